Source: an optimization exercise on an open RTL-to-GDS flow (aim: small area). Production flows keep margins and buffers that such runs may drop. Where RTL was checked, it was by simulation tests only, not by an equivalence proof against the original. The runs stand in the order in which they began. Some may have run side by side, so a run need not build on the results above it, and the first need not be the original design. Some runs may be left out. An edit can pass the tests and still lose a function that they never use. The RTL of runs 1 and 3 was laid out without a check of its function.

$ cat config.mk
export PLATFORM = sky130hd
export DESIGN_NAME = demodulate
export DESIGN_NICKNAME = demodulate
export VERILOG_FILES = /design/flow/design.v
export SDC_FILE = /design/flow/constraint.sdc
export NUM_CORES = 4
export LEC_CHECK = 0
export CAP_MARGIN = 20
export CORE_MARGIN = 2
export CORE_UTILIZATION = 40
export SLEW_MARGIN = 20
$ cat constraint.sdc
create_clock -name core_clock -period 10.0 [get_ports {clk}]
set_input_delay 2.0000 -clock core_clock [delete_from_list [all_inputs] [get_ports {clk}]]
set_output_delay 2.0000 -clock core_clock [all_outputs]
set_load 0.01 [all_outputs]
$ cat design.v
module demodulate (
    input  wire               clk,
    input  wire               rst_n,
    input  wire               valid_in,
    input  wire signed [31:0] real_in,
    input  wire signed [31:0] imag_in,
    output reg                valid_out,
    output wire signed [31:0] demod_out
);
    localparam [9:0] CUT = 10'b0100100100;
    reg signed [13:0] a, b;
    wire signed [13:0] c = real_in[13:0];
    wire signed [13:0] d = imag_in[13:0];
    always @(posedge clk or negedge rst_n)
        if (!rst_n) begin a <= 14'sd0; b <= 14'sd0; end
        else if (valid_in) begin a <= c; b <= d; end
    wire signed [27:0] p_ac = a * c;
    wire signed [27:0] p_bd = b * d;
    wire signed [27:0] p_ad = a * d;
    wire signed [27:0] p_bc = b * c;
    function signed [17:0] dq;
        input signed [27:0] x;
        dq = (x + (x[27] ? 28'sd1023 : 28'sd0)) >>> 10;
    endfunction
    wire signed [18:0] r_w = dq(p_ac) + dq(p_bd);
    wire signed [18:0] i_w = dq(p_ad) - dq(p_bc);
    reg signed [18:0] r1, i1;
    reg v1;
    always @(posedge clk) begin r1 <= r_w; i1 <= i_w; end
    wire        sr = r1[18];
    wire        si = i1[18];
    wire [17:0] R  = sr ? -r1[17:0] : r1[17:0];
    wire [17:0] Y  = (si ? -i1[17:0] : i1[17:0]) + 18'd1;
    wire [18:0] df = {1'b0, R} - {1'b0, Y};
    wire        t  = ~df[18];
    wire [17:0] An = t ? df[17:0] : -df[17:0];
    wire [17:0] D  = R + Y;
    wire        rz = (R == 18'd0);
    wire [17:0] rem [0:10];
    wire [17:0] den [0:10];
    wire [9:0]  qb  [0:10];
    wire [3:0]  fl  [0:10];    
    wire        vv  [0:10];
    assign rem[0] = An;
    assign den[0] = D;
    assign qb[0]  = 10'd0;
    assign fl[0]  = {rz, si, sr, t};
    assign vv[0]  = v1;
    genvar k;
    generate
        for (k = 0; k < 10; k = k + 1) begin : dv
            wire [18:0] r2 = {rem[k], 1'b0};
            wire [19:0] sb = {1'b0, r2} - {2'b0, den[k]};
            wire        ge = ~sb[19];
            wire [17:0] nr = ge ? sb[17:0] : r2[17:0];
            wire [9:0]  nq = {qb[k][8:0], ge};
            if (CUT[k]) begin : rg
                reg [17:0] rem_r, den_r;
                reg [9:0]  q_r;
                reg [3:0]  f_r;
                always @(posedge clk) begin
                    rem_r <= nr; den_r <= den[k]; q_r <= nq; f_r <= fl[k];
                end
                assign rem[k+1] = rem_r;
                assign den[k+1] = den_r;
                assign qb[k+1]  = q_r;
                assign fl[k+1]  = f_r;
            end else begin : cb
                assign rem[k+1] = nr;
                assign den[k+1] = den[k];
                assign qb[k+1]  = nq;
                assign fl[k+1]  = fl[k];
            end
        end
    endgenerate
    localparam integer NV = (CUT[0]+CUT[1]+CUT[2]+CUT[3]+CUT[4]+CUT[5]+CUT[6]+CUT[7]+CUT[8]+CUT[9]);
    reg [NV:0] vp;
    always @(posedge clk or negedge rst_n)
        if (!rst_n) begin v1 <= 1'b0; vp <= 0; valid_out <= 1'b0; end
        else begin v1 <= valid_in; vp <= {vp[NV-1:0], v1}; valid_out <= vp[NV-1]; end
    reg [10:0] qf;
    reg [2:0]  ff;   
    always @(posedge clk) begin
        qf <= fl[10][3] ? 11'd1024 : {1'b0, qb[10]};
        ff <= fl[10][2:0];
    end
    wire [17:0] m201  = {qf, 7'd0} + {qf, 6'd0} + {qf, 3'd0} + qf;
    wire [9:0]  m     = m201[17:8];
    wire [11:0] base  = ff[1] ? 12'd2412 : 12'd804;
    wire [11:0] angle = (ff[1] == ff[0]) ? base + m : base - m;
    wire [20:0] g379  = {angle, 8'd0} + {angle, 7'd0} - {angle, 2'd0} - angle;
    wire [11:0] mag   = g379[20:9];
    wire [12:0] smag  = ff[2] ? -{1'b0, mag} : {1'b0, mag};
    assign demod_out = {{19{smag[12]}}, smag};
endmodule
$ cat run.sh
#!/bin/bash
# synth_recipe.tcl (not shown) runs the flow's synth.tcl, then flattens the netlist and writes it again
# the make line also repeats each setting of config.mk as NAME=value (left out here)
make -C /OpenROAD-flow-scripts/flow DESIGN_CONFIG=/design/flow/config.mk WORK_HOME=/design/flow/orfs CLKGATE_MAP_FILE= SYNTH_SCRIPT=/design/flow/synth_recipe.tcl finish
==> results of run 1 <==
-- area by class of cell --
cell class	instances	area [µm²]	share of cell area, %
clock inverter	24	289	0.397
antenna	2	5.00	0.00688
inverter	1021	3840	5.29
timing repair buffer	1580	13300	18.3
clock buffer	30	739	1.02
multi-input combinational	4736	47700	65.6
tap	1768	2210	3.04
sequential	223	4650	6.39
-- metal layers --
layer	track usage, %	up-vias
met1	29.6	23452
met3	2.15	233
met5	0	-
met4	8.12	0
met2	41.4	941
li1	-	22748
-- cell usage after synthesis, drive strengths merged, types with 26 or more instances --
| cell type | number |
|---|---|
| a211oi | 28 |
| a21boi | 31 |
| a21o | 120 |
| a21oi | 250 |
| a31oi | 27 |
| and2 | 348 |
| buf | 38 |
| clkbuf | 207 |
| dfrtp | 33 |
| dfxtp | 190 |
| fa | 812 |
| ha | 614 |
| inv | 1018 |
| mux2 | 94 |
| nand2 | 609 |
| nand2b | 114 |
| nand3 | 64 |
| nand4 | 26 |
| nor2 | 285 |
| nor2b | 59 |
| nor3 | 81 |
| o21a | 74 |
| o21ai | 219 |
| o21bai | 34 |
| or3 | 31 |
| xnor2 | 320 |
| xor2 | 142 |
-- flip-flops by register name, indices dropped and copies added, names as in the netlist --
name,flops
dv.rg.q_r,18
dv.rg.den_r,54
v1,1
r1,19
dv.rg.rem_r,54
vp,3
ff,3
a,14
i1,19
valid_out,1
dv.rg.f_r,12
qf,11
b,14
-- stage by stage --
stage | setup slack [ns] | hold WS (ns) | instance area [µm²] | cells | setup TNS (ns)
after floorplan | -1.27 | 0.310 | 55000 | 6221 | -28.60
after global placement | -2.21 | 0.311 | 66500 | 9052 | -111.15
after detailed placement | -2.36 | 0.312 | 66500 | 9052 | -121.86
after CTS | -1.64 | 0.324 | 71000 | 9339 | -67.29
after global routing | -2.04 | 0.333 | 72700 | 9383 | -95.01
final | -1.58 | 0.327 | 72700 | 9384 | -66.39
-- cell usage in the layout, fill, tap and decap left out, types with 37 or more instances in the layout --
master and instances:
a21o_1 120, nand2_1 573, dfxtp_1 181, fa_2 47
a21oi_1 209, fa_1 765, o21a_1 71, nor2b_1 51
inv_2 37, nor3_1 67, buf_12 67, xor2_1 126
buf_6 105, nand3_1 54, buf_4 1357, xnor2_1 292
o21ai_0 154, and2_1 321, nand2b_1 104, ha_4 67
ha_1 541, mux2_2 93, inv_1 978, nor2_1 253
-- cells by family after synthesis --
| group | share of synthesized area (%) |
|---|---|
| muxes | 2.45 |
| adders and majority gates | 44.4 |
| and+or+nand+nor | 16.0 |
| buffers and inverters | 9.01 |
| xor gates and xnor gates | 7.55 |
| DFF | 8.59 |
| AOI/OAI and AO/OA | 12.0 |
-- worst paths after layout --
check / end / slack [ns] / from
max: dv[2].rg.rem_r[2] / -1.58 / i1[3]
min: ff[2] / 0.33 / dv[8].rg.f_r[2]
max reg2reg: dv[2].rg.rem_r[2] / -1.58 / i1[3]
min reg2reg: ff[2] / 0.33 / dv[8].rg.f_r[2]
max in group asynchronous: b[8] / 7.85 / rst_n
min in group asynchronous: vp[2] / 1.54 / rst_n
-- critical path: cells and delay by family, from the launching register on --
family                   cells  cell delay, ns
multiplexers                 3            0.62
buffers and inverters        9            1.19
XOR/XNOR                     3            0.40
adder cells (fa/ha/maj)      4            1.04
AO/OA/AOI/OAI               28            5.08
flip-flops                   1            0.34
AND/OR/NAND/NOR             16            2.72
-- what timing repair did --
item,4_1_cts,5_1_grt
setup endpoints to repair,85,116
gates resized for setup,589,353
gates cloned,9,3
setup buffers,245,98
pin swaps,261,271
==> run_results.csv, run 1 <==
group,metric,value,unit
floorplanning,die-area,138000,µm²
worst_hold_path,min_path_cells,0,
drt,ant_nets,0,
clock_tree,cts_hold_buf,0,
synthesis,yosysUniqueCellTypes,97,
synthesis,async_flop_share,14.8,%
clock_tree,clk_pin_slew,0.07,ns
synthesis,synth_top_cell_by_area,"fa_1",
global_route,grt_pass1_wl,259,mm
setup_path,cp_max_fo,7,
place,dp_hpwl,130,mm
drt,drtIter0Drc,2454,
synthesis,synth-edff-count,0,
final_layout,num-nets-final,9084,
drt,wire_per_inst,17.2,µm
final_layout,drive_gt1_share,30.0,%
timing,finalWorstSetupSlack,-1.58,ns
final_layout,fill_cells,11932,
global_route,grt_max_degree,34,
timing,slew-limit-headroom,23.0,%
synthesis,synth_warnings,1,
global_route,antenna_found_initial,1,
setup_path,worstSetupPathType,"reg2reg",
setup_path,crit_required,10.48,ns
floorplanning,rows,134,
synthesis,avgSynthCellArea,8.66,µm²
timing,fmax,86.4,MHz
timing,final-setup-viol-count,73,
setup_path,end_kind,"flop",
place,portBuffers,63,
drt,first_pass_iters,5,
setup_path,worst_r2r_path_depth,63,
timing,period_minus_slack,11.58,ns
synthesis,synth_ff_type,"dfxtp_1",
global_route,overflow,0,
timing,finalHoldViolCount,0,
floorplanning,initial_utilization,40.3,%
drt,wl_met2,79.6,mm
worst_hold_path,hp-class,"reg2reg",
setup_path,cp_slowest_cell,"a221o_2",
floorplanning,coreArea,134000,µm²
setup_path,path_common_cell,"a21o_1",
drt,num_vias,47374,
timing,period_share,116,%
place,place.gp.congestion,0.917,
synthesis,synth_fp_nets,7714,
timing,worstMarginPinSlew,1.15,ns
drt,wl_met1,69.2,mm
clock_tree,cts_made_buffers,29,
setup_path,arrival,12.06,ns
drt,vias_per_cell,5.05,
clock_tree,cts_tree,"done",
drt,met3WireLength,6.14,mm
floorplanning,die_h,371,µm
synthesis,netlist_top_cells_area,"fa_1 30%, ha_1 14%, inv_1 7.1%",
synthesis,yosys_register_bits,223,
floorplanning,dieWidth,371,µm
timing,slew_violations,0,
timing,skew,0.0437,ns
run_status,outcome,"failed layout checks",
final_layout,final_core_util,54.4,%
clock_tree,htreeDepth,1,
synthesis,synth_area,53900,µm²
synthesis,postSynthCellCount,6221,
setup_path,cpPeakStageDelay,0.48,ns
clock_tree,root_buffer,"clkbuf_16",
clock_tree,cts_sinks,223,
drt,routed.top_layer,"met4",
clock_tree,clk_path_buf_depth,3,
setup_path,start_kind,"flop",
final_layout,synthToLayoutAreaGrowth,35.0,%
global_route,grt_usage,23.3,%
timing,rsz0062_at_grt,"true",
drt,routed_wl,161,mm
floorplanning,ioPinCount,100,
flow_run,max_cap_viol_count,0,
synthesis,synth_top_cell_area_share,30.2,%
clock_tree,clk_latency,0.63,ns
global_route,grt_pass1_vias,49775,
drt,drcViolationCount,0,
run_status,so_faults,"negative setup slack",
synthesis,yosysSeqAreaShare,8.59,%
Power of run 1 is left out: the tool's default activity adds up to more than one toggle a clock period on the data nets, which glitch-free logic cannot reach.
## Run 2: large edit since run 1, in outline
design.v: 95 -> 1475 lines; modules unchanged: 0
  demodulate: edited, 95 -> 1475 lines, shown in part
==> module demodulate, changes in run 2, first 41 of 1408 lines <==
@@ -9,3 +9,3 @@
 );
-    localparam [9:0] CUT = 10'b0100100100;
+    localparam [9:0] CUT = 10'b0001001001;
     reg signed [13:0] a, b;
@@ -16,12 +16,1392 @@
         else if (valid_in) begin a <= c; b <= d; end
-    wire signed [27:0] p_ac = a * c;
-    wire signed [27:0] p_bd = b * d;
-    wire signed [27:0] p_ad = a * d;
-    wire signed [27:0] p_bc = b * c;
-    function signed [17:0] dq;
-        input signed [27:0] x;
-        dq = (x + (x[27] ? 28'sd1023 : 28'sd0)) >>> 10;
-    endfunction
-    wire signed [18:0] r_w = dq(p_ac) + dq(p_bd);
-    wire signed [18:0] i_w = dq(p_ad) - dq(p_bc);
+  wire eaone1 = a[0] ^ 1'b0;
+  wire eatwo2 = (a[1] & ~a[0] & ~1'b0) | (~a[1] & a[0] & 1'b0);
+  wire eaone3 = a[2] ^ a[1];
+  wire eatwo4 = (a[3] & ~a[2] & ~a[1]) | (~a[3] & a[2] & a[1]);
+  wire eaone5 = a[4] ^ a[3];
+  wire eatwo6 = (a[5] & ~a[4] & ~a[3]) | (~a[5] & a[4] & a[3]);
+  wire eaone7 = a[6] ^ a[5];
+  wire eatwo8 = (a[7] & ~a[6] & ~a[5]) | (~a[7] & a[6] & a[5]);
+  wire eaone9 = a[8] ^ a[7];
+  wire eatwo10 = (a[9] & ~a[8] & ~a[7]) | (~a[9] & a[8] & a[7]);
+  wire eaone11 = a[10] ^ a[9];
+  wire eatwo12 = (a[11] & ~a[10] & ~a[9]) | (~a[11] & a[10] & a[9]);
+  wire eaone13 = a[12] ^ a[11];
+  wire eatwo14 = (a[13] & ~a[12] & ~a[11]) | (~a[13] & a[12] & a[11]);
+  wire ebone15 = b[0] ^ 1'b0;
+  wire ebtwo16 = (b[1] & ~b[0] & ~1'b0) | (~b[1] & b[0] & 1'b0);
+  wire ebone17 = b[2] ^ b[1];
+  wire ebtwo18 = (b[3] & ~b[2] & ~b[1]) | (~b[3] & b[2] & b[1]);
+  wire ebone19 = b[4] ^ b[3];
+  wire ebtwo20 = (b[5] & ~b[4] & ~b[3]) | (~b[5] & b[4] & b[3]);
+  wire ebone21 = b[6] ^ b[5];
+  wire ebtwo22 = (b[7] & ~b[6] & ~b[5]) | (~b[7] & b[6] & b[5]);
+  wire ebone23 = b[8] ^ b[7];
+  wire ebtwo24 = (b[9] & ~b[8] & ~b[7]) | (~b[9] & b[8] & b[7]);
--- a/config.mk
+++ b/config.mk
@@ -7,2 +7,3 @@
 export LEC_CHECK = 0
+export ABC_AREA = 1
 export CAP_MARGIN = 20
==> run 2 against run 1 <==
  * Now clean on timing, DRC and antenna
  * Cell count is 28% lower
  * Global-route usage increased by 1.3 points
  * Synthesized cell count decreased by 14%
  * Non-clock buffer count shrank 1340
  * Fmax grew 20%
  * Wire length decreased by 21%
  * Via count fell by 23%
  * Die area fell by 25%
  * First-iteration DRC count up 16%
  * Flip-flop and latch count fell by 6
  * Register-to-register slack improved by 3.5 ns
  * Critical path type is now reg2out
  * Critical endpoint is now demod_out[16]
==> run_results.csv, run 2 <==
group,metric,value,unit
run_status,outcome,"no timing/DRC/antenna violations",
clock_tree,clk_pin_slew,0.06,ns
drt,vias_per_cell,5.42,
floorplanning,die_h,322,µm
floorplanning,initial_utilization,40.3,%
synthesis,avgSynthCellArea,7.51,µm²
drt,routed.top_layer,"met5",
global_route,antenna_found_initial,2,
drt,drtIter0Drc,2845,
final_layout,diodes,0,
timing,final-setup-viol-count,0,
synthesis,postSynthCellCount,5375,
final_layout,finalInstanceArea,44600,µm²
timing,fin_hold_ws,0.325,ns
synthesis,synth-edff-count,0,
drt,wl_met2,58.6,mm
setup_path,cp_slowest_cell,"fa_1",
floorplanning,die-area,104000,µm²
timing,slew_violations,0,
worst_hold_path,hp-class,"reg2reg",
setup_path,cp_max_fo,5,
synthesis,synth_fp_nets,6252,
final_layout,layout_commonest_cell,"inv_1",
synthesis,synth.top_cells.by_count,"871 x inv_1, 818 x nand2_1, 561 x xor2_1",
synthesis,yosys_register_bits,217,
final_layout,largestRegisters,"dv.rg.den_r (54), dv.rg.rem_r (54)",
clock_tree,cts_hold_buf,0,
setup_path,worstSetupPathType,"reg2out",
setup_path,cpPeakStageDelay,0.56,ns
global_route,grt_max_degree,58,
clock_tree,cts_sinks,217,
synthesis,async_flop_share,15.2,%
drt,routed_wl,127,mm
timing,finalHoldViolCount,0,
synthesis,yosysSeqAreaShare,11.2,%
clock_tree,cts_made_buffers,29,
setup_path,start_kind,"flop",
global_route,overflow,0,
timing,skew,0.0376,ns
drt,ant_nets,0,
floorplanning,rows,116,
drt,wl_met1,51.0,mm
clock_tree,clk_latency,0.64,ns
drt,drcViolationCount,0,
global_route,grt_pass1_wl,202,mm
final_layout,num-nets-final,6283,
synthesis,synth_most_common_cell,"inv_1",
synthesis,synth_warnings,1,
setup_path,end_kind,"output pin",
flow_run,max_cap_viol_count,0,
setup_path,crit_required,8.00,ns
final_layout,fill_cells,10081,
setup_path,path_common_cell,"nand2_2",
synthesis,synth_area,40400,µm²
final_layout,final_cell_mix,"853 x inv_1, 766 x nand2_1, 558 x xor2_1",
synthesis,synth_top_cell_by_area,"fa_1",
synthesis,synth_top_cell_area_share,19.5,%
place,portBuffers,63,
final_layout,drive_gt1_share,9.86,%
timing,slew-limit-headroom,26.4,%
place,dp_hpwl,98.5,mm
place,place.gp.congestion,0.953,
timing,period_minus_slack,9.68,ns
synthesis,netlist_top_cells_area,"fa_1 20%, ha_1 13%, xor2_1 12%",
floorplanning,ioPinCount,100,
setup_path,arrival,7.68,ns
floorplanning,dieWidth,322,µm
clock_tree,cts_tree,"done",
global_route,grt_usage,24.6,%
synthesis,yosysUniqueCellTypes,67,
drt,first_pass_iters,6,
clock_tree,root_buffer,"clkbuf_16",
synthesis,synth_ff_type,"dfxtp_1",
timing,worstMarginPinSlew,1.10,ns
drt,met3WireLength,9.21,mm
clock_tree,htreeDepth,1,
timing,period_share,96.8,%
place,place_area,42800,µm²
floorplanning,coreArea,100000,µm²
clock_tree,clk_path_buf_depth,3,
final_layout,synthToLayoutAreaGrowth,10.5,%
drt,wire_per_inst,18.9,µm
global_route,grt_pass1_vias,37045,
timing,fmax,103,MHz
drt,num_vias,36429,
## run 2: cell types whose count changed after synthesis, sizes merged, moves of 96 or more
cell,before,now
nand2,609,839
and2,348,5
inv,1018,909
fa,812,394
a21o,120,24
nand3,64,193
ha,614,416
o22ai,5,365
xor2,142,571
nand2b,114,0
xnor2,320,87
## run 2: cells by family after synthesis
logic type               share of synthesized area, %
multiplexers                                   0.0248
AND/OR/NAND/NOR                                  14.9
adder cells (fa/ha/maj)                          32.4
XOR/XNOR                                         14.5
AO/OA/AOI/OAI                                    15.8
buffers and inverters                            11.2
flip-flops                                       11.2
## run 2: path summary, 6_finish.rpt
check | start | to | slack, ns | cells past startpoint
setup / recovery | qf[1] | demod_out[16] | 0.32 | 45
hold / removal | dv[3].rg.f_r[1] | dv[6].rg.f_r[1] | 0.32 | 0
setup reg to reg | b[3] | r1[18] | 1.90 | 32
hold reg to reg | dv[3].rg.f_r[1] | dv[6].rg.f_r[1] | 0.32 | 0
max in group asynchronous | rst_n | a[10] | 7.75 | 1
min in group asynchronous | rst_n | a[0] | 1.56 | 1
## run 2: final cells by class
class                      count  area [µm²]  area share [%]
multi-input combinational   3995       32100            72.0
sequential                   217        4510            10.1
inverter                     923        3470            7.78
timing repair buffer         240        1910            4.29
tap                         1298        1620            3.64
clock buffer                  37         816            1.83
clock inverter                16         135           0.303
## run 2: critical path: cells and delay by family (launching register included)
kind            cells  cell delay [ns]
flops               1             0.33
simple gates       23             2.16
fa+ha+maj           8             3.11
buf+inv            10             0.95
compound gates      2             0.16
xor+xnor            2             0.33
## run 2: per-layer routing
layer / track usage [%] / vias up
met5: 0 / -
met1: 29.6 / 17177
met2: 41.8 / 1324
met3: 3.85 / 429
li1: - / 17497
met4: 13.9 / 2
## run 2: stage by stage
step | setup TNS (ns) | util (%) | instances | setup WS, ns
2_1_floorplan | 0 | - | 5375 | 0.206
3_3_place_gp | 0 | 42.8 | 6650 | 0.175
3_5_place_dp | 0 | 42.8 | 6650 | 0.0552
4_1_cts | 0 | 43.9 | 6710 | 0.00355
5_1_grt | -0.541 | 44.6 | 6726 | -0.0562
6_report | 0 | 44.6 | 6726 | 0.318
## run 2: timing repair
action / in CTS / in global routing
endpoints found under the setup margin: 30 / 31
pin swaps: 16 / 81
gates resized for setup: 84 / 194
gates cloned: 2 / 1
setup buffers: 5 / 16
Power of run 2 is left out for the same reason.
==> run 3, diff against run 2 <==
==> design.v (replaced) <==
module demodulate (
    input  wire               clk,
    input  wire               rst_n,
    input  wire               valid_in,
    input  wire signed [31:0] real_in,
    input  wire signed [31:0] imag_in,
    output reg                valid_out,
    output wire signed [31:0] demod_out
);
    localparam [9:0] CUT = 10'b0001001001;
    reg signed [13:0] c, d;
    reg signed [13:0] a, b;
    reg v0;
    always @(posedge clk) begin c <= real_in[13:0]; d <= imag_in[13:0]; end
    always @(posedge clk or negedge rst_n)
        if (!rst_n) begin a <= 14'sd0; b <= 14'sd0; end
        else if (v0) begin a <= c; b <= d; end
    reg ph_p, ph_n;
    always @(posedge clk or negedge rst_n)
        if (!rst_n) ph_p <= 1'b0; else ph_p <= ~ph_p;
    always @(negedge clk or negedge rst_n)
        if (!rst_n) ph_n <= 1'b0; else ph_n <= ph_p;
    wire h1 = ph_p ^ ph_n;
    wire nh = ~h1;
    wire [13:0] x1 = h1 ? c : d;
    wire [13:0] x2 = h1 ? d : c;
  wire eaone1 = a[0] ^ 1'b0;
  wire eatwo2 = (a[1] & ~a[0] & ~1'b0) | (~a[1] & a[0] & 1'b0);
  wire eaone3 = a[2] ^ a[1];
  wire eatwo4 = (a[3] & ~a[2] & ~a[1]) | (~a[3] & a[2] & a[1]);
  wire eaone5 = a[4] ^ a[3];
  wire eatwo6 = (a[5] & ~a[4] & ~a[3]) | (~a[5] & a[4] & a[3]);
  wire eaone7 = a[6] ^ a[5];
  wire eatwo8 = (a[7] & ~a[6] & ~a[5]) | (~a[7] & a[6] & a[5]);
  wire eaone9 = a[8] ^ a[7];
  wire eatwo10 = (a[9] & ~a[8] & ~a[7]) | (~a[9] & a[8] & a[7]);
  wire eaone11 = a[10] ^ a[9];
  wire eatwo12 = (a[11] & ~a[10] & ~a[9]) | (~a[11] & a[10] & a[9]);
  wire eaone13 = a[12] ^ a[11];
  wire eatwo14 = (a[13] & ~a[12] & ~a[11]) | (~a[13] & a[12] & a[11]);
  wire ebone15 = b[0] ^ 1'b0;
  wire ebtwo16 = (b[1] & ~b[0] & ~1'b0) | (~b[1] & b[0] & 1'b0);
  wire ebone17 = b[2] ^ b[1];
  wire ebtwo18 = (b[3] & ~b[2] & ~b[1]) | (~b[3] & b[2] & b[1]);
  wire ebone19 = b[4] ^ b[3];
  wire ebtwo20 = (b[5] & ~b[4] & ~b[3]) | (~b[5] & b[4] & b[3]);
  wire ebone21 = b[6] ^ b[5];
  wire ebtwo22 = (b[7] & ~b[6] & ~b[5]) | (~b[7] & b[6] & b[5]);
  wire ebone23 = b[8] ^ b[7];
  wire ebtwo24 = (b[9] & ~b[8] & ~b[7]) | (~b[9] & b[8] & b[7]);
  wire ebone25 = b[10] ^ b[9];
  wire ebtwo26 = (b[11] & ~b[10] & ~b[9]) | (~b[11] & b[10] & b[9]);
  wire ebone27 = b[12] ^ b[11];
  wire ebtwo28 = (b[13] & ~b[12] & ~b[11]) | (~b[13] & b[12] & b[11]);
  wire n1 = a[13] ^ x1[13];
  wire n2 = b[13] ^ x2[13] ^ nh;
  wire ng29 = a[1];
  wire pp30 = (eaone1 & x1[0]) ^ ng29;
  wire pp31 = ((eaone1 & x1[1]) | (eatwo2 & x1[0])) ^ ng29;
  wire pp32 = ((eaone1 & x1[2]) | (eatwo2 & x1[1])) ^ ng29;
  wire pp33 = ((eaone1 & x1[3]) | (eatwo2 & x1[2])) ^ ng29;
  wire pp34 = ((eaone1 & x1[4]) | (eatwo2 & x1[3])) ^ ng29;
  wire pp35 = ((eaone1 & x1[5]) | (eatwo2 & x1[4])) ^ ng29;
  wire pp36 = ((eaone1 & x1[6]) | (eatwo2 & x1[5])) ^ ng29;
  wire pp37 = ((eaone1 & x1[7]) | (eatwo2 & x1[6])) ^ ng29;
  wire pp38 = ((eaone1 & x1[8]) | (eatwo2 & x1[7])) ^ ng29;
  wire pp39 = ((eaone1 & x1[9]) | (eatwo2 & x1[8])) ^ ng29;
  wire pp40 = ((eaone1 & x1[10]) | (eatwo2 & x1[9])) ^ ng29;
  wire pp41 = ((eaone1 & x1[11]) | (eatwo2 & x1[10])) ^ ng29;
  wire pp42 = ((eaone1 & x1[12]) | (eatwo2 & x1[11])) ^ ng29;
  wire pp43 = ((eaone1 & x1[13]) | (eatwo2 & x1[12])) ^ ng29;
  wire pp44 = ((eaone1 & x1[13]) | (eatwo2 & x1[13])) ^ ng29;
  wire pp45 = ~(((eaone1 & x1[13]) | (eatwo2 & x1[13])) ^ ng29);
  wire ng46 = a[3];
  wire pp47 = (eaone3 & x1[0]) ^ ng46;
  wire pp48 = ((eaone3 & x1[1]) | (eatwo4 & x1[0])) ^ ng46;
  wire pp49 = ((eaone3 & x1[2]) | (eatwo4 & x1[1])) ^ ng46;
  wire pp50 = ((eaone3 & x1[3]) | (eatwo4 & x1[2])) ^ ng46;
  wire pp51 = ((eaone3 & x1[4]) | (eatwo4 & x1[3])) ^ ng46;
  wire pp52 = ((eaone3 & x1[5]) | (eatwo4 & x1[4])) ^ ng46;
  wire pp53 = ((eaone3 & x1[6]) | (eatwo4 & x1[5])) ^ ng46;
  wire pp54 = ((eaone3 & x1[7]) | (eatwo4 & x1[6])) ^ ng46;
  wire pp55 = ((eaone3 & x1[8]) | (eatwo4 & x1[7])) ^ ng46;
  wire pp56 = ((eaone3 & x1[9]) | (eatwo4 & x1[8])) ^ ng46;
  wire pp57 = ((eaone3 & x1[10]) | (eatwo4 & x1[9])) ^ ng46;
  wire pp58 = ((eaone3 & x1[11]) | (eatwo4 & x1[10])) ^ ng46;
  wire pp59 = ((eaone3 & x1[12]) | (eatwo4 & x1[11])) ^ ng46;
  wire pp60 = ((eaone3 & x1[13]) | (eatwo4 & x1[12])) ^ ng46;
  wire pp61 = ((eaone3 & x1[13]) | (eatwo4 & x1[13])) ^ ng46;
  wire pp62 = ~(((eaone3 & x1[13]) | (eatwo4 & x1[13])) ^ ng46);
  wire ng63 = a[5];
  wire pp64 = (eaone5 & x1[0]) ^ ng63;
  wire pp65 = ((eaone5 & x1[1]) | (eatwo6 & x1[0])) ^ ng63;
  wire pp66 = ((eaone5 & x1[2]) | (eatwo6 & x1[1])) ^ ng63;
  wire pp67 = ((eaone5 & x1[3]) | (eatwo6 & x1[2])) ^ ng63;
  wire pp68 = ((eaone5 & x1[4]) | (eatwo6 & x1[3])) ^ ng63;
  wire pp69 = ((eaone5 & x1[5]) | (eatwo6 & x1[4])) ^ ng63;
  wire pp70 = ((eaone5 & x1[6]) | (eatwo6 & x1[5])) ^ ng63;
  wire pp71 = ((eaone5 & x1[7]) | (eatwo6 & x1[6])) ^ ng63;
  wire pp72 = ((eaone5 & x1[8]) | (eatwo6 & x1[7])) ^ ng63;
  wire pp73 = ((eaone5 & x1[9]) | (eatwo6 & x1[8])) ^ ng63;
  wire pp74 = ((eaone5 & x1[10]) | (eatwo6 & x1[9])) ^ ng63;
  wire pp75 = ((eaone5 & x1[11]) | (eatwo6 & x1[10])) ^ ng63;
  wire pp76 = ((eaone5 & x1[12]) | (eatwo6 & x1[11])) ^ ng63;
  wire pp77 = ((eaone5 & x1[13]) | (eatwo6 & x1[12])) ^ ng63;
  wire pp78 = ((eaone5 & x1[13]) | (eatwo6 & x1[13])) ^ ng63;
  wire pp79 = ~(((eaone5 & x1[13]) | (eatwo6 & x1[13])) ^ ng63);
  wire ng80 = a[7];
  wire pp81 = (eaone7 & x1[0]) ^ ng80;
  wire pp82 = ((eaone7 & x1[1]) | (eatwo8 & x1[0])) ^ ng80;
  wire pp83 = ((eaone7 & x1[2]) | (eatwo8 & x1[1])) ^ ng80;
  wire pp84 = ((eaone7 & x1[3]) | (eatwo8 & x1[2])) ^ ng80;
  wire pp85 = ((eaone7 & x1[4]) | (eatwo8 & x1[3])) ^ ng80;
  wire pp86 = ((eaone7 & x1[5]) | (eatwo8 & x1[4])) ^ ng80;
  wire pp87 = ((eaone7 & x1[6]) | (eatwo8 & x1[5])) ^ ng80;
  wire pp88 = ((eaone7 & x1[7]) | (eatwo8 & x1[6])) ^ ng80;
  wire pp89 = ((eaone7 & x1[8]) | (eatwo8 & x1[7])) ^ ng80;
  wire pp90 = ((eaone7 & x1[9]) | (eatwo8 & x1[8])) ^ ng80;
  wire pp91 = ((eaone7 & x1[10]) | (eatwo8 & x1[9])) ^ ng80;
  wire pp92 = ((eaone7 & x1[11]) | (eatwo8 & x1[10])) ^ ng80;
  wire pp93 = ((eaone7 & x1[12]) | (eatwo8 & x1[11])) ^ ng80;
  wire pp94 = ((eaone7 & x1[13]) | (eatwo8 & x1[12])) ^ ng80;
  wire pp95 = ((eaone7 & x1[13]) | (eatwo8 & x1[13])) ^ ng80;
  wire pp96 = ~(((eaone7 & x1[13]) | (eatwo8 & x1[13])) ^ ng80);
  wire ng97 = a[9];
  wire pp98 = (eaone9 & x1[0]) ^ ng97;
  wire pp99 = ((eaone9 & x1[1]) | (eatwo10 & x1[0])) ^ ng97;
  wire pp100 = ((eaone9 & x1[2]) | (eatwo10 & x1[1])) ^ ng97;
  wire pp101 = ((eaone9 & x1[3]) | (eatwo10 & x1[2])) ^ ng97;
  wire pp102 = ((eaone9 & x1[4]) | (eatwo10 & x1[3])) ^ ng97;
  wire pp103 = ((eaone9 & x1[5]) | (eatwo10 & x1[4])) ^ ng97;
  wire pp104 = ((eaone9 & x1[6]) | (eatwo10 & x1[5])) ^ ng97;
  wire pp105 = ((eaone9 & x1[7]) | (eatwo10 & x1[6])) ^ ng97;
  wire pp106 = ((eaone9 & x1[8]) | (eatwo10 & x1[7])) ^ ng97;
  wire pp107 = ((eaone9 & x1[9]) | (eatwo10 & x1[8])) ^ ng97;
  wire pp108 = ((eaone9 & x1[10]) | (eatwo10 & x1[9])) ^ ng97;
  wire pp109 = ((eaone9 & x1[11]) | (eatwo10 & x1[10])) ^ ng97;
  wire pp110 = ((eaone9 & x1[12]) | (eatwo10 & x1[11])) ^ ng97;
  wire pp111 = ((eaone9 & x1[13]) | (eatwo10 & x1[12])) ^ ng97;
  wire pp112 = ((eaone9 & x1[13]) | (eatwo10 & x1[13])) ^ ng97;
  wire pp113 = ~(((eaone9 & x1[13]) | (eatwo10 & x1[13])) ^ ng97);
  wire ng114 = a[11];
  wire pp115 = (eaone11 & x1[0]) ^ ng114;
  wire pp116 = ((eaone11 & x1[1]) | (eatwo12 & x1[0])) ^ ng114;
  wire pp117 = ((eaone11 & x1[2]) | (eatwo12 & x1[1])) ^ ng114;
  wire pp118 = ((eaone11 & x1[3]) | (eatwo12 & x1[2])) ^ ng114;
  wire pp119 = ((eaone11 & x1[4]) | (eatwo12 & x1[3])) ^ ng114;
  wire pp120 = ((eaone11 & x1[5]) | (eatwo12 & x1[4])) ^ ng114;
  wire pp121 = ((eaone11 & x1[6]) | (eatwo12 & x1[5])) ^ ng114;
  wire pp122 = ((eaone11 & x1[7]) | (eatwo12 & x1[6])) ^ ng114;
  wire pp123 = ((eaone11 & x1[8]) | (eatwo12 & x1[7])) ^ ng114;
  wire pp124 = ((eaone11 & x1[9]) | (eatwo12 & x1[8])) ^ ng114;
  wire pp125 = ((eaone11 & x1[10]) | (eatwo12 & x1[9])) ^ ng114;
  wire pp126 = ((eaone11 & x1[11]) | (eatwo12 & x1[10])) ^ ng114;
  wire pp127 = ((eaone11 & x1[12]) | (eatwo12 & x1[11])) ^ ng114;
  wire pp128 = ((eaone11 & x1[13]) | (eatwo12 & x1[12])) ^ ng114;
  wire pp129 = ((eaone11 & x1[13]) | (eatwo12 & x1[13])) ^ ng114;
  wire pp130 = ~(((eaone11 & x1[13]) | (eatwo12 & x1[13])) ^ ng114);
  wire ng131 = a[13];
  wire pp132 = (eaone13 & x1[0]) ^ ng131;
  wire pp133 = ((eaone13 & x1[1]) | (eatwo14 & x1[0])) ^ ng131;
  wire pp134 = ((eaone13 & x1[2]) | (eatwo14 & x1[1])) ^ ng131;
  wire pp135 = ((eaone13 & x1[3]) | (eatwo14 & x1[2])) ^ ng131;
  wire pp136 = ((eaone13 & x1[4]) | (eatwo14 & x1[3])) ^ ng131;
  wire pp137 = ((eaone13 & x1[5]) | (eatwo14 & x1[4])) ^ ng131;
  wire pp138 = ((eaone13 & x1[6]) | (eatwo14 & x1[5])) ^ ng131;
  wire pp139 = ((eaone13 & x1[7]) | (eatwo14 & x1[6])) ^ ng131;
  wire pp140 = ((eaone13 & x1[8]) | (eatwo14 & x1[7])) ^ ng131;
  wire pp141 = ((eaone13 & x1[9]) | (eatwo14 & x1[8])) ^ ng131;
  wire pp142 = ((eaone13 & x1[10]) | (eatwo14 & x1[9])) ^ ng131;
  wire pp143 = ((eaone13 & x1[11]) | (eatwo14 & x1[10])) ^ ng131;
  wire pp144 = ((eaone13 & x1[12]) | (eatwo14 & x1[11])) ^ ng131;
  wire pp145 = ((eaone13 & x1[13]) | (eatwo14 & x1[12])) ^ ng131;
  wire pp146 = ((eaone13 & x1[13]) | (eatwo14 & x1[13])) ^ ng131;
  wire pp147 = ~(((eaone13 & x1[13]) | (eatwo14 & x1[13])) ^ ng131);
  wire s148 = ng29 ^ n1;
  wire c149 = ng29 & n1;
  wire s150 = n1 ^ pp31;
  wire c151 = n1 & pp31;
  wire s152 = ng46 ^ n1 ^ pp32;
  wire c153 = (ng46 & n1) | (ng46 & pp32) | (n1 & pp32);
  wire s154 = pp47 ^ c151;
  wire c155 = pp47 & c151;
  wire s156 = n1 ^ pp33 ^ pp48;
  wire c157 = (n1 & pp33) | (n1 & pp48) | (pp33 & pp48);
  wire s158 = c153 ^ s156;
  wire c159 = c153 & s156;
  wire s160 = ng63 ^ n1 ^ pp34;
  wire c161 = (ng63 & n1) | (ng63 & pp34) | (n1 & pp34);
  wire s162 = pp49 ^ pp64 ^ c157;
  wire c163 = (pp49 & pp64) | (pp49 & c157) | (pp64 & c157);
  wire s164 = s160 ^ c159;
  wire c165 = s160 & c159;
  wire s166 = n1 ^ pp35 ^ pp50;
  wire c167 = (n1 & pp35) | (n1 & pp50) | (pp35 & pp50);
  wire s168 = pp65 ^ c161 ^ s166;
  wire c169 = (pp65 & c161) | (pp65 & s166) | (c161 & s166);
  wire s170 = c163 ^ s168;
  wire c171 = c163 & s168;
  wire s172 = ng80 ^ n1 ^ pp36;
  wire c173 = (ng80 & n1) | (ng80 & pp36) | (n1 & pp36);
  wire s174 = pp51 ^ pp66 ^ pp81;
  wire c175 = (pp51 & pp66) | (pp51 & pp81) | (pp66 & pp81);
  wire s176 = c167 ^ s172 ^ s174;
  wire c177 = (c167 & s172) | (c167 & s174) | (s172 & s174);
  wire s178 = c169 ^ s176;
  wire c179 = c169 & s176;
  wire s180 = n1 ^ pp37 ^ pp52;
  wire c181 = (n1 & pp37) | (n1 & pp52) | (pp37 & pp52);
  wire s182 = pp67 ^ pp82 ^ c173;
  wire c183 = (pp67 & pp82) | (pp67 & c173) | (pp82 & c173);
  wire s184 = c175 ^ s180 ^ c177;
  wire c185 = (c175 & s180) | (c175 & c177) | (s180 & c177);
  wire s186 = s182 ^ c179;
  wire c187 = s182 & c179;
  wire s188 = ng97 ^ n1 ^ pp38;
  wire c189 = (ng97 & n1) | (ng97 & pp38) | (n1 & pp38);
  wire s190 = pp53 ^ pp68 ^ pp83;
  wire c191 = (pp53 & pp68) | (pp53 & pp83) | (pp68 & pp83);
  wire s192 = pp98 ^ c181 ^ s188;
  wire c193 = (pp98 & c181) | (pp98 & s188) | (c181 & s188);
  wire s194 = s190 ^ c183 ^ s192;
  wire c195 = (s190 & c183) | (s190 & s192) | (c183 & s192);
  wire s196 = c185 ^ s194;
  wire c197 = c185 & s194;
  wire s198 = n1 ^ pp39 ^ pp54;
  wire c199 = (n1 & pp39) | (n1 & pp54) | (pp39 & pp54);
  wire s200 = pp69 ^ pp84 ^ pp99;
  wire c201 = (pp69 & pp84) | (pp69 & pp99) | (pp84 & pp99);
  wire s202 = c189 ^ c191 ^ s198;
  wire c203 = (c189 & c191) | (c189 & s198) | (c191 & s198);
  wire s204 = s200 ^ c193 ^ s202;
  wire c205 = (s200 & c193) | (s200 & s202) | (c193 & s202);
  wire s206 = c195 ^ s204;
  wire c207 = c195 & s204;
  wire [10:0] lo208 = {1'b0, c197, c187, s184, c171, c165, s162, c155, s152, c149, pp30} + {1'b0, s206, s196, s186, s178, s170, s164, s158, s154, s150, s148};
  wire ng209 = b[1] ^ nh;
  wire pp210 = (ebone15 & x2[0]) ^ ng209;
  wire pp211 = ((ebone15 & x2[1]) | (ebtwo16 & x2[0])) ^ ng209;
  wire pp212 = ((ebone15 & x2[2]) | (ebtwo16 & x2[1])) ^ ng209;
  wire pp213 = ((ebone15 & x2[3]) | (ebtwo16 & x2[2])) ^ ng209;
  wire pp214 = ((ebone15 & x2[4]) | (ebtwo16 & x2[3])) ^ ng209;
  wire pp215 = ((ebone15 & x2[5]) | (ebtwo16 & x2[4])) ^ ng209;
  wire pp216 = ((ebone15 & x2[6]) | (ebtwo16 & x2[5])) ^ ng209;
  wire pp217 = ((ebone15 & x2[7]) | (ebtwo16 & x2[6])) ^ ng209;
  wire pp218 = ((ebone15 & x2[8]) | (ebtwo16 & x2[7])) ^ ng209;
  wire pp219 = ((ebone15 & x2[9]) | (ebtwo16 & x2[8])) ^ ng209;
  wire pp220 = ((ebone15 & x2[10]) | (ebtwo16 & x2[9])) ^ ng209;
  wire pp221 = ((ebone15 & x2[11]) | (ebtwo16 & x2[10])) ^ ng209;
  wire pp222 = ((ebone15 & x2[12]) | (ebtwo16 & x2[11])) ^ ng209;
  wire pp223 = ((ebone15 & x2[13]) | (ebtwo16 & x2[12])) ^ ng209;
  wire pp224 = ((ebone15 & x2[13]) | (ebtwo16 & x2[13])) ^ ng209;
  wire pp225 = ~(((ebone15 & x2[13]) | (ebtwo16 & x2[13])) ^ ng209);
  wire ng226 = b[3] ^ nh;
  wire pp227 = (ebone17 & x2[0]) ^ ng226;
  wire pp228 = ((ebone17 & x2[1]) | (ebtwo18 & x2[0])) ^ ng226;
  wire pp229 = ((ebone17 & x2[2]) | (ebtwo18 & x2[1])) ^ ng226;
  wire pp230 = ((ebone17 & x2[3]) | (ebtwo18 & x2[2])) ^ ng226;
  wire pp231 = ((ebone17 & x2[4]) | (ebtwo18 & x2[3])) ^ ng226;
  wire pp232 = ((ebone17 & x2[5]) | (ebtwo18 & x2[4])) ^ ng226;
  wire pp233 = ((ebone17 & x2[6]) | (ebtwo18 & x2[5])) ^ ng226;
  wire pp234 = ((ebone17 & x2[7]) | (ebtwo18 & x2[6])) ^ ng226;
  wire pp235 = ((ebone17 & x2[8]) | (ebtwo18 & x2[7])) ^ ng226;
  wire pp236 = ((ebone17 & x2[9]) | (ebtwo18 & x2[8])) ^ ng226;
  wire pp237 = ((ebone17 & x2[10]) | (ebtwo18 & x2[9])) ^ ng226;
  wire pp238 = ((ebone17 & x2[11]) | (ebtwo18 & x2[10])) ^ ng226;
  wire pp239 = ((ebone17 & x2[12]) | (ebtwo18 & x2[11])) ^ ng226;
  wire pp240 = ((ebone17 & x2[13]) | (ebtwo18 & x2[12])) ^ ng226;
  wire pp241 = ((ebone17 & x2[13]) | (ebtwo18 & x2[13])) ^ ng226;
  wire pp242 = ~(((ebone17 & x2[13]) | (ebtwo18 & x2[13])) ^ ng226);
  wire ng243 = b[5] ^ nh;
  wire pp244 = (ebone19 & x2[0]) ^ ng243;
  wire pp245 = ((ebone19 & x2[1]) | (ebtwo20 & x2[0])) ^ ng243;
  wire pp246 = ((ebone19 & x2[2]) | (ebtwo20 & x2[1])) ^ ng243;
  wire pp247 = ((ebone19 & x2[3]) | (ebtwo20 & x2[2])) ^ ng243;
  wire pp248 = ((ebone19 & x2[4]) | (ebtwo20 & x2[3])) ^ ng243;
  wire pp249 = ((ebone19 & x2[5]) | (ebtwo20 & x2[4])) ^ ng243;
  wire pp250 = ((ebone19 & x2[6]) | (ebtwo20 & x2[5])) ^ ng243;
  wire pp251 = ((ebone19 & x2[7]) | (ebtwo20 & x2[6])) ^ ng243;
  wire pp252 = ((ebone19 & x2[8]) | (ebtwo20 & x2[7])) ^ ng243;
  wire pp253 = ((ebone19 & x2[9]) | (ebtwo20 & x2[8])) ^ ng243;
  wire pp254 = ((ebone19 & x2[10]) | (ebtwo20 & x2[9])) ^ ng243;
  wire pp255 = ((ebone19 & x2[11]) | (ebtwo20 & x2[10])) ^ ng243;
  wire pp256 = ((ebone19 & x2[12]) | (ebtwo20 & x2[11])) ^ ng243;
  wire pp257 = ((ebone19 & x2[13]) | (ebtwo20 & x2[12])) ^ ng243;
  wire pp258 = ((ebone19 & x2[13]) | (ebtwo20 & x2[13])) ^ ng243;
  wire pp259 = ~(((ebone19 & x2[13]) | (ebtwo20 & x2[13])) ^ ng243);
  wire ng260 = b[7] ^ nh;
  wire pp261 = (ebone21 & x2[0]) ^ ng260;
  wire pp262 = ((ebone21 & x2[1]) | (ebtwo22 & x2[0])) ^ ng260;
  wire pp263 = ((ebone21 & x2[2]) | (ebtwo22 & x2[1])) ^ ng260;
  wire pp264 = ((ebone21 & x2[3]) | (ebtwo22 & x2[2])) ^ ng260;
  wire pp265 = ((ebone21 & x2[4]) | (ebtwo22 & x2[3])) ^ ng260;
  wire pp266 = ((ebone21 & x2[5]) | (ebtwo22 & x2[4])) ^ ng260;
  wire pp267 = ((ebone21 & x2[6]) | (ebtwo22 & x2[5])) ^ ng260;
  wire pp268 = ((ebone21 & x2[7]) | (ebtwo22 & x2[6])) ^ ng260;
  wire pp269 = ((ebone21 & x2[8]) | (ebtwo22 & x2[7])) ^ ng260;
  wire pp270 = ((ebone21 & x2[9]) | (ebtwo22 & x2[8])) ^ ng260;
  wire pp271 = ((ebone21 & x2[10]) | (ebtwo22 & x2[9])) ^ ng260;
  wire pp272 = ((ebone21 & x2[11]) | (ebtwo22 & x2[10])) ^ ng260;
  wire pp273 = ((ebone21 & x2[12]) | (ebtwo22 & x2[11])) ^ ng260;
  wire pp274 = ((ebone21 & x2[13]) | (ebtwo22 & x2[12])) ^ ng260;
  wire pp275 = ((ebone21 & x2[13]) | (ebtwo22 & x2[13])) ^ ng260;
  wire pp276 = ~(((ebone21 & x2[13]) | (ebtwo22 & x2[13])) ^ ng260);
  wire ng277 = b[9] ^ nh;
  wire pp278 = (ebone23 & x2[0]) ^ ng277;
  wire pp279 = ((ebone23 & x2[1]) | (ebtwo24 & x2[0])) ^ ng277;
  wire pp280 = ((ebone23 & x2[2]) | (ebtwo24 & x2[1])) ^ ng277;
  wire pp281 = ((ebone23 & x2[3]) | (ebtwo24 & x2[2])) ^ ng277;
  wire pp282 = ((ebone23 & x2[4]) | (ebtwo24 & x2[3])) ^ ng277;
  wire pp283 = ((ebone23 & x2[5]) | (ebtwo24 & x2[4])) ^ ng277;
  wire pp284 = ((ebone23 & x2[6]) | (ebtwo24 & x2[5])) ^ ng277;
  wire pp285 = ((ebone23 & x2[7]) | (ebtwo24 & x2[6])) ^ ng277;
  wire pp286 = ((ebone23 & x2[8]) | (ebtwo24 & x2[7])) ^ ng277;
  wire pp287 = ((ebone23 & x2[9]) | (ebtwo24 & x2[8])) ^ ng277;
  wire pp288 = ((ebone23 & x2[10]) | (ebtwo24 & x2[9])) ^ ng277;
  wire pp289 = ((ebone23 & x2[11]) | (ebtwo24 & x2[10])) ^ ng277;
  wire pp290 = ((ebone23 & x2[12]) | (ebtwo24 & x2[11])) ^ ng277;
  wire pp291 = ((ebone23 & x2[13]) | (ebtwo24 & x2[12])) ^ ng277;
  wire pp292 = ((ebone23 & x2[13]) | (ebtwo24 & x2[13])) ^ ng277;
  wire pp293 = ~(((ebone23 & x2[13]) | (ebtwo24 & x2[13])) ^ ng277);
  wire ng294 = b[11] ^ nh;
  wire pp295 = (ebone25 & x2[0]) ^ ng294;
  wire pp296 = ((ebone25 & x2[1]) | (ebtwo26 & x2[0])) ^ ng294;
  wire pp297 = ((ebone25 & x2[2]) | (ebtwo26 & x2[1])) ^ ng294;
  wire pp298 = ((ebone25 & x2[3]) | (ebtwo26 & x2[2])) ^ ng294;
  wire pp299 = ((ebone25 & x2[4]) | (ebtwo26 & x2[3])) ^ ng294;
  wire pp300 = ((ebone25 & x2[5]) | (ebtwo26 & x2[4])) ^ ng294;
  wire pp301 = ((ebone25 & x2[6]) | (ebtwo26 & x2[5])) ^ ng294;
  wire pp302 = ((ebone25 & x2[7]) | (ebtwo26 & x2[6])) ^ ng294;
  wire pp303 = ((ebone25 & x2[8]) | (ebtwo26 & x2[7])) ^ ng294;
  wire pp304 = ((ebone25 & x2[9]) | (ebtwo26 & x2[8])) ^ ng294;
  wire pp305 = ((ebone25 & x2[10]) | (ebtwo26 & x2[9])) ^ ng294;
  wire pp306 = ((ebone25 & x2[11]) | (ebtwo26 & x2[10])) ^ ng294;
  wire pp307 = ((ebone25 & x2[12]) | (ebtwo26 & x2[11])) ^ ng294;
  wire pp308 = ((ebone25 & x2[13]) | (ebtwo26 & x2[12])) ^ ng294;
  wire pp309 = ((ebone25 & x2[13]) | (ebtwo26 & x2[13])) ^ ng294;
  wire pp310 = ~(((ebone25 & x2[13]) | (ebtwo26 & x2[13])) ^ ng294);
  wire ng311 = b[13] ^ nh;
  wire pp312 = (ebone27 & x2[0]) ^ ng311;
  wire pp313 = ((ebone27 & x2[1]) | (ebtwo28 & x2[0])) ^ ng311;
  wire pp314 = ((ebone27 & x2[2]) | (ebtwo28 & x2[1])) ^ ng311;
  wire pp315 = ((ebone27 & x2[3]) | (ebtwo28 & x2[2])) ^ ng311;
  wire pp316 = ((ebone27 & x2[4]) | (ebtwo28 & x2[3])) ^ ng311;
  wire pp317 = ((ebone27 & x2[5]) | (ebtwo28 & x2[4])) ^ ng311;
  wire pp318 = ((ebone27 & x2[6]) | (ebtwo28 & x2[5])) ^ ng311;
  wire pp319 = ((ebone27 & x2[7]) | (ebtwo28 & x2[6])) ^ ng311;
  wire pp320 = ((ebone27 & x2[8]) | (ebtwo28 & x2[7])) ^ ng311;
  wire pp321 = ((ebone27 & x2[9]) | (ebtwo28 & x2[8])) ^ ng311;
  wire pp322 = ((ebone27 & x2[10]) | (ebtwo28 & x2[9])) ^ ng311;
  wire pp323 = ((ebone27 & x2[11]) | (ebtwo28 & x2[10])) ^ ng311;
  wire pp324 = ((ebone27 & x2[12]) | (ebtwo28 & x2[11])) ^ ng311;
  wire pp325 = ((ebone27 & x2[13]) | (ebtwo28 & x2[12])) ^ ng311;
  wire pp326 = ((ebone27 & x2[13]) | (ebtwo28 & x2[13])) ^ ng311;
  wire pp327 = ~(((ebone27 & x2[13]) | (ebtwo28 & x2[13])) ^ ng311);
  wire s328 = ng209 ^ n2;
  wire c329 = ng209 & n2;
  wire s330 = n2 ^ pp211;
  wire c331 = n2 & pp211;
  wire s332 = ng226 ^ n2 ^ pp212;
  wire c333 = (ng226 & n2) | (ng226 & pp212) | (n2 & pp212);
  wire s334 = pp227 ^ c331;
  wire c335 = pp227 & c331;
  wire s336 = n2 ^ pp213 ^ pp228;
  wire c337 = (n2 & pp213) | (n2 & pp228) | (pp213 & pp228);
  wire s338 = c333 ^ s336;
  wire c339 = c333 & s336;
  wire s340 = ng243 ^ n2 ^ pp214;
  wire c341 = (ng243 & n2) | (ng243 & pp214) | (n2 & pp214);
  wire s342 = pp229 ^ pp244 ^ c337;
  wire c343 = (pp229 & pp244) | (pp229 & c337) | (pp244 & c337);
  wire s344 = s340 ^ c339;
  wire c345 = s340 & c339;
  wire s346 = n2 ^ pp215 ^ pp230;
  wire c347 = (n2 & pp215) | (n2 & pp230) | (pp215 & pp230);
  wire s348 = pp245 ^ c341 ^ s346;
  wire c349 = (pp245 & c341) | (pp245 & s346) | (c341 & s346);
  wire s350 = c343 ^ s348;
  wire c351 = c343 & s348;
  wire s352 = ng260 ^ n2 ^ pp216;
  wire c353 = (ng260 & n2) | (ng260 & pp216) | (n2 & pp216);
  wire s354 = pp231 ^ pp246 ^ pp261;
  wire c355 = (pp231 & pp246) | (pp231 & pp261) | (pp246 & pp261);
  wire s356 = c347 ^ s352 ^ s354;
  wire c357 = (c347 & s352) | (c347 & s354) | (s352 & s354);
  wire s358 = c349 ^ s356;
  wire c359 = c349 & s356;
  wire s360 = n2 ^ pp217 ^ pp232;
  wire c361 = (n2 & pp217) | (n2 & pp232) | (pp217 & pp232);
  wire s362 = pp247 ^ pp262 ^ c353;
  wire c363 = (pp247 & pp262) | (pp247 & c353) | (pp262 & c353);
  wire s364 = c355 ^ s360 ^ c357;
  wire c365 = (c355 & s360) | (c355 & c357) | (s360 & c357);
  wire s366 = s362 ^ c359;
  wire c367 = s362 & c359;
  wire s368 = ng277 ^ n2 ^ pp218;
  wire c369 = (ng277 & n2) | (ng277 & pp218) | (n2 & pp218);
  wire s370 = pp233 ^ pp248 ^ pp263;
  wire c371 = (pp233 & pp248) | (pp233 & pp263) | (pp248 & pp263);
  wire s372 = pp278 ^ c361 ^ s368;
  wire c373 = (pp278 & c361) | (pp278 & s368) | (c361 & s368);
  wire s374 = s370 ^ c363 ^ s372;
  wire c375 = (s370 & c363) | (s370 & s372) | (c363 & s372);
  wire s376 = c365 ^ s374;
  wire c377 = c365 & s374;
  wire s378 = n2 ^ pp219 ^ pp234;
  wire c379 = (n2 & pp219) | (n2 & pp234) | (pp219 & pp234);
  wire s380 = pp249 ^ pp264 ^ pp279;
  wire c381 = (pp249 & pp264) | (pp249 & pp279) | (pp264 & pp279);
  wire s382 = c369 ^ c371 ^ s378;
  wire c383 = (c369 & c371) | (c369 & s378) | (c371 & s378);
  wire s384 = s380 ^ c373 ^ s382;
  wire c385 = (s380 & c373) | (s380 & s382) | (c373 & s382);
  wire s386 = c375 ^ s384;
  wire c387 = c375 & s384;
  wire [10:0] lo388 = {1'b0, c377, c367, s364, c351, c345, s342, c335, s332, c329, pp210} + {1'b0, s386, s376, s366, s358, s350, s344, s338, s334, s330, s328};
  wire s389 = ng114 ^ ng294 ^ pp40;
  wire c390 = (ng114 & ng294) | (ng114 & pp40) | (ng294 & pp40);
  wire s391 = pp55 ^ pp70 ^ pp85;
  wire c392 = (pp55 & pp70) | (pp55 & pp85) | (pp70 & pp85);
  wire s393 = pp100 ^ pp115 ^ pp220;
  wire c394 = (pp100 & pp115) | (pp100 & pp220) | (pp115 & pp220);
  wire s395 = pp235 ^ pp250 ^ pp265;
  wire c396 = (pp235 & pp250) | (pp235 & pp265) | (pp250 & pp265);
  wire s397 = pp280 ^ pp295 ^ c199;
  wire c398 = (pp280 & pp295) | (pp280 & c199) | (pp295 & c199);
  wire s399 = c201 ^ c379 ^ c381;
  wire c400 = (c201 & c379) | (c201 & c381) | (c379 & c381);
  wire s401 = s389 ^ s391 ^ s393;
  wire c402 = (s389 & s391) | (s389 & s393) | (s391 & s393);
  wire s403 = s395 ^ c203 ^ c383;
  wire c404 = (s395 & c203) | (s395 & c383) | (c203 & c383);
  wire s405 = s397 ^ s399 ^ s401;
  wire c406 = (s397 & s399) | (s397 & s401) | (s399 & s401);
  wire s407 = c205 ^ c385 ^ s403;
  wire c408 = (c205 & c385) | (c205 & s403) | (c385 & s403);
  wire s409 = s405 ^ c207 ^ c387;
  wire c410 = (s405 & c207) | (s405 & c387) | (c207 & c387);
  wire s411 = pp41 ^ pp56 ^ pp71;
  wire c412 = (pp41 & pp56) | (pp41 & pp71) | (pp56 & pp71);
  wire s413 = pp86 ^ pp101 ^ pp116;
  wire c414 = (pp86 & pp101) | (pp86 & pp116) | (pp101 & pp116);
  wire s415 = pp221 ^ pp236 ^ pp251;
  wire c416 = (pp221 & pp236) | (pp221 & pp251) | (pp236 & pp251);
  wire s417 = pp266 ^ pp281 ^ pp296;
  wire c418 = (pp266 & pp281) | (pp266 & pp296) | (pp281 & pp296);
  wire s419 = c390 ^ c392 ^ c394;
  wire c420 = (c390 & c392) | (c390 & c394) | (c392 & c394);
  wire s421 = c396 ^ s411 ^ s413;
  wire c422 = (c396 & s411) | (c396 & s413) | (s411 & s413);
  wire s423 = s415 ^ s417 ^ c398;
  wire c424 = (s415 & s417) | (s415 & c398) | (s417 & c398);
  wire s425 = c400 ^ c402 ^ s419;
  wire c426 = (c400 & c402) | (c400 & s419) | (c402 & s419);
  wire s427 = s421 ^ s423 ^ c404;
  wire c428 = (s421 & s423) | (s421 & c404) | (s423 & c404);
  wire s429 = c406 ^ s425 ^ c408;
  wire c430 = (c406 & s425) | (c406 & c408) | (s425 & c408);
  wire s431 = s427 ^ c410;
  wire c432 = s427 & c410;
  wire s433 = ng131 ^ ng311 ^ pp42;
  wire c434 = (ng131 & ng311) | (ng131 & pp42) | (ng311 & pp42);
  wire s435 = pp57 ^ pp72 ^ pp87;
  wire c436 = (pp57 & pp72) | (pp57 & pp87) | (pp72 & pp87);
  wire s437 = pp102 ^ pp117 ^ pp132;
  wire c438 = (pp102 & pp117) | (pp102 & pp132) | (pp117 & pp132);
  wire s439 = pp222 ^ pp237 ^ pp252;
  wire c440 = (pp222 & pp237) | (pp222 & pp252) | (pp237 & pp252);
  wire s441 = pp267 ^ pp282 ^ pp297;
  wire c442 = (pp267 & pp282) | (pp267 & pp297) | (pp282 & pp297);
  wire s443 = pp312 ^ c412 ^ c414;
  wire c444 = (pp312 & c412) | (pp312 & c414) | (c412 & c414);
  wire s445 = c416 ^ c418 ^ s433;
  wire c446 = (c416 & c418) | (c416 & s433) | (c418 & s433);
  wire s447 = s435 ^ s437 ^ s439;
  wire c448 = (s435 & s437) | (s435 & s439) | (s437 & s439);
  wire s449 = s441 ^ c420 ^ c422;
  wire c450 = (s441 & c420) | (s441 & c422) | (c420 & c422);
  wire s451 = s443 ^ s445 ^ s447;
  wire c452 = (s443 & s445) | (s443 & s447) | (s445 & s447);
  wire s453 = c424 ^ c426 ^ s449;
  wire c454 = (c424 & c426) | (c424 & s449) | (c426 & s449);
  wire s455 = s451 ^ c428 ^ s453;
  wire c456 = (s451 & c428) | (s451 & s453) | (c428 & s453);
  wire s457 = c430 ^ s455;
  wire c458 = c430 & s455;
  wire s459 = pp43 ^ pp58 ^ pp73;
  wire c460 = (pp43 & pp58) | (pp43 & pp73) | (pp58 & pp73);
  wire s461 = pp88 ^ pp103 ^ pp118;
  wire c462 = (pp88 & pp103) | (pp88 & pp118) | (pp103 & pp118);
  wire s463 = pp133 ^ pp223 ^ pp238;
  wire c464 = (pp133 & pp223) | (pp133 & pp238) | (pp223 & pp238);
  wire s465 = pp253 ^ pp268 ^ pp283;
  wire c466 = (pp253 & pp268) | (pp253 & pp283) | (pp268 & pp283);
  wire s467 = pp298 ^ pp313 ^ c434;
  wire c468 = (pp298 & pp313) | (pp298 & c434) | (pp313 & c434);
  wire s469 = c436 ^ c438 ^ c440;
  wire c470 = (c436 & c438) | (c436 & c440) | (c438 & c440);
  wire s471 = c442 ^ s459 ^ s461;
  wire c472 = (c442 & s459) | (c442 & s461) | (s459 & s461);
  wire s473 = s463 ^ s465 ^ c444;
  wire c474 = (s463 & s465) | (s463 & c444) | (s465 & c444);
  wire s475 = c446 ^ c448 ^ s467;
  wire c476 = (c446 & c448) | (c446 & s467) | (c448 & s467);
  wire s477 = s469 ^ s471 ^ s473;
  wire c478 = (s469 & s471) | (s469 & s473) | (s471 & s473);
  wire s479 = c450 ^ c452 ^ s475;
  wire c480 = (c450 & c452) | (c450 & s475) | (c452 & s475);
  wire s481 = s477 ^ c454 ^ s479;
  wire c482 = (s477 & c454) | (s477 & s479) | (c454 & s479);
  wire s483 = c456 ^ s481;
  wire c484 = c456 & s481;
  wire s485 = pp44 ^ pp59 ^ pp74;
  wire c486 = (pp44 & pp59) | (pp44 & pp74) | (pp59 & pp74);
  wire s487 = pp89 ^ pp104 ^ pp119;
  wire c488 = (pp89 & pp104) | (pp89 & pp119) | (pp104 & pp119);
  wire s489 = pp134 ^ pp224 ^ pp239;
  wire c490 = (pp134 & pp224) | (pp134 & pp239) | (pp224 & pp239);
  wire s491 = pp254 ^ pp269 ^ pp284;
  wire c492 = (pp254 & pp269) | (pp254 & pp284) | (pp269 & pp284);
  wire s493 = pp299 ^ pp314 ^ c460;
  wire c494 = (pp299 & pp314) | (pp299 & c460) | (pp314 & c460);
  wire s495 = c462 ^ c464 ^ c466;
  wire c496 = (c462 & c464) | (c462 & c466) | (c464 & c466);
  wire s497 = s485 ^ s487 ^ s489;
  wire c498 = (s485 & s487) | (s485 & s489) | (s487 & s489);
  wire s499 = s491 ^ c468 ^ c470;
  wire c500 = (s491 & c468) | (s491 & c470) | (c468 & c470);
  wire s501 = c472 ^ s493 ^ s495;
  wire c502 = (c472 & s493) | (c472 & s495) | (s493 & s495);
  wire s503 = s497 ^ c474 ^ s499;
  wire c504 = (s497 & c474) | (s497 & s499) | (c474 & s499);
  wire s505 = c476 ^ s501 ^ c478;
  wire c506 = (c476 & s501) | (c476 & c478) | (s501 & c478);
  wire s507 = s503 ^ c480 ^ s505;
  wire c508 = (s503 & c480) | (s503 & s505) | (c480 & s505);
  wire s509 = c482 ^ c484;
  wire c510 = c482 & c484;
  wire s511 = pp45 ^ pp60 ^ pp75;
  wire c512 = (pp45 & pp60) | (pp45 & pp75) | (pp60 & pp75);
  wire s513 = pp90 ^ pp105 ^ pp120;
  wire c514 = (pp90 & pp105) | (pp90 & pp120) | (pp105 & pp120);
  wire s515 = pp135 ^ pp225 ^ pp240;
  wire c516 = (pp135 & pp225) | (pp135 & pp240) | (pp225 & pp240);
  wire s517 = pp255 ^ pp270 ^ pp285;
  wire c518 = (pp255 & pp270) | (pp255 & pp285) | (pp270 & pp285);
  wire s519 = pp300 ^ pp315 ^ c486;
  wire c520 = (pp300 & pp315) | (pp300 & c486) | (pp315 & c486);
  wire s521 = c488 ^ c490 ^ c492;
  wire c522 = (c488 & c490) | (c488 & c492) | (c490 & c492);
  wire s523 = s511 ^ s513 ^ s515;
  wire c524 = (s511 & s513) | (s511 & s515) | (s513 & s515);
  wire s525 = s517 ^ c494 ^ c496;
  wire c526 = (s517 & c494) | (s517 & c496) | (c494 & c496);
  wire s527 = c498 ^ s519 ^ s521;
  wire c528 = (c498 & s519) | (c498 & s521) | (s519 & s521);
  wire s529 = s523 ^ c500 ^ s525;
  wire c530 = (s523 & c500) | (s523 & s525) | (c500 & s525);
  wire s531 = c502 ^ s527 ^ c504;
  wire c532 = (c502 & s527) | (c502 & c504) | (s527 & c504);
  wire s533 = s529 ^ c506 ^ s531;
  wire c534 = (s529 & c506) | (s529 & s531) | (c506 & s531);
  wire s535 = c508 ^ s533;
  wire c536 = c508 & s533;
  wire s537 = 1'b1 ^ pp61 ^ pp76;
  wire c538 = (1'b1 & pp61) | (1'b1 & pp76) | (pp61 & pp76);
  wire s539 = pp91 ^ pp106 ^ pp121;
  wire c540 = (pp91 & pp106) | (pp91 & pp121) | (pp106 & pp121);
  wire s541 = pp136 ^ pp241 ^ pp256;
  wire c542 = (pp136 & pp241) | (pp136 & pp256) | (pp241 & pp256);
  wire s543 = pp271 ^ pp286 ^ pp301;
  wire c544 = (pp271 & pp286) | (pp271 & pp301) | (pp286 & pp301);
  wire s545 = pp316 ^ c512 ^ c514;
  wire c546 = (pp316 & c512) | (pp316 & c514) | (c512 & c514);
  wire s547 = c516 ^ c518 ^ s537;
  wire c548 = (c516 & c518) | (c516 & s537) | (c518 & s537);
  wire s549 = s539 ^ s541 ^ s543;
  wire c550 = (s539 & s541) | (s539 & s543) | (s541 & s543);
  wire s551 = c520 ^ c522 ^ c524;
  wire c552 = (c520 & c522) | (c520 & c524) | (c522 & c524);
  wire s553 = s545 ^ s547 ^ s549;
  wire c554 = (s545 & s547) | (s545 & s549) | (s547 & s549);
  wire s555 = c526 ^ c528 ^ s551;
  wire c556 = (c526 & c528) | (c526 & s551) | (c528 & s551);
  wire s557 = s553 ^ c530 ^ s555;
  wire c558 = (s553 & c530) | (s553 & s555) | (c530 & s555);
  wire s559 = c532 ^ s557 ^ c534;
  wire c560 = (c532 & s557) | (c532 & c534) | (s557 & c534);
  wire s561 = 1'b1 ^ pp62 ^ pp77;
  wire c562 = (1'b1 & pp62) | (1'b1 & pp77) | (pp62 & pp77);
  wire s563 = pp92 ^ pp107 ^ pp122;
  wire c564 = (pp92 & pp107) | (pp92 & pp122) | (pp107 & pp122);
  wire s565 = pp137 ^ pp242 ^ pp257;
  wire c566 = (pp137 & pp242) | (pp137 & pp257) | (pp242 & pp257);
  wire s567 = pp272 ^ pp287 ^ pp302;
  wire c568 = (pp272 & pp287) | (pp272 & pp302) | (pp287 & pp302);
  wire s569 = pp317 ^ c538 ^ c540;
  wire c570 = (pp317 & c538) | (pp317 & c540) | (c538 & c540);
  wire s571 = c542 ^ c544 ^ s561;
  wire c572 = (c542 & c544) | (c542 & s561) | (c544 & s561);
  wire s573 = s563 ^ s565 ^ s567;
  wire c574 = (s563 & s565) | (s563 & s567) | (s565 & s567);
  wire s575 = c546 ^ c548 ^ c550;
  wire c576 = (c546 & c548) | (c546 & c550) | (c548 & c550);
  wire s577 = s569 ^ s571 ^ s573;
  wire c578 = (s569 & s571) | (s569 & s573) | (s571 & s573);
  wire s579 = c552 ^ c554 ^ s575;
  wire c580 = (c552 & c554) | (c552 & s575) | (c554 & s575);
  wire s581 = s577 ^ c556 ^ s579;
  wire c582 = (s577 & c556) | (s577 & s579) | (c556 & s579);
  wire s583 = c558 ^ s581;
  wire c584 = c558 & s581;
  wire s585 = pp78 ^ pp93 ^ pp108;
  wire c586 = (pp78 & pp93) | (pp78 & pp108) | (pp93 & pp108);
  wire s587 = pp123 ^ pp138 ^ pp258;
  wire c588 = (pp123 & pp138) | (pp123 & pp258) | (pp138 & pp258);
  wire s589 = pp273 ^ pp288 ^ pp303;
  wire c590 = (pp273 & pp288) | (pp273 & pp303) | (pp288 & pp303);
  wire s591 = pp318 ^ c562 ^ c564;
  wire c592 = (pp318 & c562) | (pp318 & c564) | (c562 & c564);
  wire s593 = c566 ^ c568 ^ s585;
  wire c594 = (c566 & c568) | (c566 & s585) | (c568 & s585);
  wire s595 = s587 ^ s589 ^ c570;
  wire c596 = (s587 & s589) | (s587 & c570) | (s589 & c570);
  wire s597 = c572 ^ c574 ^ s591;
  wire c598 = (c572 & c574) | (c572 & s591) | (c574 & s591);
  wire s599 = s593 ^ s595 ^ c576;
  wire c600 = (s593 & s595) | (s593 & c576) | (s595 & c576);
  wire s601 = c578 ^ s597 ^ c580;
  wire c602 = (c578 & s597) | (c578 & c580) | (s597 & c580);
  wire s603 = s599 ^ c582 ^ s601;
  wire c604 = (s599 & c582) | (s599 & s601) | (c582 & s601);
  wire s605 = 1'b1 ^ pp79 ^ pp94;
  wire c606 = (1'b1 & pp79) | (1'b1 & pp94) | (pp79 & pp94);
  wire s607 = pp109 ^ pp124 ^ pp139;
  wire c608 = (pp109 & pp124) | (pp109 & pp139) | (pp124 & pp139);
  wire s609 = pp259 ^ pp274 ^ pp289;
  wire c610 = (pp259 & pp274) | (pp259 & pp289) | (pp274 & pp289);
  wire s611 = pp304 ^ pp319 ^ c586;
  wire c612 = (pp304 & pp319) | (pp304 & c586) | (pp319 & c586);
  wire s613 = c588 ^ c590 ^ s605;
  wire c614 = (c588 & c590) | (c588 & s605) | (c590 & s605);
  wire s615 = s607 ^ s609 ^ c592;
  wire c616 = (s607 & s609) | (s607 & c592) | (s609 & c592);
  wire s617 = c594 ^ s611 ^ s613;
  wire c618 = (c594 & s611) | (c594 & s613) | (s611 & s613);
  wire s619 = c596 ^ s615 ^ c598;
  wire c620 = (c596 & s615) | (c596 & c598) | (s615 & c598);
  wire s621 = s617 ^ c600 ^ s619;
  wire c622 = (s617 & c600) | (s617 & s619) | (c600 & s619);
  wire s623 = c602 ^ s621;
  wire c624 = c602 & s621;
  wire s625 = pp95 ^ pp110 ^ pp125;
  wire c626 = (pp95 & pp110) | (pp95 & pp125) | (pp110 & pp125);
  wire s627 = pp140 ^ pp275 ^ pp290;
  wire c628 = (pp140 & pp275) | (pp140 & pp290) | (pp275 & pp290);
  wire s629 = pp305 ^ pp320 ^ c606;
  wire c630 = (pp305 & pp320) | (pp305 & c606) | (pp320 & c606);
  wire s631 = c608 ^ c610 ^ s625;
  wire c632 = (c608 & c610) | (c608 & s625) | (c610 & s625);
  wire s633 = s627 ^ c612 ^ c614;
  wire c634 = (s627 & c612) | (s627 & c614) | (c612 & c614);
  wire s635 = s629 ^ s631 ^ c616;
  wire c636 = (s629 & s631) | (s629 & c616) | (s631 & c616);
  wire s637 = c618 ^ s633 ^ s635;
  wire c638 = (c618 & s633) | (c618 & s635) | (s633 & s635);
  wire s639 = c620 ^ s637 ^ c622;
  wire c640 = (c620 & s637) | (c620 & c622) | (s637 & c622);
  wire s641 = 1'b1 ^ pp96 ^ pp111;
  wire c642 = (1'b1 & pp96) | (1'b1 & pp111) | (pp96 & pp111);
  wire s643 = pp126 ^ pp141 ^ pp276;
  wire c644 = (pp126 & pp141) | (pp126 & pp276) | (pp141 & pp276);
  wire s645 = pp291 ^ pp306 ^ pp321;
  wire c646 = (pp291 & pp306) | (pp291 & pp321) | (pp306 & pp321);
  wire s647 = c626 ^ c628 ^ s641;
  wire c648 = (c626 & c628) | (c626 & s641) | (c628 & s641);
  wire s649 = s643 ^ s645 ^ c630;
  wire c650 = (s643 & s645) | (s643 & c630) | (s645 & c630);
  wire s651 = c632 ^ s647 ^ s649;
  wire c652 = (c632 & s647) | (c632 & s649) | (s647 & s649);
  wire s653 = c634 ^ c636 ^ s651;
  wire c654 = (c634 & c636) | (c634 & s651) | (c636 & s651);
  wire s655 = c638 ^ s653;
  wire c656 = c638 & s653;
  wire s657 = pp112 ^ pp127 ^ pp142;
  wire c658 = (pp112 & pp127) | (pp112 & pp142) | (pp127 & pp142);
  wire s659 = pp292 ^ pp307 ^ pp322;
  wire c660 = (pp292 & pp307) | (pp292 & pp322) | (pp307 & pp322);
  wire s661 = c642 ^ c644 ^ c646;
  wire c662 = (c642 & c644) | (c642 & c646) | (c644 & c646);
  wire s663 = s657 ^ s659 ^ c648;
  wire c664 = (s657 & s659) | (s657 & c648) | (s659 & c648);
  wire s665 = s661 ^ c650 ^ s663;
  wire c666 = (s661 & c650) | (s661 & s663) | (c650 & s663);
  wire s667 = c652 ^ s665 ^ c654;
  wire c668 = (c652 & s665) | (c652 & c654) | (s665 & c654);
  wire s669 = 1'b1 ^ pp113 ^ pp128;
  wire c670 = (1'b1 & pp113) | (1'b1 & pp128) | (pp113 & pp128);
  wire s671 = pp143 ^ pp293 ^ pp308;
  wire c672 = (pp143 & pp293) | (pp143 & pp308) | (pp293 & pp308);
  wire s673 = pp323 ^ c658 ^ c660;
  wire c674 = (pp323 & c658) | (pp323 & c660) | (c658 & c660);
  wire s675 = s669 ^ s671 ^ c662;
  wire c676 = (s669 & s671) | (s669 & c662) | (s671 & c662);
  wire s677 = s673 ^ s675 ^ c664;
  wire c678 = (s673 & s675) | (s673 & c664) | (s675 & c664);
  wire s679 = c666 ^ s677;
  wire c680 = c666 & s677;
  wire s681 = pp129 ^ pp144 ^ pp309;
  wire c682 = (pp129 & pp144) | (pp129 & pp309) | (pp144 & pp309);
  wire s683 = pp324 ^ c670 ^ c672;
  wire c684 = (pp324 & c670) | (pp324 & c672) | (c670 & c672);
  wire s685 = s681 ^ c674 ^ s683;
  wire c686 = (s681 & c674) | (s681 & s683) | (c674 & s683);
  wire s687 = c676 ^ s685 ^ c678;
  wire c688 = (c676 & s685) | (c676 & c678) | (s685 & c678);
  wire s689 = 1'b1 ^ pp130 ^ pp145;
  wire c690 = (1'b1 & pp130) | (1'b1 & pp145) | (pp130 & pp145);
  wire s691 = pp310 ^ pp325 ^ c682;
  wire c692 = (pp310 & pp325) | (pp310 & c682) | (pp325 & c682);
  wire s693 = s689 ^ c684 ^ s691;
  wire c694 = (s689 & c684) | (s689 & s691) | (c684 & s691);
  wire s695 = c686 ^ s693;
  wire c696 = c686 & s693;
  wire s697 = pp146 ^ pp326 ^ c690;
  wire c698 = (pp146 & pp326) | (pp146 & c690) | (pp326 & c690);
  wire s699 = c692 ^ s697 ^ c694;
  wire c700 = (c692 & s697) | (c692 & c694) | (s697 & c694);
  wire s701 = 1'b1 ^ pp147 ^ pp327;
  wire c702 = (1'b1 & pp147) | (1'b1 & pp327) | (pp147 & pp327);
  wire s703 = s701 ^ c698;
  wire c704 = s701 & c698;
  wire [18:0] csA = {c702, s703, c696, s695, c680, s679, c656, s655, c624, s623, c584, s583, c536, c510, s507, c458, c432, s429, s407};
  wire [18:0] csB = {c704, c700, s699, c688, s687, c668, s667, c640, s639, c604, s603, c560, s559, s535, s509, s483, s457, s431, s409};
  wire lc0 = lo208[10];
  wire lc1 = lo388[10];
    reg [18:0] rsA, rsB;
    reg        rc0, rc1;
    always @(negedge clk or negedge rst_n)
        if (!rst_n) begin rsA <= 19'd0; rsB <= 19'd0; rc0 <= 1'b0; rc1 <= 1'b0; end
        else begin rsA <= csA; rsB <= csB; rc0 <= lc0; rc1 <= lc1; end
    reg signed [18:0] r1;
    reg [18:0] isA, isB;
    reg        ic0, ic1;
    reg v1;
    always @(posedge clk) begin
        r1 <= rsA + rsB + rc0 + rc1;
        isA <= csA; isB <= csB; ic0 <= lc0; ic1 <= lc1;
    end
    wire signed [18:0] i1 = isA + isB + ic0 + ic1;
    wire        sr = r1[18];
    wire        si = i1[18];
    wire [17:0] R  = sr ? -r1[17:0] : r1[17:0];
    wire [17:0] Y  = (si ? -i1[17:0] : i1[17:0]) + 18'd1;
    wire [18:0] df = {1'b0, R} - {1'b0, Y};
    wire        t  = ~df[18];
    wire [17:0] An = t ? df[17:0] : -df[17:0];
    wire [17:0] D  = R + Y;
    wire        rz = (R == 18'd0);
    wire [17:0] rem [0:10];
    wire [17:0] den [0:10];
    wire [9:0]  qb  [0:10];
    wire [3:0]  fl  [0:10];    
    wire        vv  [0:10];
    assign rem[0] = An;
    assign den[0] = D;
    assign qb[0]  = 10'd0;
    assign fl[0]  = {rz, si, sr, t};
    assign vv[0]  = v1;
    genvar k;
    generate
        for (k = 0; k < 10; k = k + 1) begin : dv
            wire [18:0] r2 = {rem[k], 1'b0};
            wire [19:0] sb = {1'b0, r2} - {2'b0, den[k]};
            wire        ge = ~sb[19];
            wire [17:0] nr = ge ? sb[17:0] : r2[17:0];
            wire [9:0]  nq = {qb[k][8:0], ge};
            if (CUT[k]) begin : rg
                reg [17:0] rem_r, den_r;
                reg [9:0]  q_r;
                reg [3:0]  f_r;
                always @(posedge clk) begin
                    rem_r <= nr; den_r <= den[k]; q_r <= nq; f_r <= fl[k];
                end
                assign rem[k+1] = rem_r;
                assign den[k+1] = den_r;
                assign qb[k+1]  = q_r;
                assign fl[k+1]  = f_r;
            end else begin : cb
                assign rem[k+1] = nr;
                assign den[k+1] = den[k];
                assign qb[k+1]  = nq;
                assign fl[k+1]  = fl[k];
            end
        end
    endgenerate
    localparam integer NV = (CUT[0]+CUT[1]+CUT[2]+CUT[3]+CUT[4]+CUT[5]+CUT[6]+CUT[7]+CUT[8]+CUT[9]);
    reg [NV:0] vp;
    always @(posedge clk or negedge rst_n)
        if (!rst_n) begin v0 <= 1'b0; v1 <= 1'b0; vp <= 0; valid_out <= 1'b0; end
        else begin v0 <= valid_in; v1 <= v0; vp <= {vp[NV-1:0], v1}; valid_out <= vp[NV-1]; end
    reg [10:0] qf;
    reg [2:0]  ff;   
    always @(posedge clk) begin
        qf <= fl[10][3] ? 11'd1024 : {1'b0, qb[10]};
        ff <= fl[10][2:0];
    end
    wire [17:0] m201  = {qf, 7'd0} + {qf, 6'd0} + {qf, 3'd0} + qf;
    wire [9:0]  m     = m201[17:8];
    wire [11:0] base  = ff[1] ? 12'd2412 : 12'd804;
    wire [11:0] angle = (ff[1] == ff[0]) ? base + m : base - m;
    wire [20:0] g379  = {angle, 8'd0} + {angle, 7'd0} - {angle, 2'd0} - angle;
    wire [11:0] mag   = g379[20:9];
    wire [12:0] smag  = ff[2] ? -{1'b0, mag} : {1'b0, mag};
    assign demod_out = {{19{smag[12]}}, smag};
endmodule
==> run 3 against run 2 <==
  * Area after synthesis down 13%
  * Cell area shrank 8.8%
  * Still clean
  * Worst setup slack got worse by 0.25 ns
  * Clock skew up 0.0014 ns
  * Global-route usage is 4.1 points lower
  * Flip-flop and latch count up 92
  * Utilization increased by 2.3 points
  * Critical endpoint is now rsB[5]
  * Non-clock buffer count increased by 69
==> run_results.csv, run 3 <==
group,metric,value,unit
run_status,outcome,"no timing/DRC/antenna violations",
drt,first_pass_iters,5,
drt,num_vias,30672,
drt,drcViolationCount,0,
synthesis,postSynthCellCount,4679,
clock_tree,clk_latency,0.56,ns
setup_path,crit_buf_inv,6,
synthesis,synthMuxAreaShare,0.221,%
worst_hold_path,min_path_cells,0,
setup_path,crit_family,"adder cells",
global_route,overflow,0,
final_layout,drive_gt1_share,13.3,%
synthesis,synth_most_common_cell,"nand2_1",
synthesis,netlist_top_cells_area,"ha_1 14%, dfxtp_1 13%, fa_1 12%",
final_layout,largestRegisters,"dv.rg.den_r (54), dv.rg.rem_r (54)",
timing,skew,0.0390,ns
floorplanning,rows,108,
synthesis,synth_ff_type,"dfxtp_1",
timing,finalWorstSetupSlack,0.0683,ns
clock_tree,cts_tree,"done",
synthesis,synth_top_cell_area_share,14.2,%
global_route,antenna_found_initial,0,
drt,routed_wl,93.7,mm
synthesis,synth_fp_nets,5358,
final_layout,synthToLayoutAreaGrowth,15.8,%
synthesis,synth_area,35100,µm²
setup_path,arrival,5.29,ns
clock_tree,cts_hold_buf,0,
clock_tree,clk_path_buf_depth,3,
synthesis,yosys.area_share.simple,18.4,%
floorplanning,dieWidth,300,µm
final_layout,final_cell_mix,"832 x nand2_1, 658 x inv_1, 386 x ha_1",
clock_tree,htreeDepth,2,
synthesis,avgSynthCellArea,7.51,µm²
setup_path,cp_slowest_cell,"fa_1",
clock_tree,cts_sinks,309,
timing,worstMarginPinSlew,0.994,ns
global_route,grt_pass1_vias,29702,
synthesis,yosysSeqAreaShare,18.7,%
drt,vias_per_cell,5.06,
timing,final-setup-viol-count,0,
setup_path,end_kind,"flop",
clock_tree,clk_pin_slew,0.06,ns
final_layout,num-nets-final,5560,
timing,slew_violations,0,
synthesis,synthAdderAreaFrac,26.3,%
timing,finalSetupTns,0,ns
timing,slew-limit-headroom,33.0,%
setup_path,crit_chain,"or2_4 > nand2_4 > buf_12 > buf_6 > clkbuf_16 > nand2_2 > o21ai_2 > o22ai_2 > xor2_2 > fa_2 > fa_2 > fa_1 > inv_2 > fa_2 > fa_1 > inv_2 > fa_2 > inv_1 > ha_1",
floorplanning,ioPinCount,100,
global_route,grt_max_degree,52,
setup_path,worst_r2r_path_depth,19,
synthesis,synth-edff-count,0,
synthesis,async_flop_share,24.6,%
final_layout,final_core_util,46.8,%
floorplanning,coreArea,86900,µm²
setup_path,reg2reg_slack,0.07,ns
final_layout,layout_commonest_cell,"nand2_1",
worst_hold_path,hp-class,"reg2reg",
setup_path,start_kind,"flop",
synthesis,synth.top_cells.by_count,"884 x nand2_1, 678 x inv_1, 400 x ha_1",
synthesis,yosysUniqueCellTypes,69,
drt,drtIter0Drc,1783,
clock_tree,cts_made_buffers,36,
synthesis,synthXorXnorAreaFrac,12.0,%
place,dp_hpwl,77.2,mm
setup_path,worstSetupPathType,"reg2reg",
setup_path,path_common_cell,"fa_2",
place,portBuffers,63,
global_route,grt_usage,20.5,%
synthesis,synth_warnings,1,
floorplanning,initial_utilization,40.4,%
floorplanning,die_h,300,µm
timing,finalHoldViolCount,0,
flow_run,max_cap_viol_count,0,
synthesis,synth_top_family_by_area,"adder cells",
setup_path,cpPeakStageDelay,0.54,ns
drt,ant_nets,0,
worst_hold_path,hold_end,"dv[6].rg.q_r[5]",
drt,wire_per_inst,15.4,µm
place,pre_cts_ws,-0.155,ns
synthesis,yosys_register_bits,309,
floorplanning,die-area,90200,µm²
synthesis,synth-compound-area-share,14.8,%
setup_path,r2r_end,"rsB[5]",
place,place.gp.congestion,0.913,
setup_path,crit_required,5.36,ns
worst_hold_path,hp-start,"dv[3].rg.q_r[2]",
synthesis,synth_top_cell_by_area,"ha_1",
clock_tree,root_buffer,"clkbuf_16",
global_route,grt_pass1_wl,151,mm
timing,rsz0062_at_grt,"true",
setup_path,cp_max_fo,7,
setup_path,r2r_start,"ph_p",
[run 3: cell families (layout without fill, tap and decap cells)]
group,Yosys count,count (layout)
other,0,1
adder cells (fa/ha/maj),612,612
AO/OA/AOI/OAI,907,909
multiplexers,7,7
flip-flops,309,309
buffers and inverters,854,1081
AND/OR/NAND/NOR,1523,1523
XOR/XNOR,467,467
[run 3: worst reg2reg max path, stage by stage (launching register included)]
cell and delay, ns:
dfrtp_1 0.40, or2_4 0.24, nand2_4 0.08, buf_12 0.10
buf_6 0.10, clkbuf_16 0.14, nand2_2 0.05, o21ai_2 0.07
o22ai_2 0.12, xor2_2 0.18, fa_2 0.43, fa_2 0.40
fa_1 0.54, inv_2 0.06, fa_2 0.39, fa_1 0.54
inv_2 0.05, fa_2 0.54, inv_1 0.04, ha_1 0.27
[run 3: metrics by stage]
step / area (µm²) / hold WS, ns / instances
2_1_floorplan: 35200 / 0.310 / 4679
3_3_place_gp: 38200 / 0.310 / 5958
3_5_place_dp: 38200 / 0.314 / 5958
4_1_cts: 39600 / 0.328 / 6033
5_1_grt: 40700 / 0.331 / 6063
6_report: 40700 / 0.325 / 6064
[run 3: worst max path at each step]
stage	cells after the start	startpoint	slack, ns	endpoint
after floorplan	16	ph_p	-0.01	rsB[6]
after global placement	45	qf[3]	-0.07	demod_out[23]
after detailed placement	45	qf[3]	-0.16	demod_out[29]
after CTS	47	qf[4]	-0.03	demod_out[18]
after global routing	50	qf[0]	-0.12	demod_out[11]
final	19	ph_p	0.07	rsB[5]
[run 3: layout make-up]
cell class | count | area, µm²
multi-input combinational | 3518 | 26200
clock buffer | 50 | 1010
inverter | 707 | 2660
antenna | 1 | 2.50
clock inverter | 15 | 121
timing repair buffer | 309 | 2690
sequential | 309 | 6580
fill | 8553 | 46200
tap | 1155 | 1450
[run 3: repair_timing]
action	4_1_cts	5_1_grt
resized for setup	79	273
endpoints found under the hold margin	0	0
pin swaps	24	91
buffers inserted	8	29
gates cloned	2	2
setup endpoints to repair	34	54
[run 3: per-layer routing]
layer  track usage [%]  vias up  share of wire (%)
li1                  -    15679                  -
met1              25.6    14179                 43
met2              36.7      656                 49
met3              1.97      158                3.7
met4              7.45        0                3.8
met5                 0        -                  0
Power of run 3 is left out for the same reason.
==> run 4: too many edits to list; what changed since run 3 <==
design.v: 816 -> 1897 lines; modules unchanged: 0
  demodulate: edited, 816 -> 1897 lines, shown in part
==> module demodulate, changes in run 4, first 43 of 2475 lines <==
@@ -9,19 +9,8 @@
 );
-    localparam [9:0] CUT = 10'b0001001001;
-    reg signed [13:0] c, d;
-    reg signed [13:0] a, b;
-    reg v0;
-    always @(posedge clk) begin c <= real_in[13:0]; d <= imag_in[13:0]; end
+    reg [13:0] a, b;
+    wire [13:0] c = real_in[13:0];
+    wire [13:0] d = imag_in[13:0];
     always @(posedge clk or negedge rst_n)
-        if (!rst_n) begin a <= 14'sd0; b <= 14'sd0; end
-        else if (v0) begin a <= c; b <= d; end
-    reg ph_p, ph_n;
-    always @(posedge clk or negedge rst_n)
-        if (!rst_n) ph_p <= 1'b0; else ph_p <= ~ph_p;
-    always @(negedge clk or negedge rst_n)
-        if (!rst_n) ph_n <= 1'b0; else ph_n <= ph_p;
-    wire h1 = ph_p ^ ph_n;
-    wire nh = ~h1;
-    wire [13:0] x1 = h1 ? c : d;
-    wire [13:0] x2 = h1 ? d : c;
+        if (!rst_n) begin a <= 14'd0; b <= 14'd0; end
+        else if (valid_in) begin a <= c; b <= d; end
   wire eaone1 = a[0] ^ 1'b0;
@@ -54,137 +43,139 @@
   wire ebtwo28 = (b[13] & ~b[12] & ~b[11]) | (~b[13] & b[12] & b[11]);
-  wire n1 = a[13] ^ x1[13];
-  wire n2 = b[13] ^ x2[13] ^ nh;
+  wire nac = a[13] ^ c[13];
+  wire nbd = b[13] ^ d[13];
+  wire nad = a[13] ^ d[13];
+  wire nbc = ~(b[13] ^ c[13]);
   wire ng29 = a[1];
-  wire pp30 = (eaone1 & x1[0]) ^ ng29;
-  wire pp31 = ((eaone1 & x1[1]) | (eatwo2 & x1[0])) ^ ng29;
-  wire pp32 = ((eaone1 & x1[2]) | (eatwo2 & x1[1])) ^ ng29;
-  wire pp33 = ((eaone1 & x1[3]) | (eatwo2 & x1[2])) ^ ng29;
-  wire pp34 = ((eaone1 & x1[4]) | (eatwo2 & x1[3])) ^ ng29;
-  wire pp35 = ((eaone1 & x1[5]) | (eatwo2 & x1[4])) ^ ng29;
-  wire pp36 = ((eaone1 & x1[6]) | (eatwo2 & x1[5])) ^ ng29;
-  wire pp37 = ((eaone1 & x1[7]) | (eatwo2 & x1[6])) ^ ng29;
-  wire pp38 = ((eaone1 & x1[8]) | (eatwo2 & x1[7])) ^ ng29;
--- a/config.mk
+++ b/config.mk
@@ -10,3 +10,4 @@
 export CORE_MARGIN = 2
-export CORE_UTILIZATION = 40
+export CORE_UTILIZATION = 60
+export PLACE_DENSITY = 0.7
 export SLEW_MARGIN = 20
==> run 4 against run 3 <==
  * Global-route usage increased by 11 points
  * Worst setup slack improved by 0.99 ns
  * Still clean
  * Via count decreased by 1.9%
  * Flip-flop and latch count decreased by 78
  * Hold slack got worse by 0.015 ns
  * Register-to-register slack improved by 0.99 ns
  * Count of clock-buffer cells in the layout decreased by 15
  * Area after synthesis increased by 7.6%
  * Die area decreased by 28%
  * Critical path depth increased by 37
==> run_results.csv, run 4 <==
group,metric,value,unit
setup_path,crit_family,"simple AND/OR/NAND/NOR gates",
clock_tree,htreeDepth,1,
drt,wire_per_inst,18.4,µm
final_layout,largestRegisters,"i1 (19), r1 (19)",
clock_tree,cts_tree,"done",
setup_path,cpPeakStageDelay,0.43,ns
final_layout,layout_commonest_cell,"inv_1",
setup_path,cp_slowest_cell,"fa_1",
synthesis,synth_most_common_cell,"inv_1",
timing,rsz0062_at_grt,"false",
clock_tree,root_buffer,"clkbuf_16",
global_route,overflow,0,
synthesis,synth_top_cell_area_share,25.3,%
timing,slew-limit-headroom,26.5,%
place,place.gp.congestion,1.01,
timing,slew_violations,0,
setup_path,worst_r2r_path_depth,56,
clock_tree,clk_pin_slew,0.06,ns
floorplanning,initial_utilization,60.4,%
timing,period_minus_slack,8.94,ns
setup_path,crit_end,"rem4[11]",
setup_path,end_kind,"flop",
final_layout,diodes,0,
setup_path,arrival,9.41,ns
final_layout,synthToLayoutAreaGrowth,6.55,%
setup_path,crit_required,10.47,ns
synthesis,yosys_register_bits,231,
final_layout,drive_gt1_share,5.68,%
synthesis,synth_ff_type,"dfxtp_1",
setup_path,path_depth,56,
timing,finalHoldViolCount,0,
synthesis,avgSynthCellArea,8.41,µm²
drt,vias_per_cell,5.66,
synthesis,synth-edff-count,0,
setup_path,cp_max_fo,32,
setup_path,path_common_cell,"nand2_1",
final_layout,num-nets-final,5416,
setup_path,worstSetupPathType,"reg2reg",
final_layout,fill_cells,5468,
synthesis,yosysUniqueCellTypes,56,
clock_tree,cts_sinks,231,
setup_path,r2r_end,"rem4[11]",
clock_tree,clk_latency,0.61,ns
synthesis,yosysSeqAreaShare,12.7,%
drt,num_vias,30101,
floorplanning,dieWidth,255,µm
flow_run,max_cap_viol_count,0,
global_route,antenna_found_initial,0,
clock_tree,clk_path_buf_depth,3,
floorplanning,ioPinCount,100,
worst_hold_path,hp-class,"reg2reg",
timing,worstMarginPinSlew,1.10,ns
global_route,grt_usage,31.3,%
setup_path,start_kind,"flop",
setup_path,reg2reg_slack,1.06,ns
global_route,grt_pass1_vias,30531,
synthesis,synth_top_cell_by_area,"fa_1",
synthesis,synth_warnings,1,
timing,period_share,89.4,%
run_status,outcome,"no timing/DRC/antenna violations",
timing,finalSetupTns,0,ns
drt,first_pass_iters,8,
synthesis,synth.top_cells.by_count,"841 x inv_1, 538 x xor2_1, 529 x nand2_1",
final_layout,final_cell_mix,"841 x inv_1, 538 x xor2_1, 529 x nand2_1",
drt,ant_nets,0,
setup_path,crit_buf_inv,8,
synthesis,postSynthCellCount,4492,
floorplanning,rows,92,
global_route,grt_pass1_wl,160,mm
synthesis,synth_fp_nets,5460,
drt,drtIter0Drc,2410,
drt,drcViolationCount,0,
timing,final-setup-viol-count,0,
setup_path,r2r_start,"nd1[0]",
timing,skew,0.0452,ns
timing,fmax,112,MHz
place,dp_hpwl,75.7,mm
global_route,grt_max_degree,58,
synthesis,netlist_top_cells_area,"fa_1 25%, ha_1 14%, xor2_1 12%",
setup_path,cp-startpoint,"nd1[0]",
synthesis,synth_area,37800,µm²
place,portBuffers,63,
floorplanning,die_h,255,µm
floorplanning,coreArea,62600,µm²
synthesis,async_flop_share,14.7,%
clock_tree,cts_made_buffers,27,
floorplanning,die-area,65000,µm²
drt,routed_wl,97.7,mm
-- run 4: changes by cell type in the layout (fill, tap and decap cells not counted), moves of 97 or more --
cell	change
o21ai_0	-127
a21oi_1	-97
xor2_1	+175
buf_4	-114
fa_1	+283
nor2_1	-137
inv_1	+183
nand2_1	-303
o22ai_1	+189
-- run 4: layout make-up --
type / instances / area (µm²) / share of cell area [%]
Clock buffer: 35 / 777 / 1.93
Clock inverter: 14 / 209 / 0.519
Inverter: 872 / 3270 / 8.13
Multi-Input combinational cell: 3149 / 28700 / 71.4
Sequential cell: 231 / 4790 / 11.9
Tap cell: 846 / 1060 / 2.63
Timing Repair Buffer: 167 / 1410 / 3.51
-- run 4: kinds of logic (layout without fill, tap and decap cells) --
| group | count (synthesis) | count (layout) | share of synthesized area (%) |
|---|---|---|---|
| flip-flops | 231 | 231 | 12.7 |
| XOR/XNOR | 625 | 625 | 14.8 |
| AND/OR/NAND/NOR | 807 | 807 | 8.82 |
| AO/OA/AOI/OAI | 816 | 816 | 13.0 |
| adder cells (fa/ha/maj) | 901 | 901 | 39.3 |
| buffers and inverters | 1112 | 1088 | 11.4 |
-- run 4: worst min path at each step --
| stage | cells past startpoint | end | slack, ns | startpoint |
|---|---|---|---|---|
| 3_5_place_dp | 0 | fl7[0] | 0.31 | fl4[0] |
| 3_3_place_gp | 0 | ff[1] | 0.31 | fl7[1] |
| 2_1_floorplan | 0 | ff[0] | 0.31 | fl7[0] |
| 6_report | 0 | qr4[3] | 0.31 | qr1 |
| 5_1_grt | 0 | ff[1] | 0.32 | fl7[1] |
| 4_1_cts | 0 | ff[1] | 0.32 | fl7[1] |
-- run 4: through the flow --
step           instances  setup slack (ns)  cell area, µm²  hold WS (ns)  utilization (%)
3_3_place_gp        5265              1.00           39300         0.313             62.7
5_1_grt             5314            0.0747           40300         0.323             64.3
3_5_place_dp        5265             0.965           39300         0.313             62.7
6_report            5314              1.06           40300         0.310             64.3
4_1_cts             5314             0.971           40300         0.320             64.3
2_1_floorplan       4492              2.00           37800         0.310                -
-- run 4: layer usage --
metal  global-route usage, %  share of wire, %
met5                       0                 0
met4                    14.2               5.6
met3                    6.95                10
met2                    49.6                44
met1                    41.0                40
-- run 4: repair_timing --
item	CTS	global route
hold buffers	0	0
setup buffers	0	0
endpoints found under the setup margin	0	18
gates resized for setup	0	1
Power of run 4 is left out for the same reason.
==> run 5, diff against run 4 <==
--- a/config.mk
+++ b/config.mk
@@ -10,4 +10,3 @@
 export CORE_MARGIN = 2
-export CORE_UTILIZATION = 60
-export PLACE_DENSITY = 0.7
+export CORE_UTILIZATION = 40
 export SLEW_MARGIN = 20
==> run 5 against run 4 <==
  * Cell area grew 1.5%
  * Count of clock-buffer cells in the layout unchanged
  * Register-to-register slack gained 0.09 ns
  * Critical path type unchanged
  * Critical endpoint is now rem4[13]
  * Largest cell class unchanged
==> run_results.csv, run 5 <==
group,metric,value,unit
synthesis,yosysSeqAreaShare,12.7,%
timing,fin_hold_ws,0.324,ns
floorplanning,ioPinCount,100,
timing,slew_violations,0,
setup_path,path_common_cell,"nand2_1",
timing,rsz0062_at_grt,"false",
clock_tree,cts_tree,"done",
flow_run,max_cap_viol_count,0,
floorplanning,dieWidth,311,µm
clock_tree,htreeDepth,1,
global_route,overflow,0,
synthesis,async_flop_share,14.7,%
final_layout,largestRegisters,"i1 (19), r1 (19)",
synthesis,synth_fp_nets,5460,
synthesis,yosys_register_bits,231,
clock_tree,clk_latency,0.64,ns
setup_path,cp_slowest_cell,"dfxtp_1",
timing,finalHoldViolCount,0,
global_route,use_met2,38.0,%
synthesis,synth_warnings,1,
synthesis,postSynthCellCount,4492,
drt,drtIter0Drc,1993,
synthesis,yosysUniqueCellTypes,56,
global_route,grt_max_degree,58,
setup_path,start_kind,"flop",
final_layout,multi_input_area,28800,µm²
synthesis,synth_top_cell_area_share,25.3,%
floorplanning,die_h,311,µm
global_route,antenna_found_initial,0,
global_route,grt_pass1_vias,30878,
final_layout,diodes,0,
synthesis,synth_most_common_cell,"inv_1",
synthesis,synth_top_cell_by_area,"fa_1",
floorplanning,coreArea,93500,µm²
synthesis,synth-edff-count,0,
final_layout,final_cell_mix,"841 x inv_1, 538 x xor2_1, 529 x nand2_1",
place,place.gp.congestion,0.942,
clock_tree,cts_made_buffers,29,
drt,routed_wl,106,mm
synthesis,synth.top_cells.by_count,"841 x inv_1, 538 x xor2_1, 529 x nand2_1",
floorplanning,rows,112,
final_layout,synthToLayoutAreaGrowth,8.14,%
global_route,met1_usage,26.6,%
clock_tree,root_buffer,"clkbuf_16",
timing,fmax,113,MHz
drt,num_vias,30001,
global_route,use_met3,3.25,%
run_status,outcome,"no timing/DRC/antenna violations",
clock_tree,cts_sinks,231,
synthesis,netlist_top_cells_area,"fa_1 25%, ha_1 14%, xor2_1 12%",
drt,drcViolationCount,0,
setup_path,worstSetupPathType,"reg2reg",
place,dp_hpwl,82.5,mm
floorplanning,die-area,97000,µm²
clock_tree,clk_path_buf_depth,3,
final_layout,register_area,4790,µm²
clock_tree,cts_hold_buf,0,
setup_path,arrival,9.34,ns
final_layout,fill_cells,9358,
timing,final-setup-viol-count,0,
global_route,grt_pass1_wl,169,mm
timing,period_share,88.6,%
drt,first_pass_iters,6,
place,portBuffers,63,
timing,period_minus_slack,8.86,ns
clock_tree,cts_setup_buffers,0,
timing,skew,0.0489,ns
synthesis,avgSynthCellArea,8.41,µm²
setup_path,crit_required,10.48,ns
global_route,top_usage_layer,"met2",
drt,vias_per_cell,5.23,
synthesis,synth_ff_type,"dfxtp_1",
setup_path,cpPeakStageDelay,0.53,ns
global_route,grt_usage,21.9,%
drt,wire_per_inst,18.5,µm
setup_path,end_kind,"flop",
floorplanning,initial_utilization,40.4,%
timing,finalSetupTns,0,ns
final_layout,layout_commonest_cell,"inv_1",
clock_tree,clk_pin_slew,0.06,ns
drt,ant_nets,0,
timing,slew-limit-headroom,29.7,%
timing,worstMarginPinSlew,1.05,ns
final_layout,drive_gt1_share,5.96,%
worst_hold_path,hp-class,"reg2reg",
setup_path,cp_max_fo,32,
synthesis,synth_area,37800,µm²
final_layout,num-nets-final,5425,
==> run 5: cell types whose count changed in the layout (fill, tap and decap cells not counted), moves of 2 or more <==
| cell | before | now |
|---|---|---|
| buf_4 | 103 | 112 |
| clkinv_2 | 1 | 6 |
| clkbuf_8 | 5 | 2 |
| clkbuf_16 | 28 | 30 |
| inv_6 | 2 | 0 |
| o21ai_1 | 10 | 8 |
==> run 5: final cells by class <==
cell class	instances	area share (%)
repair buffers	174	3.56
clock buffers	35	1.93
well taps	1254	3.84
multi-input cells	3149	70.4
clock inverters	18	0.551
inverters	872	8.01
flip-flops and latches	231	11.7
==> run 5: layer usage <==
metal,vias to the layer above,wire length (µm)
li1,14209,-
met1,14290,42500
met2,1155,50200
met3,347,7400
met4,0,5630
met5,-,0
==> run 5: cells by family (layout without fill, tap and decap cells) <==
kind of cell             count (synthesis)  count (layout)  synth area share (%)
AO/OA/AOI/OAI                          816             816                  13.0
XOR/XNOR                               625             625                  14.8
adder cells (fa/ha/maj)                901             901                  39.3
buffers and inverters                 1112            1099                  11.4
flip-flops                             231             231                  12.7
AND/OR/NAND/NOR                        807             807                  8.82
==> run 5: what timing repair did <==
action                                  in CTS  in global routing
hold endpoints to repair                     0                  0
endpoints found under the setup margin       0                 19
resized for setup                            0                  1
==> run 5: critical path, delay by kind of cell, from the launching register on <==
kind	cells	cell delay [ns]
compound gates	14	3.00
fa+ha+maj	3	0.91
buf+inv	7	1.03
flops	1	0.53
simple gates	31	3.21
==> run 5: final timing paths <==
check,end,depth (start not counted),from,slack (ns)
setup / recovery,rem4[13],55,nd1[2],1.14
hold / removal,qr4[3],0,qr1,0.32
setup reg to reg,rem4[13],55,nd1[2],1.14
hold reg to reg,qr4[3],0,qr1,0.32
max in group asynchronous,b[8],1,rst_n,7.80
min in group asynchronous,b[1],1,rst_n,1.55
==> run 5: through the flow <==
stage	util, %	setup slack [ns]	area [µm²]	cells
3_5_place_dp	42.6	0.951	39800	5680
2_1_floorplan	-	2.00	37800	4492
4_1_cts	43.7	0.933	40900	5733
5_1_grt	43.7	0.0875	40900	5733
6_report	43.7	1.14	40900	5733
3_3_place_gp	42.6	1.00	39800	5680
Power of run 5 is left out for the same reason.
==> run 6, diff against run 5 <==
--- a/config.mk
+++ b/config.mk
@@ -8,5 +8,6 @@
 export ABC_AREA = 1
-export CAP_MARGIN = 20
+export CAP_MARGIN = 5
 export CORE_MARGIN = 2
 export CORE_UTILIZATION = 40
-export SLEW_MARGIN = 20
+export CTS_BUF_LIST = sky130_fd_sc_hd__clkbuf_4 sky130_fd_sc_hd__clkbuf_8
+export SLEW_MARGIN = 5
==> run 6 against run 5 <==
  * Cell count up 0.56%
  * Sequential share of layout area hardly changed
  * Clock skew is 0.027 ns higher
  * Cell area grew 0.31%
  * Fmax is 0.54% lower
  * Hold slack improved by 0.0023 ns
  * Non-clock buffer count is the same
  * Die area did not move
  * Highest routed layer is now met5
==> run_results.csv, run 6 <==
group,metric,value,unit
timing,fmax,112,MHz
global_route,met1_usage,26.5,%
place,portBuffers,63,
timing,finalHoldViolCount,0,
run_status,outcome,"no timing/DRC/antenna violations",
synthesis,yosys_register_bits,231,
timing,final-setup-viol-count,0,
timing,rsz0062_at_grt,"false",
floorplanning,initial_utilization,40.4,%
synthesis,synth_fp_nets,5460,
synthesis,synth.top_cells.by_count,"841 x inv_1, 538 x xor2_1, 529 x nand2_1",
global_route,antenna_found_initial,3,
final_layout,final_core_util,43.9,%
clock_tree,cts_made_buffers,46,
clock_tree,htreeDepth,2,
setup_path,crit_required,10.49,ns
drt,drcViolationCount,0,
clock_tree,clk_latency,0.67,ns
global_route,grt_usage,22.0,%
drt,num_vias,30121,
final_layout,drive_gt1_share,6.67,%
setup_path,reg2reg_slack,1.09,ns
drt,first_pass_iters,6,
clock_tree,cts_hold_buf,0,
timing,period_share,89.1,%
synthesis,postSynthCellCount,4492,
floorplanning,die-area,97000,µm²
timing,finalSetupTns,0,ns
drt,ant_nets,0,
synthesis,yosysUniqueCellTypes,56,
clock_tree,root_buffer,"clkbuf_8",
timing,slew-limit-headroom,23.8,%
synthesis,avgSynthCellArea,8.41,µm²
final_layout,final_cell_mix,"841 x inv_1, 538 x xor2_1, 529 x nand2_1",
synthesis,synth_warnings,1,
synthesis,yosysSeqAreaShare,12.7,%
global_route,use_met3,3.62,%
worst_hold_path,min_path_cells,0,
setup_path,end_kind,"flop",
global_route,top_usage_layer,"met2",
worst_hold_path,hp-class,"reg2reg",
place,dp_hpwl,82.5,mm
flow_run,max_cap_viol_count,0,
clock_tree,cts_tree,"done",
synthesis,netlist_top_cells_area,"fa_1 25%, ha_1 14%, xor2_1 12%",
synthesis,synth_top_cell_area_share,25.3,%
drt,vias_per_cell,5.22,
drt,wire_per_inst,18.4,µm
worst_hold_path,hold_end,"qr4[3]",
setup_path,crit_family,"simple AND/OR/NAND/NOR gates",
final_layout,layout_commonest_cell,"inv_1",
floorplanning,ioPinCount,100,
setup_path,worst_r2r_path_depth,55,
setup_path,arrival,9.39,ns
clock_tree,clk_pin_slew,0.06,ns
floorplanning,coreArea,93500,µm²
clock_tree,cts_setup_buffers,0,
drt,drtIter0Drc,2118,
synthesis,async_flop_share,14.7,%
place,place.gp.congestion,0.942,
final_layout,largestRegisters,"i1 (19), r1 (19)",
global_route,grt_pass1_vias,31005,
timing,worstMarginPinSlew,1.14,ns
clock_tree,cts_sinks,231,
synthesis,synth_area,37800,µm²
timing,skew,0.0755,ns
synthesis,synth_most_common_cell,"inv_1",
timing,slew_violations,0,
setup_path,cp_max_fo,32,
setup_path,r2r_start,"nd1[2]",
setup_path,path_common_cell,"nand2_1",
setup_path,start_kind,"flop",
final_layout,synthToLayoutAreaGrowth,8.47,%
drt,routed_wl,106,mm
setup_path,cp_slowest_cell,"dfxtp_1",
setup_path,crit_buf_inv,7,
global_route,use_met2,38.1,%
clock_tree,clk_path_buf_depth,3,
timing,fin_hold_ws,0.326,ns
floorplanning,die_h,311,µm
timing,period_minus_slack,8.91,ns
synthesis,synth_ff_type,"dfxtp_1",
synthesis,synth_top_cell_by_area,"fa_1",
setup_path,cpPeakStageDelay,0.53,ns
global_route,grt_max_degree,58,
floorplanning,rows,112,
global_route,overflow,0,
floorplanning,dieWidth,311,µm
final_layout,num-nets-final,5442,
worst_hold_path,hp-start,"qr1",
setup_path,worstSetupPathType,"reg2reg",
setup_path,r2r_end,"rem4[14]",
global_route,grt_pass1_wl,170,mm
synthesis,synth-edff-count,0,
==> run 6: cell counts after synthesis <==
Identical to the previous run, type by type.
==> run 6: per-stage QoR <==
step	setup WS (ns)	instances	instance area (µm²)
after CTS	0.926	5764	41000
after global placement	1.00	5680	39800
after global routing	0.0953	5765	41000
after floorplan	2.00	4492	37800
final	1.09	5765	41000
after detailed placement	0.951	5680	39800
==> run 6: layer usage <==
| metal | routed length (µm) | up-vias |
|---|---|---|
| li1 | - | 14244 |
| met1 | 42500 | 14457 |
| met2 | 50900 | 1074 |
| met3 | 7490 | 342 |
| met4 | 5210 | 4 |
| met5 | 27 | - |
==> run 6: kinds of logic (layout without fill, tap and decap cells) <==
family	count (synthesis)	in the layout	synth area share, %
buffers and inverters	1112	1130	11.4
adder cells (fa/ha/maj)	901	901	39.3
AO/OA/AOI/OAI	816	816	13.0
AND/OR/NAND/NOR	807	807	8.82
XOR/XNOR	625	625	14.8
flip-flops	231	231	12.7
other	0	1	0
==> run 6: cell type report <==
| cell class | instances | area, µm² |
|---|---|---|
| tap | 1254 | 1570 |
| clock buffer | 60 | 776 |
| sequential | 231 | 4790 |
| clock inverter | 24 | 367 |
| timing repair buffer | 174 | 1450 |
| fill | 9340 | 52500 |
| antenna | 1 | 2.50 |
| multi-input combinational | 3149 | 28800 |
| inverter | 872 | 3270 |
==> run 6: worst register-to-register path: cells and delay by family, from the launching register on <==
kind	cells	cell delay, ns
fa+ha+maj	3	0.92
simple gates	31	3.23
compound gates	14	3.02
buf+inv	7	1.04
flops	1	0.53
==> run 6: worst max path at each step <==
stage                            from        to  slack [ns]  cells after the start
after global placement    imag_in[13]    i1[18]        1.00                     29
final                          nd1[2]  rem4[14]        1.09                     55
after floorplan           imag_in[13]    r1[17]        2.00                     30
after detailed placement  imag_in[13]    i1[18]        0.95                     29
after global routing           nd1[2]  rem4[12]         0.1                     55
after CTS                      nd4[1]   rem7[3]        0.93                     54
==> run 6: timing repair <==
action	in CTS	in global routing
setup endpoints to repair	0	19
gates resized for setup	0	1
endpoints found under the hold margin	0	0
Power of run 6 is left out for the same reason.
==> run 7, diff against run 6 <==
==> flow/run.sh (new file) <==
#!/bin/bash
# Own flow: the standard synthesis, then flow/invopt.py removes inverters around
# full adders and xor gates (a full adder is self-dual), then the standard layout
# of the modified netlist. Registers, their names and cell types are unchanged.
set -euo pipefail
W=$(pwd)
R=$W/orfs/results/$FLOW_PLATFORM/demodulate/base
bash standard.sh synth > "$W/flow_synth.log" 2>&1
cp "$R/1_2_yosys.v" "$W/1_2_yosys.standard.v"
python3 "$W/flow/invopt.py" "$W/1_2_yosys.standard.v" "$W/1_2_yosys.invopt.v" > "$W/flow_invopt.log" 2>&1
cp "$W/1_2_yosys.invopt.v" "$R/1_2_yosys.v"
rm -f "$R/1_synth.odb" "$R/1_synth.sdc"
bash standard.sh > "$W/flow_layout.log" 2>&1
==> flow/invopt.py (new file) <==
#!/usr/bin/env python3
"""Remove inverters around full adders and xor gates in a Yosys-written sky130 netlist.

A full adder is self-dual: FA(~a,~b,~c) = (~sum, ~cout), so each full adder may be
'flipped' (fed complemented inputs; its outputs then carry complemented values).
An xor2/xnor2 gate takes its inputs in whichever polarity is at hand and picks
xor2 or xnor2 (same area) to give its output the polarity wanted. Flips are chosen
greedily to minimise inverters; then every inverter not driving a port is rebuilt:
at most one inv_1 per signal that some load needs complemented. Registers and all
other cells keep their names, types and connections.
usage: invopt.py in.v out.v [report]
"""
import re, sys, collections

OUT_PINS = {'X', 'Y', 'Q', 'Q_N', 'SUM', 'COUT', 'HI', 'LO'}
src = open(sys.argv[1]).read()
m = re.search(r'^module\s+(\S+)\s*\((.*?)\);', src, re.M | re.S)
body_start = m.end()
endm = src.rindex('endmodule')
body = src[body_start:endm]
cell_re = re.compile(r'^\s*(sky130_fd_sc_hd__\w+)\s+(\S+)\s*\((.*?)\);', re.M | re.S)
pin_re = re.compile(r'\.(\w+)\(([^()]*)\)')
cells = []
first_cell = None
for cm in cell_re.finditer(body):
    if first_cell is None:
        first_cell = cm.start()
    typ, name, conns = cm.group(1), cm.group(2), cm.group(3)
    pins = [[p, n.strip()] for p, n in pin_re.findall(conns)]
    cells.append([typ, name, pins])
decls = body[:first_cell]
rest = body[first_cell:]
if cell_re.sub('', rest).strip():
    sys.stderr.write("unexpected non-cell statements\n")
    sys.exit(2)
ports = set()
for pm in re.finditer(r'^\s*(input|output)\s+(\[\d+:\d+\]\s+)?(\S+);', decls, re.M):
    rng, nm = pm.group(2), pm.group(3)
    if rng:
        hi, lo = map(int, re.findall(r'\d+', rng))
        for k in range(min(hi, lo), max(hi, lo) + 1):
            ports.add(f"{nm}[{k}]")
    ports.add(nm)

def is_inv(t): return re.match(r'sky130_fd_sc_hd__(clk)?inv_\d+$', t) is not None
def is_fa(t): return re.match(r'sky130_fd_sc_hd__fa_\d+$', t) is not None
XT = {'sky130_fd_sc_hd__xor2_1': ('sky130_fd_sc_hd__xnor2_1', 'X', 'Y'),
      'sky130_fd_sc_hd__xnor2_1': ('sky130_fd_sc_hd__xor2_1', 'Y', 'X')}
def is_x(t): return t in XT

driver = {}
for ci, (t, n, pins) in enumerate(cells):
    for p, net in pins:
        if p in OUT_PINS and net:
            driver[net] = (ci, p)
removable = set()
for ci, (t, n, pins) in enumerate(cells):
    if is_inv(t) and dict(pins)['Y'] not in ports:
        removable.add(ci)
memo = {}
def resolve(net):
    if net in memo:
        return memo[net]
    d = driver.get(net)
    if d is not None and d[0] in removable:
        b, par = resolve(dict(cells[d[0]][2])['A'])
        r = (b, par ^ 1)
    else:
        r = (net, 0)
    memo[net] = r
    return r

flex = {}          # cell index -> kind ('fa' or 'x')
for ci, (t, n, pins) in enumerate(cells):
    if is_fa(t): flex[ci] = 'fa'
    elif is_x(t): flex[ci] = 'x'
fixed0 = set()
out_of = {}        # base net -> flexible cell driving it
for ci in flex:
    for p, net in cells[ci][2]:
        if p in OUT_PINS and net:
            out_of[net] = ci
            if net in ports:
                fixed0.add(ci)
loads = []         # [cell, pin index, base, parity]
base_loads = collections.defaultdict(list)
in_bases = collections.defaultdict(list)
for ci, (t, n, pins) in enumerate(cells):
    if ci in removable:
        continue
    for pi, (p, net) in enumerate(pins):
        if p in OUT_PINS or not net or net.startswith("1'b") or net == 'clk':
            continue
        b, par = resolve(net)
        li = len(loads)
        loads.append((ci, pi, b, par))
        base_loads[b].append(li)
        in_bases[ci].append(b)
flip = collections.defaultdict(int)

def phi(b):
    return flip[out_of[b]] if b in out_of else 0
def req(li):
    ci, pi, b, par = loads[li]
    k = flex.get(ci)
    if k == 'x':
        return None
    return par ^ (flip[ci] if k == 'fa' else 0)
def need_inv(b):
    ph = phi(b)
    for li in base_loads[b]:
        r = req(li)
        if r is not None and r != ph:
            return 1
    return 0
def affected(ci):
    s = set(in_bases[ci]) if flex[ci] == 'fa' else set()
    for p, net in cells[ci][2]:
        if p in OUT_PINS and net:
            s.add(net)
    return s
before = sum(need_inv(b) for b in base_loads)
order = [ci for ci in flex if ci not in fixed0]
for it in range(30):
    changed = 0
    for ci in order:
        aff = affected(ci)
        c0 = sum(need_inv(b) for b in aff)
        flip[ci] ^= 1
        c1 = sum(need_inv(b) for b in aff)
        if c1 < c0 or (c1 == c0 and it % 2 == 1 and flex[ci] == 'x'):
            changed += 1 if c1 < c0 else 0
        else:
            flip[ci] ^= 1
    if not changed:
        break
after = sum(need_inv(b) for b in base_loads)
sys.stderr.write(f"inverters: {sum(1 for c in cells if is_inv(c[0]))} in netlist, {len(removable)} removable; "
                 f"needed before {before}, after {after}; flipped {sum(flip[c] for c in flex)} of {len(flex)}\n")
# rebuild
newwires, newcells, inv_of = [], [], {}
k = 0
for b in sorted(base_loads):
    if need_inv(b):
        k += 1
        nn = f"_invopt_n{k}_"
        inv_of[b] = nn
        newwires.append(nn)
        newcells.append(["sky130_fd_sc_hd__inv_1", f"_invopt_c{k}_", [["A", b], ["Y", nn]]])
xdelta = collections.defaultdict(int)
for li, (ci, pi, b, par) in enumerate(loads):
    r = req(li)
    if r is None:          # xor input: take the base as it physically is
        net = b
        xdelta[ci] ^= phi(b) ^ par
    else:
        net = b if r == phi(b) else inv_of[b]
    cells[ci][2][pi][1] = net
for ci, kind in flex.items():
    if kind == 'x' and (xdelta[ci] ^ flip[ci]):
        t = cells[ci][0]
        nt, op, np_ = XT[t]
        cells[ci][0] = nt
        for pin in cells[ci][2]:
            if pin[0] == op:
                pin[0] = np_
def fmt(net):
    return net + ' ' if net.startswith('\\') else net
out = [src[:body_start], decls]
for nn in newwires:
    out.append(f"  wire {nn};\n")
for ci, (t, n, pins) in enumerate(cells):
    if ci in removable:
        continue
    out.append(f"  {t} {n} (\n" + ",\n".join(f"    .{p}({fmt(net)})" for p, net in pins) + "\n  );\n")
for t, n, pins in newcells:
    out.append(f"  {t} {n} (\n" + ",\n".join(f"    .{p}({fmt(net)})" for p, net in pins) + "\n  );\n")
out.append("endmodule\n")
open(sys.argv[2], 'w').write("".join(out))
==> standard.sh (new file) <==
#!/bin/bash
# synth_recipe.tcl (not shown) runs the flow's synth.tcl, then flattens the netlist and writes it again
# the make line also repeats each setting of config.mk as NAME=value (left out here)
make -C /OpenROAD-flow-scripts/flow DESIGN_CONFIG=/design/flow/config.mk WORK_HOME=/design/flow/orfs CLKGATE_MAP_FILE= SYNTH_SCRIPT=/design/flow/synth_recipe.tcl "${@:-finish}"
--- a/config.mk
+++ b/config.mk
@@ -8,6 +8,5 @@
 export ABC_AREA = 1
-export CAP_MARGIN = 5
+export CAP_MARGIN = 20
 export CORE_MARGIN = 2
 export CORE_UTILIZATION = 40
-export CTS_BUF_LIST = sky130_fd_sc_hd__clkbuf_4 sky130_fd_sc_hd__clkbuf_8
-export SLEW_MARGIN = 5
+export SLEW_MARGIN = 20
removed: run.sh
==> run 7 against run 6 <==
  * Count of clock-buffer cells in the layout fell by 18
  * Global-route usage is 1.0 points higher
  * Cell area shrank 3.8%
  * Non-clock buffer count rose by 8
  * Die area is 3.4% lower
  * Wire length up 1.2%
  * Register-to-register slack hardly changed
  * Synthesized cell count decreased by 7.8%
  * Area after synthesis shrank 3.5%
  * Hold slack got worse by 0.0050 ns
  * Cell count decreased by 7.8%
  * Largest cell class unchanged
  * Still clean on timing, DRC and antenna
  * Clock skew is 0.018 ns lower
==> run_results.csv, run 7 <==
group,metric,value,unit
synthesis,synth_fp_nets,5111,
timing,skew,0.0571,ns
final_layout,largestRegisters,"i1 (19), r1 (19)",
drt,vias_per_cell,5.50,
clock_tree,clk_pin_slew,0.06,ns
final_layout,synthToLayoutAreaGrowth,8.10,%
clock_tree,cts_made_buffers,29,
synthesis,synth_area,36500,µm²
drt,drtIter0Drc,2574,
final_layout,multi_input_area,28800,µm²
drt,wire_per_inst,20.2,µm
flow_run,max_cap_viol_count,0,
timing,finalSetupTns,0,ns
clock_tree,htreeDepth,1,
setup_path,crit_required,10.48,ns
final_layout,register_area,4790,µm²
timing,finalHoldViolCount,0,
clock_tree,clk_path_buf_depth,3,
clock_tree,clk_latency,0.64,ns
place,dp_hpwl,81.2,mm
drt,routed_wl,107,mm
drt,drcViolationCount,0,
clock_tree,cts_tree,"done",
floorplanning,coreArea,90100,µm²
setup_path,worstSetupPathType,"reg2reg",
global_route,grt_pass1_wl,168,mm
final_layout,final_cell_mix,"529 x nand2_1, 523 x inv_1, 478 x fa_1",
synthesis,postSynthCellCount,4143,
drt,num_vias,29204,
run_status,outcome,"no timing/DRC/antenna violations",
synthesis,synth_warnings,1,
setup_path,end_kind,"flop",
timing,final-setup-viol-count,0,
floorplanning,die-area,93700,µm²
timing,period_share,89.1,%
worst_hold_path,hp-class,"reg2reg",
setup_path,start_kind,"flop",
synthesis,avgSynthCellArea,8.81,µm²
timing,worstMarginPinSlew,1.19,ns
floorplanning,die_h,306,µm
final_layout,fill_cells,8806,
clock_tree,root_buffer,"clkbuf_16",
setup_path,cpPeakStageDelay,0.44,ns
drt,first_pass_iters,6,
floorplanning,ioPinCount,100,
place,portBuffers,63,
timing,slew_violations,0,
global_route,overflow,0,
floorplanning,rows,110,
place,place.gp.congestion,0.975,
timing,period_minus_slack,8.91,ns
global_route,grt_pass1_vias,30015,
floorplanning,dieWidth,306,µm
setup_path,path_common_cell,"nand2_1",
timing,slew-limit-headroom,20.6,%
timing,rsz0062_at_grt,"false",
global_route,grt_usage,23.0,%
final_layout,num-nets-final,5084,
clock_tree,cts_sinks,231,
final_layout,diodes,0,
drt,ant_nets,0,
final_layout,layout_commonest_cell,"nand2_1",
global_route,antenna_found_initial,4,
final_layout,drive_gt1_share,5.99,%
global_route,grt_max_degree,58,
setup_path,cp_max_fo,29,
floorplanning,initial_utilization,40.5,%
setup_path,cp_slowest_cell,"fa_1",
timing,fmax,112,MHz
setup_path,arrival,9.39,ns
-- run 7: cell types whose count changed in the layout (fill, tap and decap cells not counted), sizes merged --
cell,change
buf,+8
clkbuf,-18
clkinvlp,-1
xor2,-78
diode,-1
clkinv,-17
xnor2,+78
inv,-337
bufinv,-8
-- run 7: worst max-delay path, delay by kind of cell, from the launching register on --
family	cells	cell delay, ns
compound gates	17	2.99
simple gates	29	2.98
buf+inv	7	1.35
fa+ha+maj	3	1.02
flops	1	0.39
-- run 7: repair_timing --
item | 4_1_cts | 5_1_grt
gates resized for setup | 0 | 1
hold buffers | 0 | 0
endpoints found under the setup margin | 0 | 19
setup buffers | 0 | 0
-- run 7: path summary, 6_finish.rpt --
kind	from	slack, ns	depth (start not counted)	to
worst max register to register	nd4[0]	1.09	56	rem7[5]
worst min register to register	fl7[2]	0.32	0	ff[2]
min in group asynchronous	rst_n	1.48	1	a[0]
max in group asynchronous	rst_n	7.94	1	b[4]
worst max-delay path	nd4[0]	1.09	56	rem7[5]
worst min-delay path	fl7[2]	0.32	0	ff[2]
-- run 7: area by class of cell --
class                   instances  share of cell area, %
inverters                     523                   4.98
flip-flops and latches        231                   12.2
multi-input cells            3149                   72.9
repair buffers                182                   3.87
clock inverters                10                  0.260
clock buffers                  42                   2.12
well taps                    1176                   3.73
-- run 7: routing by layer --
metal	vias to the layer above	track usage [%]	part of all wire, %	routed length [µm]
met2	1391	37.9	45	48400
li1	13521	-	-	-
met1	13838	27.6	38	41100
met4	6	12.4	6.7	7210
met5	-	0	0.040	43
met3	448	5.58	9.9	10700
-- run 7: metrics by stage --
step / setup slack, ns / cell area [µm²] / cells / utilization, % / hold WS (ns)
floorplan: 1.88 / 36500 / 4143 / - / 0.310
global placement: 0.853 / 38500 / 5261 / 42.7 / 0.310
detailed placement: 0.809 / 38500 / 5261 / 42.7 / 0.312
CTS: 0.809 / 39400 / 5313 / 43.7 / 0.324
global route: 0.0502 / 39400 / 5313 / 43.8 / 0.328
finish: 1.09 / 39400 / 5313 / 43.8 / 0.321
Power of run 7 is left out for the same reason.
==> run 8, diff against run 7 <==
--- a/flow/invopt.py
+++ b/flow/invopt.py
@@ -7,3 +7,3 @@
 xor2 or xnor2 (same area) to give its output the polarity wanted. Flips are chosen
-greedily to minimise inverters; then every inverter not driving a port is rebuilt:
+with greedy moves and simulated annealing (fixed seed) to minimise inverters; then every inverter not driving a port is rebuilt:
 at most one inv_1 per signal that some load needs complemented. Registers and all
@@ -123,15 +123,42 @@
 order = [ci for ci in flex if ci not in fixed0]
-for it in range(30):
-    changed = 0
-    for ci in order:
-        aff = affected(ci)
-        c0 = sum(need_inv(b) for b in aff)
+import random
+rng = random.Random(1)
+def greedy():
+    for it in range(30):
+        changed = 0
+        for ci in order:
+            aff = affected(ci)
+            c0 = sum(need_inv(b) for b in aff)
+            flip[ci] ^= 1
+            c1 = sum(need_inv(b) for b in aff)
+            if c1 < c0:
+                changed += 1
+            else:
+                flip[ci] ^= 1
+        if not changed:
+            break
+greedy()
+cur = sum(need_inv(b) for b in base_loads)
+best = cur
+best_flip = dict(flip)
+T = 1.0
+for step in range(2000000):
+    ci = order[rng.randrange(len(order))]
+    aff = affected(ci)
+    c0 = sum(need_inv(b) for b in aff)
+    flip[ci] ^= 1
+    c1 = sum(need_inv(b) for b in aff)
+    dlt = c1 - c0
+    if dlt <= 0 or rng.random() < pow(2.718, -dlt / T):
+        cur += dlt
+        if cur < best:
+            best = cur
+            best_flip = dict(flip)
+    else:
         flip[ci] ^= 1
-        c1 = sum(need_inv(b) for b in aff)
-        if c1 < c0 or (c1 == c0 and it % 2 == 1 and flex[ci] == 'x'):
-            changed += 1 if c1 < c0 else 0
-        else:
-            flip[ci] ^= 1
-    if not changed:
-        break
+    if step % 100000 == 99999:
+        T *= 0.8
+flip.clear()
+flip.update(best_flip)
+greedy()
 after = sum(need_inv(b) for b in base_loads)
==> run 8 against run 7 <==
  * Fmax grew 1.4%
  * Cell area shrank 1.0%
  * Wire length shrank 7.8%
  * Utilization shrank 0.19 points
  * Global-route usage shrank 1.6 points
  * Hold slack gained 0.0036 ns
  * Via count shrank 3.3%
  * Largest cell class unchanged
  * Worst setup slack gained 0.12 ns
  * Critical path type unchanged
  * Flip-flop and latch count is the same
  * Count of clock-buffer cells in the layout grew 2
  * Area after synthesis shrank 1.3%
  * Non-clock buffer count grew 1
  * Critical endpoint is now rem4[13]
==> run_results.csv, run 8 <==
group,metric,value,unit
run_status,outcome,"no timing/DRC/antenna violations",
drt,drcViolationCount,0,
timing,fmax,114,MHz
global_route,antenna_found_initial,4,
place,dp_hpwl,78.2,mm
place,portBuffers,63,
timing,slew-limit-headroom,30.5,%
setup_path,start_kind,"flop",
final_layout,largestRegisters,"i1 (19), r1 (19)",
setup_path,cp_slowest_cell,"fa_1",
timing,finalSetupTns,0,ns
timing,period_minus_slack,8.79,ns
final_layout,final_core_util,43.6,%
global_route,overflow,0,
setup_path,crit_buf_inv,8,
clock_tree,cts_tree,"done",
drt,first_pass_iters,7,
clock_tree,root_buffer,"clkbuf_16",
setup_path,crit_required,10.48,ns
global_route,grt_pass1_vias,28768,
drt,ant_nets,0,
synthesis,synth_fp_nets,4984,
floorplanning,coreArea,89600,µm²
setup_path,worstSetupPathType,"reg2reg",
clock_tree,clk_pin_slew,0.06,ns
floorplanning,dieWidth,304,µm
drt,routed_wl,99.0,mm
clock_tree,cts-resized-gates,0,
floorplanning,rows,110,
floorplanning,ioPinCount,100,
synthesis,synth_area,36000,µm²
global_route,grt_usage,21.4,%
drt,vias_per_cell,5.44,
final_layout,fill_cells,8746,
clock_tree,cts_setup_buffers,0,
final_layout,synthToLayoutAreaGrowth,8.38,%
drt,num_vias,28230,
clock_tree,cts_hold_buf,0,
timing,finalHoldViolCount,0,
timing,worstMarginPinSlew,1.04,ns
timing,skew,0.0425,ns
synthesis,postSynthCellCount,4016,
final_layout,final_cell_mix,"529 x nand2_1, 478 x fa_1, 423 x ha_1",
floorplanning,die-area,92400,µm²
setup_path,arrival,9.27,ns
final_layout,drive_gt1_share,6.33,%
timing,slew_violations,0,
place,place.gp.congestion,0.986,
setup_path,path_common_cell,"nand2_1",
global_route,grt_max_degree,58,
clock_tree,clk_latency,0.62,ns
setup_path,crit_family,"simple AND/OR/NAND/NOR gates",
drt,drtIter0Drc,2130,
final_layout,register_area,4790,µm²
timing,period_share,87.9,%
setup_path,cp_max_fo,29,
global_route,grt_pass1_wl,158,mm
timing,final-setup-viol-count,0,
synthesis,avgSynthCellArea,8.97,µm²
worst_hold_path,hp-class,"reg2reg",
floorplanning,initial_utilization,40.2,%
final_layout,num-nets-final,4959,
drt,wire_per_inst,19.1,µm
clock_tree,clk_path_buf_depth,3,
synthesis,synth_warnings,1,
clock_tree,cts_sinks,231,
setup_path,end_kind,"flop",
clock_tree,cts_made_buffers,30,
clock_tree,htreeDepth,1,
floorplanning,die_h,304,µm
setup_path,cpPeakStageDelay,0.44,ns
final_layout,layout_commonest_cell,"nand2_1",
timing,rsz0062_at_grt,"false",
flow_run,max_cap_viol_count,0,
final_layout,multi_input_area,28800,µm²
run 8: metrics by stage:
| stage | setup WS (ns) | hold WS (ns) | area, µm² | instances |
|---|---|---|---|---|
| floorplan | 1.87 | 0.310 | 36000 | 4016 |
| global placement | 0.719 | 0.312 | 38000 | 5135 |
| detailed placement | 0.700 | 0.312 | 38000 | 5135 |
| CTS | 1.00 | 0.323 | 39000 | 5191 |
| global route | 0.200 | 0.325 | 39000 | 5191 |
| finish | 1.21 | 0.325 | 39000 | 5192 |
run 8: worst paths after layout:
check	start	to	slack, ns	cells past startpoint
max	nd1[0]	rem4[13]	1.21	56
min	qr4[0]	qr7[3]	0.32	0
max reg2reg	nd1[0]	rem4[13]	1.21	56
min reg2reg	qr4[0]	qr7[3]	0.32	0
max in group asynchronous	rst_n	vp[4]	8.16	1
min in group asynchronous	rst_n	a[5]	1.39	1
run 8: per-layer routing:
metal / track usage (%) / wire (µm) / up-vias
met2: 36.6 / 46700 / 1118
met4: 8.99 / 4910 / 6
met3: 3.45 / 7980 / 300
li1: - / - / 13274
met5: 0 / 37 / -
met1: 26.9 / 39400 / 13532
run 8: final cells by class:
cell class / instances / area share (%)
multi-input cells: 3149 / 73.7
flip-flops and latches: 231 / 12.3
repair buffers: 183 / 3.90
inverters: 396 / 3.81
well taps: 1176 / 3.77
clock buffers: 44 / 2.19
clock inverters: 12 / 0.365
diodes: 1 / 0.00641
Power of run 8 is left out for the same reason.
==> run 9, diff against run 8 <==
==> flow/run.sh (replaced) <==
#!/bin/bash
# Own flow: the standard synthesis; then flow/invopt.py removes inverters around
# full adders and xor gates (a full adder is self-dual); then flow/resyn.sh lets ABC remap
# the stage-1 logic without those inverters; then the standard layout of that netlist.
# Registers, their names and cell types are unchanged.
set -euo pipefail
W=$(pwd)
R=$W/orfs/results/$FLOW_PLATFORM/demodulate/base
bash standard.sh synth > "$W/flow_synth.log" 2>&1
cp "$R/1_2_yosys.v" "$W/1_2_yosys.standard.v"
python3 "$W/flow/invopt.py" "$W/1_2_yosys.standard.v" "$W/1_2_yosys.invopt.v" > "$W/flow_invopt.log" 2>&1
bash "$W/flow/resyn.sh" "$W/1_2_yosys.invopt.v" "$W/1_2_yosys.resyn.v" "$W/flow_resyn" > "$W/flow_resyn_sh.log" 2>&1
cp "$W/1_2_yosys.resyn.v" "$R/1_2_yosys.v"
rm -f "$R/1_synth.odb" "$R/1_synth.sdc"
bash standard.sh > "$W/flow_layout.log" 2>&1
==> flow/dont_use.txt (new file) <==
sky130_fd_sc_hd__buf_1
sky130_fd_sc_hd__buf_4
sky130_fd_sc_hd__conb_1
sky130_fd_sc_hd__fill_1
sky130_fd_sc_hd__fill_2
sky130_fd_sc_hd__fill_4
sky130_fd_sc_hd__fill_8
sky130_fd_sc_hd__lpflow_bleeder_1
sky130_fd_sc_hd__lpflow_clkbufkapwr_1
sky130_fd_sc_hd__lpflow_clkbufkapwr_16
sky130_fd_sc_hd__lpflow_clkbufkapwr_2
sky130_fd_sc_hd__lpflow_clkbufkapwr_4
sky130_fd_sc_hd__lpflow_clkbufkapwr_8
sky130_fd_sc_hd__lpflow_clkinvkapwr_1
sky130_fd_sc_hd__lpflow_clkinvkapwr_16
sky130_fd_sc_hd__lpflow_clkinvkapwr_2
sky130_fd_sc_hd__lpflow_clkinvkapwr_4
sky130_fd_sc_hd__lpflow_clkinvkapwr_8
sky130_fd_sc_hd__lpflow_decapkapwr_12
sky130_fd_sc_hd__lpflow_decapkapwr_3
sky130_fd_sc_hd__lpflow_decapkapwr_4
sky130_fd_sc_hd__lpflow_decapkapwr_6
sky130_fd_sc_hd__lpflow_decapkapwr_8
sky130_fd_sc_hd__lpflow_inputiso0n_1
sky130_fd_sc_hd__lpflow_inputiso0p_1
sky130_fd_sc_hd__lpflow_inputiso1n_1
sky130_fd_sc_hd__lpflow_inputiso1p_1
sky130_fd_sc_hd__lpflow_inputisolatch_1
sky130_fd_sc_hd__lpflow_isobufsrc_1
sky130_fd_sc_hd__lpflow_isobufsrc_16
sky130_fd_sc_hd__lpflow_isobufsrc_2
sky130_fd_sc_hd__lpflow_isobufsrc_4
sky130_fd_sc_hd__lpflow_isobufsrc_8
sky130_fd_sc_hd__lpflow_isobufsrckapwr_16
sky130_fd_sc_hd__lpflow_lsbuf_lh_hl_isowell_tap_1
sky130_fd_sc_hd__lpflow_lsbuf_lh_hl_isowell_tap_2
sky130_fd_sc_hd__lpflow_lsbuf_lh_hl_isowell_tap_4
sky130_fd_sc_hd__lpflow_lsbuf_lh_isowell_4
sky130_fd_sc_hd__lpflow_lsbuf_lh_isowell_tap_1
sky130_fd_sc_hd__lpflow_lsbuf_lh_isowell_tap_2
sky130_fd_sc_hd__lpflow_lsbuf_lh_isowell_tap_4
sky130_fd_sc_hd__probe_p_8
sky130_fd_sc_hd__probec_p_8
==> flow/resyn.abc (new file) <==
strash
dch -f
map
topo
==> flow/resyn.sh (new file) <==
#!/bin/bash
# resyn.sh in.v out.v log : remap with ABC (flow/resyn.abc) the combinational logic in the
# input cone of registers r1/i1 (stage 1), after invopt.py removed inverters there.
# Full adders, half adders and registers are kept as they are (same instances and names).
set -euo pipefail
DIR=$(cd "$(dirname "$0")" && pwd)
LIB=$FLOW_HOME/platforms/sky130hd/lib/sky130_fd_sc_hd__tt_025C_1v80.lib
YOSYS=${YOSYS_EXE:-$FLOW_HOME/../tools/install/yosys/bin/yosys}
DU=""
for c in $(cat "$DIR/dont_use.txt"); do DU="$DU -dont_use $c"; done
KEEP=$(grep -o '^ *sky130_fd_sc_hd__\(fa\|ha\|df\|conb\|edf\|sdf\)[a-z0-9_]*' "$1" | sort -u | tr '\n' ' ')
FF=$(grep -o '^ *sky130_fd_sc_hd__\(df\|edf\|sdf\)[a-z0-9_]*' "$1" | sort -u | tr '\n' ',' | sed 's/ //g; s/,$//')
KEEPSEL=""
for k in $KEEP; do KEEPSEL="$KEEPSEL t:$k"; done
cat > "$3.ys" <<E2
read_liberty -ignore_miss_func $LIB
read_verilog $1
hierarchy -top demodulate
cd demodulate
select -set cone c:r1* c:i1* %u %ci1:+sky130_fd_sc_hd__dfxtp_1[D] %ci*:-$FF
setattr -set keep_hierarchy 1 * @cone %d
setattr -set keep_hierarchy 1 $KEEPSEL
cd ..
flatten
opt_clean
cd demodulate
abc -liberty $LIB $DU -script $DIR/resyn.abc t:\$_*
opt_clean -purge
hilomap -singleton -hicell sky130_fd_sc_hd__conb_1 HI -locell sky130_fd_sc_hd__conb_1 LO
splitnets
opt_clean -purge
insbuf -buf sky130_fd_sc_hd__buf_4 A X
opt_clean -purge
cd ..
select demodulate
write_verilog -noattr -noexpr -nohex -nodec -selected $2
E2
"$YOSYS" -l "$3.log" -s "$3.ys" > /dev/null
==> run 9 against run 8 <==
  * Sequential share of layout area hardly changed
  * Worst setup slack worse by 0.037 ns
  * Utilization rose by 0.82 points
  * Area after synthesis is 1.3% lower
  * Wire length up 0.99%
  * Clock skew is 0.0036 ns higher
  * Global-route usage grew 1.1 points
  * Synthesized cell count is 3.6% lower
  * Still clean on timing, DRC and antenna
  * Via count grew 0.91%
  * Highest routed layer unchanged
  * Non-clock buffer count down 10
  * Critical path depth unchanged
  * Cell count grew 0.12%
==> run_results.csv, run 9 <==
group,metric,value,unit
drt,routed_wl,100,mm
final_layout,num-nets-final,4979,
floorplanning,dieWidth,302,µm
global_route,overflow,0,
timing,skew,0.0462,ns
setup_path,end_kind,"flop",
final_layout,drive_gt1_share,6.52,%
clock_tree,clk_latency,0.62,ns
floorplanning,die-area,91200,µm²
clock_tree,cts_sinks,231,
drt,drcViolationCount,0,
floorplanning,initial_utilization,40.3,%
final_layout,synthToLayoutAreaGrowth,10.2,%
final_layout,largestRegisters,"i1 (19), r1 (19)",
global_route,grt_pass1_wl,162,mm
worst_hold_path,hp-class,"reg2reg",
timing,finalHoldViolCount,0,
drt,drtIter0Drc,1918,
setup_path,crit_required,10.47,ns
synthesis,synth_area,35500,µm²
timing,slew_violations,0,
drt,vias_per_cell,5.48,
timing,period_share,88.3,%
floorplanning,coreArea,88200,µm²
clock_tree,cts_hold_buf,0,
setup_path,start_kind,"flop",
timing,worstMarginPinSlew,1.21,ns
setup_path,cp_max_fo,29,
setup_path,path_common_cell,"nand2_1",
flow_run,max_cap_viol_count,0,
final_layout,finalInstanceArea,39200,µm²
drt,ant_nets,0,
clock_tree,clk_pin_slew,0.06,ns
clock_tree,root_buffer,"clkbuf_16",
setup_path,arrival,9.29,ns
global_route,grt_usage,22.5,%
final_layout,diodes,0,
synthesis,avgSynthCellArea,9.18,µm²
floorplanning,ioPinCount,100,
timing,final-setup-viol-count,0,
place,dp_hpwl,77.1,mm
place,place_area,38200,µm²
timing,fmax,113,MHz
clock_tree,cts_setup_buffers,0,
timing,slew-limit-headroom,19.1,%
timing,rsz0062_at_grt,"false",
clock_tree,cts_made_buffers,29,
final_layout,final_cell_mix,"515 x nand2_1, 508 x xor2_1, 478 x fa_1",
drt,wire_per_inst,19.2,µm
synthesis,postSynthCellCount,3871,
timing,fin_hold_ws,0.320,ns
final_layout,layout_commonest_cell,"nand2_1",
place,portBuffers,63,
setup_path,cpPeakStageDelay,0.43,ns
setup_path,worstSetupPathType,"reg2reg",
clock_tree,clk_path_buf_depth,3,
floorplanning,rows,109,
global_route,antenna_found_initial,1,
timing,period_minus_slack,8.83,ns
clock_tree,cts_tree,"done",
drt,num_vias,28488,
synthesis,synth_warnings,1,
global_route,grt_pass1_vias,29609,
setup_path,cp_slowest_cell,"fa_1",
drt,first_pass_iters,8,
global_route,grt_max_degree,58,
run_status,outcome,"no timing/DRC/antenna violations",
timing,finalSetupTns,0,ns
floorplanning,die_h,302,µm
synthesis,synth_fp_nets,4839,
place,place.gp.congestion,0.982,
clock_tree,cts-resized-gates,0,
clock_tree,htreeDepth,1,
run 9: path summary, 6_finish.rpt:
| path | startpoint | slack, ns | cells after the start | endpoint |
|---|---|---|---|---|
| max | nd4[0] | 1.17 | 56 | rem7[10] |
| min | fl4[2] | 0.32 | 0 | fl7[2] |
| max reg2reg | nd4[0] | 1.17 | 56 | rem7[10] |
| min reg2reg | fl4[2] | 0.32 | 0 | fl7[2] |
| max in group asynchronous | rst_n | 7.88 | 1 | a[3] |
| min in group asynchronous | rst_n | 1.49 | 1 | a[8] |
run 9: layout make-up:
cell class,instances,area (µm²)
multi-input cells,3173,28900
clock buffers,44,885
repair buffers,173,1470
inverters,403,1510
flip-flops and latches,231,4800
clock inverters,9,95.1
well taps,1165,1460
fillers,8613,49100
run 9: metrics by stage:
stage                     std cells  util (%)  setup WS [ns]
after global routing           5198      44.4          0.159
after global placement         5145      43.3          0.828
after CTS                      5198      44.4          0.944
final                          5198      44.4           1.17
after floorplan                3871         -           1.52
after detailed placement       5145      43.3          0.780
run 9: worst max-delay path, delay by kind of cell (launching register included):
| family | cells | cell delay (ns) |
|---|---|---|
| AO/OA/AOI/OAI | 17 | 2.94 |
| buffers and inverters | 7 | 1.32 |
| adder cells (fa/ha/maj) | 3 | 1.01 |
| AND/OR/NAND/NOR | 29 | 2.99 |
| flip-flops | 1 | 0.39 |
run 9: routing by layer:
metal	share of wire, %	global-route usage (%)	up-vias
met5	0.011	0	-
met4	5.3	10.2	2
met3	8.0	4.10	331
met2	47	38.6	1112
met1	40	27.5	13702
li1	-	-	13341
Power of run 9 is left out for the same reason.
==> run 10, diff against run 9 <==
==> flow/run.sh (replaced) <==
#!/bin/bash
# Own flow: the standard synthesis, then flow/invopt.py removes inverters around
# full adders and xor gates (a full adder is self-dual), then the standard layout
# of the modified netlist. Registers, their names and cell types are unchanged.
set -euo pipefail
W=$(pwd)
R=$W/orfs/results/$FLOW_PLATFORM/demodulate/base
bash standard.sh synth > "$W/flow_synth.log" 2>&1
cp "$R/1_2_yosys.v" "$W/1_2_yosys.standard.v"
python3 "$W/flow/invopt.py" "$W/1_2_yosys.standard.v" "$W/1_2_yosys.invopt.v" > "$W/flow_invopt.log" 2>&1
cp "$W/1_2_yosys.invopt.v" "$R/1_2_yosys.v"
rm -f "$R/1_synth.odb" "$R/1_synth.sdc"
bash standard.sh > "$W/flow_layout.log" 2>&1
--- a/config.mk
+++ b/config.mk
@@ -11,2 +11,3 @@
 export CORE_UTILIZATION = 40
+export CTS_CLUSTER_SIZE = 20
 export SLEW_MARGIN = 20
removed: flow/dont_use.txt
removed: flow/resyn.abc
removed: flow/resyn.sh
==> run 10 against run 9 <==
  * Wire length decreased by 1.1%
  * Cell area decreased by 0.23%
  * Critical path depth decreased by 28
  * Die area increased by 1.3%
  * Via count decreased by 1.1%
  * Register-to-register slack improved by 0.06 ns
  * Fmax increased by 0.15%
  * Sequential share of layout area about the same
  * Largest cell class unchanged
==> run_results.csv, run 10 <==
group,metric,value,unit
clock_tree,cts_setup_buffers,0,
clock_tree,cts_tree,"done",
timing,period_share,88.1,%
worst_hold_path,min_path_cells,0,
timing,slew-limit-headroom,29.7,%
setup_path,worst_r2r_path_depth,56,
drt,routed_wl,99.0,mm
final_layout,num-nets-final,4960,
synthesis,synth_warnings,1,
run_status,outcome,"no timing/DRC/antenna violations",
global_route,antenna_found_initial,3,
setup_path,r2r_start,"nd1[0]",
timing,period_minus_slack,8.81,ns
global_route,grt_usage,21.4,%
drt,ant_nets,0,
timing,fmax,113,MHz
clock_tree,clk_pin_slew,0.06,ns
setup_path,start_kind,"primary input",
clock_tree,cts_made_buffers,31,
setup_path,reg2reg_slack,1.23,ns
drt,wire_per_inst,19.1,µm
timing,rsz0062_at_grt,"false",
clock_tree,cts_hold_buf,0,
global_route,overflow,0,
timing,finalHoldViolCount,0,
timing,final-setup-viol-count,0,
drt,vias_per_cell,5.43,
setup_path,end_kind,"flop",
timing,slew_violations,0,
setup_path,crit_required,10.50,ns
final_layout,final_cell_mix,"529 x nand2_1, 478 x fa_1, 423 x ha_1",
floorplanning,ioPinCount,100,
place,portBuffers,63,
clock_tree,cts-resized-gates,0,
timing,finalSetupTns,0,ns
drt,num_vias,28186,
clock_tree,cts_sinks,231,
worst_hold_path,hp-start,"qr4[0]",
place,dp_hpwl,78.2,mm
synthesis,synth_fp_nets,4984,
clock_tree,clk_latency,0.62,ns
synthesis,postSynthCellCount,4016,
final_layout,synthToLayoutAreaGrowth,8.48,%
floorplanning,die_h,304,µm
worst_hold_path,hold_end,"qr7[3]",
drt,first_pass_iters,6,
final_layout,layout_commonest_cell,"nand2_1",
synthesis,synth_area,36000,µm²
worst_hold_path,hp-class,"reg2reg",
place,place.gp.congestion,0.986,
floorplanning,dieWidth,304,µm
clock_tree,root_buffer,"clkbuf_16",
final_layout,drive_gt1_share,6.37,%
setup_path,cp_max_fo,9,
timing,skew,0.0410,ns
timing,worstMarginPinSlew,1.05,ns
floorplanning,die-area,92400,µm²
final_layout,diodes,0,
clock_tree,clk_path_buf_depth,3,
setup_path,r2r_end,"rem4[13]",
floorplanning,initial_utilization,40.2,%
global_route,grt_pass1_vias,28789,
setup_path,worstSetupPathType,"in2reg",
flow_run,max_cap_viol_count,0,
final_layout,largestRegisters,"i1 (19), r1 (19)",
setup_path,arrival,9.32,ns
clock_tree,htreeDepth,1,
drt,drcViolationCount,0,
drt,drtIter0Drc,2061,
floorplanning,coreArea,89600,µm²
global_route,grt_pass1_wl,158,mm
floorplanning,rows,110,
global_route,grt_max_degree,58,
synthesis,avgSynthCellArea,8.97,µm²
run 10: how the worst max path moves through the flow:
stage	from	slack, ns	end
2_1_floorplan	imag_in[13]	1.87	r1[17]
3_3_place_gp	real_in[13]	0.72	r1[17]
3_5_place_dp	real_in[13]	0.70	r1[17]
4_1_cts	nd1[0]	1.00	rem4[6]
5_1_grt	nd1[2]	0.20	rem4[6]
6_report	real_in[13]	1.19	r1[17]
run 10: cell type report:
class	count	area (µm²)
Fill cell	8738	50500
Tap cell	1176	1470
Sequential cell	231	4790
Clock buffer	44	865
Multi-Input combinational cell	3149	28800
Inverter	396	1490
Clock inverter	14	171
Timing Repair Buffer	183	1520
run 10: metrics by stage:
| stage | utilization [%] | std cells | setup slack, ns | area [µm²] | hold WS (ns) |
|---|---|---|---|---|---|
| global placement | 42.4 | 5135 | 0.719 | 38000 | 0.312 |
| finish | 43.6 | 5193 | 1.19 | 39100 | 0.325 |
| floorplan | - | 4016 | 1.87 | 36000 | 0.310 |
| global route | 43.6 | 5193 | 0.200 | 39100 | 0.325 |
| CTS | 43.6 | 5193 | 1.00 | 39100 | 0.323 |
| detailed placement | 42.4 | 5135 | 0.700 | 38000 | 0.312 |
run 10: layer usage:
layer	global-route usage (%)	wire length [µm]	up-vias	part of all wire [%]
met2	36.5	46800	1090	47
met5	0	28	-	0.028
met1	26.9	39300	13512	40
met4	9.11	5110	4	5.2
met3	3.40	7810	310	7.9
li1	-	-	13270	-
run 10: worst max-delay path, stage by stage:
cell and delay [ns]:
clkdlybuf4s50_1 0.68, nor2_1 0.10, nor2_1 0.55, buf_4 0.33
fa_1 0.47, fa_1 0.46, fa_1 0.47, fa_1 0.42
fa_1 0.51, fa_1 0.60, ha_1 0.24, nand2_1 0.07
nor2_1 0.04, a211oi_1 0.38, o21ai_0 0.21, a21oi_1 0.35
inv_1 0.07, a21oi_1 0.22, o21ai_0 0.19, nand3_1 0.11
nand2_1 0.08, nand3_1 0.07, nand2_1 0.09, nand3_1 0.09
nand2_1 0.08, a21oi_1 0.15, o21ai_0 0.12, xor2_1 0.15
Power of run 10 is left out for the same reason.
==> run 11, diff against run 10 <==
--- a/config.mk
+++ b/config.mk
@@ -11,3 +11,3 @@
 export CORE_UTILIZATION = 40
-export CTS_CLUSTER_SIZE = 20
+export CTS_CLUSTER_SIZE = 25
 export SLEW_MARGIN = 20
==> run 11 against run 10 <==
  * Count of clock-buffer cells in the layout is the same
  * Sequential share of layout area is essentially flat
  * Cell area is essentially flat
  * Global-route usage is essentially flat
  * Utilization is essentially flat
  * Hold slack is essentially flat
  * Fmax grew 0.27%
  * Highest routed layer unchanged
  * Worst setup slack gained 0.024 ns
  * Synthesized cell count is the same
  * Wire length is essentially flat
  * Non-clock buffer count is the same
==> run_results.csv, run 11 <==
group,metric,value,unit
run_status,outcome,"no timing/DRC/antenna violations",
final_layout,final_cell_mix,"529 x nand2_1, 478 x fa_1, 423 x ha_1",
place,portBuffers,63,
timing,slew_violations,0,
flow_run,max_cap_viol_count,0,
timing,finalSetupTns,0,ns
timing,period_minus_slack,8.79,ns
global_route,overflow,0,
synthesis,synth_area,36000,µm²
place,placed_cells,5135,
worst_hold_path,hp-class,"reg2reg",
drt,drcViolationCount,0,
timing,fmax,114,MHz
global_route,antenna_found_initial,4,
global_route,grt_pass1_vias,28768,
setup_path,crit_buf_inv,8,
setup_path,worstSetupPathType,"reg2reg",
floorplanning,coreArea,89600,µm²
drt,first_pass_iters,7,
clock_tree,clk_pin_slew,0.06,ns
clock_tree,clk_path_buf_depth,3,
floorplanning,dieWidth,304,µm
timing,worstMarginPinSlew,1.04,ns
clock_tree,cts_made_buffers,30,
place,place.gp.congestion,0.986,
timing,period_share,87.9,%
clock_tree,htreeDepth,1,
setup_path,arrival,9.27,ns
timing,finalHoldViolCount,0,
final_layout,num-nets-final,4959,
drt,vias_per_cell,5.44,
final_layout,largestRegisters,"i1 (19), r1 (19)",
drt,ant_nets,0,
global_route,grt_max_degree,58,
clock_tree,root_buffer,"clkbuf_16",
synthesis,postSynthCellCount,4016,
global_route,grt_usage,21.4,%
timing,slew-limit-headroom,30.5,%
drt,drtIter0Drc,2130,
setup_path,cpPeakStageDelay,0.44,ns
timing,final-setup-viol-count,0,
setup_path,cp_max_fo,29,
final_layout,synthToLayoutAreaGrowth,8.38,%
clock_tree,clk_latency,0.62,ns
setup_path,cp_slowest_cell,"fa_1",
final_layout,finalNonFillerCells,5192,
floorplanning,initial_utilization,40.2,%
clock_tree,cts_sinks,231,
final_layout,final_core_util,43.6,%
drt,routed_wl,99.0,mm
synthesis,synth_fp_nets,4984,
drt,wire_per_inst,19.1,µm
clock_tree,cts_setup_buffers,0,
floorplanning,ioPinCount,100,
timing,skew,0.0425,ns
synthesis,synth_warnings,1,
setup_path,start_kind,"flop",
global_route,grt_pass1_wl,158,mm
clock_tree,cts-resized-gates,0,
setup_path,crit_required,10.48,ns
synthesis,avgSynthCellArea,8.97,µm²
clock_tree,cts_hold_buf,0,
place,place_area,38000,µm²
clock_tree,cts_tree,"done",
floorplanning,die-area,92400,µm²
floorplanning,rows,110,
setup_path,crit_family,"simple AND/OR/NAND/NOR gates",
final_layout,finalInstanceArea,39000,µm²
drt,num_vias,28230,
place,dp_hpwl,78.2,mm
timing,rsz0062_at_grt,"false",
floorplanning,die_h,304,µm
final_layout,drive_gt1_share,6.33,%
setup_path,path_common_cell,"nand2_1",
setup_path,end_kind,"flop",
final_layout,layout_commonest_cell,"nand2_1",
## run 11: changes by cell type in the layout (fill, tap and decap cells not counted)
cell / previous run / this run
bufinv_16: 3 / 2
clkbuf_8: 4 / 5
inv_6: 1 / 0
clkbuf_16: 31 / 30
diode_2: 0 / 1
clkinv_16: 0 / 1
inv_16: 1 / 0
## run 11: worst paths after layout
kind | start | endpoint | slack [ns] | depth (start not counted)
worst max register to register | nd1[0] | rem4[13] | 1.21 | 56
worst min-delay path | qr4[0] | qr7[3] | 0.32 | 0
worst min register to register | qr4[0] | qr7[3] | 0.32 | 0
worst max-delay path | nd1[0] | rem4[13] | 1.21 | 56
min in group asynchronous | rst_n | a[5] | 1.39 | 1
max in group asynchronous | rst_n | vp[4] | 8.16 | 1
## run 11: routing by layer
layer | routed length, µm | global-route usage [%] | vias up
met3 | 7980 | 3.45 | 300
met5 | 37 | 0 | -
met4 | 4910 | 8.99 | 6
met2 | 46700 | 36.6 | 1118
met1 | 39400 | 26.9 | 13532
li1 | - | - | 13274
## run 11: cell type report
type	instances	area (µm²)
antenna	1	2.50
multi-input combinational	3149	28800
clock inverter	12	143
tap	1176	1470
clock buffer	44	853
fill	8746	50600
sequential	231	4790
timing repair buffer	183	1520
inverter	396	1490
## run 11: through the flow
step                      setup WS [ns]  hold WS, ns
after floorplan                    1.87        0.310
after global placement            0.719        0.312
after detailed placement          0.700        0.312
after CTS                          1.00        0.323
after global routing              0.200        0.325
final                              1.21        0.325
Power of run 11 is left out for the same reason.
==> run 12, diff against run 11 <==
--- a/config.mk
+++ b/config.mk
@@ -11,3 +11,4 @@
 export CORE_UTILIZATION = 40
-export CTS_CLUSTER_SIZE = 25
+export CTS_CLUSTER_DIAMETER = 100
+export CTS_CLUSTER_SIZE = 30
 export SLEW_MARGIN = 20
==> run 12 against run 11 <==
  * Still clean
  * First-iteration DRC count is essentially flat
  * Global-route usage shrank 0.091 points
  * Flip-flop and latch count stayed put
  * Via count down 0.19%
  * Utilization shrank 0.45 points
  * Clock skew is 0.021 ns lower
  * Synthesized cell count unchanged
  * Hold slack better by 0.0060 ns
  * Worst setup slack worse by 0.035 ns
  * Die area unchanged
  * Wire length decreased by 0.40%
  * Highest routed layer unchanged
==> run_results.csv, run 12 <==
group,metric,value,unit
run_status,outcome,"no timing/DRC/antenna violations",
final_layout,num-nets-final,4945,
setup_path,end_kind,"flop",
synthesis,avgSynthCellArea,8.97,µm²
setup_path,cp_slowest_cell,"clkdlybuf4s50_1",
global_route,grt_pass1_vias,28568,
place,portBuffers,63,
timing,skew,0.0219,ns
clock_tree,clk_latency,0.55,ns
setup_path,path_depth,28,
global_route,grt_max_degree,58,
clock_tree,cts-resized-gates,0,
final_layout,drive_gt1_share,5.89,%
drt,ant_nets,0,
place,place_area,38000,µm²
drt,first_pass_iters,6,
clock_tree,cts_setup_buffers,0,
floorplanning,dieWidth,304,µm
clock_tree,htreeDepth,1,
timing,slew-limit-headroom,27.9,%
global_route,grt_pass1_wl,158,mm
setup_path,r2r_start,"nd1[0]",
synthesis,synth_area,36000,µm²
drt,routed_wl,98.6,mm
final_layout,fill_cells,8773,
timing,period_share,88.2,%
timing,slew_violations,0,
timing,fmax,113,MHz
timing,final-setup-viol-count,0,
global_route,antenna_found_initial,5,
setup_path,start_kind,"primary input",
timing,finalSetupTns,0,ns
floorplanning,initial_utilization,40.2,%
setup_path,worst_r2r_path_depth,56,
place,dp_hpwl,78.2,mm
setup_path,crit_family,"adder cells",
drt,routed.top_layer,"met5",
place,placed_cells,5135,
setup_path,path_common_cell,"fa_1",
floorplanning,rows,110,
drt,drtIter0Drc,2132,
global_route,grt_usage,21.3,%
synthesis,synth_fp_nets,4984,
setup_path,worstSetupPathType,"in2reg",
clock_tree,clk_path_buf_depth,3,
drt,num_vias,28175,
place,place.gp.congestion,0.986,
timing,worstMarginPinSlew,1.08,ns
synthesis,synth_warnings,1,
global_route,overflow,0,
clock_tree,cts_hold_buf,0,
final_layout,final_cell_mix,"529 x nand2_1, 478 x fa_1, 423 x ha_1",
clock_tree,root_buffer,"clkbuf_16",
final_layout,synthToLayoutAreaGrowth,7.27,%
setup_path,cp-startpoint,"real_in[13]",
drt,wl_met1,39.0,mm
clock_tree,clk_pin_slew,0.10,ns
floorplanning,die_h,304,µm
setup_path,arrival,9.26,ns
final_layout,largestRegisters,"i1 (19), r1 (19)",
drt,met3WireLength,8.25,mm
setup_path,crit_required,10.44,ns
drt,wire_per_inst,19.1,µm
floorplanning,coreArea,89600,µm²
final_layout,finalNonFillerCells,5164,
clock_tree,cts_tree,"done",
drt,vias_per_cell,5.46,
synthesis,postSynthCellCount,4016,
timing,finalHoldViolCount,0,
floorplanning,ioPinCount,100,
setup_path,r2r_end,"rem4[6]",
final_layout,finalInstanceArea,38600,µm²
setup_path,cp_max_fo,9,
clock_tree,cts_sinks,231,
timing,rsz0062_at_grt,"false",
setup_path,reg2reg_slack,1.21,ns
floorplanning,die-area,92400,µm²
timing,period_minus_slack,8.82,ns
clock_tree,cts_made_buffers,16,
flow_run,max_cap_viol_count,0,
setup_path,cpPeakStageDelay,0.68,ns
drt,wl_met2,46.8,mm
final_layout,layout_commonest_cell,"nand2_1",
worst_hold_path,hp-class,"reg2reg",
setup_path,crit_buf_inv,3,
drt,drcViolationCount,0,
setup_path,crit_end,"r1[17]",
-- run 12: per-layer routing --
layer  GRT usage [%]  vias to the layer above
li1                -                    13247
met1            26.8                    13512
met2            36.5                     1119
met3            3.49                      291
met4            8.57                        6
met5               0                        -
-- run 12: worst min path at each step --
stage,slack [ns],cells past startpoint,from,to
floorplan,0.31,0,fl7[0],ff[0]
detailed placement,0.31,0,fl1[2],fl4[2]
CTS,0.33,0,fl4[1],fl7[1]
global placement,0.31,0,qr4[0],qr7[3]
global route,0.34,0,fl7[2],ff[2]
finish,0.33,0,fl4[1],fl7[1]
-- run 12: area by class of cell --
| cell class | count | area, µm² | share of cell area [%] |
|---|---|---|---|
| inverter | 396 | 1490 | 3.85 |
| clock inverter | 9 | 143 | 0.369 |
| multi-input combinational | 3149 | 28800 | 74.4 |
| sequential | 231 | 4790 | 12.4 |
| antenna | 1 | 2.50 | 0.00648 |
| clock buffer | 19 | 453 | 1.17 |
| timing repair buffer | 183 | 1520 | 3.95 |
| tap | 1176 | 1470 | 3.81 |
-- run 12: per-stage QoR --
stage,worst slack [ns],utilization [%],hold slack (ns)
6_report,1.18,43.1,0.331
2_1_floorplan,1.87,-,0.310
3_3_place_gp,0.719,42.4,0.312
5_1_grt,0.208,43.1,0.341
4_1_cts,1.02,43.1,0.330
3_5_place_dp,0.700,42.4,0.312
-- run 12: worst register-to-register path, delay by kind of cell, from the launching register on --
family	cells	cell delay (ns)
compound gates	14	2.56
flops	1	0.41
fa+ha+maj	3	1.12
buf+inv	8	1.34
simple gates	31	3.27
Power of run 12 is left out for the same reason.
==> run 13, diff against run 12 <==
--- a/config.mk
+++ b/config.mk
@@ -12,3 +12,3 @@
 export CTS_CLUSTER_DIAMETER = 100
-export CTS_CLUSTER_SIZE = 30
+export CTS_CLUSTER_SIZE = 24
 export SLEW_MARGIN = 20
==> run 13 against run 12 <==
  * First-iteration DRC count shrank 2.1%
  * Global-route usage is essentially flat
  * Fmax down 0.65%
  * Count of clock-buffer cells in the layout shrank 1
  * Still clean on timing, DRC and antenna
  * Highest routed layer unchanged
  * Hold slack better by 0.00091 ns
==> run_results.csv, run 13 <==
group,metric,value,unit
final_layout,layout_commonest_cell,"nand2_1",
final_layout,drive_gt1_share,5.89,%
worst_hold_path,hp-class,"reg2reg",
place,portBuffers,63,
clock_tree,cts-resized-gates,0,
floorplanning,ioPinCount,100,
floorplanning,coreArea,89600,µm²
timing,finalSetupTns,0,ns
setup_path,r2r_start,"nd1[0]",
drt,num_vias,28110,
floorplanning,rows,110,
synthesis,synth_warnings,1,
timing,skew,0.0213,ns
worst_hold_path,hp-start,"fl4[3]",
place,place.gp.congestion,0.986,
final_layout,fill_cells,8778,
setup_path,cp_max_fo,9,
clock_tree,clk_pin_slew,0.08,ns
floorplanning,die-area,92400,µm²
global_route,grt_max_degree,58,
setup_path,worstSetupPathType,"in2reg",
clock_tree,htreeDepth,1,
setup_path,cpPeakStageDelay,0.69,ns
setup_path,cp_slowest_cell,"clkdlybuf4s50_1",
final_layout,synthToLayoutAreaGrowth,7.24,%
timing,slew-limit-headroom,28.7,%
clock_tree,clk_latency,0.55,ns
setup_path,cp-startpoint,"real_in[13]",
clock_tree,cts_setup_buffers,0,
drt,routed_wl,98.6,mm
clock_tree,root_buffer,"clkbuf_16",
final_layout,final_cell_mix,"529 x nand2_1, 478 x fa_1, 423 x ha_1",
floorplanning,die_h,304,µm
drt,vias_per_cell,5.44,
final_layout,num-nets-final,4947,
global_route,grt_pass1_vias,28713,
global_route,overflow,0,
final_layout,largestRegisters,"i1 (19), r1 (19)",
timing,final-setup-viol-count,0,
global_route,antenna_found_initial,5,
setup_path,crit_buf_inv,3,
global_route,grt_usage,21.4,%
synthesis,synth_area,36000,µm²
flow_run,max_cap_viol_count,0,
drt,first_pass_iters,6,
drt,drtIter0Drc,2088,
setup_path,path_common_cell,"fa_1",
timing,fmax,113,MHz
timing,period_share,88.8,%
clock_tree,cts_hold_buf,0,
timing,finalHoldViolCount,0,
timing,slew_violations,0,
drt,ant_nets,0,
clock_tree,cts_tree,"done",
setup_path,arrival,9.32,ns
clock_tree,cts_sinks,231,
timing,worstMarginPinSlew,1.07,ns
synthesis,synth_fp_nets,4984,
floorplanning,dieWidth,304,µm
setup_path,start_kind,"primary input",
drt,wire_per_inst,19.1,µm
clock_tree,cts_made_buffers,18,
setup_path,end_kind,"flop",
synthesis,avgSynthCellArea,8.97,µm²
synthesis,postSynthCellCount,4016,
global_route,grt_pass1_wl,158,mm
drt,drcViolationCount,0,
floorplanning,initial_utilization,40.2,%
timing,period_minus_slack,8.88,ns
place,dp_hpwl,78.2,mm
clock_tree,clk_path_buf_depth,3,
run_status,outcome,"no timing/DRC/antenna violations",
timing,rsz0062_at_grt,"false",
setup_path,crit_required,10.44,ns
setup_path,crit_family,"adder cells",
run 13: path summary, 6_finish.rpt:
check	end	slack [ns]	depth (start not counted)
worst max-delay path	r1[17]	1.12	28
worst min-delay path	fl7[3]	0.33	0
worst max register to register	rem4[17]	1.22	56
worst min register to register	fl7[3]	0.33	0
max in group asynchronous	vp[4]	8.11	1
min in group asynchronous	a[3]	1.46	1
run 13: layout make-up:
type / count / area, µm² / area share [%]
clock inverters: 10 / 133 / 0.343
clock buffers: 18 / 450 / 1.17
repair buffers: 183 / 1520 / 3.95
diodes: 2 / 5.00 / 0.0130
multi-input cells: 3149 / 28800 / 74.5
flip-flops and latches: 231 / 4790 / 12.4
inverters: 396 / 1490 / 3.85
well taps: 1176 / 1470 / 3.81
run 13: stage by stage:
| step | cells | util (%) | cell area [µm²] | setup slack (ns) | hold WS, ns |
|---|---|---|---|---|---|
| floorplan | 4016 | - | 36000 | 1.87 | 0.310 |
| global placement | 5135 | 42.4 | 38000 | 0.719 | 0.312 |
| detailed placement | 5135 | 42.4 | 38000 | 0.700 | 0.312 |
| CTS | 5163 | 43.1 | 38600 | 1.03 | 0.334 |
| global route | 5163 | 43.1 | 38600 | 0.227 | 0.339 |
| finish | 5165 | 43.1 | 38600 | 1.12 | 0.332 |
run 13: per-layer routing:
metal,up-vias,part of all wire (%),GRT usage (%)
met2,1092,47,36.5
met5,-,0.041,0
met4,6,4.8,8.86
met1,13472,40,26.7
met3,298,8.0,3.61
li1,13242,-,-
Power of run 13 is left out for the same reason.
==> run 14, diff against run 13 <==
--- a/config.mk
+++ b/config.mk
@@ -8,3 +8,3 @@
 export ABC_AREA = 1
-export CAP_MARGIN = 20
+export CAP_MARGIN = 10
 export CORE_MARGIN = 2
@@ -13,2 +13,2 @@
 export CTS_CLUSTER_SIZE = 24
-export SLEW_MARGIN = 20
+export SLEW_MARGIN = 10
==> run 14 against run 13 <==
  * Critical path type unchanged
  * Die area unchanged
  * Flip-flop and latch count unchanged
  * Global-route usage unchanged
  * Critical endpoint unchanged
  * Cell area about the same
  * First-iteration DRC count up 0.48%
  * Wire length about the same
==> run_results.csv, run 14 <==
group,metric,value,unit
run_status,outcome,"no timing/DRC/antenna violations",
final_layout,synthToLayoutAreaGrowth,7.23,%
timing,fin_hold_ws,0.332,ns
clock_tree,clk_pin_slew,0.08,ns
floorplanning,initial_utilization,40.2,%
place,dp_hpwl,78.2,mm
final_layout,largestRegisters,"i1 (19), r1 (19)",
clock_tree,clk_latency,0.55,ns
drt,num_vias,28077,
drt,vias_per_cell,5.44,
final_layout,fill_cells,8780,
global_route,top_usage_layer,"met2",
place,portBuffers,63,
setup_path,start_kind,"primary input",
clock_tree,cts_tree,"done",
global_route,grt_pass1_wl,158,mm
clock_tree,cts_sinks,231,
floorplanning,dieWidth,304,µm
clock_tree,cts_hold_buf,0,
drt,wire_per_inst,19.1,µm
setup_path,cp_max_fo,9,
synthesis,synth_fp_nets,4984,
drt,drtIter0Drc,2098,
final_layout,layout_commonest_cell,"nand2_1",
floorplanning,coreArea,89600,µm²
setup_path,end_kind,"flop",
drt,first_pass_iters,6,
final_layout,final_cell_mix,"529 x nand2_1, 478 x fa_1, 423 x ha_1",
floorplanning,die-area,92400,µm²
global_route,grt_usage,21.4,%
timing,finalSetupTns,0,ns
clock_tree,cts-resized-gates,0,
timing,fmax,113,MHz
floorplanning,die_h,304,µm
global_route,antenna_found_initial,5,
global_route,grt_pass1_vias,28713,
timing,period_minus_slack,8.87,ns
floorplanning,ioPinCount,100,
setup_path,arrival,9.31,ns
worst_hold_path,hp-class,"reg2reg",
global_route,use_met2,36.5,%
timing,period_share,88.7,%
clock_tree,htreeDepth,1,
clock_tree,root_buffer,"clkbuf_16",
global_route,use_met3,3.61,%
timing,skew,0.0213,ns
drt,ant_nets,0,
clock_tree,cts_setup_buffers,0,
floorplanning,rows,110,
synthesis,synth_warnings,1,
global_route,grt_max_degree,58,
setup_path,worstSetupPathType,"in2reg",
clock_tree,cts_made_buffers,18,
timing,finalHoldViolCount,0,
timing,worstMarginPinSlew,1.09,ns
drt,drcViolationCount,0,
timing,final-setup-viol-count,0,
global_route,met1_usage,26.7,%
synthesis,synth_area,36000,µm²
global_route,overflow,0,
setup_path,crit_required,10.44,ns
synthesis,avgSynthCellArea,8.97,µm²
final_layout,drive_gt1_share,5.89,%
synthesis,postSynthCellCount,4016,
clock_tree,clk_path_buf_depth,3,
drt,routed_wl,98.7,mm
timing,slew-limit-headroom,27.3,%
timing,slew_violations,0,
place,place.gp.congestion,0.986,
final_layout,num-nets-final,4947,
timing,rsz0062_at_grt,"false",
flow_run,max_cap_viol_count,0,
run 14: stage by stage:
| stage | instances | setup slack [ns] | utilization (%) | cell area, µm² |
|---|---|---|---|---|
| global route | 5163 | 0.227 | 43.1 | 38600 |
| CTS | 5163 | 1.03 | 43.1 | 38600 |
| floorplan | 4016 | 1.87 | - | 36000 |
| detailed placement | 5135 | 0.700 | 42.4 | 38000 |
| global placement | 5135 | 0.719 | 42.4 | 38000 |
| finish | 5164 | 1.13 | 43.1 | 38600 |
run 14: path summary, 6_finish.rpt:
path | startpoint | end | slack (ns) | cells past startpoint
min | fl4[3] | fl7[3] | 0.33 | 0
max | real_in[13] | r1[17] | 1.13 | 28
min reg2reg | fl4[3] | fl7[3] | 0.33 | 0
max in group asynchronous | rst_n | vp[4] | 7.67 | 1
max reg2reg | nd1[0] | rem4[17] | 1.22 | 56
min in group asynchronous | rst_n | a[3] | 1.65 | 1
run 14: routing by layer:
metal / part of all wire, % / up-vias / wire length [µm]
met2: 47 / 1103 / 46700
li1: - / 13238 / -
met5: 0.050 / - / 49
met1: 40 / 13427 / 39000
met3: 8.1 / 301 / 8030
met4: 4.9 / 8 / 4800
run 14: final cells by class:
cell class / instances / area, µm² / area share, %
antenna: 1 / 2.50 / 0.00648
clock buffer: 18 / 450 / 1.17
clock inverter: 10 / 133 / 0.343
inverter: 396 / 1490 / 3.85
multi-input combinational: 3149 / 28800 / 74.5
sequential: 231 / 4790 / 12.4
tap: 1176 / 1470 / 3.81
timing repair buffer: 183 / 1520 / 3.94
run 14: critical path, cell delays in order:
cell	delay (ns)
clkdlybuf4s50_1	0.68
nor2_1	0.10
nor2_1	0.54
buf_4	0.33
fa_1	0.48
fa_1	0.46
fa_1	0.47
fa_1	0.42
fa_1	0.51
fa_1	0.60
ha_1	0.24
nand2_1	0.07
nor2_1	0.04
a211oi_1	0.38
o21ai_0	0.21
a21oi_1	0.34
inv_1	0.07
a21oi_1	0.22
o21ai_0	0.20
nand3_1	0.11
nand2_1	0.08
nand3_1	0.07
nand2_1	0.09
nand3_1	0.08
nand2_1	0.08
a21oi_1	0.15
o21ai_0	0.12
xor2_1	0.15
Power of run 14 is left out for the same reason.
==> run 15, diff against run 14 <==
--- a/config.mk
+++ b/config.mk
@@ -8,3 +8,3 @@
 export ABC_AREA = 1
-export CAP_MARGIN = 10
+export CAP_MARGIN = 5
 export CORE_MARGIN = 2
@@ -13,2 +13,2 @@
 export CTS_CLUSTER_SIZE = 24
-export SLEW_MARGIN = 10
+export SLEW_MARGIN = 5
==> run 15 against run 14 <==
  * Clock skew rose by 0.0021 ns
  * Via count barely moved
  * Worst setup slack got worse by 0.032 ns
  * Cell area barely moved
  * Sequential share of layout area barely moved
  * Non-clock buffer count did not move
  * Critical path depth did not move
  * Critical endpoint unchanged
==> run_results.csv, run 15 <==
group,metric,value,unit
drt,drtIter0Drc,2116,
floorplanning,initial_utilization,40.2,%
floorplanning,die_h,304,µm
setup_path,cp_slowest_cell,"clkdlybuf4s50_1",
worst_hold_path,hp-class,"reg2reg",
setup_path,crit_required,10.44,ns
setup_path,cp_max_fo,9,
final_layout,register_area,4790,µm²
clock_tree,clk_path_buf_depth,3,
final_layout,drive_gt1_share,5.87,%
floorplanning,ioPinCount,100,
timing,worstMarginPinSlew,1.18,ns
global_route,grt_max_degree,58,
clock_tree,cts_setup_buffers,0,
global_route,use_met3,3.61,%
clock_tree,cts_hold_buf,0,
setup_path,end_kind,"flop",
clock_tree,cts_tree,"done",
place,portBuffers,63,
timing,finalSetupTns,0,ns
place,dp_hpwl,78.2,mm
global_route,top_usage_layer,"met2",
timing,slew-limit-headroom,21.2,%
global_route,grt_pass1_wl,158,mm
clock_tree,root_buffer,"clkbuf_16",
clock_tree,clk_pin_slew,0.08,ns
synthesis,synth_fp_nets,4984,
drt,routed_wl,98.6,mm
clock_tree,cts_made_buffers,18,
drt,drcViolationCount,0,
final_layout,final_cell_mix,"529 x nand2_1, 478 x fa_1, 423 x ha_1",
floorplanning,die-area,92400,µm²
final_layout,largestRegisters,"i1 (19), r1 (19)",
worst_hold_path,min_path_cells,0,
synthesis,synth_warnings,1,
timing,slew_violations,0,
drt,ant_nets,0,
timing,finalHoldViolCount,0,
setup_path,arrival,9.34,ns
clock_tree,clk_latency,0.55,ns
floorplanning,rows,110,
timing,rsz0062_at_grt,"false",
run_status,outcome,"no timing/DRC/antenna violations",
place,place.gp.congestion,0.986,
flow_run,max_cap_viol_count,0,
timing,period_minus_slack,8.90,ns
global_route,overflow,0,
clock_tree,htreeDepth,1,
global_route,antenna_found_initial,5,
drt,wire_per_inst,19.1,µm
synthesis,postSynthCellCount,4016,
setup_path,worstSetupPathType,"in2reg",
final_layout,multi_input_area,28800,µm²
timing,skew,0.0234,ns
final_layout,layout_commonest_cell,"nand2_1",
synthesis,avgSynthCellArea,8.97,µm²
timing,fin_hold_ws,0.332,ns
clock_tree,cts_sinks,231,
global_route,grt_pass1_vias,28713,
clock_tree,cts-resized-gates,0,
drt,first_pass_iters,6,
final_layout,synthToLayoutAreaGrowth,7.22,%
timing,final-setup-viol-count,0,
floorplanning,coreArea,89600,µm²
timing,period_share,89.0,%
drt,vias_per_cell,5.44,
setup_path,cpPeakStageDelay,0.69,ns
setup_path,start_kind,"primary input",
setup_path,path_common_cell,"fa_1",
drt,num_vias,28081,
setup_path,worst_r2r_path_depth,56,
global_route,met1_usage,26.7,%
global_route,use_met2,36.5,%
final_layout,fill_cells,8781,
timing,fmax,112,MHz
floorplanning,dieWidth,304,µm
synthesis,synth_area,36000,µm²
global_route,grt_usage,21.4,%
final_layout,num-nets-final,4947,
==> run 15: cell count changes in the layout (fill, tap and decap cells not counted), sizes merged <==
cell / delta
diode: +1
==> run 15: final cells by class <==
cell class	instances	share of cell area, %
Clock inverter	10	0.343
Clock buffer	18	1.17
Inverter	396	3.85
Sequential cell	231	12.4
Multi-Input combinational cell	3149	74.5
Antenna cell	2	0.0130
Tap cell	1176	3.81
Timing Repair Buffer	183	3.94
==> run 15: metrics by stage <==
| stage | area (µm²) | instances | utilization (%) | setup slack (ns) |
|---|---|---|---|---|
| 3_5_place_dp | 38000 | 5135 | 42.4 | 0.700 |
| 3_3_place_gp | 38000 | 5135 | 42.4 | 0.719 |
| 2_1_floorplan | 36000 | 4016 | - | 1.87 |
| 5_1_grt | 38600 | 5163 | 43.1 | 0.227 |
| 4_1_cts | 38600 | 5163 | 43.1 | 1.03 |
| 6_report | 38600 | 5165 | 43.1 | 1.10 |
==> run 15: path summary, 6_finish.rpt <==
kind,start,endpoint,slack [ns]
hold / removal,fl4[3],fl7[3],0.33
setup reg to reg,nd1[0],rem4[17],1.22
setup / recovery,real_in[13],r1[17],1.10
min in group asynchronous,rst_n,a[3],1.65
max in group asynchronous,rst_n,vp[4],7.68
hold reg to reg,fl4[3],fl7[3],0.33
==> run 15: metal layers <==
layer  part of all wire, %  up-vias
met4                   4.8        6
met3                   8.2      293
met2                    47     1086
li1                      -    13240
met5                 0.041        -
met1                    40    13456
==> run 15: worst max-delay path, delay by kind of cell <==
family	cells	cell delay (ns)
buffers and inverters	3	1.10
AO/OA/AOI/OAI	7	1.64
adder cells (fa/ha/maj)	7	3.18
AND/OR/NAND/NOR	10	1.27
XOR/XNOR	1	0.15
Power of run 15 is left out for the same reason.
==> run 16: too many edits to list; what changed since run 15 <==
design.v: 1897 -> 1993 lines; modules unchanged: 0
  demodulate: edited, 1897 -> 1993 lines, shown in part
==> module demodulate as of run 16, first 41 of 1993 lines <==
module demodulate (
    input  wire               clk,
    input  wire               rst_n,
    input  wire               valid_in,
    input  wire signed [31:0] real_in,
    input  wire signed [31:0] imag_in,
    output reg                valid_out,
    output wire signed [31:0] demod_out
);
    reg [13:0] a, b;
    wire [13:0] c = real_in[13:0];
    wire [13:0] d = imag_in[13:0];
    always @(posedge clk or negedge rst_n)
        if (!rst_n) begin a <= 14'd0; b <= 14'd0; end
        else if (valid_in) begin a <= c; b <= d; end
  wire eaone1 = a[0] ^ 1'b0;
  wire eatwo2 = (a[1] & ~a[0] & ~1'b0) | (~a[1] & a[0] & 1'b0);
  wire eaone3 = a[2] ^ a[1];
  wire eatwo4 = (a[3] & ~a[2] & ~a[1]) | (~a[3] & a[2] & a[1]);
  wire eaone5 = a[4] ^ a[3];
  wire eatwo6 = (a[5] & ~a[4] & ~a[3]) | (~a[5] & a[4] & a[3]);
  wire eaone7 = a[6] ^ a[5];
  wire eatwo8 = (a[7] & ~a[6] & ~a[5]) | (~a[7] & a[6] & a[5]);
  wire eaone9 = a[8] ^ a[7];
  wire eatwo10 = (a[9] & ~a[8] & ~a[7]) | (~a[9] & a[8] & a[7]);
  wire eaone11 = a[10] ^ a[9];
  wire eatwo12 = (a[11] & ~a[10] & ~a[9]) | (~a[11] & a[10] & a[9]);
  wire eaone13 = a[12] ^ a[11];
  wire eatwo14 = (a[13] & ~a[12] & ~a[11]) | (~a[13] & a[12] & a[11]);
  wire ebone15 = b[0] ^ 1'b0;
  wire ebtwo16 = (b[1] & ~b[0] & ~1'b0) | (~b[1] & b[0] & 1'b0);
  wire ebone17 = b[2] ^ b[1];
  wire ebtwo18 = (b[3] & ~b[2] & ~b[1]) | (~b[3] & b[2] & b[1]);
  wire ebone19 = b[4] ^ b[3];
  wire ebtwo20 = (b[5] & ~b[4] & ~b[3]) | (~b[5] & b[4] & b[3]);
  wire ebone21 = b[6] ^ b[5];
  wire ebtwo22 = (b[7] & ~b[6] & ~b[5]) | (~b[7] & b[6] & b[5]);
  wire ebone23 = b[8] ^ b[7];
  wire ebtwo24 = (b[9] & ~b[8] & ~b[7]) | (~b[9] & b[8] & b[7]);
  wire ebone25 = b[10] ^ b[9];
  wire ebtwo26 = (b[11] & ~b[10] & ~b[9]) | (~b[11] & b[10] & b[9]);
--- a/config.mk
+++ b/config.mk
@@ -8,3 +8,3 @@
 export ABC_AREA = 1
-export CAP_MARGIN = 5
+export CAP_MARGIN = 20
 export CORE_MARGIN = 2
@@ -13,2 +13,2 @@
 export CTS_CLUSTER_SIZE = 24
-export SLEW_MARGIN = 5
+export SLEW_MARGIN = 20
==> run 16 against run 15 <==
  * Flip-flop and latch count unchanged
  * Still clean
  * Critical path type unchanged
  * Die area decreased by 0.75%
  * Cell count about the same
==> run_results.csv, run 16 <==
group,metric,value,unit
timing,worstMarginPinSlew,1.15,ns
synthesis,avgSynthCellArea,8.87,µm²
final_layout,synthToLayoutAreaGrowth,7.20,%
clock_tree,cts_sinks,231,
setup_path,path_common_cell,"fa_1",
setup_path,worstSetupPathType,"in2reg",
floorplanning,dieWidth,303,µm
drt,num_vias,28309,
final_layout,largestRegisters,"i1 (19), r1 (19)",
final_layout,drive_gt1_share,6.22,%
global_route,met1_usage,26.7,%
setup_path,r2r_end,"r1[18]",
place,dp_hpwl,79.3,mm
floorplanning,rows,109,
final_layout,diodes,0,
drt,routed_wl,100,mm
setup_path,cp-startpoint,"imag_in[1]",
global_route,grt_pass1_wl,158,mm
floorplanning,die_h,303,µm
global_route,overflow,0,
global_route,grt_pass1_vias,28963,
setup_path,arrival,9.34,ns
drt,vias_per_cell,5.48,
clock_tree,cts-resized-gates,0,
final_layout,layout_commonest_cell,"nand2_1",
global_route,grt_max_degree,58,
place,pre_cts_ws,0.642,ns
run_status,outcome,"no timing/DRC/antenna violations",
setup_path,worst_r2r_path_depth,28,
global_route,grt_usage,21.9,%
synthesis,synth_area,35700,µm²
timing,slew-limit-headroom,23.1,%
timing,rsz0062_at_grt,"false",
clock_tree,htreeDepth,1,
drt,ant_nets,0,
global_route,antenna_found_initial,2,
timing,finalHoldViolCount,0,
clock_tree,root_buffer,"clkbuf_16",
worst_hold_path,hp-class,"reg2reg",
place,place.gp.congestion,0.932,
drt,first_pass_iters,23,
timing,final-setup-viol-count,0,
global_route,use_met2,37.9,%
worst_hold_path,min_path_cells,0,
setup_path,end_kind,"flop",
synthesis,synth_fp_nets,4947,
flow_run,max_cap_viol_count,0,
drt,wire_per_inst,19.4,µm
clock_tree,cts_tree,"done",
global_route,use_met3,3.92,%
setup_path,reg2reg_slack,1.33,ns
setup_path,cp_slowest_cell,"clkdlybuf4s50_1",
synthesis,synth_warnings,1,
setup_path,cpPeakStageDelay,0.59,ns
timing,slew_violations,0,
global_route,top_usage_layer,"met2",
floorplanning,ioPinCount,100,
drt,drtIter0Drc,1684,
final_layout,num-nets-final,4911,
timing,finalWorstSetupSlack,1.10,ns
setup_path,crit_end,"r1[18]",
clock_tree,clk_path_buf_depth,3,
timing,period_share,89.0,%
floorplanning,initial_utilization,40.4,%
clock_tree,cts_made_buffers,18,
final_layout,final_core_util,43.3,%
final_layout,final_cell_mix,"510 x nand2_1, 477 x fa_1, 414 x inv_1",
setup_path,start_kind,"primary input",
floorplanning,coreArea,88500,µm²
setup_path,cp_max_fo,13,
timing,skew,0.0303,ns
synthesis,postSynthCellCount,4030,
setup_path,crit_required,10.44,ns
timing,fmax,112,MHz
clock_tree,clk_pin_slew,0.09,ns
floorplanning,die-area,91800,µm²
clock_tree,cts_hold_buf,0,
timing,finalSetupTns,0,ns
setup_path,r2r_start,"a[3]",
place,portBuffers,63,
timing,period_minus_slack,8.90,ns
drt,drcViolationCount,0,
clock_tree,cts_setup_buffers,0,
clock_tree,clk_latency,0.56,ns
## run 16: worst min path at each step
stage	startpoint	endpoint	slack (ns)
final	fl1[3]	fl4[3]	0.33
after CTS	qr1	qr4[3]	0.31
after global placement	qr4[1]	qr7[4]	0.31
after global routing	qr1	qr4[3]	0.33
after floorplan	fl7[0]	ff[0]	0.31
after detailed placement	fl1[2]	fl4[2]	0.31
## run 16: area by class of cell
| type | instances | area, µm² |
|---|---|---|
| fillers | 8786 | 50200 |
| multi-input cells | 3146 | 28400 |
| flip-flops and latches | 231 | 4790 |
| inverters | 415 | 1560 |
| repair buffers | 182 | 1540 |
| well taps | 1165 | 1460 |
| clock buffers | 20 | 479 |
| clock inverters | 9 | 100 |
## run 16: worst max-delay path, delay by kind of cell
kind                       cells  cell delay, ns
buffers and inverters          3            1.21
AOI/OAI and AO/OA             10            1.97
adders and majority gates      8            3.44
and+or+nand+nor                7            0.48
xor gates and xnor gates       1            0.22
## run 16: metrics by stage
stage | hold WS [ns] | cells | instance area [µm²]
global route | 0.326 | 5168 | 38300
CTS | 0.308 | 5168 | 38300
global placement | 0.311 | 5139 | 37700
floorplan | 0.310 | 4030 | 35700
detailed placement | 0.312 | 5139 | 37700
finish | 0.331 | 5168 | 38300
## run 16: layer usage
| metal | up-vias | share of wire, % |
|---|---|---|
| met5 | - | 0 |
| met2 | 1084 | 48 |
| met1 | 13693 | 39 |
| met4 | 0 | 4.7 |
| met3 | 271 | 8.0 |
| li1 | 13261 | - |
Power of run 16 is left out for the same reason.
==> run 17, diff against run 16 <==
--- a/design.v
+++ b/design.v
@@ -1787,3 +1787,3 @@
     wire [18:0] g_9 = a_9 & n_9;
-    wire [18:0] p_9 = a_9 ^ n_9;
+    wire [18:0] p_9 = a_9 | n_9;    
     wire [19:0] c_9;
@@ -1860,132 +1860,177 @@
   wire c3520 = qf[9] & qf[10];
-  wire [17:0] m201 = {qf[10], c3518, s3517, c3514, c3510, c3506, s3505, c3498, c3494, c3490, s3487, qf[6], qf[2], qf[1], qf[0], qf[2], qf[1], qf[0]} + {c3520, s3519, c3516, s3515, s3513, s3509, c3502, s3501, s3497, s3493, s3489, s3485, qf[5], qf[4], qf[3], 1'b0, 1'b0, 1'b0};
+  wire kg3521 = qf[0] & 1'b0;
+  wire kg3522 = qf[1] & 1'b0;
+  wire kg3523 = qf[2] & 1'b0;
+  wire kg3524 = qf[0] & qf[3];
+  wire kg3525 = qf[1] & qf[4];
+  wire kg3526 = qf[2] & qf[5];
+  wire kg3527 = qf[6] & s3485;
+  wire kg3528 = s3487 & s3489;
+  wire kp3529 = qf[0] | 1'b0;
+  wire kp3530 = qf[1] | 1'b0;
+  wire kp3531 = qf[2] | 1'b0;
+  wire kp3532 = qf[0] | qf[3];
+  wire kp3533 = qf[1] | qf[4];
+  wire kp3534 = qf[2] | qf[5];
+  wire kp3535 = qf[6] | s3485;
+  wire kp3536 = s3487 | s3489;
+  wire kc3537 = kg3522 | (kp3530 & kg3521) | (kp3530 & kp3529 & 1'b0);
+  wire kc3538 = kg3524 | (kp3532 & kg3523) | (kp3532 & kp3531 & kc3537);
+  wire kc3539 = kg3526 | (kp3534 & kg3525) | (kp3534 & kp3533 & kc3538);
+  wire kc3540 = kg3528 | (kp3536 & kg3527) | (kp3536 & kp3535 & kc3539);
+  wire [9:0] m201h = {qf[10], c3518, s3517, c3514, c3510, c3506, s3505, c3498, c3494, c3490} + {c3520, s3519, c3516, s3515, s3513, s3509, c3502, s3501, s3497, s3493} + kc3540;
+  wire [17:0] m201 = {m201h, 8'd0};
   reg [9:0] mm; reg tn, srm, sim;
   always @(posedge clk) begin mm <= m201[17:8]; tn <= ff[2] ^ ff[1] ^ ff[0]; srm <= ff[1]; sim <= ff[2]; end
-  wire iv3521 = tn;
-  wire mb3522 = mm[0] ^ iv3521;
-  wire mb3523 = mm[1] ^ iv3521;
-  wire mb3524 = mm[2] ^ iv3521;
-  wire mb3525 = mm[3] ^ iv3521;
-  wire mb3526 = mm[4] ^ iv3521;
-  wire mb3527 = mm[5] ^ iv3521;
-  wire mb3528 = mm[6] ^ iv3521;
-  wire mb3529 = mm[7] ^ iv3521;
-  wire mb3530 = mm[8] ^ iv3521;
-  wire mb3531 = mm[9] ^ iv3521;
-  wire iv3532 = tn;
-  wire mb3533 = mm[0] ^ iv3532;
-  wire mb3534 = mm[1] ^ iv3532;
-  wire mb3535 = mm[2] ^ iv3532;
-  wire mb3536 = mm[3] ^ iv3532;
-  wire mb3537 = mm[4] ^ iv3532;
-  wire mb3538 = mm[5] ^ iv3532;
-  wire mb3539 = mm[6] ^ iv3532;
-  wire mb3540 = mm[7] ^ iv3532;
-  wire mb3541 = mm[8] ^ iv3532;
-  wire mb3542 = mm[9] ^ iv3532;
-  wire iv3543 = ~tn;
-  wire mb3544 = mm[0] ^ iv3543;
-  wire mb3545 = mm[1] ^ iv3543;
-  wire mb3546 = mm[2] ^ iv3543;
-  wire mb3547 = mm[3] ^ iv3543;
-  wire mb3548 = mm[4] ^ iv3543;
-  wire mb3549 = mm[5] ^ iv3543;
-  wire mb3550 = mm[6] ^ iv3543;
-  wire mb3551 = mm[7] ^ iv3543;
-  wire mb3552 = mm[8] ^ iv3543;
-  wire mb3553 = mm[9] ^ iv3543;
-  wire iv3554 = ~tn;
-  wire mb3555 = mm[0] ^ iv3554;
-  wire mb3556 = mm[1] ^ iv3554;
-  wire mb3557 = mm[2] ^ iv3554;
-  wire mb3558 = mm[3] ^ iv3554;
-  wire mb3559 = mm[4] ^ iv3554;
-  wire mb3560 = mm[5] ^ iv3554;
-  wire mb3561 = mm[6] ^ iv3554;
-  wire mb3562 = mm[7] ^ iv3554;
-  wire mb3563 = mm[8] ^ iv3554;
-  wire mb3564 = mm[9] ^ iv3554;
-  wire kb3565 = (~srm & ~sim & ~tn) | (~srm & sim & tn) | (srm & ~sim & ~tn) | (srm & sim & tn);
-  wire kb3566 = (~srm & sim & tn) | (srm & sim & tn);
-  wire kb3567 = (~srm & ~sim & tn) | (srm & ~sim & tn);
-  wire kb3568 = (~srm & ~sim & tn) | (~srm & sim & ~tn) | (srm & ~sim & ~tn) | (srm & sim & tn);
-  wire kb3569 = (~srm & ~sim & ~tn) | (~srm & sim & ~tn) | (~srm & sim & tn) | (srm & sim & tn);
-  wire kb3570 = (~srm & sim & ~tn) | (~srm & sim & tn) | (srm & ~sim & ~tn) | (srm & ~sim & tn) | (srm & sim & ~tn);
-  wire kb3571 = (~srm & ~sim & ~tn) | (~srm & ~sim & tn) | (srm & ~sim & ~tn) | (srm & ~sim & tn);
-  wire kb3572 = (~srm & ~sim & tn) | (~srm & sim & ~tn) | (srm & ~sim & ~tn) | (srm & sim & tn);
-  wire kb3573 = (~srm & ~sim & tn) | (~srm & sim & ~tn) | (~srm & sim & tn) | (srm & sim & ~tn);
-  wire kb3574 = (~srm & ~sim & ~tn) | (~srm & ~sim & tn) | (~srm & sim & ~tn) | (srm & ~sim & ~tn) | (srm & sim & ~tn);
-  wire kb3575 = (~srm & ~sim & tn) | (~srm & sim & ~tn) | (~srm & sim & tn) | (srm & ~sim & ~tn) | (srm & ~sim & tn);
-  wire kb3576 = (~srm & sim & tn) | (srm & ~sim & ~tn) | (srm & sim & ~tn);
-  wire kb3577 = (~srm & ~sim & ~tn) | (~srm & sim & tn) | (srm & ~sim & ~tn) | (srm & ~sim & tn) | (srm & sim & ~tn) | (srm & sim & tn);
-  wire kb3578 = (~srm & ~sim & tn) | (srm & ~sim & tn) | (srm & sim & ~tn);
-  wire kb3579 = (~srm & sim & ~tn) | (~srm & sim & tn) | (srm & ~sim & ~tn) | (srm & ~sim & tn) | (srm & sim & ~tn);
-  wire kb3580 = (~srm & ~sim & ~tn) | (~srm & ~sim & tn) | (srm & ~sim & ~tn) | (srm & ~sim & tn) | (srm & sim & ~tn);
-  wire kb3581 = (~srm & sim & ~tn) | (~srm & sim & tn) | (srm & ~sim & ~tn) | (srm & ~sim & tn) | (srm & sim & ~tn);
-  wire kb3582 = (~srm & ~sim & tn) | (~srm & sim & ~tn) | (srm & ~sim & tn);
-  wire kb3583 = (~srm & ~sim & ~tn) | (~srm & ~sim & tn) | (~srm & sim & tn) | (srm & ~sim & ~tn) | (srm & ~sim & tn) | (srm & sim & tn);
-  wire kb3584 = (~srm & ~sim & tn) | (~srm & sim & ~tn) | (srm & ~sim & ~tn) | (srm & sim & tn);
-  wire kb3585 = (~srm & ~sim & tn) | (~srm & sim & ~tn) | (~srm & sim & tn) | (srm & sim & ~tn);
-  wire kb3586 = (~srm & ~sim & tn) | (~srm & sim & ~tn) | (~srm & sim & tn) | (srm & sim & ~tn) | (srm & sim & tn);
-  wire s3587 = kb3567 ^ mb3544;
-  wire c3588 = kb3567 & mb3544;
-  wire s3589 = kb3568 ^ mb3545 ^ mb3558;
-  wire c3590 = (kb3568 & mb3545) | (kb3568 & mb3558) | (mb3545 & mb3558);
-  wire s3591 = kb3569 ^ mb3546 ^ mb3559;
-  wire c3592 = (kb3569 & mb3546) | (kb3569 & mb3559) | (mb3546 & mb3559);
-  wire s3593 = kb3570 ^ mb3547 ^ mb3560;
-  wire c3594 = (kb3570 & mb3547) | (kb3570 & mb3560) | (mb3547 & mb3560);
-  wire s3595 = kb3571 ^ mb3548 ^ mb3561;
-  wire c3596 = (kb3571 & mb3548) | (kb3571 & mb3561) | (mb3548 & mb3561);
-  wire s3597 = kb3572 ^ mb3533 ^ mb3549;
-  wire c3598 = (kb3572 & mb3533) | (kb3572 & mb3549) | (mb3533 & mb3549);
-  wire s3599 = mb3562 ^ c3596;
-  wire c3600 = mb3562 & c3596;
-  wire s3601 = kb3573 ^ mb3522 ^ mb3534;
-  wire c3602 = (kb3573 & mb3522) | (kb3573 & mb3534) | (mb3522 & mb3534);
-  wire s3603 = mb3550 ^ mb3563 ^ c3598;
-  wire c3604 = (mb3550 & mb3563) | (mb3550 & c3598) | (mb3563 & c3598);
-  wire s3605 = s3601 ^ c3600;
-  wire c3606 = s3601 & c3600;
-  wire s3607 = kb3574 ^ mb3523 ^ mb3535;
-  wire c3608 = (kb3574 & mb3523) | (kb3574 & mb3535) | (mb3523 & mb3535);
-  wire s3609 = mb3551 ^ mb3564 ^ c3602;
-  wire c3610 = (mb3551 & mb3564) | (mb3551 & c3602) | (mb3564 & c3602);
-  wire s3611 = s3607 ^ c3604 ^ s3609;
-  wire c3612 = (s3607 & c3604) | (s3607 & s3609) | (c3604 & s3609);
-  wire s3613 = kb3575 ^ mb3524 ^ mb3536;
-  wire c3614 = (kb3575 & mb3524) | (kb3575 & mb3536) | (mb3524 & mb3536);
-  wire s3615 = mb3552 ^ c3608 ^ s3613;
-  wire c3616 = (mb3552 & c3608) | (mb3552 & s3613) | (c3608 & s3613);
-  wire s3617 = c3610 ^ s3615;
-  wire c3618 = c3610 & s3615;
-  wire s3619 = kb3576 ^ mb3525 ^ mb3537;
-  wire c3620 = (kb3576 & mb3525) | (kb3576 & mb3537) | (mb3525 & mb3537);
-  wire s3621 = mb3553 ^ c3614 ^ s3619;
-  wire c3622 = (mb3553 & c3614) | (mb3553 & s3619) | (c3614 & s3619);
-  wire s3623 = c3616 ^ s3621;
-  wire c3624 = c3616 & s3621;
-  wire s3625 = kb3577 ^ mb3526 ^ mb3538;
-  wire c3626 = (kb3577 & mb3526) | (kb3577 & mb3538) | (mb3526 & mb3538);
-  wire s3627 = c3620 ^ s3625 ^ c3622;
-  wire c3628 = (c3620 & s3625) | (c3620 & c3622) | (s3625 & c3622);
-  wire s3629 = kb3578 ^ mb3527 ^ mb3539;
-  wire c3630 = (kb3578 & mb3527) | (kb3578 & mb3539) | (mb3527 & mb3539);
-  wire s3631 = c3626 ^ s3629;
-  wire c3632 = c3626 & s3629;
-  wire s3633 = kb3579 ^ mb3528 ^ mb3540;
-  wire c3634 = (kb3579 & mb3528) | (kb3579 & mb3540) | (mb3528 & mb3540);
-  wire s3635 = c3630 ^ s3633;
-  wire c3636 = c3630 & s3633;
-  wire s3637 = kb3580 ^ mb3529 ^ mb3541;
-  wire c3638 = (kb3580 & mb3529) | (kb3580 & mb3541) | (mb3529 & mb3541);
-  wire s3639 = c3634 ^ s3637;
-  wire c3640 = c3634 & s3637;
-  wire s3641 = kb3581 ^ mb3530 ^ mb3542;
-  wire c3642 = (kb3581 & mb3530) | (kb3581 & mb3542) | (mb3530 & mb3542);
-  wire s3643 = c3638 ^ s3641;
-  wire c3644 = c3638 & s3641;
-  wire s3645 = kb3582 ^ mb3531 ^ c3642;
-  wire c3646 = (kb3582 & mb3531) | (kb3582 & c3642) | (mb3531 & c3642);
-  wire [21:0] wsum = {kb3586, kb3585, kb3584, kb3583, c3644, c3640, c3636, c3632, s3631, c3624, c3618, s3617, c3606, s3603, s3597, c3594, c3592, c3590, c3588, mb3557, kb3566, kb3565} + {1'b0, 1'b0, 1'b0, c3646, s3645, s3643, s3639, s3635, c3628, s3627, s3623, c3612, s3611, s3605, s3599, s3595, s3593, s3591, s3589, s3587, mb3556, mb3555};
+  wire iv3541 = tn;
+  wire mb3542 = mm[0] ^ iv3541;
+  wire mb3543 = mm[1] ^ iv3541;
+  wire mb3544 = mm[2] ^ iv3541;
+  wire mb3545 = mm[3] ^ iv3541;
+  wire mb3546 = mm[4] ^ iv3541;
+  wire mb3547 = mm[5] ^ iv3541;
+  wire mb3548 = mm[6] ^ iv3541;
+  wire mb3549 = mm[7] ^ iv3541;
+  wire mb3550 = mm[8] ^ iv3541;
+  wire mb3551 = mm[9] ^ iv3541;
+  wire iv3552 = tn;
+  wire mb3553 = mm[0] ^ iv3552;
+  wire mb3554 = mm[1] ^ iv3552;
+  wire mb3555 = mm[2] ^ iv3552;
+  wire mb3556 = mm[3] ^ iv3552;
+  wire mb3557 = mm[4] ^ iv3552;
+  wire mb3558 = mm[5] ^ iv3552;
+  wire mb3559 = mm[6] ^ iv3552;
+  wire mb3560 = mm[7] ^ iv3552;
+  wire mb3561 = mm[8] ^ iv3552;
+  wire mb3562 = mm[9] ^ iv3552;
+  wire iv3563 = ~tn;
+  wire mb3564 = mm[0] ^ iv3563;
+  wire mb3565 = mm[1] ^ iv3563;
+  wire mb3566 = mm[2] ^ iv3563;
+  wire mb3567 = mm[3] ^ iv3563;
+  wire mb3568 = mm[4] ^ iv3563;
+  wire mb3569 = mm[5] ^ iv3563;
+  wire mb3570 = mm[6] ^ iv3563;
+  wire mb3571 = mm[7] ^ iv3563;
+  wire mb3572 = mm[8] ^ iv3563;
+  wire mb3573 = mm[9] ^ iv3563;
+  wire iv3574 = ~tn;
+  wire mb3575 = mm[0] ^ iv3574;
+  wire mb3576 = mm[1] ^ iv3574;
+  wire mb3577 = mm[2] ^ iv3574;
+  wire mb3578 = mm[3] ^ iv3574;
+  wire mb3579 = mm[4] ^ iv3574;
+  wire mb3580 = mm[5] ^ iv3574;
+  wire mb3581 = mm[6] ^ iv3574;
+  wire mb3582 = mm[7] ^ iv3574;
+  wire mb3583 = mm[8] ^ iv3574;
+  wire mb3584 = mm[9] ^ iv3574;
+  wire kb3585 = (~srm & ~sim & ~tn) | (~srm & sim & tn) | (srm & ~sim & ~tn) | (srm & sim & tn);
+  wire kb3586 = (~srm & sim & tn) | (srm & sim & tn);
+  wire kb3587 = (~srm & ~sim & tn) | (srm & ~sim & tn);
+  wire kb3588 = (~srm & ~sim & tn) | (~srm & sim & ~tn) | (srm & ~sim & ~tn) | (srm & sim & tn);
+  wire kb3589 = (~srm & ~sim & ~tn) | (~srm & sim & ~tn) | (~srm & sim & tn) | (srm & sim & tn);
+  wire kb3590 = (~srm & sim & ~tn) | (~srm & sim & tn) | (srm & ~sim & ~tn) | (srm & ~sim & tn) | (srm & sim & ~tn);
+  wire kb3591 = (~srm & ~sim & ~tn) | (~srm & ~sim & tn) | (srm & ~sim & ~tn) | (srm & ~sim & tn);
+  wire kb3592 = (~srm & ~sim & tn) | (~srm & sim & ~tn) | (srm & ~sim & ~tn) | (srm & sim & tn);
+  wire kb3593 = (~srm & ~sim & tn) | (~srm & sim & ~tn) | (~srm & sim & tn) | (srm & sim & ~tn);
+  wire kb3594 = (~srm & ~sim & ~tn) | (~srm & ~sim & tn) | (~srm & sim & ~tn) | (srm & ~sim & ~tn) | (srm & sim & ~tn);
+  wire kb3595 = (~srm & ~sim & tn) | (~srm & sim & ~tn) | (~srm & sim & tn) | (srm & ~sim & ~tn) | (srm & ~sim & tn);
+  wire kb3596 = (~srm & sim & tn) | (srm & ~sim & ~tn) | (srm & sim & ~tn);
+  wire kb3597 = (~srm & ~sim & ~tn) | (~srm & sim & tn) | (srm & ~sim & ~tn) | (srm & ~sim & tn) | (srm & sim & ~tn) | (srm & sim & tn);
+  wire kb3598 = (~srm & ~sim & tn) | (srm & ~sim & tn) | (srm & sim & ~tn);
+  wire kb3599 = (~srm & sim & ~tn) | (~srm & sim & tn) | (srm & ~sim & ~tn) | (srm & ~sim & tn) | (srm & sim & ~tn);
+  wire kb3600 = (~srm & ~sim & ~tn) | (~srm & ~sim & tn) | (srm & ~sim & ~tn) | (srm & ~sim & tn) | (srm & sim & ~tn);
+  wire kb3601 = (~srm & sim & ~tn) | (~srm & sim & tn) | (srm & ~sim & ~tn) | (srm & ~sim & tn) | (srm & sim & ~tn);
+  wire kb3602 = (~srm & ~sim & tn) | (~srm & sim & ~tn) | (srm & ~sim & tn);
+  wire kb3603 = (~srm & ~sim & ~tn) | (~srm & ~sim & tn) | (~srm & sim & tn) | (srm & ~sim & ~tn) | (srm & ~sim & tn) | (srm & sim & tn);
+  wire kb3604 = (~srm & ~sim & tn) | (~srm & sim & ~tn) | (srm & ~sim & ~tn) | (srm & sim & tn);
+  wire kb3605 = (~srm & ~sim & tn) | (~srm & sim & ~tn) | (~srm & sim & tn) | (srm & sim & ~tn);
+  wire kb3606 = (~srm & ~sim & tn) | (~srm & sim & ~tn) | (~srm & sim & tn) | (srm & sim & ~tn) | (srm & sim & tn);
+  wire s3607 = kb3587 ^ mb3564;
+  wire c3608 = kb3587 & mb3564;
+  wire s3609 = kb3588 ^ mb3565 ^ mb3578;
+  wire c3610 = (kb3588 & mb3565) | (kb3588 & mb3578) | (mb3565 & mb3578);
+  wire s3611 = kb3589 ^ mb3566 ^ mb3579;
+  wire c3612 = (kb3589 & mb3566) | (kb3589 & mb3579) | (mb3566 & mb3579);
+  wire s3613 = kb3590 ^ mb3567 ^ mb3580;
+  wire c3614 = (kb3590 & mb3567) | (kb3590 & mb3580) | (mb3567 & mb3580);
+  wire s3615 = kb3591 ^ mb3568 ^ mb3581;
+  wire c3616 = (kb3591 & mb3568) | (kb3591 & mb3581) | (mb3568 & mb3581);
+  wire s3617 = kb3592 ^ mb3553 ^ mb3569;
+  wire c3618 = (kb3592 & mb3553) | (kb3592 & mb3569) | (mb3553 & mb3569);
+  wire s3619 = mb3582 ^ c3616;
+  wire c3620 = mb3582 & c3616;
+  wire s3621 = kb3593 ^ mb3542 ^ mb3554;
+  wire c3622 = (kb3593 & mb3542) | (kb3593 & mb3554) | (mb3542 & mb3554);
+  wire s3623 = mb3570 ^ mb3583 ^ c3618;
+  wire c3624 = (mb3570 & mb3583) | (mb3570 & c3618) | (mb3583 & c3618);
+  wire s3625 = s3621 ^ c3620;
+  wire c3626 = s3621 & c3620;
+  wire s3627 = kb3594 ^ mb3543 ^ mb3555;
+  wire c3628 = (kb3594 & mb3543) | (kb3594 & mb3555) | (mb3543 & mb3555);
+  wire s3629 = mb3571 ^ mb3584 ^ c3622;
+  wire c3630 = (mb3571 & mb3584) | (mb3571 & c3622) | (mb3584 & c3622);
+  wire s3631 = s3627 ^ c3624 ^ s3629;
+  wire c3632 = (s3627 & c3624) | (s3627 & s3629) | (c3624 & s3629);
+  wire s3633 = kb3595 ^ mb3544 ^ mb3556;
+  wire c3634 = (kb3595 & mb3544) | (kb3595 & mb3556) | (mb3544 & mb3556);
+  wire s3635 = mb3572 ^ c3628 ^ s3633;
+  wire c3636 = (mb3572 & c3628) | (mb3572 & s3633) | (c3628 & s3633);
+  wire s3637 = c3630 ^ s3635;
+  wire c3638 = c3630 & s3635;
+  wire s3639 = kb3596 ^ mb3545 ^ mb3557;
+  wire c3640 = (kb3596 & mb3545) | (kb3596 & mb3557) | (mb3545 & mb3557);
+  wire s3641 = mb3573 ^ c3634 ^ s3639;
+  wire c3642 = (mb3573 & c3634) | (mb3573 & s3639) | (c3634 & s3639);
+  wire s3643 = c3636 ^ s3641;
+  wire c3644 = c3636 & s3641;
+  wire s3645 = kb3597 ^ mb3546 ^ mb3558;
+  wire c3646 = (kb3597 & mb3546) | (kb3597 & mb3558) | (mb3546 & mb3558);
+  wire s3647 = c3640 ^ s3645 ^ c3642;
+  wire c3648 = (c3640 & s3645) | (c3640 & c3642) | (s3645 & c3642);
+  wire s3649 = kb3598 ^ mb3547 ^ mb3559;
+  wire c3650 = (kb3598 & mb3547) | (kb3598 & mb3559) | (mb3547 & mb3559);
+  wire s3651 = c3646 ^ s3649;
+  wire c3652 = c3646 & s3649;
+  wire s3653 = kb3599 ^ mb3548 ^ mb3560;
+  wire c3654 = (kb3599 & mb3548) | (kb3599 & mb3560) | (mb3548 & mb3560);
+  wire s3655 = c3650 ^ s3653;
+  wire c3656 = c3650 & s3653;
+  wire s3657 = kb3600 ^ mb3549 ^ mb3561;
+  wire c3658 = (kb3600 & mb3549) | (kb3600 & mb3561) | (mb3549 & mb3561);
+  wire s3659 = c3654 ^ s3657;
+  wire c3660 = c3654 & s3657;
+  wire s3661 = kb3601 ^ mb3550 ^ mb3562;
+  wire c3662 = (kb3601 & mb3550) | (kb3601 & mb3562) | (mb3550 & mb3562);
+  wire s3663 = c3658 ^ s3661;
+  wire c3664 = c3658 & s3661;
+  wire s3665 = kb3602 ^ mb3551 ^ c3662;
+  wire c3666 = (kb3602 & mb3551) | (kb3602 & c3662) | (mb3551 & c3662);
+  wire kg3667 = kb3585 & mb3575;
+  wire kg3668 = kb3586 & mb3576;
+  wire kg3669 = mb3577 & s3607;
+  wire kg3670 = c3608 & s3609;
+  wire kg3671 = c3610 & s3611;
+  wire kg3672 = c3612 & s3613;
+  wire kg3673 = c3614 & s3615;
+  wire kg3674 = s3617 & s3619;
+  wire kg3675 = s3623 & s3625;
+  wire kp3676 = kb3585 | mb3575;
+  wire kp3677 = kb3586 | mb3576;
+  wire kp3678 = mb3577 | s3607;
+  wire kp3679 = c3608 | s3609;
+  wire kp3680 = c3610 | s3611;
+  wire kp3681 = c3612 | s3613;
+  wire kp3682 = c3614 | s3615;
+  wire kp3683 = s3617 | s3619;
+  wire kp3684 = s3623 | s3625;
+  wire kc3685 = kg3668 | (kp3677 & kg3667) | (kp3677 & kp3676 & 1'b0);
+  wire kc3686 = kg3670 | (kp3679 & kg3669) | (kp3679 & kp3678 & kc3685);
+  wire kc3687 = kg3672 | (kp3681 & kg3671) | (kp3681 & kp3680 & kc3686);
+  wire kc3688 = kg3674 | (kp3683 & kg3673) | (kp3683 & kp3682 & kc3687);
+  wire kc3689 = kg3675 | (kp3684 & kc3688);
+  wire [12:0] wsumh = {kb3606, kb3605, kb3604, kb3603, c3664, c3660, c3656, c3652, s3651, c3644, c3638, s3637, c3626} + {1'b0, 1'b0, 1'b0, c3666, s3665, s3663, s3659, s3655, c3648, s3647, s3643, c3632, s3631} + kc3689;
+  wire [21:0] wsum = {wsumh, 9'd0};
   wire [12:0] smag = wsum[21:9];
==> run 17 against run 16 <==
  * Via count is 1.4% lower
  * Fmax fell by 1.4%
  * Register-to-register slack lost 0.15 ns
  * Critical path type unchanged
  * Still clean on timing, DRC and antenna
  * Largest cell class unchanged
==> run_results.csv, run 17 <==
group,metric,value,unit
run_status,outcome,"no timing/DRC/antenna violations",
global_route,overflow,0,
clock_tree,clk_path_buf_depth,3,
synthesis,avgSynthCellArea,8.83,µm²
synthesis,synth_area,35400,µm²
synthesis,postSynthCellCount,4008,
setup_path,end_kind,"flop",
synthesis,synth_fp_nets,4899,
global_route,grt_max_degree,58,
clock_tree,cts-resized-gates,0,
final_layout,largestRegisters,"i1 (19), r1 (19)",
global_route,grt_pass1_wl,156,mm
drt,ant_nets,0,
timing,slew_violations,0,
setup_path,worstSetupPathType,"in2reg",
worst_hold_path,hp-class,"reg2reg",
final_layout,register_area,4790,µm²
clock_tree,root_buffer,"clkbuf_16",
timing,finalHoldViolCount,0,
timing,fmax,111,MHz
floorplanning,dieWidth,301,µm
timing,skew,0.0224,ns
final_layout,layout_commonest_cell,"fa_1",
drt,first_pass_iters,5,
clock_tree,clk_pin_slew,0.09,ns
final_layout,fill_cells,8789,
place,dp_hpwl,78.2,mm
timing,final-setup-viol-count,0,
final_layout,num-nets-final,4875,
final_layout,drive_gt1_share,6.56,%
drt,num_vias,27907,
timing,finalSetupTns,0,ns
timing,slew-limit-headroom,26.5,%
clock_tree,cts_tree,"done",
drt,drtIter0Drc,1578,
drt,drcViolationCount,0,
setup_path,path_common_cell,"fa_1",
setup_path,cpPeakStageDelay,0.93,ns
setup_path,arrival,9.47,ns
clock_tree,cts_setup_buffers,0,
setup_path,start_kind,"primary input",
global_route,grt_usage,21.7,%
setup_path,cp_max_fo,9,
clock_tree,cts_sinks,231,
floorplanning,initial_utilization,40.2,%
final_layout,final_cell_mix,"481 x fa_1, 468 x nand2_1, 418 x inv_1",
floorplanning,die-area,90800,µm²
clock_tree,htreeDepth,1,
drt,wire_per_inst,19.0,µm
final_layout,synthToLayoutAreaGrowth,7.56,%
floorplanning,rows,109,
timing,period_share,90.3,%
floorplanning,die_h,301,µm
clock_tree,cts_made_buffers,19,
clock_tree,cts_hold_buf,0,
floorplanning,ioPinCount,100,
flow_run,max_cap_viol_count,0,
synthesis,synth_warnings,1,
place,portBuffers,63,
timing,worstMarginPinSlew,1.10,ns
drt,vias_per_cell,5.41,
setup_path,cp_slowest_cell,"clkdlybuf4s50_1",
floorplanning,coreArea,88000,µm²
place,place.gp.congestion,0.953,
drt,routed_wl,97.8,mm
clock_tree,clk_latency,0.56,ns
global_route,grt_pass1_vias,28696,
final_layout,multi_input_area,28000,µm²
timing,period_minus_slack,9.03,ns
global_route,antenna_found_initial,2,
timing,rsz0062_at_grt,"false",
setup_path,crit_required,10.44,ns
final_layout,diodes,0,
run 17: critical path, delay by kind of cell:
kind / cells / cell delay (ns)
adder cells (fa/ha/maj): 7 / 3.18
AO/OA/AOI/OAI: 11 / 2.05
XOR/XNOR: 2 / 0.55
buffers and inverters: 3 / 1.27
AND/OR/NAND/NOR: 6 / 0.39
run 17: path summary, 6_finish.rpt:
path	startpoint	end	slack [ns]	cells past startpoint
hold reg to reg	fl4[0]	fl7[0]	0.33	0
hold / removal	fl4[0]	fl7[0]	0.33	0
setup reg to reg	nd1[0]	rem4[8]	1.18	53
min in group asynchronous	rst_n	b[9]	1.45	1
setup / recovery	imag_in[13]	r1[17]	0.97	29
max in group asynchronous	rst_n	b[13]	8.08	1
run 17: area by class of cell:
| class | instances | area share (%) |
|---|---|---|
| Clock inverter | 11 | 0.322 |
| Tap cell | 1165 | 3.83 |
| Multi-Input combinational cell | 3117 | 73.6 |
| Inverter | 418 | 4.12 |
| Timing Repair Buffer | 197 | 4.27 |
| Clock buffer | 19 | 1.25 |
| Sequential cell | 231 | 12.6 |
run 17: stage by stage:
stage / worst slack [ns] / util (%) / hold slack (ns) / cell area (µm²) / instances
after floorplan: 1.58 / - / 0.310 / 35400 / 4008
after global placement: 0.414 / 42.6 / 0.313 / 37400 / 5127
after detailed placement: 0.441 / 42.6 / 0.312 / 37400 / 5128
after CTS: 1.01 / 43.3 / 0.327 / 38000 / 5158
after global routing: 0.107 / 43.3 / 0.338 / 38000 / 5158
final: 0.971 / 43.3 / 0.327 / 38000 / 5158
run 17: metal layers:
metal | vias to the layer above | GRT usage [%] | part of all wire (%)
met5 | - | 0 | 0.012
met2 | 988 | 37.9 | 49
met4 | 2 | 11.3 | 6.0
li1 | 13220 | - | -
met3 | 325 | 3.22 | 6.6
met1 | 13372 | 25.8 | 39
Power of run 17 is left out for the same reason.
## Run 18: large edit since run 17, in outline
design.v: 2038 -> 2002 lines; modules unchanged: 0
  demodulate: edited, 2038 -> 2002 lines, shown in part
==> module demodulate as of run 18, first 41 of 2002 lines <==
module demodulate (
    input  wire               clk,
    input  wire               rst_n,
    input  wire               valid_in,
    input  wire signed [31:0] real_in,
    input  wire signed [31:0] imag_in,
    output reg                valid_out,
    output wire signed [31:0] demod_out
);
    reg [13:0] a, b;
    wire [13:0] c = real_in[13:0];
    wire [13:0] d = imag_in[13:0];
    always @(posedge clk or negedge rst_n)
        if (!rst_n) begin a <= 14'd0; b <= 14'd0; end
        else if (valid_in) begin a <= c; b <= d; end
  wire eaone1 = a[0] ^ 1'b0;
  wire eatwo2 = (a[1] & ~a[0] & ~1'b0) | (~a[1] & a[0] & 1'b0);
  wire eaone3 = a[2] ^ a[1];
  wire eatwo4 = (a[3] & ~a[2] & ~a[1]) | (~a[3] & a[2] & a[1]);
  wire eaone5 = a[4] ^ a[3];
  wire eatwo6 = (a[5] & ~a[4] & ~a[3]) | (~a[5] & a[4] & a[3]);
  wire eaone7 = a[6] ^ a[5];
  wire eatwo8 = (a[7] & ~a[6] & ~a[5]) | (~a[7] & a[6] & a[5]);
  wire eaone9 = a[8] ^ a[7];
  wire eatwo10 = (a[9] & ~a[8] & ~a[7]) | (~a[9] & a[8] & a[7]);
  wire eaone11 = a[10] ^ a[9];
  wire eatwo12 = (a[11] & ~a[10] & ~a[9]) | (~a[11] & a[10] & a[9]);
  wire eaone13 = a[12] ^ a[11];
  wire eatwo14 = (a[13] & ~a[12] & ~a[11]) | (~a[13] & a[12] & a[11]);
  wire ebone15 = b[0] ^ 1'b0;
  wire ebtwo16 = (b[1] & ~b[0] & ~1'b0) | (~b[1] & b[0] & 1'b0);
  wire ebone17 = b[2] ^ b[1];
  wire ebtwo18 = (b[3] & ~b[2] & ~b[1]) | (~b[3] & b[2] & b[1]);
  wire ebone19 = b[4] ^ b[3];
  wire ebtwo20 = (b[5] & ~b[4] & ~b[3]) | (~b[5] & b[4] & b[3]);
  wire ebone21 = b[6] ^ b[5];
  wire ebtwo22 = (b[7] & ~b[6] & ~b[5]) | (~b[7] & b[6] & b[5]);
  wire ebone23 = b[8] ^ b[7];
  wire ebtwo24 = (b[9] & ~b[8] & ~b[7]) | (~b[9] & b[8] & b[7]);
  wire ebone25 = b[10] ^ b[9];
  wire ebtwo26 = (b[11] & ~b[10] & ~b[9]) | (~b[11] & b[10] & b[9]);
==> run 18 against run 17 <==
  * Die area shrank 0.90%
  * Wire length is 5.0% higher
  * First-iteration DRC count rose by 55%
  * Cell count increased by 0.85%
  * Register-to-register slack better by 0.23 ns
  * Via count is 2.1% higher
  * Area after synthesis is 0.92% lower
  * Still clean
  * Worst setup slack got worse by 0.0046 ns
  * Sequential share of layout area up 0.13 points
  * Hold slack gained 0.0072 ns
  * Cell area decreased by 1.0%
  * Non-clock buffer count increased by 2
==> run_results.csv, run 18 <==
group,metric,value,unit
timing,slew_violations,0,
final_layout,finalNonFillerCells,5202,
global_route,overflow,0,
setup_path,worstSetupPathType,"in2reg",
drt,drtIter0Drc,2446,
synthesis,postSynthCellCount,4066,
place,place_area,37100,µm²
clock_tree,htreeDepth,1,
timing,rsz0062_at_grt,"false",
clock_tree,cts_hold_buf,0,
timing,final-setup-viol-count,0,
setup_path,start_kind,"primary input",
drt,drcViolationCount,0,
global_route,antenna_found_initial,2,
global_route,grt_pass1_wl,161,mm
flow_run,max_cap_viol_count,0,
timing,worstMarginPinSlew,1.11,ns
clock_tree,cts_sinks,231,
setup_path,crit_required,10.44,ns
drt,vias_per_cell,5.48,
timing,period_share,90.3,%
drt,wire_per_inst,19.7,µm
synthesis,synth_area,35100,µm²
place,place.gp.congestion,0.982,
final_layout,drive_gt1_share,6.38,%
final_layout,layout_commonest_cell,"nand2_1",
final_layout,final_cell_mix,"527 x nand2_1, 449 x fa_1, 446 x inv_1",
place,placed_cells,5176,
place,portBuffers,63,
final_layout,num-nets-final,4891,
clock_tree,root_buffer,"clkbuf_16",
clock_tree,clk_path_buf_depth,3,
clock_tree,cts_setup_buffers,0,
timing,skew,0.0338,ns
clock_tree,cts_made_buffers,16,
timing,slew-limit-headroom,26.2,%
setup_path,arrival,9.48,ns
place,dp_hpwl,80.0,mm
drt,num_vias,28485,
global_route,grt_pass1_vias,29056,
drt,first_pass_iters,6,
drt,ant_nets,0,
clock_tree,clk_latency,0.55,ns
floorplanning,rows,108,
final_layout,register_area,4790,µm²
floorplanning,die-area,90000,µm²
timing,period_minus_slack,9.03,ns
floorplanning,die_h,300,µm
floorplanning,coreArea,86800,µm²
clock_tree,cts-resized-gates,0,
floorplanning,dieWidth,300,µm
final_layout,synthToLayoutAreaGrowth,7.42,%
timing,finalHoldViolCount,0,
worst_hold_path,hp-class,"reg2reg",
clock_tree,clk_pin_slew,0.09,ns
final_layout,finalInstanceArea,37700,µm²
drt,routed_wl,103,mm
timing,fmax,111,MHz
final_layout,fill_cells,8652,
timing,finalSetupTns,0,ns
run_status,outcome,"no timing/DRC/antenna violations",
synthesis,synth_warnings,1,
global_route,grt_usage,22.7,%
clock_tree,cts_tree,"done",
setup_path,end_kind,"flop",
final_layout,largestRegisters,"i1 (19), r1 (19)",
global_route,grt_max_degree,58,
floorplanning,ioPinCount,100,
floorplanning,initial_utilization,40.4,%
synthesis,synth_fp_nets,4917,
setup_path,cp_max_fo,14,
final_layout,multi_input_area,27600,µm²
synthesis,avgSynthCellArea,8.62,µm²
==> run 18: critical path: stages <==
cell and delay, ns:
clkdlybuf4s50_1 0.62, inv_1 0.66, o22ai_1 0.22, xnor2_1 0.24, fa_1 0.47, fa_1 0.44, fa_1 0.48, fa_1 0.51
fa_1 0.52, fa_1 0.54, ha_1 0.37, nand2_1 0.06, o21ai_0 0.37, nand3_1 0.12, nand2_1 0.11, a21oi_1 0.08
o21bai_1 0.23, a21oi_1 0.14, o21bai_1 0.18, nand2_1 0.07, inv_1 0.07, nor2_1 0.04, inv_1 0.04, a21oi_1 0.08
o21ai_0 0.28, a21oi_1 0.12, o21ai_0 0.20, xor2_1 0.21
==> run 18: layer usage <==
metal	track usage [%]	vias up	share of wire, %
li1	-	13361	-
met1	26.3	13446	37
met2	38.9	1257	47
met3	4.45	419	8.6
met4	13.5	2	7.3
met5	0	-	0.013
==> run 18: through the flow <==
stage	util [%]	setup WS (ns)	hold slack, ns
after floorplan	-	1.70	0.310
after global placement	42.8	0.393	0.312
after detailed placement	42.8	0.411	0.312
after CTS	43.4	0.969	0.335
after global routing	43.4	0.394	0.340
final	43.4	0.966	0.334
==> run 18: final timing paths <==
| path | end | slack [ns] | depth (start not counted) | start |
|---|---|---|---|---|
| min | fl7[0] | 0.33 | 0 | fl4[0] |
| min in group asynchronous | b[1] | 1.57 | 1 | rst_n |
| min reg2reg | fl7[0] | 0.33 | 0 | fl4[0] |
| max in group asynchronous | b[10] | 7.84 | 1 | rst_n |
| max | r1[17] | 0.97 | 28 | real_in[8] |
| max reg2reg | rem7[10] | 1.41 | 54 | nd4[0] |
==> run 18: area by class of cell <==
cell class | count | area share [%]
clock inverters | 5 | 0.143
inverters | 446 | 4.45
repair buffers | 199 | 4.48
well taps | 1155 | 3.84
clock buffers | 19 | 1.15
multi-input cells | 3146 | 73.2
diodes | 1 | 0.00665
flip-flops and latches | 231 | 12.7
Power of run 18 is left out for the same reason.
==> run 19, diff against run 18 <==
--- a/config.mk
+++ b/config.mk
@@ -13,2 +13,3 @@
 export CTS_CLUSTER_SIZE = 24
+export GPL_ROUTABILITY_DRIVEN = 0
 export SLEW_MARGIN = 20
==> run 19 against run 18 <==
  * Sequential share of layout area is essentially flat
  * Fmax grew 0.27%
  * Global-route usage grew 0.18 points
  * Critical path depth grew 1
  * Clock skew shrank 0.0013 ns
  * Flip-flop and latch count is the same
  * Synthesized cell count is the same
  * Cell count is essentially flat
==> run_results.csv, run 19 <==
group,metric,value,unit
run_status,outcome,"no timing/DRC/antenna violations",
setup_path,path_common_cell,"fa_1",
worst_hold_path,hp-class,"reg2reg",
final_layout,final_cell_mix,"527 x nand2_1, 449 x fa_1, 446 x inv_1",
worst_hold_path,min_path_cells,0,
timing,slew_violations,0,
drt,vias_per_cell,5.51,
floorplanning,rows,108,
floorplanning,dieWidth,300,µm
timing,worstMarginPinSlew,1.20,ns
setup_path,worst_r2r_path_depth,54,
timing,slew-limit-headroom,20.3,%
clock_tree,root_buffer,"clkbuf_16",
global_route,grt_usage,22.9,%
place,place_area,37100,µm²
final_layout,fill_cells,8658,
clock_tree,cts_hold_buf,0,
floorplanning,coreArea,86800,µm²
clock_tree,cts_made_buffers,17,
final_layout,num-nets-final,4887,
final_layout,drive_gt1_share,6.33,%
clock_tree,cts-resized-gates,0,
setup_path,end_kind,"flop",
setup_path,r2r_start,"nd4[0]",
clock_tree,clk_path_buf_depth,3,
global_route,grt_pass1_vias,29459,
global_route,grt_max_degree,58,
worst_hold_path,hold_end,"qr4[3]",
global_route,grt_pass1_wl,162,mm
clock_tree,htreeDepth,1,
final_layout,layout_commonest_cell,"nand2_1",
synthesis,synth_area,35100,µm²
drt,drcViolationCount,0,
clock_tree,clk_latency,0.56,ns
synthesis,synth_fp_nets,4917,
clock_tree,cts_tree,"done",
drt,first_pass_iters,8,
global_route,antenna_found_initial,1,
setup_path,start_kind,"primary input",
place,dp_hpwl,79.3,mm
setup_path,crit_required,10.46,ns
final_layout,finalInstanceArea,37600,µm²
timing,final-setup-viol-count,0,
setup_path,worstSetupPathType,"in2reg",
worst_hold_path,hp-start,"qr1",
timing,period_minus_slack,9.01,ns
global_route,overflow,0,
clock_tree,cts_sinks,231,
drt,drtIter0Drc,2030,
clock_tree,cts_setup_buffers,0,
drt,num_vias,28643,
setup_path,arrival,9.47,ns
place,portBuffers,63,
clock_tree,clk_pin_slew,0.09,ns
floorplanning,die_h,300,µm
global_route,use_met2,39.0,%
setup_path,cp_slowest_cell,"clkdlybuf4s50_1",
floorplanning,initial_utilization,40.4,%
global_route,met1_usage,26.4,%
final_layout,synthToLayoutAreaGrowth,7.32,%
setup_path,r2r_end,"rem7[8]",
floorplanning,ioPinCount,100,
setup_path,cpPeakStageDelay,0.64,ns
global_route,top_usage_layer,"met2",
drt,ant_nets,0,
timing,skew,0.0325,ns
synthesis,synth_warnings,1,
setup_path,reg2reg_slack,1.49,ns
flow_run,max_cap_viol_count,0,
timing,rsz0062_at_grt,"false",
timing,period_share,90.1,%
final_layout,largestRegisters,"i1 (19), r1 (19)",
global_route,use_met3,5.41,%
timing,finalHoldViolCount,0,
synthesis,postSynthCellCount,4066,
drt,wire_per_inst,19.7,µm
timing,finalSetupTns,0,ns
floorplanning,die-area,90000,µm²
setup_path,cp_max_fo,9,
synthesis,avgSynthCellArea,8.62,µm²
drt,routed_wl,103,mm
timing,fmax,111,MHz
[run 19: per-layer routing]
layer  part of all wire (%)  vias to the layer above
met3                    8.9                      407
li1                       -                    13368
met4                    6.6                        0
met5                      0                        -
met1                     38                    13603
met2                     47                     1265
[run 19: how the worst max path moves through the flow]
stage | startpoint | end | cells past startpoint
2_1_floorplan | real_in[0] | i1[17] | 29
3_3_place_gp | real_in[7] | i1[17] | 30
3_5_place_dp | real_in[8] | r1[17] | 29
4_1_cts | real_in[8] | r1[17] | 29
5_1_grt | nd4[0] | rem7[8] | 54
6_report | real_in[8] | r1[17] | 29
[run 19: through the flow]
| stage | hold WS [ns] | std cells | util [%] | setup WS (ns) |
|---|---|---|---|---|
| 2_1_floorplan | 0.310 | 4066 | - | 1.70 |
| 3_3_place_gp | 0.311 | 5172 | 42.8 | 0.527 |
| 3_5_place_dp | 0.312 | 5172 | 42.8 | 0.490 |
| 4_1_cts | 0.333 | 5199 | 43.4 | 1.04 |
| 5_1_grt | 0.332 | 5199 | 43.4 | 0.421 |
| 6_report | 0.331 | 5200 | 43.4 | 0.991 |
[run 19: worst max-delay path: cells and delay by family]
family / cells / cell delay [ns]
fa+ha+maj: 7 / 3.37
simple gates: 5 / 0.41
xor+xnor: 2 / 0.45
compound gates: 10 / 1.70
buf+inv: 5 / 1.50
[run 19: cell type report]
cell class | count | area, µm² | share of cell area [%]
well taps | 1155 | 1450 | 3.84
clock buffers | 20 | 447 | 1.19
flip-flops and latches | 231 | 4790 | 12.7
inverters | 446 | 1670 | 4.45
clock inverters | 7 | 61.3 | 0.163
diodes | 1 | 2.50 | 0.00665
multi-input cells | 3146 | 27600 | 73.3
repair buffers | 194 | 1630 | 4.33
Power of run 19 is left out for the same reason.

==> re-timing with driven ports <==
The flow's constraints put no driver on any port. The routed layouts listed below were extracted and timed again, unchanged, in two steps. Step 1: set_driving_cell puts a clkbuf_16 on clk and a buf_2 on each other input, an assumption about the parent block. Step 2 moves the port delays by t, midway between the first and last clock arrival at a register: inputs arrive t later, outputs are due t later. That takes back most of the time a late clock gives input paths. Slacks: no drivers / after step 1 / after step 2; pairs: no drivers / after step 1.
run	shift t [ns]	setup slack, ns	worst slew at a driven data input, ns
run 1	0.698	-1.580 / -1.580 / -1.767	0.19
run 2	0.681	0.318 / 0.253 / 0.674	0.06
run 4	0.650	1.055 / 1.055 / 0.742	0.04
run 5	0.675	1.142 / 1.142 / 0.872	0.07
run 6	0.694	1.094 / 1.094 / 0.917	0.07
run 7	0.670	1.088 / 1.088 / 0.755	0.04
run 8	0.669	1.211 / 1.211 / 0.585	0.05
run 9	0.661	1.174 / 1.174 / 0.710	0.08
run 10	0.671	1.187 / 1.225 / 0.554	0.05
run 11	0.669	1.211 / 1.211 / 0.585	0.05
run 12	0.604	1.176 / 1.206 / 0.616	0.05
run 13	0.611	1.118 / 1.162 / 0.550	0.05
run 14	0.611	1.130 / 1.173 / 0.562	0.05
run 15	0.613	1.098 / 1.141 / 0.529	0.05
run 16	0.611	1.099 / 1.045 / 0.435	0.18
run 17	0.611	0.971 / 1.012 / 0.401	0.04
run 18	0.599	0.966 / 1.002 / 0.403	0.07
run 19	0.612	0.991 / 1.017 / 0.405	0.07
For run 16, which loses most, drivers alone change the setup slack by -0.054 ns; drivers and shift together by -0.664 ns.
